From an optimization exercise on the open Yosys and OpenROAD flow, aimed at small area; shortcuts taken in it are not production practice.
At most, simulation tests tie the RTL to the original design; equivalence was not proved.
Order is by start time. A run may have started before the one above it ended, and the first run may already hold edits.
The series may have gaps, and a smaller design here may also do less where the tests do not look.
The RTL of runs 1 to 6 was laid out without a check of its function.
Power is estimated from default activity; no workload was simulated.

<file path="flow/config.mk">
export PLATFORM = sky130hd
export DESIGN_NAME = clock_top_57
export DESIGN_NICKNAME = clock_top_57
export VERILOG_FILES = /design/flow/design.v
export SDC_FILE = /design/flow/constraint.sdc
export NUM_CORES = 4
export LEC_CHECK = 0
export CAP_MARGIN = 20
export CORE_MARGIN = 2
export CORE_UTILIZATION = 40
export SLEW_MARGIN = 20
</file>
<file path="flow/constraint.sdc">
create_clock -name core_clock -period 20.0 [get_ports {clk_50m_57}]
set_input_delay 4.0000 -clock core_clock [delete_from_list [all_inputs] [get_ports {clk_50m_57}]]
set_output_delay 4.0000 -clock core_clock [all_outputs]
set_load 0.01 [all_outputs]
</file>
<file path="flow/design.v">
module deshake1_57(
    input  clk_50m_57 ,
    input  key_in_57  ,
    output key_out_57
); 
reg     key_in_57_1;
reg     key_in_57_2;
reg     key_in_57_3;
reg     key_in_57_4;
reg     key_in_57_5;
reg     key_in_57_6;
reg     key_in_57_7;
reg     key_in_57_8;
always@(posedge clk_50m_57)begin
        begin
            key_in_57_1 <= key_in_57;
            key_in_57_2 <= key_in_57_1;
            key_in_57_3 <= key_in_57_2;
            key_in_57_4 <= key_in_57_3;
            key_in_57_5 <= key_in_57_4;
            key_in_57_6 <= key_in_57_5;
            key_in_57_7 <= key_in_57_6;
            key_in_57_8 <= key_in_57_7;
        end
end
assign key_out_57 = key_in_57_1 &
                    key_in_57_2 &
                    key_in_57_3 &
                    key_in_57_4 &
                    key_in_57_5 &
                    key_in_57_6 &
                    key_in_57_7 &
                    key_in_57_8 ;
endmodule
module fre_div_57 (
    input               clk_50m_57  ,
    input               rst_57      ,
    output   reg        clk_1fs_57  ,
    output   reg        clk_1_57    ,
    output   reg        clk_05_57   ,  
    output   reg        clk_500_57  ,
    output   reg        clk_1k_57   ,
    output   reg        clk_5k_57   ,
    output   reg        clk_523_57  ,
    output   reg        clk_587_57  ,
    output   reg        clk_659_57  ,
    output   reg        clk_698_57  ,
    output   reg        clk_784_57  ,
    output   reg        clk_880_57  ,
    output   reg        clk_988_57  ,
    output   reg        clk_1047_57 
);
parameter freqfs1  =  5;
parameter freq1    =  2500;
parameter freq05   =  1250;
parameter freq500  =  50;
parameter freq1k   =  25;
parameter freq5k   =  5;
parameter freq523  =  47;
parameter freq587  =  42;
parameter freq659  =  37;
parameter freq698  =  35;
parameter freq784  =  31;
parameter freq880  =  28;
parameter freq988  =  25;
parameter freq1047 =  23;
reg [31:0] cnt_fs1_57   ;
reg [31:0] cnt_1_57     ;
reg [31:0] cnt_05_57    ;
reg [31:0] cnt_500_57   ;
reg [31:0] cnt_1k_57    ;
reg [31:0] cnt_5k_57    ;
reg [31:0] cnt_523_57   ;
reg [31:0] cnt_587_57   ;
reg [31:0] cnt_659_57   ;
reg [31:0] cnt_698_57   ;
reg [31:0] cnt_784_57   ;
reg [31:0] cnt_880_57   ;
reg [31:0] cnt_988_57   ;
reg [31:0] cnt_1047_57  ;
always @(posedge clk_50m_57) begin
    if(rst_57) begin
        cnt_fs1_57 <= 0;clk_1fs_57 <= 0;
        cnt_1_57 <= 0; clk_1_57 <= 0;
        cnt_05_57 <= 0; clk_05_57 <= 0;
        cnt_500_57 <= 0; clk_500_57 <= 0;
        cnt_1k_57 <= 0; clk_1k_57 <= 0;
        cnt_5k_57 <= 0; clk_5k_57 <= 0;
    end else begin
        if(cnt_fs1_57 == freqfs1-1)begin
            cnt_fs1_57 <= 0; clk_1fs_57 <= ~clk_1fs_57;
        end else cnt_fs1_57 <= cnt_fs1_57+1;
        if(cnt_1_57 == freq1-1)begin
            cnt_1_57 <= 0; clk_1_57 <= ~clk_1_57;
        end else cnt_1_57 <= cnt_1_57+1;
        if(cnt_05_57 == freq05-1)begin
            cnt_05_57 <= 0; clk_05_57 <= ~clk_05_57;
        end else cnt_05_57 <= cnt_05_57+1;
        if (cnt_500_57 == freq500 - 1) begin 
            cnt_500_57 <= 0; clk_500_57 <= ~clk_500_57; 
        end else cnt_500_57 <= cnt_500_57 + 1;
        if (cnt_1k_57 == freq1k - 1) begin 
            cnt_1k_57 <= 0; clk_1k_57 <= ~clk_1k_57; 
        end else cnt_1k_57 <= cnt_1k_57 + 1;
        if (cnt_5k_57 == freq5k - 1) begin 
            cnt_5k_57 <= 0; clk_5k_57 <= ~clk_5k_57; 
        end else cnt_5k_57 <= cnt_5k_57 + 1;
    end
end
always @(posedge clk_50m_57) begin
    if (rst_57) begin
        cnt_523_57  <= 0; clk_523_57  <= 0;
        cnt_587_57  <= 0; clk_587_57  <= 0;
        cnt_659_57  <= 0; clk_659_57  <= 0;
        cnt_698_57  <= 0; clk_698_57  <= 0;
        cnt_784_57  <= 0; clk_784_57  <= 0;
        cnt_880_57  <= 0; clk_880_57  <= 0;
        cnt_988_57  <= 0; clk_988_57  <= 0;
        cnt_1047_57 <= 0; clk_1047_57 <= 0;
    end else begin
        if (cnt_523_57 == freq523 - 1) begin 
            cnt_523_57 <= 0; clk_523_57 <= ~clk_523_57; 
        end else cnt_523_57 <= cnt_523_57 + 1;
        if (cnt_587_57 == freq587 - 1) begin 
            cnt_587_57 <= 0; clk_587_57 <= ~clk_587_57; 
        end else cnt_587_57 <= cnt_587_57 + 1;
        if (cnt_659_57 == freq659 - 1) begin 
            cnt_659_57 <= 0; clk_659_57 <= ~clk_659_57; 
        end else cnt_659_57 <= cnt_659_57 + 1;
        if (cnt_698_57 == freq698 - 1) begin 
            cnt_698_57 <= 0; clk_698_57 <= ~clk_698_57; 
        end else cnt_698_57 <= cnt_698_57 + 1;
        if (cnt_784_57 == freq784 - 1) begin 
            cnt_784_57 <= 0; clk_784_57 <= ~clk_784_57; 
        end else cnt_784_57 <= cnt_784_57 + 1;
        if (cnt_880_57 == freq880 - 1) begin 
            cnt_880_57 <= 0; clk_880_57 <= ~clk_880_57; 
        end else cnt_880_57 <= cnt_880_57 + 1;
        if (cnt_988_57 == freq988 - 1) begin 
            cnt_988_57 <= 0; clk_988_57 <= ~clk_988_57; 
        end else cnt_988_57 <= cnt_988_57 + 1;
        if (cnt_1047_57 == freq1047 - 1) begin 
            cnt_1047_57 <= 0; clk_1047_57 <= ~clk_1047_57; 
        end else cnt_1047_57 <= cnt_1047_57 + 1;
    end
end
endmodule
module display_57 (
    input               clk_57       ,
    input               tick_57      ,  
    input               clk_05_57    ,
    input               rst_57       ,
    input               time_model_57,
    input               shine_e_57   ,  
    input  wire [2:0]   select_57    ,  
    input  wire [6:0]   sec_57       ,
    input  wire [6:0]   min_57       ,
    input  wire [6:0]   hour_57      ,
    input               week_e_57    ,
    input  wire [3:0]   week_day_57  ,
    output wire [6:0]    seg_57      ,
    output wire [7:0]    dig_o_57    
);
reg   shine_57;
parameter freq05   =  1000/2/2;
reg [31:0] cnt_05_57    ;
always @(posedge clk_57) begin
    if(rst_57) begin
        cnt_05_57 <= 0; shine_57 <= 0;
    end else if(tick_57) begin
        if(cnt_05_57 == freq05-1)begin
            cnt_05_57 <= 0; shine_57 <= ~shine_57;
        end else cnt_05_57 <= cnt_05_57+1;
    end
end
reg  [7:0]    dig_scan_57;
wire [7:0]    dig_shine_57;
wire [7:0]    dig_0_57 = 8'b11111110;
always @(posedge clk_57) begin
    if(rst_57)begin
        dig_scan_57 <= 8'b11111110;
    end else if(tick_57) begin
        dig_scan_57 <= {dig_scan_57[6:0], dig_scan_57[7]};
    end
end
wire [7:0] select_two_57;
assign select_two_57 = select_57==3'b001 ? 8'b00000011 : 
                       select_57==3'b010 ? 8'b00011000 :
                       select_57==3'b100 ? 8'b11000000 :
                       8'b00000000 ;
integer  i;
assign dig_shine_57[0] = select_two_57[0] == 1'b1 ? ((~shine_57) | dig_scan_57[0]) : dig_scan_57[0];
assign dig_shine_57[1] = select_two_57[1] == 1'b1 ? ((~shine_57) | dig_scan_57[1]) : dig_scan_57[1];
assign dig_shine_57[2] = select_two_57[2] == 1'b1 ? ((~shine_57) | dig_scan_57[2]) : dig_scan_57[2];
assign dig_shine_57[3] = select_two_57[3] == 1'b1 ? ((~shine_57) | dig_scan_57[3]) : dig_scan_57[3];
assign dig_shine_57[4] = select_two_57[4] == 1'b1 ? ((~shine_57) | dig_scan_57[4]) : dig_scan_57[4];
assign dig_shine_57[5] = select_two_57[5] == 1'b1 ? ((~shine_57) | dig_scan_57[5]) : dig_scan_57[5];
assign dig_shine_57[6] = select_two_57[6] == 1'b1 ? ((~shine_57) | dig_scan_57[6]) : dig_scan_57[6];
assign dig_shine_57[7] = select_two_57[7] == 1'b1 ? ((~shine_57) | dig_scan_57[7]) : dig_scan_57[7];
assign dig_o_57 =   week_e_57  ? dig_0_57     :
                    shine_e_57 ? dig_shine_57 : 
                    dig_scan_57;
wire [3:0] current_num_57;
assign current_num_57 = week_e_57 ? week_day_57:
    time_model_57 ? (
    dig_scan_57 == 8'b11111110 ? sec_57 % 10 : 
    dig_scan_57 == 8'b11111101 ? sec_57 / 10 : 
    dig_scan_57 == 8'b11111011 ? 10 : 
    dig_scan_57 == 8'b11110111 ? min_57 % 10 : 
    dig_scan_57 == 8'b11101111 ? min_57 / 10 : 
    dig_scan_57 == 8'b11011111 ? 10 : 
    dig_scan_57 == 8'b10111111 ? hour_57 % 10 : 
    dig_scan_57 == 8'b01111111 ? hour_57 / 10 : 
    4'b1111                            ) : 
    4'b1111                              ;  
assign seg_57 = (current_num_57 == 4'b0000) ? 7'b0111111 :  
                (current_num_57 == 4'b0001) ? 7'b0000110 :  
                (current_num_57 == 4'b0010) ? 7'b1011011 :  
                (current_num_57 == 4'b0011) ? 7'b1001111 :  
                (current_num_57 == 4'b0100) ? 7'b1100110 :  
                (current_num_57 == 4'b0101) ? 7'b1101101 :  
                (current_num_57 == 4'b0110) ? 7'b1111101 :  
                (current_num_57 == 4'b0111) ? 7'b0000111 :  
                (current_num_57 == 4'b1000) ? 7'b1111111 :  
                (current_num_57 == 4'b1001) ? 7'b1101111 :  
                (current_num_57 == 4'b1010) ? 7'b1000000 :  
                7'b0000000;  
endmodule
module register_57(
    input wire clk_57,                 
    input wire rst_57,               
    input wire read_e_57,              
    input wire [2:0] read_addr_57,       
    input wire write_e_57,             
    input wire [2:0] write_addr_57,      
    input wire [6:0] write_sec_57,       
    input wire [6:0] write_min_57,       
    input wire [6:0] write_hour_57,      
    output reg [6:0] read_sec_57,        
    output reg [6:0] read_min_57,        
    output reg [6:0] read_hour_57       
);
reg [6:0] second [6:0];
reg [6:0] minute [6:0];
reg [6:0] hour   [6:0];
integer i;
always @(posedge clk_57) begin
    if (rst_57) begin
        for (i = 0; i < 7; i = i + 1) begin
            second[i] <= 0;
            minute[i] <= 0;
            hour[i] <= 0;
        end
    end else if (write_e_57) begin
        second[write_addr_57] <= write_sec_57;
        minute[write_addr_57] <= write_min_57;
        hour[write_addr_57] <= write_hour_57;
    end
end
always @(posedge clk_57) begin
    if (rst_57) begin
        read_sec_57 <= 0;
        read_min_57 <= 0;
        read_hour_57 <= 0;
    end else if (read_e_57) begin
        read_sec_57 <= second[read_addr_57];
        read_min_57 <= minute[read_addr_57];
        read_hour_57 <= hour[read_addr_57];
    end
end
endmodule
module time_clock_correct_57 (
    input               clk_50m_57   ,
    input               clk_1_57     ,
    input               rst_57       ,
    input               clock_e_57   ,  
    input               correct_e_57 ,
    input               key_select_rise_57,  
    input               key_select_57,  
    input               key_add_57   ,  
    input               key_sub_57   ,  
    output  wire[2:0]  select_57    ,
    output  reg [6:0]   sec_57       ,
    output  reg [6:0]   min_57       ,
    output  reg [6:0]   hour_57      
);
reg [2:0]    select_reg_57;
assign select_57 = select_reg_57;
reg clk_1_57_prev;
always @(posedge clk_50m_57) begin
    if(rst_57) begin
        clk_1_57_prev <= 1'b0;
    end else begin
        clk_1_57_prev <= clk_1_57;
    end
end
reg key_add_57_prev;
always @(posedge clk_50m_57) begin
    if(rst_57) begin
        key_add_57_prev <= 1'b0;
    end else begin
        key_add_57_prev <= key_add_57;
    end
end
reg key_sub_57_prev;
always @(posedge clk_50m_57) begin
    if(rst_57) begin
        key_sub_57_prev <= 1'b0;
    end else begin
        key_sub_57_prev <= key_sub_57;
    end
end
always @(posedge clk_50m_57) begin
    if(rst_57) begin
        sec_57  <= 0;
        min_57  <= 0;
        hour_57 <= 0;
    end
    else if(clock_e_57) begin
        if(clk_1_57 && !clk_1_57_prev) begin
            if(sec_57==59) begin
                sec_57<=0;
                if(min_57==59) begin
                    min_57<=0;
                    if(hour_57==23) begin
                        hour_57<=0;
                    end else begin
                        hour_57<=hour_57+1;
                    end
                end else begin
                    min_57<=min_57+1;
                end
            end 
            else begin
                sec_57<=sec_57+1;
            end
        end
    end 
    else if(correct_e_57) begin
        if(key_add_57 && !key_add_57_prev) begin
            case (select_57)
                3'b001: begin
                    if(sec_57==59) begin
                        sec_57<=0;
                    end 
                    else begin
                        sec_57<=sec_57+1;
                    end
                end
                3'b010: begin
                    if(min_57==59) begin
                        min_57<=0;
                    end 
                    else begin
                        min_57<=min_57+1;
                    end
                end
                3'b100: begin
                    if(hour_57==23) begin
                        hour_57<=0;
                    end 
                    else begin
                        hour_57<=hour_57+1;
                    end
                end                
                default: ;
            endcase
        end
        else if(key_sub_57 && !key_sub_57_prev) begin
            case (select_57)
                3'b001: begin
                    if(sec_57==0) begin
                        sec_57<=59;
                    end 
                    else begin
                        sec_57<=sec_57-1;
                    end
                end
                3'b010: begin
                    if(min_57==0) begin
                        min_57<=59;
                    end 
                    else begin
                        min_57<=min_57-1;
                    end
                end
                3'b100: begin
                    if(hour_57==0) begin
                        hour_57<=23;
                    end 
                    else begin
                        hour_57<=hour_57-1;
                    end
                end                
                default: ;
            endcase
        end
    end
end
always @(posedge clk_50m_57) begin
    if(rst_57)
        select_reg_57  <= 3'b001;
    else if(key_select_rise_57 && correct_e_57)
        select_reg_57  <= {select_reg_57[1:0], select_reg_57[2]};
end
endmodule
module time_stopwatch_run (
    input               clk_50m_57                ,
    input               tick_fs_57                ,  
    input               rst_57                    ,
    input               stopwatch_run_e_57            ,
    input               key_run_stop_57           ,  
    input               key_record_57             ,  
    input               key_rst_57                ,  
    output   reg         write_e_57               ,
    output   reg  [2:0]  write_addr_57            ,
    output   reg  [6:0]  record_stopwatch_sec_57  ,
    output   reg  [6:0]  record_stopwatch_min_57  ,
    output   reg  [6:0]  record_stopwatch_hour_57 ,
    output  reg [6:0]    fsec_57                  ,
    output  reg [6:0]    sec_57                   ,
    output  reg [6:0]    min_57     
);
reg     run_57;
reg key_record_57_prev;
always @(posedge clk_50m_57) begin
    if(rst_57) begin
        key_record_57_prev <= 1'b0;
    end else begin
        key_record_57_prev <= key_record_57;
    end
end
reg key_run_stop_57_prev;
always @(posedge clk_50m_57) begin
    if(rst_57) begin
        key_run_stop_57_prev <= 1'b0;
    end else begin
        key_run_stop_57_prev <= key_run_stop_57;
    end
end
wire key_record_rise_57   = key_record_57 && !key_record_57_prev;
wire key_run_stop_rise_57 = key_run_stop_57 && !key_run_stop_57_prev;
always @(posedge clk_50m_57) begin
    if(rst_57) begin
        fsec_57 <= 0;
        sec_57  <= 0;
        min_57  <= 0;
    end
    else if(tick_fs_57) begin
        if(key_rst_57) begin
            fsec_57 <= 0;
            sec_57  <= 0;
            min_57  <= 0;
        end
        else if(run_57 & stopwatch_run_e_57) begin
            if(fsec_57==99) begin
                fsec_57<=0;
                if(sec_57==59) begin
                    sec_57<=0;
                    if(min_57==59) begin
                        min_57<=0;
                    end else begin
                        min_57<=min_57+1;
                    end
                end else begin
                    sec_57<=sec_57+1;
                end
            end 
            else begin
                fsec_57<=fsec_57+1;
            end
        end
    end
end
always @(posedge clk_50m_57) begin
    if(rst_57)
        run_57 <= 1'b0;
    else if(key_run_stop_rise_57 && stopwatch_run_e_57)begin
        run_57  <= ~run_57;
    end
end
always @(posedge clk_50m_57) begin
    if(rst_57)begin
        record_stopwatch_sec_57 <= 0;
        record_stopwatch_min_57 <= 0;
        record_stopwatch_hour_57<= 0;
    end
    else if(key_record_rise_57 && stopwatch_run_e_57)begin
        record_stopwatch_sec_57 <= fsec_57;
        record_stopwatch_min_57 <= sec_57 ;
        record_stopwatch_hour_57<= min_57 ;
    end
end
always @(posedge clk_50m_57) begin
    if(rst_57)begin
        write_addr_57 <= 0;
        write_e_57 <= 0;
    end
    else if(stopwatch_run_e_57)begin
        if(key_record_rise_57)begin
            write_e_57 <= 1;
            if(write_addr_57==4) begin
                write_addr_57 <= 0;
            end
            else begin
                write_addr_57 <= write_addr_57+1;
            end
        end
        else write_e_57 <= 0;
    end
    else write_e_57 <= 0;
end
endmodule
module time_stopwatch_record_57 (
    input               clk_50m_57                ,
    input               rst_57                    ,
    input               stopwatch_read_e_57       ,
    input               key_next_57               ,  
    output   reg        read_e_57               ,
    output   reg  [2:0] read_addr_57            ,
    input     [6:0]     record_stopwatch_sec_57  ,
    input     [6:0]     record_stopwatch_min_57  ,
    input     [6:0]     record_stopwatch_hour_57 ,
    output  reg [6:0]   sec_57                   ,
    output  reg [6:0]   min_57                   ,
    output  reg [6:0]   hour_57    
);
reg key_next_57_prev;
always @(posedge clk_50m_57) begin
    if(rst_57) begin
        key_next_57_prev <= 1'b0;
    end else begin
        key_next_57_prev <= key_next_57;
    end
end
always @(posedge clk_50m_57) begin
    if(rst_57)begin
        read_addr_57 <= 0;
        read_e_57 <= 0;
    end
    else if(stopwatch_read_e_57)begin
        if(key_next_57 && !key_next_57_prev)begin
            read_e_57 <= 1;
            if(read_addr_57==4) begin
                read_addr_57 <= 0;
            end
            else begin
                read_addr_57 <= read_addr_57+1;
            end
        end
        else read_e_57 <= 0;
    end
    else read_e_57 <= 0;
end
always @(posedge clk_50m_57) begin
    if(rst_57)begin
        sec_57  <= 0;
        min_57  <= 0;
        hour_57 <= 0;
    end
    else begin
        if(stopwatch_read_e_57) begin
            sec_57  <= record_stopwatch_sec_57  ;
            min_57  <= record_stopwatch_min_57  ; 
            hour_57 <= record_stopwatch_hour_57 ;
        end
    end
end
endmodule
module time_alarm_set_57 (
    input               clk_50m_57   ,
    input               clk_1_57     ,
    input               rst_57       ,
    input               alarm_e_57   ,
    input               key_select_rise_57,  
    input               key_select_57,  
    input               key_add_57   ,  
    input               key_sub_57   ,  
    input               key_confirm_57,  
    output  wire[2:0]   select_57    ,
    output  reg [6:0]   sec_57       ,
    output  reg [6:0]   min_57       ,
    output  reg [6:0]   hour_57      ,
    output  reg         write_clock_e_57
);
reg [2:0]    select_reg_57;
assign select_57 = select_reg_57;
reg key_confirm_57_prev;
always @(posedge clk_50m_57) begin
    if(rst_57) begin
        key_confirm_57_prev <= 1'b0;
    end else begin
        key_confirm_57_prev <= key_confirm_57;
    end
end
reg key_add_57_prev;
always @(posedge clk_50m_57) begin
    if(rst_57) begin
        key_add_57_prev <= 1'b0;
    end else begin
        key_add_57_prev <= key_add_57;
    end
end
reg key_sub_57_prev;
always @(posedge clk_50m_57) begin
    if(rst_57) begin
        key_sub_57_prev <= 1'b0;
    end else begin
        key_sub_57_prev <= key_sub_57;
    end
end
always @(posedge clk_50m_57) begin
    if(rst_57) begin
        sec_57  <= 0;
        min_57  <= 0;
        hour_57 <= 0;
    end
    else if(alarm_e_57) begin
        if(key_add_57 && !key_add_57_prev) begin
            case (select_57)
                3'b001: begin
                    if(sec_57==59) begin
                        sec_57<=0;
                    end 
                    else begin
                        sec_57<=sec_57+1;
                    end
                end
                3'b010: begin
                    if(min_57==59) begin
                        min_57<=0;
                    end 
                    else begin
                        min_57<=min_57+1;
                    end
                end
                3'b100: begin
                    if(hour_57==23) begin
                        hour_57<=0;
                    end 
                    else begin
                        hour_57<=hour_57+1;
                    end
                end                
                default: ;
            endcase
        end
        else if(key_sub_57 && !key_sub_57_prev) begin
            case (select_57)
                3'b001: begin
                    if(sec_57==0) begin
                        sec_57<=59;
                    end 
                    else begin
                        sec_57<=sec_57-1;
                    end
                end
                3'b010: begin
                    if(min_57==0) begin
                        min_57<=59;
                    end 
                    else begin
                        min_57<=min_57-1;
                    end
                end
                3'b100: begin
                    if(hour_57==0) begin
                        hour_57<=23;
                    end 
                    else begin
                        hour_57<=hour_57-1;
                    end
                end                
                default: ;
            endcase
        end
    end
end
always @(posedge clk_50m_57) begin
    if(rst_57)
        select_reg_57  <= 3'b001;
    else if(key_select_rise_57 && alarm_e_57)
        select_reg_57  <= {select_reg_57[1:0], select_reg_57[2]};
end
always @(posedge clk_50m_57) begin
    if(rst_57) write_clock_e_57 <= 0;
    else if(alarm_e_57) begin
        if(key_add_57 && !key_add_57_prev) begin
            write_clock_e_57 <= 1;
        end
        else write_clock_e_57 <= 0;
    end
end
endmodule
module week_ctrl_57 (
    input               clk_50m_57   ,
    input               tick_57     ,  
    input               rst_57      ,
    input               week_e_57   ,
    input               key_add_57  ,
    input               key_sub_57  ,
    output   [2:0]      week_day_o_57
);
reg [2:0]   week_day_57;
assign week_day_o_57 = week_day_57;
reg key_add_57_prev;
always @(posedge clk_50m_57) begin
    if(rst_57) begin
        key_add_57_prev <= 1'b0;
    end else if(tick_57) begin
        key_add_57_prev <= key_add_57;
    end
end
reg key_sub_57_prev;
always @(posedge clk_50m_57) begin
    if(rst_57) begin
        key_sub_57_prev <= 1'b0;
    end else if(tick_57) begin
        key_sub_57_prev <= key_sub_57;
    end
end
always @(posedge clk_50m_57) begin
    if(rst_57) begin
        week_day_57  <= 0;
    end
    else if(tick_57 && week_e_57) begin
        if(key_add_57 && !key_add_57_prev) begin
            week_day_57 <= week_day_57+1;
            if (week_day_57 == 7) begin
                week_day_57 <= 1;
            end
        end
        else if(key_sub_57 && !key_sub_57_prev) begin
            week_day_57 <= week_day_57-1;
            if (week_day_57 == 1) begin
                week_day_57 <= 7;
            end
        end
    end
end
endmodule
module bell_sound_57(
    input 	  clk_50m_57    ,
    input     tick_05_57    ,  
    input     rst_57        ,
    input     bell_e_57     ,    
    input     sound_e_57    ,  
    input     sound_model_57,  
    input     organ_e_57    ,
    input     key0_out_57   ,
    input     key1_out_57   ,
    input     key2_out_57   ,
    input     key3_out_57   ,
    input     key4_out_57   ,
    input     key5_out_57   ,    
    input     key6_out_57   ,
    input     key7_out_57   ,
    input     do_57         ,
    input     re_57         ,
    input     mi_57         ,
    input     fa_57         ,
    input     so_57         ,
    input     la_57         ,
    input     ti_57         ,
    input     doh_57        ,
    output  wire  bell_w_57    
);
reg [6:0] cnt_57     ;
reg [5:0] num_57      ;
reg [6:0] cnt1_57     ;
reg [5:0] num1_57      ;
reg bell_57;
always @(posedge clk_50m_57) begin
    if(rst_57) begin
        cnt_57 <= 0;    
        num_57 <= 0;
    end
    else if(tick_05_57) begin
        if(cnt_57 == 63) begin
            cnt_57 <=0;
        end else begin
            cnt_57 <= cnt_57+1;
        end
    end
end
always @(posedge clk_50m_57) begin
    if(rst_57) begin
        bell_57 <= 0;    
    end
    else begin
        case (cnt_57)
            7'd0, 7'd1, 7'd2, 7'd16, 7'd17, 7'd18:bell_57<=doh_57 ;
            7'd3, 7'd19, 7'd48, 7'd49, 7'd50, 7'd51:bell_57<=la_57;
            7'd4, 7'd5, 7'd6, 7'd20, 7'd21, 7'd22, 7'd52, 7'd53, 7'd54, 7'd56, 7'd57, 7'd58, 7'd59, 7'd60, 7'd61:bell_57<=so_57;
            7'd7, 7'd23, 7'd12, 7'd13, 7'd14, 7'd15, 7'd27, 7'd35, 7'd44, 7'd45, 7'd46, 7'd55:bell_57<=fa_57;
            7'd8, 7'd9, 7'd10, 7'd24, 7'd25, 7'd26, 7'd32, 7'd33, 7'd34, 7'd40, 7'd41, 7'd42:bell_57<=re_57;
            7'd11, 7'd43:bell_57<=mi_57;
            7'd28, 7'd29, 7'd30, 7'd31, 7'd36, 7'd37, 7'd38, 7'd39:bell_57<=do_57;
            7'd47:bell_57<=ti_57;
            7'd62, 7'd63:bell_57<=0;
            default: bell_57<=0;
        endcase
    end
end
reg bell1_57;
always @(posedge clk_50m_57) begin
    if(rst_57) begin
        cnt1_57 <= 0;    
        num1_57 <= 0;
    end
    else if(tick_05_57 && sound_e_57) begin
        if(cnt1_57 == 63) begin
            cnt1_57 <=0;
            num1_57 <= num1_57 +1;
        end else if(num1_57>=4)begin
            cnt1_57 <= 64;
        end else begin
            cnt1_57 <= cnt1_57+1;
        end
    end
end
always @(posedge clk_50m_57) begin
    if(rst_57) begin
        bell1_57 <= 0;    
    end
    else if(sound_e_57) begin
        case (cnt1_57)
            7'd0, 7'd2:bell1_57<=re_57 ;
            7'd4, 7'd6:bell1_57<=la_57;
            default: bell1_57<=0;
        endcase
    end
end
reg bell3_57;
always @(posedge clk_50m_57) begin
    if(rst_57) begin
        bell3_57 <= 0;    
    end
    else begin
        if(key7_out_57)      bell3_57 <= do_57 ;
        else if(key6_out_57) bell3_57 <= re_57 ;
        else if(key5_out_57) bell3_57 <= mi_57 ;
        else if(key4_out_57) bell3_57 <= fa_57 ;
        else if(key3_out_57) bell3_57 <= so_57 ;
        else if(key2_out_57) bell3_57 <= la_57 ;
        else if(key1_out_57) bell3_57 <= ti_57 ;   
        else if(key0_out_57) bell3_57 <= doh_57;        
    end
end
assign bell_w_57 = organ_e_57 ? bell3_57 :
                bell_e_57 ? bell_57 : 0;
endmodule
module bell_led_ctrl_57(
    input 	  clk_50m_57    ,
    input     clk_05_57     ,
    input     rst_57        ,
    input [6:0]    now_sec_57    ,
    input [6:0]    now_min_57    ,
    input [6:0]    now_hour_57    ,
    input [6:0]    clock_sec_57    ,
    input [6:0]    clock_min_57    ,
    input [6:0]    clock_hour_57   ,
    output       sound_e_57      ,
    output reg   sound_model_57 
);
reg sound0_57;
reg sound1_57;
always @(posedge clk_50m_57) begin
    if(rst_57) begin
        sound0_57 <= 0;
        sound1_57 <= 0;
        sound_model_57 <= 0;
    end
    else if(now_sec_57 == clock_sec_57 && now_min_57 == clock_min_57 && now_hour_57 == clock_hour_57 ) begin
        sound0_57 <= 1;
        sound_model_57 <= 0;
    end
    else if(now_sec_57 == 0 && now_min_57 == 0) begin
        sound1_57 <= 1;
        sound_model_57 <= 1;
    end
end
assign sound_e_57 = sound0_57 | sound1_57;
endmodule
module led_light_57(
    input 	  clk_50m_57    ,
    input     clk_1_57     ,
    input     rst_57        ,
    input     game_e_57     ,
    input     sound_e_57    ,  
    input     sound_model_57,  
    output  wire [7:0]  led_w_57 
);
reg clk_1_57_prev;
always @(posedge clk_50m_57) begin
    if(rst_57) begin
        clk_1_57_prev <= 1'b0;
    end else begin
        clk_1_57_prev <= clk_1_57;
    end
end
reg [7:0] led2_57;
always @(posedge clk_50m_57) begin
    if(rst_57) begin
        led2_57 <= 8'b00000001;
    end
    else if(game_e_57) begin
        if(clk_1_57 && !clk_1_57_prev) begin
            led2_57 <= {led2_57[6:0], led2_57[7]};
        end
    end
end
reg [6:0] cnt_57     ;
reg [5:0] num_57      ;
reg [6:0] cnt1_57     ;
reg [5:0] num1_57      ;
reg [7:0] led_57;
wire tick_1_57 = clk_1_57 && !clk_1_57_prev;
always @(posedge clk_50m_57) begin
    if(rst_57) begin
        cnt_57 <= 0;    
        num_57 <= 0;
    end
    else if(tick_1_57 && sound_e_57) begin
        if(cnt_57 == 63) begin
            cnt_57 <=0;
            num_57 <= num_57 +1;
        end else if(num_57>=4)begin
            cnt_57 <= 64;
        end else begin
            cnt_57 <= cnt_57+1;
        end
    end
end
always @(posedge clk_50m_57) begin
    if(rst_57) begin
        led_57 <= 8'b00000001;    
    end
    else if(!tick_1_57) begin
    end
    else if(cnt_57!=64) begin
        led_57 <= {led_57[6:0], led_57[7]};
    end else begin
        led_57 <= 8'b00000000;
    end
end
reg [7:0] led1_57;
always @(posedge clk_50m_57) begin
    if(rst_57) begin
        cnt1_57 <= 0;    
        num1_57 <= 0;
    end
    else if(tick_1_57 && sound_e_57) begin
        if(cnt1_57 == 7) begin
            cnt1_57 <=0;
            num1_57 <= num1_57 +1;
        end else if(num1_57>=4)begin
            cnt1_57 <= 64;
        end else begin
            cnt1_57 <= cnt1_57+1;
        end
    end
end
always @(posedge clk_50m_57) begin
    if(rst_57) begin
        led1_57 <= 8'b00000000;    
    end
    else if(tick_1_57 && sound_e_57) begin
        case (cnt1_57)
            7'd0, 7'd2:led1_57<=8'b01010101 ;
            7'd4, 7'd6:led1_57<=8'b10101010;
            default: led1_57<=8'b00000000;
        endcase
    end
end
assign led_w_57 = game_e_57 ? led2_57 :
                    sound_e_57 ? 
                   (sound_model_57 ? led1_57 : led_57) : 8'b00000000;
endmodule
module clock_top_57 (
    input           clk_50m_57,
    input   [7:0]   sw_57 ,
    input   [7:0]   key_57 ,
    output  [6:0]    seg_57,
    output  [7:0]    dig_57,
    output  [7:0]    led_57,
    output           bell_57
);
wire   rst_57         ;
wire   clock_e_57     ;
wire   correct_e_57   ;
wire   stopwatch_e_57 ;
wire   alarm_e_57     ;
wire   week_e_57      ;
wire   game_e_57      ;
wire   organ_e_57     ;
wire   bell_e_57      ;
assign  clock_e_57     = sw_57[0];
assign  correct_e_57   = sw_57[1];
assign  stopwatch_e_57 = sw_57[2];
assign  alarm_e_57     = sw_57[3];
assign  week_e_57      = sw_57[4];
assign  game_e_57      = sw_57[5];
assign  organ_e_57     = sw_57[6];
assign  bell_e_57      = sw_57[7];
wire    key0_in_57 ;
wire    key1_in_57 ;
wire    key2_in_57 ;
wire    key3_in_57 ;
wire    key4_in_57 ;
wire    key5_in_57 ;
wire    key6_in_57 ;
wire    key7_in_57 ;
assign  key0_in_57 = key_57[0];
assign  key1_in_57 = key_57[1]; 
assign  key2_in_57 = key_57[2]; 
assign  key3_in_57 = key_57[3]; 
assign  key4_in_57 = key_57[4]; 
assign  key5_in_57 = key_57[5]; 
assign  key6_in_57 = key_57[6]; 
assign  key7_in_57 = key_57[7]; 
wire    key0_out_57 ;
wire    key1_out_57 ;
wire    key2_out_57 ;
wire    key3_out_57 ;
wire    key4_out_57 ;
wire    key5_out_57 ;
wire    key6_out_57 ;
wire    key7_out_57 ;
deshake1_57 u_deshake0(
    .clk_50m_57     (clk_50m_57     ),
    .key_in_57      (key0_in_57     ),
    .key_out_57     (key0_out_57    )
); 
deshake1_57 u_deshake1(
    .clk_50m_57     (clk_50m_57     ),
    .key_in_57      (key1_in_57     ),
    .key_out_57     (key1_out_57    )
); 
deshake1_57 u_deshake2(
    .clk_50m_57     (clk_50m_57     ),
    .key_in_57      (key2_in_57     ),
    .key_out_57     (key2_out_57    )
); 
deshake1_57 u_deshake3(
    .clk_50m_57     (clk_50m_57     ),
    .key_in_57      (key3_in_57     ),
    .key_out_57     (key3_out_57    )
); 
deshake1_57 u_deshake4(
    .clk_50m_57     (clk_50m_57     ),
    .key_in_57      (key4_in_57     ),
    .key_out_57     (key4_out_57    )
); 
deshake1_57 u_deshake5(
    .clk_50m_57     (clk_50m_57     ),
    .key_in_57      (key5_in_57     ),
    .key_out_57     (key5_out_57    )
); 
deshake1_57 u_deshake6(
    .clk_50m_57     (clk_50m_57     ),
    .key_in_57      (key6_in_57     ),
    .key_out_57     (key6_out_57    )
); 
deshake1_57 u_deshake7(
    .clk_50m_57     (clk_50m_57     ),
    .key_in_57      (key7_in_57     ),
    .key_out_57     (key7_out_57    )
); 
assign rst_57 = key7_out_57;
wire  clk_1fs_57 ;
wire  clk_1_57   ;
wire  clk_05_57  ;
wire  clk_500_57 ;
wire  clk_1k_57  ;
wire  clk_5k_57  ;
wire  do_57   ;
wire  re_57   ;
wire  mi_57   ;
wire  fa_57   ;
wire  so_57   ;
wire  la_57   ;
wire  ti_57   ;
wire  doh_57  ;
fre_div_57 u_fre_div_57(
    .clk_50m_57  (clk_50m_57 ),
    .rst_57      (rst_57     ),
    .clk_1fs_57  (clk_1fs_57 ),
    .clk_1_57    (clk_1_57   ),
    .clk_05_57   (clk_05_57  ),
    .clk_500_57  (clk_500_57 ),
    .clk_1k_57   (clk_1k_57  ),
    .clk_5k_57   (clk_5k_57  ),
    .clk_523_57  (do_57      ),
    .clk_587_57  (re_57      ),
    .clk_659_57  (mi_57      ),
    .clk_698_57  (fa_57      ),
    .clk_784_57  (so_57      ),
    .clk_880_57  (la_57      ),
    .clk_988_57  (ti_57      ),
    .clk_1047_57 (doh_57     )
);
reg clk_1fs_57_prev;
reg clk_1_57_prev;
reg clk_1k_57_prev;
reg clk_5k_57_prev;
reg key2_out_57_prev;
reg key6_out_57_prev;
always @(posedge clk_50m_57) begin
    if(rst_57) begin
        clk_1fs_57_prev  <= 1'b0;
        clk_1_57_prev    <= 1'b0;
        clk_1k_57_prev   <= 1'b0;
        clk_5k_57_prev   <= 1'b0;
        key2_out_57_prev <= 1'b0;
        key6_out_57_prev <= 1'b0;
    end else begin
        clk_1fs_57_prev  <= clk_1fs_57;
        clk_1_57_prev    <= clk_1_57;
        clk_1k_57_prev   <= clk_1k_57;
        clk_5k_57_prev   <= clk_5k_57;
        key2_out_57_prev <= key2_out_57;
        key6_out_57_prev <= key6_out_57;
    end
end
wire tick_1fs_57  = clk_1fs_57  && !clk_1fs_57_prev;
wire tick_1_57    = clk_1_57    && !clk_1_57_prev;
wire tick_1k_57   = clk_1k_57   && !clk_1k_57_prev;
wire tick_5k_57   = clk_5k_57   && !clk_5k_57_prev;
wire key2_rise_57 = key2_out_57 && !key2_out_57_prev;
wire key6_rise_57 = key6_out_57 && !key6_out_57_prev;
wire  is_time_model_57;
wire  is_week_model_57; 
wire  shine_e_57;
wire  [2:0] select_dig_57;
wire  stopwatch_run_model_57;
wire  stopwatch_record_model_57;
wire  alarm_set_model_57;
wire  [2:0] clock_select_dig_57;
wire  [2:0] alarm_select_dig_57;
wire  [6:0] display_sec_57 ;
wire  [6:0] display_min_57 ;
wire  [6:0] display_hour_57;
wire  [2:0] display_weekday_57;
assign is_time_model_57 = clock_e_57 | correct_e_57 | stopwatch_e_57 | alarm_e_57;
assign is_week_model_57 =     ~correct_e_57  
                            & ~stopwatch_e_57
                            & ~alarm_e_57    
                            & week_e_57     
                            & ~game_e_57     
                            & ~organ_e_57    ;
assign shine_e_57 = correct_e_57 | alarm_set_model_57;
assign stopwatch_run_model_57 = stopwatch_e_57 & ~alarm_e_57;
assign stopwatch_record_model_57 = stopwatch_e_57 & alarm_e_57;
assign alarm_set_model_57 = alarm_e_57 & ~stopwatch_e_57;
assign select_dig_57 =  alarm_set_model_57 ?  alarm_select_dig_57 : 
                        correct_e_57       ?  clock_select_dig_57 :
                        3'b000;
wire [6:0] sec_clock_57   ;
wire [6:0] min_clock_57   ;
wire [6:0] hour_clock_57  ;
wire [6:0] sec_stopwatch_run_57    ;
wire [6:0] min_stopwatch_run_57    ;
wire [6:0] hour_stopwatch_run_57   ;
wire [6:0] sec_stopwatch_record_57 ;
wire [6:0] min_stopwatch_record_57 ;
wire [6:0] hour_stopwatch_record_57;
wire [6:0] alarm_sec_clock_57 ;
wire [6:0] alarm_min_clock_57 ;
wire [6:0] alarm_hour_clock_57;
assign display_sec_57 = stopwatch_run_model_57 ? sec_stopwatch_run_57 :
                        stopwatch_record_model_57 ? sec_stopwatch_record_57 :
                        alarm_set_model_57 ? alarm_sec_clock_57 :
                        sec_clock_57 ;
assign display_min_57 = stopwatch_run_model_57 ? min_stopwatch_run_57 :
                        stopwatch_record_model_57 ? min_stopwatch_record_57 :
                        alarm_set_model_57 ? alarm_min_clock_57 :
                        min_clock_57 ;
assign display_hour_57= stopwatch_run_model_57 ? hour_stopwatch_run_57 :
                        stopwatch_record_model_57 ? hour_stopwatch_record_57 :
                        alarm_set_model_57 ? alarm_hour_clock_57 :
                        hour_clock_57 ;
wire write_clock_e_57;
reg [6:0]  sotred_sec_clock_57 ;
reg [6:0]  sotred_min_clock_57 ;
reg [6:0]  sotred_hour_clock_57;
always @(posedge clk_50m_57) begin
    if(rst_57)begin
        sotred_sec_clock_57  <= 0;
        sotred_min_clock_57  <= 0;
        sotred_hour_clock_57 <= 0;
    end
    else if(tick_5k_57 && write_clock_e_57)begin
        sotred_sec_clock_57  <= alarm_sec_clock_57  ;
        sotred_min_clock_57  <= alarm_min_clock_57  ;
        sotred_hour_clock_57 <= alarm_hour_clock_57 ;
    end
end
display_57 u_display_57(
    .clk_57       (clk_50m_57),
    .tick_57      (tick_1k_57),
    .clk_05_57    (clk_05_57),
    .rst_57       (rst_57),
    .time_model_57(is_time_model_57),
    .shine_e_57   (shine_e_57      ),
    .select_57    (select_dig_57),
    .sec_57       (display_sec_57),
    .min_57       (display_min_57),
    .hour_57      (display_hour_57),
    .week_e_57    (is_week_model_57),
    .week_day_57  (display_weekday_57),
    .seg_57       (seg_57),
    .dig_o_57     (dig_57)
);
wire         read_e_57    ;
wire [2:0]   read_addr_57 ;
wire         write_e_57   ;
wire [2:0]   write_addr_57;
wire [6:0]   write_sec_57 ;
wire [6:0]   write_min_57 ;
wire [6:0]   write_hour_57;
wire [6:0]   read_sec_57  ;
wire [6:0]   read_min_57  ;
wire [6:0]   read_hour_57 ;
register_57 u_register_57(
    .clk_57             (clk_50m_57   ),                 
    .rst_57             (rst_57       ),               
    .read_e_57          (read_e_57    ),     
    .read_addr_57       (read_addr_57 ),  
    .write_e_57         (write_e_57   ),    
    .write_addr_57      (write_addr_57), 
    .write_sec_57       (write_sec_57 ),  
    .write_min_57       (write_min_57 ),  
    .write_hour_57      (write_hour_57), 
    .read_sec_57        (read_sec_57  ),   
    .read_min_57        (read_min_57  ),   
    .read_hour_57       (read_hour_57 )
);
reg [1:0] freq_choice_57;
always @(posedge clk_50m_57) begin
    if(rst_57)begin
        freq_choice_57 <= 2'd0;
    end else if(!key6_rise_57)begin
    end else if(freq_choice_57 == 2'd3)begin
        freq_choice_57 <= 2'd0;
    end else begin
        freq_choice_57 <= freq_choice_57+ 1;
    end
end
wire clk_clock_57;
assign clk_clock_57 = freq_choice_57 == 2'd0 ? clk_1_57   :
                      freq_choice_57 == 2'd1 ? clk_500_57 :
                      freq_choice_57 == 2'd2 ? clk_5k_57  :
                      0;
time_clock_correct_57 u_time_clock_correct_57(
    .clk_50m_57     (clk_50m_57),
    .clk_1_57       (clk_clock_57),
    .rst_57         (rst_57),
    .clock_e_57     (clock_e_57),
    .correct_e_57   (correct_e_57),
    .key_select_rise_57 (key2_rise_57),
    .key_select_57  (key2_out_57),
    .key_add_57     (key0_out_57), 
    .key_sub_57     (key1_out_57),
    .select_57      (clock_select_dig_57),
    .sec_57         (sec_clock_57 ),
    .min_57         (min_clock_57 ),
    .hour_57        (hour_clock_57)
);
time_stopwatch_run U_time_stopwatch_run(
   .clk_50m_57                (clk_50m_57),
   .tick_fs_57                (tick_1fs_57),
   .rst_57                    (rst_57),
   .stopwatch_run_e_57        (stopwatch_run_model_57),
   .key_run_stop_57           (key0_out_57),  
   .key_record_57             (key1_out_57),  
   .key_rst_57                (key2_out_57),  
   . write_e_57               (write_e_57),
   . write_addr_57            (write_addr_57),
   . record_stopwatch_sec_57  (write_sec_57 ),
   . record_stopwatch_min_57  (write_min_57 ),
   . record_stopwatch_hour_57 (write_hour_57),
   .fsec_57                   (sec_stopwatch_run_57 ),
   .sec_57                    (min_stopwatch_run_57 ),
   .min_57                    (hour_stopwatch_run_57)
);
time_stopwatch_record_57 u_time_stopwatch_record_57(
    .clk_50m_57               (clk_50m_57),
    .rst_57                   (rst_57),
    .stopwatch_read_e_57      (stopwatch_record_model_57),
    .key_next_57              (key0_out_57),
    .read_e_57                (read_e_57    ),
    .read_addr_57             (read_addr_57 ),
    .record_stopwatch_sec_57  (read_sec_57 ),
    .record_stopwatch_min_57  (read_min_57 ),
    .record_stopwatch_hour_57 (read_hour_57),
    .sec_57                   (sec_stopwatch_record_57 ),
    .min_57                   (min_stopwatch_record_57 ),
    .hour_57                  (hour_stopwatch_record_57)
);
time_alarm_set_57 u_time_alarm_set_57(
    .clk_50m_57       (clk_50m_57),
    .clk_1_57         (clk_1_57),
    .rst_57           (rst_57),
    .alarm_e_57       (alarm_set_model_57),
    .key_select_rise_57 (key2_rise_57),
    .key_select_57    (key2_out_57),  
    .key_add_57       (key0_out_57),  
    .key_sub_57       (key1_out_57),  
    .key_confirm_57   (key3_out_57),  
    .select_57        (alarm_select_dig_57),
    .sec_57           (alarm_sec_clock_57 ),
    .min_57           (alarm_min_clock_57 ),
    .hour_57          (alarm_hour_clock_57),
    .write_clock_e_57 (write_clock_e_57   )
);
week_ctrl_57 u_week_ctrl_57 (
    .clk_50m_57 (clk_50m_57),
    .tick_57    (tick_1k_57),
    .rst_57     (rst_57),
    .week_e_57  (is_week_model_57),
    .key_add_57 (key0_out_57),
    .key_sub_57 (key1_out_57),
    .week_day_o_57(display_weekday_57)
);
wire sound_e_57;
wire sound_model_57;
bell_sound_57 u_bell_sound_57(
    .clk_50m_57    (clk_50m_57),
    .tick_05_57    (tick_1_57),
    .rst_57        (rst_57),
    .bell_e_57     (bell_e_57),    
    .sound_e_57    (sound_e_57),  
    .sound_model_57(sound_model_57),  
    .organ_e_57    (organ_e_57 ),  
    .key0_out_57   (key0_out_57),  
    .key1_out_57   (key1_out_57),  
    .key2_out_57   (key2_out_57),  
    .key3_out_57   (key3_out_57),  
    .key4_out_57   (key4_out_57),  
    .key5_out_57   (key5_out_57),  
    .key6_out_57   (key6_out_57),  
    .key7_out_57   (key7_out_57),  
    .do_57         (do_57 ),
    .re_57         (re_57 ),
    .mi_57         (mi_57 ),
    .fa_57         (fa_57 ),
    .so_57         (so_57 ),
    .la_57         (la_57 ),
    .ti_57         (ti_57 ),
    .doh_57        (doh_57),
    .bell_w_57     (bell_57)
);
bell_led_ctrl_57 u_bell_led_ctrl_57(
    .clk_50m_57    (clk_50m_57),
    .clk_05_57     (clk_1_57),
    .rst_57        (rst_57),
    .now_sec_57    (sec_clock_57 ),
    .now_min_57    (min_clock_57 ),
    .now_hour_57   (hour_clock_57),
    .clock_sec_57    (sotred_sec_clock_57),
    .clock_min_57    (sotred_min_clock_57),
    .clock_hour_57   (sotred_hour_clock_57),
    .sound_e_57      (sound_e_57),
    .sound_model_57  (sound_model_57)
);
led_light_57 u_led_light_57(
    .clk_50m_57     (clk_50m_57),
    .clk_1_57       (clk_1_57),
    .rst_57         (rst_57),
    .game_e_57      (game_e_57),
    .sound_e_57     (sound_e_57),
    .sound_model_57 (sound_model_57),
    .led_w_57       (led_57)
);
endmodule
</file>
<file path="flow/run.sh">
#!/bin/bash
# synth_recipe.tcl (not shown) runs the flow's synth.tcl, then flattens the netlist and writes it again
# the make line also repeats each setting of config.mk as NAME=value (left out here)
make -C /OpenROAD-flow-scripts/flow DESIGN_CONFIG=/design/flow/config.mk WORK_HOME=/design/flow/orfs CLKGATE_MAP_FILE= SYNTH_SCRIPT=/design/flow/synth_recipe.tcl finish
</file>
==> results of run 1 <==
-- worst max-delay path, cell delays in order --
cell,delay (ns)
buf_2,0.08
buf_4,0.46
mux4_2,0.72
inv_1,0.17
ha_1,0.16
inv_1,0.04
ha_1,0.33
nand2b_1,0.19
o21ai_1,0.46
nand2_1,0.11
o22ai_1,0.24
inv_1,0.13
ha_1,0.27
a211o_1,0.27
o211ai_1,0.10
a32o_2,0.19
nand4b_2,0.22
o22a_1,0.32
a211oi_2,0.28
mux2_2,0.38
a211oi_2,0.71
nand2_1,0.23
and2_4,0.24
a211oi_1,0.17
clkdlybuf4s50_1,0.57
-- layout make-up --
cell class | instances | area share
Clock buffer | 146 | 0.0597
Multi-Input combinational cell | 3708 | 0.454
Inverter | 157 | 0.0119
Clock inverter | 41 | 0.0134
Timing Repair Buffer | 86 | 0.0151
Sequential cell | 937 | 0.409
Tap cell | 1476 | 0.0373
-- power groups by stage --
stage                     Clock, uW  Sequential [uW]  Combinational, uW
after global routing           2120             2340                812
final                          2000             2310                707
after global placement            0             2340                696
after CTS                      2050             2310                713
after floorplan                   0             2250                597
after detailed placement          0             2350                709
-- routing by layer --
metal / routed length, um / vias up / global-route usage
li1: - / 17500 / -
met1: 48900 / 16400 / 0.248
met2: 47900 / 665 / 0.301
met3: 4320 / 165 / 0.0261
met4: 2580 / 2 / 0.0530
met5: 20 / - / 0
-- synthesized netlist by cell type (all sizes together), types with 84 or more instances --
master,n,area share
a21oi,275,0.031
and3,86,0.012
clkbuf,201,0.017
dfxtp,790,0.36
edfxtp,147,0.10
ha,87,0.025
inv,157,0.013
nand2,563,0.048
nand3,250,0.028
nand4,137,0.019
nor2,851,0.073
nor3,101,0.012
nor4,94,0.013
o21ai,172,0.020
or3,84,0.012
xnor2,160,0.032
xor2,304,0.061
-- through the flow --
step / cells / hold WS [ns] / setup WS (ns) / util
2_1_floorplan: 5027 / 0.330 / 6.82 / -
3_3_place_gp: 6364 / 0.333 / 4.94 / 0.420
3_5_place_dp: 6364 / 0.337 / 4.89 / 0.420
4_1_cts: 6551 / 0.348 / 4.89 / 0.453
5_1_grt: 6551 / 0.353 / 4.36 / 0.453
6_report: 6551 / 0.347 / 4.90 / 0.453
-- worst min-delay path by stage --
stage | startpoint | end | slack, ns | cells after the start
after global routing | u_deshake5.key_in_57_2 | u_deshake5.key_in_57_3 | 0.35 | 0
final | u_deshake0.key_in_57_6 | u_deshake0.key_in_57_7 | 0.35 | 0
after global placement | u_deshake5.key_in_57_3 | u_deshake5.key_in_57_4 | 0.33 | 0
after CTS | u_deshake3.key_in_57_7 | u_deshake3.key_in_57_8 | 0.35 | 0
after detailed placement | u_deshake6.key_in_57_4 | u_deshake6.key_in_57_5 | 0.34 | 0
after floorplan | u_deshake0.key_in_57_2 | u_deshake0.key_in_57_3 | 0.33 | 0
-- logic make-up after synthesis --
| group | after synthesis |
|---|---|
| buf+inv | 382 |
| xor+xnor | 464 |
| simple gates | 2384 |
| fa+ha+maj | 87 |
| compound gates | 668 |
| mux | 105 |
| flops | 937 |
==> reports/metrics.cfg, run 1 <==
[cells_and_area]
area_growth_pct=12.2
largestRegisters=u_register_57.hour (56), u_register_57.minute (56), u_register_57.second (56)
multi_input_comb_area_um2=22400
fin_nets=5095
regArea_um2=20200
drive_gt1_frac=0.0739
antenna_cells=0
layout_commonest_cell=nor2_1
fin_area_um2=49500
filler_cell_count=10600
mostFrequentLayoutCells=nor2_1 (846), dfxtp_1 (788), nand2_1 (563), xor2_1 (303), a21oi_1 (273)

[global_routing]
grt_pass1_wl_um=170000
grt_pass1_vias=32700
overflow=0
antenna_found_initial=3
grt_usage=0.182
grt_max_degree=114

[yosys]
synth_warnings=14
synthSimpleGateAreaFrac=0.254
syn-mean-instance-area_um2=8.77
synth_compound_area_frac=0.0942
synthMuxAreaShare=0.0418
async_reset_ff_frac=0
synth_edf_count=147
netlist_instances=5027
synth_seq_cells=937
ys.flop_type=dfxtp_1
synth_cell_type_count=106
yosysSeqAreaShare=0.459
synth_xor_area_frac=0.0923
synth_nets=5131
syn-cell-area_um2=44100
synth_top_family_by_area=simple AND/OR/NAND/NOR gates
synth_fa_ha_area_frac=0.0247

[floorplan]
initial_core_util=0.404
die-width_um=336
rows=121
die_area_um2=113000
die-height_um=336
coreArea_um2=109000
ios=41

[cts]
post_cts_buffers=0
postCtsHoldBufs=0
post_cts_resized=0
cts.sinks=937
cts_tree=built
cts_buffers=101
clockRootBuffer=clkbuf_16
clk_pin_slew_ns=0.06
clk_path_buf_depth=3
h-tree-depth=3
clk_latency_ns=0.70

[power]
p_leak_uw=0.0185
swShare=0.279
power_density_nw_per_um2=101
vdd_ir_drop_max_mv=0.0615
clockPowerShare=0.398
pwr-share-comb=0.141
p_int_uw=3610
switchingPower_uw=1400
power.share.sequential=0.461
report.power.total_uw=5010

[setup_path]
endpoint=seg_57[3]
timing.rr.end=u_register_57.minute[2][3]
crit_path_max_fanout=35
cp.required_ns=16.00
reg2reg_depth=8
arrival_ns=11.10
r2r_start=u_deshake7.key_in_57_1
worstSetupPathType=in -> out
cp-end-kind=primary output
start_kind=input port
ff2ff_setup_slack_ns=16.50
critPathLaunch=sw_57[2]

[routing]
first_pass_iters=6
vias=34700
wl_per_cell_um=15.8
totalWireLength_um=104000
drc=0
viasPerCell=5.30
drt_iter0_markers=2116
detail-route-antenna-nets=0

[place]
portBuffers=40
gp_routability_congestion=0.896
dpl_cell_area_um2=45900
dp_hpwl_um=69200

[timing]
hold_viol_final=0
finalSetupTns_ns=0
tightest_slew_ns=1.06
maxSlewHeadroom=0.286
fin_crit_sh=0.755
fin_crit_ns=15.10
skew_ns=0.0537
final_max_slew_viol_count=0
grt_setup_unrepaired=no
setup_viol=0
max_freq_mhz=66.2

[worst_hold_path]
min_path_type=reg -> reg

[run]
drv_cap=0

[outcome]
status=finished clean

==> inputs of run 2 (changes only) <==
==> flow/design.v (replaced) <==
module deshake1_57 #(
    parameter EDGE = 1
) (
    input  clk_50m_57 ,
    input  rst_57     ,
    input  key_in_57  ,
    output key_out_57 ,
    output key_rise_57
);
reg [3:0] cnt_57;
always @(posedge clk_50m_57) begin
    if (!key_in_57)
        cnt_57 <= 4'd0;
    else if (!cnt_57[3])
        cnt_57 <= cnt_57 + 4'd1;
    else
        cnt_57 <= {3'b100, (EDGE != 0) & ~rst_57};
end
assign key_out_57  = cnt_57[3];
assign key_rise_57 = cnt_57[3] & ~cnt_57[0];
endmodule
module clock_top_57 (
    input           clk_50m_57,
    input   [7:0]   sw_57 ,
    input   [7:0]   key_57 ,
    output  [6:0]   seg_57,
    output  [7:0]   dig_57,
    output  [7:0]   led_57,
    output          bell_57
);
wire clk = clk_50m_57;
wire rst;
wire [7:0] kout;
wire [7:0] krise;
deshake1_57 #(.EDGE(1)) u_deshake0 (.clk_50m_57(clk), .rst_57(rst), .key_in_57(key_57[0]), .key_out_57(kout[0]), .key_rise_57(krise[0]));
deshake1_57 #(.EDGE(1)) u_deshake1 (.clk_50m_57(clk), .rst_57(rst), .key_in_57(key_57[1]), .key_out_57(kout[1]), .key_rise_57(krise[1]));
deshake1_57 #(.EDGE(1)) u_deshake2 (.clk_50m_57(clk), .rst_57(rst), .key_in_57(key_57[2]), .key_out_57(kout[2]), .key_rise_57(krise[2]));
deshake1_57 #(.EDGE(0)) u_deshake3 (.clk_50m_57(clk), .rst_57(rst), .key_in_57(key_57[3]), .key_out_57(kout[3]), .key_rise_57(krise[3]));
deshake1_57 #(.EDGE(0)) u_deshake4 (.clk_50m_57(clk), .rst_57(rst), .key_in_57(key_57[4]), .key_out_57(kout[4]), .key_rise_57(krise[4]));
deshake1_57 #(.EDGE(0)) u_deshake5 (.clk_50m_57(clk), .rst_57(rst), .key_in_57(key_57[5]), .key_out_57(kout[5]), .key_rise_57(krise[5]));
deshake1_57 #(.EDGE(1)) u_deshake6 (.clk_50m_57(clk), .rst_57(rst), .key_in_57(key_57[6]), .key_out_57(kout[6]), .key_rise_57(krise[6]));
deshake1_57 #(.EDGE(0)) u_deshake7 (.clk_50m_57(clk), .rst_57(rst), .key_in_57(key_57[7]), .key_out_57(kout[7]), .key_rise_57(krise[7]));
assign rst = kout[7];
reg  [1:0] t4;       
reg  [2:0] t5;       
reg  [2:0] t25;      
reg        c500;     
reg  [4:0] t50;      
reg        c1;       
reg  [2:0] t2500;    
reg  [1:0] t3;       
reg  [2:0] t7;       
reg  [5:0] n47;      
reg  [5:0] n37;      
reg  [4:0] n31;      
reg  [4:0] n23;      
reg        n42;      
reg        n35;      
reg        n28;      
wire p        = t4[0];
wire t5_end   = t5 == 3'd4;
wire t25_end  = t5_end & (t25 == 3'd4);           
wire t50_end  = t25_end & p;                      
wire t2500_end= t50_end & (t50 == 5'd24) & c500;  
wire t7_end   = t7 == 3'd6;
wire t25_zero = (t5 == 3'd0) & (t25 == 3'd0);
wire clk5k    = t5[0] ^ p;                        
wire tick5k   = (t5 == 3'd0) & p;                 
wire clk1k    = t5[0] ^ t25[0] ^ p;               
wire tick1k   = t25_zero & p;                     
wire tick1    = t25_zero & ~p & ~c500 & (t50 == 5'd0) & c1;   
always @(posedge clk) begin
    if (rst) begin
        t4 <= 0; t5 <= 0; t25 <= 0; c500 <= 0; t50 <= 0; c1 <= 0; t2500 <= 0;
        t3 <= 0; t7 <= 0; n47 <= 0; n37 <= 0; n31 <= 0; n23 <= 0;
        n42 <= 0; n35 <= 0; n28 <= 0;
    end else begin
        t4 <= t4 + 2'd1;
        t5 <= t5_end ? 3'd0 : t5 + 3'd1;
        if (t5_end) t25 <= (t25 == 3'd4) ? 3'd0 : t25 + 3'd1;
        if (t50_end) begin
            c500 <= ~c500;
            t50  <= (t50 == 5'd24) ? 5'd0 : t50 + 5'd1;
        end
        if (t2500_end) begin
            c1    <= ~c1;
            t2500 <= (t2500 == 3'd4) ? 3'd0 : t2500 + 3'd1;
        end
        t3  <= (t3 == 2'd2) ? 2'd0 : t3 + 2'd1;
        t7  <= t7_end ? 3'd0 : t7 + 3'd1;
        n47 <= (n47 == 6'd46) ? 6'd0 : n47 + 6'd1;
        n37 <= (n37 == 6'd36) ? 6'd0 : n37 + 6'd1;
        n31 <= (n31 == 5'd30) ? 5'd0 : n31 + 5'd1;
        n23 <= (n23 == 5'd22) ? 5'd0 : n23 + 5'd1;
        if (t7_end & p & (t3 == 2'd2)) n42 <= ~n42;
        if (t7_end & t5_end)           n35 <= ~n35;
        if (t7_end & (t4 == 2'd3))     n28 <= ~n28;
    end
end
wire note_do  = n47[0] ^ p;
wire note_re  = n42;
wire note_mi  = n37[0] ^ p;
wire note_fa  = n35;
wire note_so  = n31[0] ^ p;
wire note_la  = n28;
wire note_ti  = clk1k;
wire note_doh = n23[0] ^ p;
reg [2:0] scan;
reg       shine;
always @(posedge clk) begin
    if (rst) begin
        scan  <= 0;
        shine <= 0;
    end else if (tick1k) begin
        scan <= scan + 3'd1;
        if ((t50 == 5'd24) & c500 & (t2500 == 3'd4)) shine <= ~shine;   
    end
end
reg [5:0] mel;
reg [2:0] num;
always @(posedge clk) begin
    if (rst) begin
        mel <= 0;
        num <= 0;
    end else if (tick1) begin
        mel <= mel + 6'd1;
        if ((mel == 6'd63) & (num != 3'd5)) num <= num + 3'd1;
    end
end
wire clock_e   = sw_57[0];
wire correct_e = sw_57[1];
wire run_m     = sw_57[2] & ~sw_57[3];
wire rec_m     = sw_57[2] &  sw_57[3];
wire alarm_m   = sw_57[3] & ~sw_57[2];
wire game_e    = sw_57[5];
wire organ_e   = sw_57[6];
wire bell_e    = sw_57[7];
wire time_m    = sw_57[0] | sw_57[1] | sw_57[2] | sw_57[3];
wire week_m    = ~sw_57[1] & ~sw_57[2] & ~sw_57[3] & sw_57[4] & ~sw_57[5] & ~sw_57[6];
function [5:0] inc60(input [5:0] v);
    inc60 = (v == 6'd59) ? 6'd0 : v + 6'd1;
endfunction
function [5:0] dec60(input [5:0] v);
    dec60 = (v == 6'd0) ? 6'd59 : v - 6'd1;
endfunction
function [4:0] inc24(input [4:0] v);
    inc24 = (v == 5'd23) ? 5'd0 : v + 5'd1;
endfunction
function [4:0] dec24(input [4:0] v);
    dec24 = (v == 5'd0) ? 5'd23 : v - 5'd1;
endfunction
reg [1:0] fc;        
reg       cprev;
reg [5:0] sec, min;
reg [4:0] hour;
reg [1:0] csel;      
wire cclk  = (fc == 2'd0) ? c1 : (fc == 2'd1) ? c500 : (fc == 2'd2) ? clk5k : 1'b0;
wire ctick = cclk & ~cprev;
always @(posedge clk) begin
    if (rst) begin
        fc    <= 0;
        cprev <= 0;
        csel  <= 0;
    end else begin
        if (krise[6]) fc <= fc + 2'd1;
        cprev <= cclk;
        if (krise[2] & correct_e) csel <= (csel == 2'd2) ? 2'd0 : csel + 2'd1;
    end
end
always @(posedge clk) begin
    if (rst) begin
        sec <= 0; min <= 0; hour <= 0;
    end else if (clock_e) begin
        if (ctick) begin
            sec <= inc60(sec);
            if (sec == 6'd59) begin
                min <= inc60(min);
                if (min == 6'd59) hour <= inc24(hour);
            end
        end
    end else if (correct_e) begin
        if (krise[0]) begin
            case (csel)
                2'd0: sec  <= inc60(sec);
                2'd1: min  <= inc60(min);
                2'd2: hour <= inc24(hour);
                default: ;
            endcase
        end else if (krise[1]) begin
            case (csel)
                2'd0: sec  <= dec60(sec);
                2'd1: min  <= dec60(min);
                2'd2: hour <= dec24(hour);
                default: ;
            endcase
        end
    end
end
reg [5:0] asec, amin;
reg [4:0] ahour;
reg [1:0] asel;
reg       wce;
reg [5:0] ssec, smin;    
reg [4:0] shour;
always @(posedge clk) begin
    if (rst) begin
        asec <= 0; amin <= 0; ahour <= 0; asel <= 0; wce <= 0;
    end else begin
        if (alarm_m) begin
            if (krise[0]) begin
                case (asel)
                    2'd0: asec  <= inc60(asec);
                    2'd1: amin  <= inc60(amin);
                    2'd2: ahour <= inc24(ahour);
                    default: ;
                endcase
            end else if (krise[1]) begin
                case (asel)
                    2'd0: asec  <= dec60(asec);
                    2'd1: amin  <= dec60(amin);
                    2'd2: ahour <= dec24(ahour);
                    default: ;
                endcase
            end
            wce <= krise[0];
            if (krise[2]) asel <= (asel == 2'd2) ? 2'd0 : asel + 2'd1;
        end
    end
end
always @(posedge clk) begin
    if (rst) begin
        ssec <= 0; smin <= 0; shour <= 0;
    end else if (tick5k & wce) begin
        ssec <= asec; smin <= amin; shour <= ahour;
    end
end
reg       wpa, wps;
reg [2:0] wd;
always @(posedge clk) begin
    if (rst) begin
        wpa <= 0; wps <= 0; wd <= 0;
    end else if (tick1k) begin
        wpa <= kout[0];
        wps <= kout[1];
        if (week_m) begin
            if (kout[0] & ~wpa)      wd <= (wd == 3'd7) ? 3'd1 : wd + 3'd1;
            else if (kout[1] & ~wps) wd <= (wd == 3'd1) ? 3'd7 : wd - 3'd1;
        end
    end
end
reg        run;
reg  [6:0] fs;
reg  [5:0] ss, ms;
reg  [2:0] wa;       
reg  [2:0] ra;
reg        re;
reg [18:0] m0, m1, m2, m3, m4;
reg [18:0] rd, rec;
wire wr = run_m & krise[1];
always @(posedge clk) begin
    if (rst) begin
        run <= 0;
        fs <= 0; ss <= 0; ms <= 0;
    end else begin
        if (krise[0] & run_m) run <= ~run;
        if (tick5k) begin
            if (kout[2]) begin
                fs <= 0; ss <= 0; ms <= 0;
            end else if (run & run_m) begin
                fs <= (fs == 7'd99) ? 7'd0 : fs + 7'd1;
                if (fs == 7'd99) begin
                    ss <= inc60(ss);
                    if (ss == 6'd59) ms <= inc60(ms);
                end
            end
        end
    end
end
always @(posedge clk) begin
    if (rst) begin
        wa <= 3'd1;
        ra <= 0;
        re <= 0;
    end else begin
        if (wr) wa <= wa[2] ? 3'd0 : wa + 3'd1;
        if (rec_m & krise[0]) ra <= ra[2] ? 3'd0 : ra + 3'd1;
        re <= rec_m & krise[0];
    end
end
wire [18:0] lap = {ms, ss, fs};
always @(posedge clk) begin
    if (rst) begin
        m0 <= 0; m1 <= 0; m2 <= 0; m3 <= 0; m4 <= 0;
    end else if (wr) begin
        if (wa == 3'd0) m0 <= lap;
        if (wa == 3'd1) m1 <= lap;
        if (wa == 3'd2) m2 <= lap;
        if (wa == 3'd3) m3 <= lap;
        if (wa[2])      m4 <= lap;
    end
end
wire [18:0] mrd = ra[2] ? m4 : ra[1] ? (ra[0] ? m3 : m2) : (ra[0] ? m1 : m0);
always @(posedge clk) begin
    if (rst) begin
        rd  <= 0;
        rec <= 0;
    end else begin
        if (re) rd <= mrd;
        if (rec_m) rec <= rd;
    end
end
wire [6:0] v_sec  = run_m ? fs : rec_m ? rec[6:0]   : alarm_m ? {1'b0, asec}  : {1'b0, sec};
wire [5:0] v_min  = run_m ? ss : rec_m ? rec[12:7]  : alarm_m ? amin  : min;
wire [5:0] v_hour = run_m ? ms : rec_m ? rec[18:13] : alarm_m ? {1'b0, ahour} : {1'b0, hour};
wire pos_sec  = (scan == 3'd0) | (scan == 3'd1);
wire pos_min  = (scan == 3'd3) | (scan == 3'd4);
wire pos_dash = (scan == 3'd2) | (scan == 3'd5);
wire pos_tens = (scan == 3'd1) | (scan == 3'd4) | (scan == 3'd7);
wire [6:0] v = pos_sec ? v_sec : pos_min ? {1'b0, v_min} : {1'b0, v_hour};
reg [7:0] bcd;
integer bi;
always @(*) begin
    bcd = 8'd0;
    for (bi = 0; bi < 100; bi = bi + 1)
        if (v == bi) bcd = ((bi / 10) << 4) | (bi % 10);
end
wire [3:0] num_d = week_m ? {1'b0, wd} :
                   time_m ? (pos_dash ? 4'd10 : pos_tens ? bcd[7:4] : bcd[3:0]) :
                   4'd15;
assign seg_57 = (num_d == 4'd0) ? 7'b0111111 :
                (num_d == 4'd1) ? 7'b0000110 :
                (num_d == 4'd2) ? 7'b1011011 :
                (num_d == 4'd3) ? 7'b1001111 :
                (num_d == 4'd4) ? 7'b1100110 :
                (num_d == 4'd5) ? 7'b1101101 :
                (num_d == 4'd6) ? 7'b1111101 :
                (num_d == 4'd7) ? 7'b0000111 :
                (num_d == 4'd8) ? 7'b1111111 :
                (num_d == 4'd9) ? 7'b1101111 :
                (num_d == 4'd10) ? 7'b1000000 :
                7'b0000000;
wire       shine_e = correct_e | alarm_m;
wire [1:0] bsel    = alarm_m ? asel : csel;
wire       blink   = shine_e & ~shine & ~pos_dash &
                     (bsel == (pos_sec ? 2'd0 : pos_min ? 2'd1 : 2'd2));
wire [7:0] scan_oh = 8'd1 << scan;
assign dig_57 = week_m ? 8'b11111110 : ~(scan_oh & {8{~blink}});
reg se;        
reg model;     
always @(posedge clk) begin
    if (rst) begin
        se    <= 0;
        model <= 0;
    end else begin
        se <= 1'b1;
        if ((sec == ssec) & (min == smin) & (hour == shour)) model <= 1'b0;
        else if ((sec == 6'd0) & (min == 6'd0))              model <= 1'b1;
    end
end
reg [2:0] pos2;
always @(posedge clk) begin
    if (rst) pos2 <= 0;
    else if (tick1 & game_e) pos2 <= pos2 + 3'd1;
end
wire       cleared = (num == 3'd5) | ((num == 3'd4) & (mel[5:1] != 5'd0));
wire       led1_on = (num == 3'd0) & mel[0] & (mel <= 6'd33);
wire [7:0] led1    = led1_on ? (mel[2] ? 8'b10101010 : 8'b01010101) : 8'd0;
wire [7:0] led0    = cleared ? 8'd0 : (8'd1 << mel[2:0]);
assign led_57 = game_e ? (8'd1 << pos2) : se ? (model ? led1 : led0) : 8'd0;
reg bm, b3;
reg note_m;
always @(*) begin
    case (mel)
        6'd0, 6'd1, 6'd2, 6'd16, 6'd17, 6'd18: note_m = note_doh;
        6'd3, 6'd19, 6'd48, 6'd49, 6'd50, 6'd51: note_m = note_la;
        6'd4, 6'd5, 6'd6, 6'd20, 6'd21, 6'd22, 6'd52, 6'd53, 6'd54, 6'd56, 6'd57, 6'd58, 6'd59, 6'd60, 6'd61: note_m = note_so;
        6'd7, 6'd23, 6'd12, 6'd13, 6'd14, 6'd15, 6'd27, 6'd35, 6'd44, 6'd45, 6'd46, 6'd55: note_m = note_fa;
        6'd8, 6'd9, 6'd10, 6'd24, 6'd25, 6'd26, 6'd32, 6'd33, 6'd34, 6'd40, 6'd41, 6'd42: note_m = note_re;
        6'd11, 6'd43: note_m = note_mi;
        6'd28, 6'd29, 6'd30, 6'd31, 6'd36, 6'd37, 6'd38, 6'd39: note_m = note_do;
        6'd47: note_m = note_ti;
        default: note_m = 1'b0;
    endcase
end
always @(posedge clk) begin
    if (rst) begin
        bm <= 0;
        b3 <= 0;
    end else begin
        bm <= note_m;
        if      (kout[6]) b3 <= note_re;
        else if (kout[5]) b3 <= note_mi;
        else if (kout[4]) b3 <= note_fa;
        else if (kout[3]) b3 <= note_so;
        else if (kout[2]) b3 <= note_la;
        else if (kout[1]) b3 <= note_ti;
        else if (kout[0]) b3 <= note_doh;
    end
end
assign bell_57 = organ_e ? b3 : bell_e ? bm : 1'b0;
endmodule
==> run 2 against run 1 <==
Net effect: still clean; clock power is 63% lower; non-clock buffer count is 28 lower; utilization decreased by 0.080 points; die area down 60%; power down 53%; count of clock-buffer cells in the layout is 95 lower; sequential share of layout area is 6.9 points lower; cell area down 61%; critical path type unchanged; highest routed layer is now met4.
==> reports/metrics.cfg, run 2 <==
[outcome]
status=finished clean

[worst_hold_path]
min_path_type=reg -> reg

[power]
switchingPower_uw=832
p_int_uw=1540
vdd_ir_drop_max_mv=0.0550
report.power.total_uw=2370
p_leak_uw=0.00702
clockPowerShare=0.309
pwr-share-comb=0.314
power_density_nw_per_um2=124
power.share.sequential=0.376
swShare=0.351

[cts]
cts_tree=built
clk_pin_slew_ns=0.06
cts.sinks=324
clk_path_buf_depth=3
cts_buffers=37
clockRootBuffer=clkbuf_16
post_cts_resized=0
postCtsHoldBufs=0
post_cts_buffers=0
h-tree-depth=2
clk_latency_ns=0.56

[routing]
first_pass_iters=8
vias=14600
drt_iter0_markers=1111
drc=0
wl_per_cell_um=17.4
viasPerCell=5.57
detail-route-antenna-nets=0
totalWireLength_um=45500

[floorplan]
initial_core_util=0.407
die-width_um=211
die_area_um2=44700
coreArea_um2=42200
die-height_um=211
ios=41
rows=75

[timing]
finalSetupTns_ns=0
fin_crit_ns=12.68
grt_setup_unrepaired=no
hold_viol_final=0
skew_ns=0.0161
maxSlewHeadroom=0.277
final_max_slew_viol_count=0
fin_crit_sh=0.634
tightest_slew_ns=1.08
setup_viol=0
max_freq_mhz=78.9

[cells_and_area]
regArea_um2=6490
fin_nets=2147
antenna_cells=0
mostFrequentLayoutCells=nand2_1 (384), dfxtp_1 (323), a21oi_1 (228), nor2_1 (196), ha_1 (78)
fin_area_um2=19100
filler_cell_count=4140
multi_input_comb_area_um2=9870
area_growth_pct=11.1
layout_commonest_cell=nand2_1
drive_gt1_frac=0.0707

[setup_path]
arrival_ns=8.68
worstSetupPathType=in -> out
start_kind=input port
crit_chain=clkdlybuf4s50_1, buf_4, mux4_2, a32o_1, a21oi_2, a41oi_1, a211oi_1, o32ai_1, a221oi_4, inv_2, a2111oi_0, a21oi_1, clkdlybuf4s50_1
cp_common_cell=clkdlybuf4s50_1
crit_path_max_fanout=27
max_stage_delay_ns=0.59
cp-end-kind=primary output
crit_buf_inv=4
cp.required_ns=16.00
crit_slowest_cell=mux4_2
crit_family=compound AO/OA/AOI/OAI gates

[yosys]
synth.most_common_cell=nand2_1
synth_edf_count=0
netlist_instances=2109
synth_nets=2204
ys.flop_type=dfxtp_1
synth_seq_cells=324
yosys-top-cells-count=nand2_1 (384), dfxtp_1 (324), a21oi_1 (228)
yosysSeqAreaShare=0.377
synth_top_area_share=0.377
synth_warnings=3
synth_cell_type_count=93
syn-mean-instance-area_um2=8.16
yosys-top-cells-area=dfxtp_1 (38%), nand2_1 (8.4%), a21oi_1 (6.6%), ha_1 (5.7%), mux4_2 (4.6%)
async_reset_ff_frac=0
synth_top_cell_by_area=dfxtp_1
syn-cell-area_um2=17200

[place]
portBuffers=40
dpl_cell_area_um2=17800
dp_hpwl_um=30900
gp_routability_congestion=0.857

[global_routing]
antenna_found_initial=0
grt_pass1_wl_um=73200
grt_pass1_vias=13800
grt_usage=0.203
overflow=0
grt_max_degree=98

[run]
drv_cap=0

run 2: cell count changes in the layout (fill, tap and decap cells not counted), sizes merged, moves of 147 or more:
cell,change
nor2,-655
dfxtp,-466
xor2,-268
nand3,-194
nand2,-178
edfxtp,-147
run 2: final cells by class:
class | instances | area share
clock inverters | 15 | 0.0135
repair buffers | 58 | 0.0280
well taps | 539 | 0.0353
inverters | 58 | 0.0114
clock buffers | 51 | 0.0554
flip-flops and latches | 324 | 0.340
multi-input cells | 1573 | 0.517
run 2: power by group through the flow:
stage / logic, uW / clock network [uW] / registers [uW]
floorplan: 580 / 0 / 824
global placement: 726 / 0 / 900
detailed placement: 740 / 0 / 904
CTS: 745 / 751 / 891
global route: 830 / 775 / 909
finish: 746 / 734 / 894
run 2: final timing paths:
check	startpoint	to	slack (ns)	cells after the start
min reg2reg	t3[0]	t3[0]	0.43	1
max reg2reg	t4[0]	min[5]	17.01	9
max	sw_57[2]	seg_57[1]	7.32	13
min	t3[0]	t3[0]	0.43	1
run 2: through the flow:
step	instances	hold WS (ns)	utilization	worst slack, ns
after floorplan	2109	0.401	-	9.22
after global placement	2552	0.409	0.421	7.43
after detailed placement	2552	0.417	0.421	7.41
after CTS	2618	0.425	0.453	7.41
after global routing	2618	0.457	0.453	7.02
final	2618	0.425	0.453	7.32
run 2: layer usage:
| metal | global-route usage | part of all wire | vias up |
|---|---|---|---|
| met2 | 0.339 | 0.46 | 330 |
| met4 | 0.0585 | 0.024 | 0 |
| met3 | 0.0313 | 0.044 | 79 |
| met1 | 0.271 | 0.47 | 6952 |
| met5 | 0 | 0 | - |
| li1 | - | - | 7215 |
run 2: cells by family after synthesis:
kind of cell             count (synthesis)  synth area share
AND/OR/NAND/NOR                        845             0.224
multiplexers                            87            0.0766
adder cells (fa/ha/maj)                 79            0.0573
XOR/XNOR                                90            0.0458
flip-flops                             324             0.377
AO/OA/AOI/OAI                          472             0.170
buffers and inverters                  212            0.0492
==> inputs of run 3 (changes only) <==
--- a/flow/config.mk
+++ b/flow/config.mk
@@ -8,4 +8,6 @@
 export CAP_MARGIN = 20
 export CORE_MARGIN = 2
 export CORE_UTILIZATION = 40
+export CTS_BUF_LIST = sky130_fd_sc_hd__clkbuf_16
+export CTS_CLUSTER_SIZE = 20
 export SLEW_MARGIN = 20
==> run 3 against run 2 <==
Net effect: register-to-register slack is essentially flat; synthesized cell count unchanged; power down 1.4%; maximum frequency fell by 0.28%; sequential power hardly changed; count of clock-buffer cells in the layout decreased by 14; flip-flop and latch count unchanged; setup slack worse by 0.036 ns.
==> reports/metrics.cfg, run 3 <==
[outcome]
status=finished clean

[setup_path]
crit_family=compound AO/OA/AOI/OAI gates
worstSetupPathType=in -> out
max_stage_delay_ns=0.59
arrival_ns=8.71
cp.required_ns=16.00
reg2reg_depth=9
crit_slowest_cell=mux4_2
crit_buf_inv=4
ff2ff_setup_slack_ns=17.02
r2r_start=t4[0]
crit_path_max_fanout=27
start_kind=input port
crit_chain=clkdlybuf4s50_1, buf_4, mux4_2, a32o_1, a21oi_2, a41oi_1, a211oi_1, o32ai_1, a221oi_4, inv_2, a2111oi_0, a21oi_1, clkdlybuf4s50_1
cp_common_cell=clkdlybuf4s50_1
timing.rr.end=min[5]
cp-end-kind=primary output

[yosys]
synth_fa_ha_area_frac=0.0573
async_reset_ff_frac=0
synth.most_common_cell=nand2_1
synth_nets=2204
synth_warnings=3
synth_xor_area_frac=0.0458
syn-mean-instance-area_um2=8.16
netlist_instances=2109
synth_compound_area_frac=0.170
synth_top_cell_by_area=dfxtp_1
synth_cell_type_count=93
ys.flop_type=dfxtp_1
synth_edf_count=0
yosys-top-cells-count=nand2_1 (384), dfxtp_1 (324), a21oi_1 (228)
synthMuxAreaShare=0.0766
synth_seq_cells=324
synth_top_area_share=0.377
synth_top_family_by_area=simple AND/OR/NAND/NOR gates
yosysSeqAreaShare=0.377
syn-cell-area_um2=17200
yosys-top-cells-area=dfxtp_1 (38%), nand2_1 (8.4%), a21oi_1 (6.6%), ha_1 (5.7%), mux4_2 (4.6%)
synthSimpleGateAreaFrac=0.224

[routing]
drt_iter0_markers=1113
detail-route-antenna-nets=0
drc=0
first_pass_iters=7
vias=14600
wl_per_cell_um=17.4
viasPerCell=5.58
totalWireLength_um=45500

[cts]
clk_pin_slew_ns=0.06
cts.sinks=324
cts_buffers=37
h-tree-depth=2
clockRootBuffer=clkbuf_16
post_cts_buffers=0
postCtsHoldBufs=0
post_cts_resized=0
clk_path_buf_depth=3
cts_tree=built
clk_latency_ns=0.56

[cells_and_area]
fin_nets=2147
antenna_cells=0
fin_area_um2=19000
multi_input_comb_area_um2=9870
area_growth_pct=10.6
layout_commonest_cell=nand2_1
filler_cell_count=4146
drive_gt1_frac=0.0669
instances_no_fill=2618
regArea_um2=6490
mostFrequentLayoutCells=nand2_1 (384), dfxtp_1 (323), a21oi_1 (228), nor2_1 (196), ha_1 (78)

[timing]
layout_setup_ws_ns=7.29
skew_ns=0.0150
max_freq_mhz=78.7
hold_viol_final=0
grt_setup_unrepaired=no
setup_viol=0
tightest_slew_ns=1.12
final_max_slew_viol_count=0
maxSlewHeadroom=0.254
fin_crit_ns=12.71
fin_crit_sh=0.636
finalSetupTns_ns=0

[place]
dpl_cell_area_um2=17800
portBuffers=40
dp_hpwl_um=30900
place_inst=2552
gp_routability_congestion=0.857
place_ws_ns=7.41

[power]
swShare=0.356
p_leak_uw=0.00700
power.share.sequential=0.382
pwr-share-comb=0.319
p_int_uw=1510
power_density_nw_per_um2=123
clockPowerShare=0.299
switchingPower_uw=832
vdd_ir_drop_max_mv=0.0552

[floorplan]
rows=75
die_area_um2=44700
initial_core_util=0.407
coreArea_um2=42200
ios=41
die-width_um=211
die-height_um=211

[global_routing]
grt_pass1_wl_um=73100
grt_use_met1=0.271
grt_use_met3=0.0313
grtUsageMet2=0.339
grt_pass1_vias=13800
grt_usage=0.203
grt_max_degree=98
antenna_found_initial=0
overflow=0
grt.busiest_layer=met2

[run]
drv_cap=0

[worst_hold_path]
hold_start=t3[0]
holdPathEnd=t3[0]
whs_path_depth=1
min_path_type=reg -> reg

==> run 3: cell types whose count changed in the layout (fill, tap and decap cells not counted) <==
cell      before  now
clkbuf_1       6    0
clkinv_1       0    8
inv_1         57   63
clkbuf_8       8    0
==> run 3: how the worst max path moves through the flow <==
stage | startpoint | endpoint | slack (ns) | cells past startpoint
6_report | sw_57[2] | seg_57[1] | 7.29 | 13
5_1_grt | sw_57[2] | seg_57[1] | 7.02 | 12
4_1_cts | sw_57[2] | seg_57[0] | 7.41 | 13
3_5_place_dp | sw_57[2] | seg_57[1] | 7.41 | 13
3_3_place_gp | sw_57[2] | seg_57[0] | 7.43 | 13
2_1_floorplan | sw_57[3] | seg_57[1] | 9.22 | 11
==> run 3: area by class of cell <==
class | instances | area share
timing repair buffer | 58 | 0.0281
clock buffer | 37 | 0.0487
tap | 539 | 0.0354
sequential | 324 | 0.341
clock inverter | 29 | 0.0163
inverter | 58 | 0.0114
multi-input combinational | 1573 | 0.519
==> run 3: logic make-up (layout without fill, tap and decap cells) <==
| family | Yosys count | after routing |
|---|---|---|
| AO/OA/AOI/OAI | 472 | 472 |
| XOR/XNOR | 90 | 90 |
| adder cells (fa/ha/maj) | 79 | 79 |
| buffers and inverters | 212 | 182 |
| flip-flops | 324 | 324 |
| multiplexers | 87 | 87 |
| AND/OR/NAND/NOR | 845 | 845 |
==> run 3: metrics by stage <==
step,util,hold slack (ns),power [uW]
2_1_floorplan,-,0.401,1400
3_3_place_gp,0.421,0.409,1630
3_5_place_dp,0.421,0.417,1640
4_1_cts,0.451,0.425,2350
5_1_grt,0.451,0.457,2480
6_report,0.451,0.425,2340
==> run 3: worst reg2reg max path: stages (launching register included) <==
cell and delay (ns):
dfxtp_1 0.85, xor2_1 0.30, nand3b_1 0.11, a21oi_1 0.15
a21oi_1 0.08, nor3b_1 0.24, o22ai_1 0.17, a221o_1 0.48
or3_1 0.40, a21oi_1 0.14
==> run 3: power groups by stage <==
stage	Combinational, uW	Sequential (uW)	Clock, uW
after detailed placement	740	904	0
after floorplan	580	824	0
after global placement	726	900	0
final	747	894	699
after global routing	830	909	740
after CTS	745	891	715
==> run 3: layer usage <==
layer / wire length, um / share of wire
met1: 21400 / 0.47
met4: 1050 / 0.023
met3: 1990 / 0.044
met5: 0 / 0
met2: 21100 / 0.46
==> inputs of run 4 (changes only) <==
--- a/flow/config.mk
+++ b/flow/config.mk
@@ -8,6 +8,6 @@
 export CAP_MARGIN = 20
 export CORE_MARGIN = 2
 export CORE_UTILIZATION = 40
-export CTS_BUF_LIST = sky130_fd_sc_hd__clkbuf_16
-export CTS_CLUSTER_SIZE = 20
+export CTS_BUF_LIST = sky130_fd_sc_hd__clkbuf_8
+export CTS_CLUSTER_SIZE = 10
 export SLEW_MARGIN = 20
==> run 4 against run 3 <==
Net effect: still clean; critical path depth unchanged; worst hold slack worse by 0.0021 ns; sequential share of layout area up 0.24 points; first-iteration DRC count up 7.9%; critical endpoint unchanged.
==> reports/metrics.cfg, run 4 <==
[global_routing]
grt_usage=0.202
grt_max_degree=98
grt_pass1_vias=13900
grt_pass1_wl_um=73300
overflow=0
antenna_found_initial=0

[cells_and_area]
fin_area_um2=18900
antenna_cells=0
instances_no_fill=2651
layout_commonest_cell=nand2_1
area_growth_pct=9.86
final_core_util=0.447
fin_nets=2164
mostFrequentLayoutCells=nand2_1 (384), dfxtp_1 (323), a21oi_1 (228), nor2_1 (196), ha_1 (78)
drive_gt1_frac=0.0800
filler_cell_count=4170

[yosys]
async_reset_ff_frac=0
yosys-top-cells-area=dfxtp_1 (38%), nand2_1 (8.4%), a21oi_1 (6.6%), ha_1 (5.7%), mux4_2 (4.6%)
syn-cell-area_um2=17200
yosys-top-cells-count=nand2_1 (384), dfxtp_1 (324), a21oi_1 (228)
synth_seq_cells=324
ys.flop_type=dfxtp_1
synth_top_cell_by_area=dfxtp_1
syn-mean-instance-area_um2=8.16
synth_edf_count=0
synth_warnings=3
yosysSeqAreaShare=0.377
synth_nets=2204
synth.most_common_cell=nand2_1
synth_cell_type_count=93
netlist_instances=2109
synth_top_area_share=0.377

[cts]
cts_tree=built
clk_path_buf_depth=3
post_cts_buffers=0
cts.sinks=324
post_cts_resized=0
clockRootBuffer=clkbuf_8
clk_latency_ns=0.64
clk_pin_slew_ns=0.06
postCtsHoldBufs=0
h-tree-depth=2
cts_buffers=54

[place]
portBuffers=40
dpl_cell_area_um2=17800
gp_routability_congestion=0.857
place_inst=2552
dp_hpwl_um=30900

[worst_hold_path]
min_path_type=reg -> reg
holdPathEnd=t3[0]
whs_path_depth=1
hold_start=t3[0]

[floorplan]
initial_core_util=0.407
die-width_um=211
rows=75
die_area_um2=44700
ios=41
coreArea_um2=42200
die-height_um=211

[setup_path]
start_kind=input port
timing.rr.end=min[5]
cp.required_ns=16.00
crit_path_max_fanout=27
arrival_ns=8.68
worstSetupPathType=in -> out
r2r_start=t4[0]
cp-end-kind=primary output
reg2reg_depth=9
ff2ff_setup_slack_ns=17.03

[timing]
setup_viol=0
fin_crit_ns=12.68
grt_setup_unrepaired=no
final_max_slew_viol_count=0
tightest_slew_ns=1.08
fin_crit_sh=0.634
maxSlewHeadroom=0.276
max_freq_mhz=78.8
skew_ns=0.0239
hold_viol_final=0
finalSetupTns_ns=0
hold_slack_ns=0.423

[routing]
viasPerCell=5.54
first_pass_iters=5
totalWireLength_um=45500
vias=14700
drc=0
detail-route-antenna-nets=0
drt_iter0_markers=1201
wl_per_cell_um=17.1

[power]
p_leak_uw=0.00702
vdd_ir_drop_max_mv=0.0533
power_density_nw_per_um2=118

[outcome]
status=finished clean

[run]
drv_cap=0

[run 4: where the power goes]
part / leakage (uW) / internal [uW] / switching, uW / total [uW]
Combinational: 0.00373 / 346 / 400 / 746
Sequential: 0.00265 / 745 / 148 / 893
Clock: 0.000646 / 317 / 278 / 595
Total: 0.00702 / 1410 / 825 / 2230
[run 4: metal layers]
layer  up-vias  wire [um]  track usage
met1      7008      21400        0.270
met3        66       2020       0.0288
met5         -          0            0
met2       344      21200        0.339
met4         0        857       0.0597
li1       7268          -            -
[run 4: per-stage QoR]
step	setup slack, ns	power (uW)
after detailed placement	7.41	1640
after global routing	7.02	2380
after CTS	7.41	2250
final	7.32	2230
after floorplan	9.22	1400
after global placement	7.43	1630
[run 4: critical path: stages]
cell             delay (ns)
clkdlybuf4s50_1        0.45
buf_4                  0.36
mux4_2                 0.59
a32o_1                 0.31
a21oi_2                0.53
a41oi_1                0.26
a211oi_1               0.31
o32ai_1                0.17
a221oi_4               0.42
inv_2                  0.13
a2111oi_0              0.52
a21oi_1                0.09
clkdlybuf4s50_1        0.51
[run 4: cell type report]
class	instances	area, um^2	area share
inverter	58	218	0.0115
multi-input combinational	1573	9870	0.523
clock inverter	32	180	0.00954
sequential	324	6490	0.343
clock buffer	67	922	0.0488
timing repair buffer	58	536	0.0283
tap	539	674	0.0357
[run 4: how the worst max path moves through the flow]
stage	from	to	cells past startpoint
after detailed placement	sw_57[2]	seg_57[1]	13
after global placement	sw_57[2]	seg_57[0]	13
after global routing	sw_57[2]	seg_57[1]	12
after floorplan	sw_57[3]	seg_57[1]	11
after CTS	sw_57[2]	seg_57[0]	13
final	sw_57[2]	seg_57[1]	13
[run 4: cells by family after synthesis]
| group | Yosys count | share of synthesized area |
|---|---|---|
| DFF | 324 | 0.377 |
| muxes | 87 | 0.0766 |
| xor gates and xnor gates | 90 | 0.0458 |
| AOI/OAI and AO/OA | 472 | 0.170 |
| buffers and inverters | 212 | 0.0492 |
| and+or+nand+nor | 845 | 0.224 |
| adders and majority gates | 79 | 0.0573 |
==> inputs of run 5 (changes only) <==
--- a/flow/config.mk
+++ b/flow/config.mk
@@ -8,6 +8,7 @@
 export CAP_MARGIN = 20
 export CORE_MARGIN = 2
 export CORE_UTILIZATION = 40
-export CTS_BUF_LIST = sky130_fd_sc_hd__clkbuf_8
-export CTS_CLUSTER_SIZE = 10
+export CTS_BUF_LIST = sky130_fd_sc_hd__clkbuf_16
+export CTS_CLUSTER_DIAMETER = 150
+export CTS_CLUSTER_SIZE = 25
 export SLEW_MARGIN = 20
==> run 5 against run 4 <==
Net effect: clock skew decreased by 0.0047 ns; clock power decreased by 36%; sequential share of layout area increased by 1.2 points; setup slack got worse by 0.019 ns; flip-flop and latch count unchanged; critical endpoint unchanged; largest cell class unchanged.
==> reports/metrics.cfg, run 5 <==
[cells_and_area]
drive_gt1_frac=0.0526
instances_no_fill=2572
area_growth_pct=6.16
filler_cell_count=4201
mostFrequentLayoutCells=nand2_1 (384), dfxtp_1 (323), a21oi_1 (228), nor2_1 (196), ha_1 (78)
layout_commonest_cell=nand2_1
fin_area_um2=18300
antenna_cells=0
fin_nets=2127

[floorplan]
die_area_um2=44700
coreArea_um2=42200
initial_core_util=0.407
rows=75
die-width_um=211
die-height_um=211
ios=41

[yosys]
async_reset_ff_frac=0
synth_top_area_share=0.377
syn-cell-area_um2=17200
yosysSeqAreaShare=0.377
synth_edf_count=0
synth.most_common_cell=nand2_1
synth_seq_cells=324
synth_cell_type_count=93
synth_warnings=3
syn-mean-instance-area_um2=8.16
ys.flop_type=dfxtp_1
synth_top_cell_by_area=dfxtp_1
yosys-top-cells-count=nand2_1 (384), dfxtp_1 (324), a21oi_1 (228)
yosys-top-cells-area=dfxtp_1 (38%), nand2_1 (8.4%), a21oi_1 (6.6%), ha_1 (5.7%), mux4_2 (4.6%)
synth_nets=2204
netlist_instances=2109

[timing]
hold_viol_final=0
final_max_slew_viol_count=0
tightest_slew_ns=1.10
fin_crit_ns=12.70
skew_ns=0.0192
hold_slack_ns=0.430
max_freq_mhz=78.7
finalSetupTns_ns=0
fin_crit_sh=0.635
grt_setup_unrepaired=no
maxSlewHeadroom=0.264
setup_viol=0

[routing]
detail-route-antenna-nets=0
wl_per_cell_um=17.4
vias=14400
viasPerCell=5.59
totalWireLength_um=44800
drt_iter0_markers=1118
drc=0
first_pass_iters=7

[setup_path]
reg2reg_depth=9
crit_path_max_fanout=27
timing.rr.end=min[5]
worstSetupPathType=in -> out
r2r_start=t4[0]
cp.required_ns=16.00
arrival_ns=8.70
cp-end-kind=primary output
start_kind=input port
ff2ff_setup_slack_ns=17.02
critPathLaunch=sw_57[2]

[cts]
clk_path_buf_depth=3
cts_buffers=17
post_cts_resized=0
h-tree-depth=1
clk_pin_slew_ns=0.10
cts_tree=built
cts.sinks=324
post_cts_buffers=0
clk_latency_ns=0.54
postCtsHoldBufs=0
clockRootBuffer=clkbuf_16

[place]
portBuffers=40
dp_hpwl_um=30900
dpl_cell_area_um2=17800
gp_routability_congestion=0.857
place_inst=2552

[outcome]
status=finished clean

[power]
power_density_nw_per_um2=110
p_leak_uw=0.00661
vdd_ir_drop_max_mv=0.0533

[global_routing]
grt_pass1_wl_um=72200
grt_pass1_vias=13600
overflow=0
antenna_found_initial=0
grt_usage=0.198
grt_max_degree=98

[worst_hold_path]
holdPathEnd=t3[0]
hold_start=t3[0]
whs_path_depth=1
min_path_type=reg -> reg

[run]
drv_cap=0

[run 5: changes by cell type in the layout (fill, tap and decap cells not counted), sizes merged]
cell	change
clkbuf	-50
inv	-18
clkinv	-10
bufinv	-1
[run 5: final cells by class]
class / instances / area [um^2] / share of cell area
well taps: 539 / 674 / 0.0369
flip-flops and latches: 324 / 6490 / 0.355
clock buffers: 17 / 425 / 0.0233
inverters: 58 / 218 / 0.0119
clock inverters: 3 / 41.3 / 0.00226
multi-input cells: 1573 / 9870 / 0.541
repair buffers: 58 / 536 / 0.0293
[run 5: worst max-delay path: stages]
cell	delay, ns
clkdlybuf4s50_1	0.45
buf_4	0.36
mux4_2	0.59
a32o_1	0.31
a21oi_2	0.55
a41oi_1	0.27
a211oi_1	0.31
o32ai_1	0.17
a221oi_4	0.42
inv_2	0.13
a2111oi_0	0.52
a21oi_1	0.09
clkdlybuf4s50_1	0.51
[run 5: routing by layer]
layer	up-vias	wire [um]	global-route usage	part of all wire
li1	7150	-	-	-
met1	6921	21200	0.270	0.47
met2	265	21100	0.338	0.47
met3	51	1690	0.0208	0.038
met4	0	791	0.0444	0.018
met5	-	0	0	0
[run 5: worst max path at each step]
stage / slack (ns) / to / depth (start not counted)
floorplan: 9.22 / seg_57[1] / 11
global placement: 7.43 / seg_57[0] / 13
detailed placement: 7.41 / seg_57[1] / 13
CTS: 7.41 / seg_57[0] / 13
global route: 7.02 / seg_57[1] / 12
finish: 7.30 / seg_57[1] / 13
[run 5: report_power, final]
group          switching (uW)  leakage (uW)  internal (uW)
Clock                     220      0.000228            158
Combinational             400       0.00373            346
Sequential                148       0.00265            744
[run 5: kinds of logic (layout without fill, tap and decap cells)]
family	Yosys count	in the layout	synth area share
simple gates	845	845	0.224
compound gates	472	472	0.170
flops	324	324	0.377
buf+inv	212	136	0.0492
xor+xnor	90	90	0.0458
mux	87	87	0.0766
fa+ha+maj	79	79	0.0573
[run 5: through the flow]
step            util  setup WS, ns  power [uW]
6_report       0.432          7.30        2020
5_1_grt        0.432          7.02        2150
4_1_cts        0.432          7.41        2030
3_5_place_dp   0.421          7.41        1640
3_3_place_gp   0.421          7.43        1630
2_1_floorplan      -          9.22        1400
==> inputs of run 6 (changes only) <==
--- a/flow/config.mk
+++ b/flow/config.mk
@@ -8,7 +8,7 @@
 export CAP_MARGIN = 20
 export CORE_MARGIN = 2
 export CORE_UTILIZATION = 40
-export CTS_BUF_LIST = sky130_fd_sc_hd__clkbuf_16
+export CTS_BUF_LIST = sky130_fd_sc_hd__clkbuf_8
 export CTS_CLUSTER_DIAMETER = 150
-export CTS_CLUSTER_SIZE = 25
+export CTS_CLUSTER_SIZE = 16
 export SLEW_MARGIN = 20
==> run 6 against run 5 <==
Net effect: combinational power is essentially flat; global-route usage is 0.059 points higher; cell area decreased by 0.59%; sequential share of layout area rose by 0.21 points; setup slack improved by 0.032 ns; first-iteration DRC count up 12%; register-to-register slack got worse by 0.04 ns; die area did not move; count of clock-buffer cells in the layout grew 7; power down 2.7%; maximum frequency rose by 0.25%; clock power decreased by 14%; critical path type unchanged.
==> reports/metrics.cfg, run 6 <==
[routing]
viasPerCell=5.59
wl_per_cell_um=17.4
detail-route-antenna-nets=0
first_pass_iters=9
drc=0
vias=14400
drt_iter0_markers=1252
totalWireLength_um=44800

[timing]
tightest_slew_ns=1.10
final_max_slew_viol_count=0
fin_crit_sh=0.634
grt_setup_unrepaired=no
fin_crit_ns=12.67
hold_viol_final=0
maxSlewHeadroom=0.264
finalSetupTns_ns=0
skew_ns=0.0436
setup_viol=0
max_freq_mhz=78.9

[cells_and_area]
instances_no_fill=2579
final_core_util=0.430
fin_nets=2134
antenna_cells=0
filler_cell_count=4226
layout_commonest_cell=nand2_1
mostFrequentLayoutCells=nand2_1 (384), dfxtp_1 (323), a21oi_1 (228), nor2_1 (196), ha_1 (78)
drive_gt1_frac=0.0554
area_growth_pct=5.54

[floorplan]
rows=75
die_area_um2=44700
die-width_um=211
die-height_um=211
coreArea_um2=42200
initial_core_util=0.407
ios=41

[yosys]
yosysSeqAreaShare=0.377
synth_seq_cells=324
ys.flop_type=dfxtp_1
netlist_instances=2109
synth_cell_type_count=93
synth.most_common_cell=nand2_1
synth_edf_count=0
async_reset_ff_frac=0
synth_warnings=3
yosys-top-cells-area=dfxtp_1 (38%), nand2_1 (8.4%), a21oi_1 (6.6%), ha_1 (5.7%), mux4_2 (4.6%)
syn-mean-instance-area_um2=8.16
synth_top_cell_by_area=dfxtp_1
yosys-top-cells-count=nand2_1 (384), dfxtp_1 (324), a21oi_1 (228)
synth_nets=2204
synth_top_area_share=0.377
syn-cell-area_um2=17200

[cts]
cts.sinks=324
post_cts_resized=0
clk_pin_slew_ns=0.10
cts_buffers=24
post_cts_buffers=0
h-tree-depth=1
cts_tree=built
clk_path_buf_depth=3
clk_latency_ns=0.63
postCtsHoldBufs=0
clockRootBuffer=clkbuf_8

[worst_hold_path]
min_path_type=reg -> reg

[global_routing]
grt_usage=0.199
grt_pass1_vias=13600
overflow=0
antenna_found_initial=0
grt_max_degree=98
grt_pass1_wl_um=72400

[place]
portBuffers=40
place_inst=2552
gp_routability_congestion=0.857
dp_hpwl_um=30900

[power]
p_leak_uw=0.00657
vdd_ir_drop_max_mv=0.0533
power_density_nw_per_um2=108
report.power.total_uw=1960

[run]
drv_cap=0

[setup_path]
arrival_ns=8.67
crit_path_max_fanout=27
start_kind=input port
cp.required_ns=16.00
worstSetupPathType=in -> out
cp-end-kind=primary output

[outcome]
status=finished clean

[run 6: cells by family after synthesis]
logic type	share of synthesized area
buffers and inverters	0.0492
flip-flops	0.377
AND/OR/NAND/NOR	0.224
adder cells (fa/ha/maj)	0.0573
XOR/XNOR	0.0458
multiplexers	0.0766
AO/OA/AOI/OAI	0.170
[run 6: metal layers]
metal,GRT usage,wire (um)
met4,0.0505,1020
met2,0.337,20800
met1,0.271,21100
met5,0,0
met3,0.0215,1800
[run 6: report_power, final]
part / internal (uW) / total, uW / switching (uW)
clock network: 111 / 326 / 215
registers: 744 / 891 / 147
logic: 346 / 746 / 399
total: 1200 / 1960 / 761
[run 6: final timing paths]
| check | start | end | slack, ns | cells past startpoint |
|---|---|---|---|---|
| worst min-delay path | t3[0] | t3[0] | 0.43 | 1 |
| worst max register to register | t4[0] | min[5] | 16.98 | 9 |
| worst max-delay path | sw_57[2] | seg_57[1] | 7.33 | 13 |
| worst min register to register | t3[0] | t3[0] | 0.43 | 1 |
[run 6: through the flow]
stage	hold slack, ns	cell area, um^2	worst slack (ns)
final	0.427	18200	7.33
after global routing	0.464	18200	7.02
after CTS	0.431	18200	7.41
after detailed placement	0.417	17800	7.41
after global placement	0.409	17800	7.43
after floorplan	0.401	17200	9.22
[run 6: cell type report]
| type | instances | area [um^2] | area share |
|---|---|---|---|
| timing repair buffer | 58 | 536 | 0.0295 |
| tap | 539 | 674 | 0.0372 |
| inverter | 58 | 218 | 0.0120 |
| clock buffer | 24 | 330 | 0.0182 |
| sequential | 324 | 6490 | 0.358 |
| clock inverter | 3 | 28.8 | 0.00159 |
| multi-input combinational | 1573 | 9870 | 0.544 |
[run 6: critical path, cell delays in order]
cell and delay [ns]:
clkdlybuf4s50_1 0.45, buf_4 0.36, mux4_2 0.59, a32o_1 0.31, a21oi_2 0.52, a41oi_1 0.26
a211oi_1 0.31, o32ai_1 0.17, a221oi_4 0.42, inv_2 0.13, a2111oi_0 0.51, a21oi_1 0.09
clkdlybuf4s50_1 0.51
==> inputs of run 7 (changes only) <==
--- a/flow/design.v
+++ b/flow/design.v
@@ -137,17 +137,13 @@
 wire bell_e    = sw_57[7];
 wire time_m    = sw_57[0] | sw_57[1] | sw_57[2] | sw_57[3];
 wire week_m    = ~sw_57[1] & ~sw_57[2] & ~sw_57[3] & sw_57[4] & ~sw_57[5] & ~sw_57[6];
-function [5:0] inc60(input [5:0] v);
-    inc60 = (v == 6'd59) ? 6'd0 : v + 6'd1;
-endfunction
-function [5:0] dec60(input [5:0] v);
-    dec60 = (v == 6'd0) ? 6'd59 : v - 6'd1;
-endfunction
-function [4:0] inc24(input [4:0] v);
-    inc24 = (v == 5'd23) ? 5'd0 : v + 5'd1;
-endfunction
-function [4:0] dec24(input [4:0] v);
-    dec24 = (v == 5'd0) ? 5'd23 : v - 5'd1;
+function [5:0] step(input [5:0] v, input dn, input h);
+    reg [5:0] lim;
+    begin
+        lim = h ? 6'd23 : 6'd59;
+        if (dn) step = (v == 6'd0) ? lim : v - 6'd1;
+        else    step = (v == lim) ? 6'd0 : v + 6'd1;
+    end
 endfunction
 reg [1:0] fc;        
 reg       cprev;
@@ -167,33 +163,22 @@
         if (krise[2] & correct_e) csel <= (csel == 2'd2) ? 2'd0 : csel + 2'd1;
     end
 end
+wire       cdn  = ~clock_e & ~krise[0];
+wire [5:0] s_n  = step(sec, cdn, 1'b0);
+wire [5:0] m_n  = step(min, cdn, 1'b0);
+wire [5:0] h_n  = step({1'b0, hour}, cdn, 1'b1);
+wire       ckey = correct_e & ~clock_e & (krise[0] | krise[1]);
+wire       crun = clock_e & ctick;
+wire       s_en = crun | (ckey & (csel == 2'd0));
+wire       m_en = (crun & (sec == 6'd59)) | (ckey & (csel == 2'd1));
+wire       h_en = (crun & (sec == 6'd59) & (min == 6'd59)) | (ckey & (csel == 2'd2));
 always @(posedge clk) begin
     if (rst) begin
         sec <= 0; min <= 0; hour <= 0;
-    end else if (clock_e) begin
-        if (ctick) begin
-            sec <= inc60(sec);
-            if (sec == 6'd59) begin
-                min <= inc60(min);
-                if (min == 6'd59) hour <= inc24(hour);
-            end
-        end
-    end else if (correct_e) begin
-        if (krise[0]) begin
-            case (csel)
-                2'd0: sec  <= inc60(sec);
-                2'd1: min  <= inc60(min);
-                2'd2: hour <= inc24(hour);
-                default: ;
-            endcase
-        end else if (krise[1]) begin
-            case (csel)
-                2'd0: sec  <= dec60(sec);
-                2'd1: min  <= dec60(min);
-                2'd2: hour <= dec24(hour);
-                default: ;
-            endcase
-        end
+    end else begin
+        if (s_en) sec  <= s_n;
+        if (m_en) min  <= m_n;
+        if (h_en) hour <= h_n[4:0];
     end
 end
 reg [5:0] asec, amin;
@@ -202,26 +187,17 @@
 reg       wce;
 reg [5:0] ssec, smin;    
 reg [4:0] shour;
+wire       akey = alarm_m & (krise[0] | krise[1]);
+wire [5:0] a_in = (asel == 2'd0) ? asec : (asel == 2'd1) ? amin : {1'b0, ahour};
+wire [5:0] a_n  = step(a_in, ~krise[0], asel[1]);
 always @(posedge clk) begin
     if (rst) begin
         asec <= 0; amin <= 0; ahour <= 0; asel <= 0; wce <= 0;
     end else begin
+        if (akey & (asel == 2'd0)) asec  <= a_n;
+        if (akey & (asel == 2'd1)) amin  <= a_n;
+        if (akey & (asel == 2'd2)) ahour <= a_n[4:0];
         if (alarm_m) begin
-            if (krise[0]) begin
-                case (asel)
-                    2'd0: asec  <= inc60(asec);
-                    2'd1: amin  <= inc60(amin);
-                    2'd2: ahour <= inc24(ahour);
-                    default: ;
-                endcase
-            end else if (krise[1]) begin
-                case (asel)
-                    2'd0: asec  <= dec60(asec);
-                    2'd1: amin  <= dec60(amin);
-                    2'd2: ahour <= dec24(ahour);
-                    default: ;
-                endcase
-            end
             wce <= krise[0];
             if (krise[2]) asel <= (asel == 2'd2) ? 2'd0 : asel + 2'd1;
         end
@@ -269,8 +245,8 @@
             end else if (run & run_m) begin
                 fs <= (fs == 7'd99) ? 7'd0 : fs + 7'd1;
                 if (fs == 7'd99) begin
-                    ss <= inc60(ss);
-                    if (ss == 6'd59) ms <= inc60(ms);
+                    ss <= step(ss, 1'b0, 1'b0);
+                    if (ss == 6'd59) ms <= step(ms, 1'b0, 1'b0);
                 end
             end
         end
@@ -287,17 +263,14 @@
         re <= rec_m & krise[0];
     end
 end
-wire [18:0] lap = {ms, ss, fs};
+wire [18:0] lap  = {ms, ss, fs};
+wire [18:0] lapd = lap & {19{~rst}};    
 always @(posedge clk) begin
-    if (rst) begin
-        m0 <= 0; m1 <= 0; m2 <= 0; m3 <= 0; m4 <= 0;
-    end else if (wr) begin
-        if (wa == 3'd0) m0 <= lap;
-        if (wa == 3'd1) m1 <= lap;
-        if (wa == 3'd2) m2 <= lap;
-        if (wa == 3'd3) m3 <= lap;
-        if (wa[2])      m4 <= lap;
-    end
+    if (rst | (wr & (wa == 3'd0))) m0 <= lapd;
+    if (rst | (wr & (wa == 3'd1))) m1 <= lapd;
+    if (rst | (wr & (wa == 3'd2))) m2 <= lapd;
+    if (rst | (wr & (wa == 3'd3))) m3 <= lapd;
+    if (rst | (wr & wa[2]))        m4 <= lapd;
 end
 wire [18:0] mrd = ra[2] ? m4 : ra[1] ? (ra[0] ? m3 : m2) : (ra[0] ? m1 : m0);
 always @(posedge clk) begin
==> run 7 against run 6 <==
Net effect: largest power group unchanged; highest routed layer unchanged; utilization is 0.44 points higher; final cell count decreased by 12%; sequential share of layout area increased by 6.1 points; worst hold slack worse by 0.0056 ns; first-iteration DRC count down 22%; still clean; critical endpoint unchanged; power is 6.9% higher; global-route usage down 1.5 points; critical path type unchanged; critical path depth is the same; maximum frequency increased by 1.1%.
==> reports/metrics.cfg, run 7 <==
[cells_and_area]
antenna_cells=0
mostFrequentLayoutCells=dfxtp_1 (228), nor2_1 (213), nand2_1 (186), a21oi_1 (113), edfxtp_1 (95)
fin_area_um2=17800
drive_gt1_frac=0.0646
area_growth_pct=6.80
layout_commonest_cell=dfxtp_1
fin_nets=1817

[setup_path]
crit_path_max_fanout=28
cp-end-kind=primary output
reg2reg_depth=11
arrival_ns=8.53
worstSetupPathType=in -> out
r2r_start=t5[0]
cp.required_ns=16.00
timing.rr.end=ms[5]
start_kind=input port
critPathLaunch=sw_57[2]
ff2ff_setup_slack_ns=16.99
endpoint=seg_57[1]

[yosys]
synth_nets=1836
ys.flop_type=dfxtp_1
synth.most_common_cell=dfxtp_1
syn-cell-area_um2=16600
synth_cell_type_count=82
netlist_instances=1743
synth_edf_count=95
synth_seq_cells=324
yosys-top-cells-count=dfxtp_1 (229), nor2_1 (213), nand2_1 (188)
yosys-top-cells-area=dfxtp_1 (28%), edfxtp_1 (17%), ha_1 (5.7%), mux4_2 (4.9%), nor2_1 (4.8%)
synth_top_area_share=0.276
async_reset_ff_frac=0
yosysSeqAreaShare=0.447
synth_warnings=3
synth_top_cell_by_area=dfxtp_1
syn-mean-instance-area_um2=9.55

[timing]
max_freq_mhz=79.8
finalSetupTns_ns=0
fin_crit_sh=0.626
fin_crit_ns=12.53
tightest_slew_ns=1.13
maxSlewHeadroom=0.249
skew_ns=0.0460
hold_viol_final=0
setup_viol=0
final_max_slew_viol_count=0
grt_setup_unrepaired=no

[global_routing]
grt_usage=0.184
overflow=0
grt_pass1_vias=11900
antenna_found_initial=0
grt_max_degree=87
grt_pass1_wl_um=64900

[cts]
post_cts_resized=0
cts_tree=built
clk_path_buf_depth=3
clk_latency_ns=0.61
clk_pin_slew_ns=0.09
cts_buffers=24
postCtsHoldBufs=0
clockRootBuffer=clkbuf_8
h-tree-depth=1
cts.sinks=324
post_cts_buffers=0

[routing]
drc=0
wl_per_cell_um=17.9
viasPerCell=5.56
first_pass_iters=7
totalWireLength_um=40500
detail-route-antenna-nets=0
vias=12600
drt_iter0_markers=981

[power]
vdd_ir_drop_max_mv=0.104
switchingPower_uw=815
p_leak_uw=0.00667
swShare=0.388
clockPowerShare=0.159
pwr-share-comb=0.410
report.power.total_uw=2100
power_density_nw_per_um2=118
power.share.sequential=0.431
p_int_uw=1280

[floorplan]
ios=41
coreArea_um2=40900
rows=74
die_area_um2=43200
die-height_um=208
die-width_um=208
initial_core_util=0.407

[place]
portBuffers=40
gp_routability_congestion=0.882
dp_hpwl_um=28500
dpl_cell_area_um2=17400

[outcome]
status=finished clean

[worst_hold_path]
hold_start=t3[0]
min_path_type=reg -> reg

[run]
drv_cap=0

run 7: changes by cell type after synthesis, moves of 14 or more:
cell      change
mux2i_1      +16
edfxtp_1     +95
nand3_1      -15
nor2_1       +17
a21oi_1     -115
nand2_1     -196
o21ai_0      -18
dfxtp_1      -95
clkbuf_1     -49
nor2b_1      +14
a211oi_1     +15
run 7: worst min-delay path by stage:
stage          slack, ns  depth (start not counted)     to
2_1_floorplan       0.40                          1  t3[0]
3_3_place_gp        0.40                          1  t3[0]
3_5_place_dp        0.41                          1  t3[0]
4_1_cts             0.43                          1  t3[0]
5_1_grt             0.44                          1  t3[0]
6_report            0.42                          1  t3[0]
run 7: power by group through the flow:
stage	Clock [uW]	Combinational [uW]	Sequential (uW)
finish	333	861	904
global placement	0	839	915
floorplan	0	658	848
CTS	345	861	904
global route	370	959	919
detailed placement	0	856	919
run 7: logic make-up after synthesis:
family,share of synthesized area
and+or+nand+nor,0.182
adders and majority gates,0.0578
DFF,0.447
AOI/OAI and AO/OA,0.133
buffers and inverters,0.0398
muxes,0.0928
xor gates and xnor gates,0.0474
run 7: critical path: stages:
cell,delay (ns)
clkdlybuf4s50_1,0.46
buf_4,0.34
clkinv_1,0.32
or4_1,0.64
nor2b_1,0.66
nor2_1,0.12
a311o_1,0.36
a31oi_1,0.18
o211a_1,0.23
a2bb2oi_4,0.28
o21ai_2,0.14
o22ai_1,0.20
clkdlybuf4s50_1,0.56
run 7: area by class of cell:
cell class	instances	area (um^2)
Fill cell	4065	23200
Multi-Input combinational cell	1263	8540
Sequential cell	324	7440
Tap cell	532	666
Timing Repair Buffer	56	519
Clock buffer	25	344
Inverter	55	206
Clock inverter	11	48.8
run 7: metal layers:
metal  GRT usage  vias up  routed length (um)
met5           0        -                   0
met4      0.0455        0                 938
met3      0.0229       58                1840
met2       0.311      293               19300
met1       0.251     6095               18400
li1            -     6152                   -
run 7: metrics by stage:
stage          hold WS (ns)  std cells   util  setup WS [ns]
6_report              0.422       2266  0.434           7.47
5_1_grt               0.438       2266  0.434           7.18
4_1_cts               0.426       2265  0.434           7.51
3_5_place_dp          0.411       2229  0.424           7.51
3_3_place_gp          0.405       2229  0.424           7.60
2_1_floorplan         0.397       1743      -           9.31
==> inputs of run 8 (changes only) <==
--- a/flow/design.v
+++ b/flow/design.v
@@ -228,7 +228,7 @@
 reg  [6:0] fs;
 reg  [5:0] ss, ms;
 reg  [2:0] wa;       
-reg  [2:0] ra;
+reg  [4:0] ra;       
 reg        re;
 reg [18:0] m0, m1, m2, m3, m4;
 reg [18:0] rd, rec;
@@ -255,11 +255,11 @@
 always @(posedge clk) begin
     if (rst) begin
         wa <= 3'd1;
-        ra <= 0;
+        ra <= 5'b00001;
         re <= 0;
     end else begin
         if (wr) wa <= wa[2] ? 3'd0 : wa + 3'd1;
-        if (rec_m & krise[0]) ra <= ra[2] ? 3'd0 : ra + 3'd1;
+        if (rec_m & krise[0]) ra <= {ra[3:0], ra[4]};
         re <= rec_m & krise[0];
     end
 end
@@ -272,31 +272,36 @@
     if (rst | (wr & (wa == 3'd3))) m3 <= lapd;
     if (rst | (wr & wa[2]))        m4 <= lapd;
 end
-wire [18:0] mrd = ra[2] ? m4 : ra[1] ? (ra[0] ? m3 : m2) : (ra[0] ? m1 : m0);
+wire        rd_keep = ~rst & ~re;
+wire [4:0]  rd_sel  = ra & {5{~rst & re}};
+wire [18:0] rd_n = ({19{rd_sel[0]}} & m0) | ({19{rd_sel[1]}} & m1) | ({19{rd_sel[2]}} & m2) |
+                   ({19{rd_sel[3]}} & m3) | ({19{rd_sel[4]}} & m4) | ({19{rd_keep}} & rd);
 always @(posedge clk) begin
-    if (rst) begin
-        rd  <= 0;
-        rec <= 0;
-    end else begin
-        if (re) rd <= mrd;
-        if (rec_m) rec <= rd;
-    end
+    rd <= rd_n;
+    if (rst) rec <= 0;
+    else if (rec_m) rec <= rd;
 end
-wire [6:0] v_sec  = run_m ? fs : rec_m ? rec[6:0]   : alarm_m ? {1'b0, asec}  : {1'b0, sec};
-wire [5:0] v_min  = run_m ? ss : rec_m ? rec[12:7]  : alarm_m ? amin  : min;
-wire [5:0] v_hour = run_m ? ms : rec_m ? rec[18:13] : alarm_m ? {1'b0, ahour} : {1'b0, hour};
+wire clock_m  = ~sw_57[2] & ~sw_57[3];
 wire pos_sec  = (scan == 3'd0) | (scan == 3'd1);
 wire pos_min  = (scan == 3'd3) | (scan == 3'd4);
+wire pos_hour = (scan == 3'd6) | (scan == 3'd7);
 wire pos_dash = (scan == 3'd2) | (scan == 3'd5);
 wire pos_tens = (scan == 3'd1) | (scan == 3'd4) | (scan == 3'd7);
-wire [6:0] v = pos_sec ? v_sec : pos_min ? {1'b0, v_min} : {1'b0, v_hour};
-reg [7:0] bcd;
-integer bi;
-always @(*) begin
-    bcd = 8'd0;
-    for (bi = 0; bi < 100; bi = bi + 1)
-        if (v == bi) bcd = ((bi / 10) << 4) | (bi % 10);
-end
+wire [6:0] v = ({7{run_m   & pos_sec }} & fs)               | ({7{run_m   & pos_min }} & {1'b0, ss})
+             | ({7{run_m   & pos_hour}} & {1'b0, ms})        | ({7{rec_m   & pos_sec }} & rec[6:0])
+             | ({7{rec_m   & pos_min }} & {1'b0, rec[12:7]}) | ({7{rec_m   & pos_hour}} & {1'b0, rec[18:13]})
+             | ({7{alarm_m & pos_sec }} & {1'b0, asec})      | ({7{alarm_m & pos_min }} & {1'b0, amin})
+             | ({7{alarm_m & pos_hour}} & {2'b0, ahour})     | ({7{clock_m & pos_sec }} & {1'b0, sec})
+             | ({7{clock_m & pos_min }} & {1'b0, min})       | ({7{clock_m & pos_hour}} & {2'b0, hour});
+function [3:0] add3(input [3:0] x);
+    add3 = (x >= 4'd5) ? x + 4'd3 : x;
+endfunction
+wire [3:0] dd1 = add3({1'b0, v[6:4]});
+wire [3:0] dd2 = add3({dd1[2:0], v[3]});
+wire [3:0] dd3 = add3({dd2[2:0], v[2]});
+wire [3:0] dd4 = add3({dd3[2:0], v[1]});
+wire [3:0] dd5 = add3({1'b0, dd1[3], dd2[3], dd3[3]});
+wire [7:0] bcd = {dd5[2:0], dd4[3], dd4[2:0], v[0]};
 wire [3:0] num_d = week_m ? {1'b0, wd} :
                    time_m ? (pos_dash ? 4'd10 : pos_tens ? bcd[7:4] : bcd[3:0]) :
                    4'd15;
==> flow/flow/run.sh (new file) <==
#!/bin/bash
# Own layout flow: the standard ORFS flow (standard.sh) with three changes:
#  - synthesis maps all logic (no separate adder-cell mapping) with an area-oriented
#    ABC script (flow/abc_area.script).
#    Flip-flops are mapped before ABC runs, so the registers, their names and cell
#    types are exactly those of the standard synthesis;
#  - port buffers are the smallest buffer (buf_1) instead of clkdlybuf4s50_1;
#  - clock tree synthesis options (flow/cts_args.txt).
# Each tool's full output goes to the ORFS step logs under orfs/logs/ and the whole
# make output to flow_make.log in the folder the flow runs in.
set -euo pipefail
F="$(cd "$(dirname "${BASH_SOURCE[0]}")" && pwd)"
W="$(pwd)"
{
    printf 'proc abc {args} {\n'
    printf '  set i [lsearch -exact $args -script]\n'
    printf '  if {$i >= 0} { lset args [expr {$i + 1}] {%s} }\n' "$F/abc_area.script"
    printf '  puts "own flow: abc with %s"\n' "$F/abc_area.script"
    printf '  yosys abc {*}$args\n'
    printf '}\n'
    cat "$W/synth_recipe.tcl"
} > "$W/own_synth.tcl"
CTS="$(tr '\n' ' ' < "$F/cts_args.txt")"
bash "$W/standard.sh" \
    SYNTH_SCRIPT="$W/own_synth.tcl" \
    ADDER_MAP_FILE= \
    BUFFER_PORTS_ARGS="-buffer_cell sky130_fd_sc_hd__buf_1" \
    CTS_ARGS="$CTS" \
    finish > "$W/flow_make.log" 2>&1
==> flow/flow/abc_area.script (new file) <==
strash
dch -f
map -a
mfs2 -a
strash
dch -f
map -a
mfs2 -a
strash
dch -f
map -a
mfs2 -a
strash
dch -f
map -a
mfs2 -a
strash
dch -f
map -a
topo
==> flow/flow/cts_args.txt (new file) <==
-sink_clustering_enable -repair_clock_nets -buf_list sky130_fd_sc_hd__clkbuf_8 -sink_clustering_size 12 -sink_clustering_max_diameter 100
==> flow/standard.sh (new file) <==
#!/bin/bash
# synth_recipe.tcl (not shown) runs the flow's synth.tcl, then flattens the netlist and writes it again
# the make line also repeats each setting of config.mk as NAME=value (left out here)
make -C /OpenROAD-flow-scripts/flow DESIGN_CONFIG=/design/flow/config.mk WORK_HOME=/design/flow/orfs CLKGATE_MAP_FILE= SYNTH_SCRIPT=/design/flow/synth_recipe.tcl "${@:-finish}"
--- a/flow/config.mk
+++ b/flow/config.mk
@@ -8,7 +8,4 @@
 export CAP_MARGIN = 20
 export CORE_MARGIN = 2
 export CORE_UTILIZATION = 40
-export CTS_BUF_LIST = sky130_fd_sc_hd__clkbuf_8
-export CTS_CLUSTER_DIAMETER = 150
-export CTS_CLUSTER_SIZE = 16
 export SLEW_MARGIN = 20
removed: flow/run.sh
==> run 8 against run 7 <==
Net effect: sequential share of layout area grew 6.8 points; still clean; cell area shrank 13%; routed wire length shrank 6.1%; count of clock-buffer cells in the layout grew 6; clock power grew 14%.
==> reports/metrics.cfg, run 8 <==
[outcome]
status=finished clean

[global_routing]
grt_pass1_wl_um=60400
antenna_found_initial=2
grt.busiest_layer=met2
grt_max_degree=73
overflow=0
grt_usage=0.209
grtUsageMet2=0.351
grt_use_met1=0.278
grt_use_met3=0.0356
grt_pass1_vias=11400

[timing]
skew_ns=0.0347
hold_viol_final=0
final_max_slew_viol_count=0
finalSetupTns_ns=0
setup_viol=0
fin_crit_sh=0.673
fin_crit_ns=13.45
max_freq_mhz=74.3
grt_setup_unrepaired=no
maxSlewHeadroom=0.275
tightest_slew_ns=1.09

[yosys]
netlist_instances=1709
synth_seq_cells=326
synth_nets=1726
synth_warnings=3
yosys-top-cells-area=dfxtp_1 (33%), edfxtp_1 (20%), nor2_1 (8.6%), clkinv_1 (6.3%), nand2_1 (5.8%)
ys.flop_type=dfxtp_1
synth_edf_count=95
yosys-top-cells-count=nor2_1 (322), clkinv_1 (237), dfxtp_1 (231)
syn-mean-instance-area_um2=8.21
yosysSeqAreaShare=0.533
syn-cell-area_um2=14000
synth_top_area_share=0.330
synth.most_common_cell=nor2_1
async_reset_ff_frac=0
synth_top_cell_by_area=dfxtp_1
synth_cell_type_count=37

[setup_path]
timing.rr.end=rd[11]
ff2ff_setup_slack_ns=16.41
start_kind=input port
cp_common_cell=nand2_1
endpoint=seg_57[3]
worstSetupPathType=in -> out
crit_slowest_cell=nor2_1
critPathLaunch=sw_57[2]
crit_path_max_fanout=25
cp.required_ns=16.00
r2r_start=u_deshake7.cnt_57[3]
reg2reg_depth=8
cp-end-kind=primary output
max_stage_delay_ns=0.64
arrival_ns=9.45

[routing]
first_pass_iters=5
totalWireLength_um=38000
wl_per_cell_um=16.8
drc=0
vias=12100
detail-route-antenna-nets=0
viasPerCell=5.36
drt_iter0_markers=986

[cts]
post_cts_buffers=0
postCtsHoldBufs=0
clk_latency_ns=0.62
cts_buffers=31
clockRootBuffer=clkbuf_8
clk_pin_slew_ns=0.08
post_cts_resized=0
cts_tree=built
clk_path_buf_depth=3
h-tree-depth=1
cts.sinks=326

[floorplan]
die_area_um2=36600
rows=68
ios=41
coreArea_um2=34500
die-width_um=191
die-height_um=191
initial_core_util=0.406

[power]
p_leak_uw=0.00548
vdd_ir_drop_max_mv=0.0721
power_density_nw_per_um2=119

[place]
dp_hpwl_um=26800
gp_routability_congestion=0.925
portBuffers=40

[run]
drv_cap=0

[worst_hold_path]
min_path_type=reg -> reg

[cells_and_area]
area_growth_pct=9.63
layout_commonest_cell=nor2_1
final_core_util=0.445
fin_nets=1810
mostFrequentLayoutCells=nor2_1 (320), clkinv_1 (236), dfxtp_1 (230), nand2_1 (217), o21ai_0 (158)
drive_gt1_frac=0.0327
filler_cell_count=3482

## run 8: changes by cell type after synthesis, sizes merged, moves of 50 or more
cell	delta
a22oi	+50
clkbuf	-77
clkinv	+236
ha	-76
inv	-54
mux2i	-65
nor2	+109
o21ai	+97
## run 8: cells by family after synthesis
group,count (synthesis),synth area share
AO/OA/AOI/OAI,452,0.194
AND/OR/NAND/NOR,672,0.196
buffers and inverters,237,0.0634
XOR/XNOR,22,0.0137
flip-flops,326,0.533
## run 8: worst min path at each step
stage / start / to / slack [ns] / cells after the start
floorplan: t3[0] / t3[0] / 0.41 / 1
global placement: t3[0] / t3[0] / 0.41 / 1
detailed placement: t3[0] / t3[0] / 0.42 / 1
CTS: t3[0] / t3[0] / 0.44 / 1
global route: t3[0] / t3[0] / 0.46 / 1
finish: t3[0] / t3[0] / 0.43 / 1
## run 8: final cells by class
type | instances | area (um^2) | area share
flip-flops and latches | 326 | 7480 | 0.486
multi-input cells | 1146 | 5680 | 0.369
inverters | 237 | 891 | 0.0579
well taps | 455 | 569 | 0.0370
clock buffers | 31 | 427 | 0.0278
repair buffers | 51 | 236 | 0.0154
clock inverters | 15 | 95.1 | 0.00618
diodes | 1 | 2.50 | 0.000163
## run 8: worst max-delay path, delay by kind of cell
family                    cells  cell delay (ns)
and+or+nand+nor              18             2.35
buffers and inverters        11             1.75
AOI/OAI and AO/OA             7             1.15
xor gates and xnor gates      1             0.17
## run 8: per-stage QoR
step | worst slack, ns | hold WS, ns | instance area, um^2 | cells | power, uW
global route | 5.91 | 0.456 | 15400 | 2261 | 1970
detailed placement | 6.68 | 0.424 | 14800 | 2214 | 1460
finish | 6.55 | 0.435 | 15400 | 2262 | 1840
global placement | 6.99 | 0.413 | 14800 | 2214 | 1440
floorplan | 7.60 | 0.406 | 14000 | 1709 | 1290
CTS | 6.68 | 0.435 | 15400 | 2260 | 1840
## run 8: per-layer routing
layer	up-vias	wire [um]
met5	-	13
met4	2	881
met3	71	1960
met2	285	17800
met1	5674	17400
li1	6093	-
## run 8: report_power, final
| part | total [uW] | switching [uW] | internal (uW) |
|---|---|---|---|
| logic | 574 | 373 | 201 |
| registers | 884 | 97.8 | 786 |
| clock network | 379 | 223 | 156 |
==> inputs of run 9 (changes only) <==
--- a/flow/design.v
+++ b/flow/design.v
@@ -106,16 +106,12 @@
 wire note_ti  = clk1k;
 wire note_doh = n23[0] ^ p;
 reg [2:0] scan;
-reg       shine;
 always @(posedge clk) begin
-    if (rst) begin
-        scan  <= 0;
-        shine <= 0;
-    end else if (tick1k) begin
-        scan <= scan + 3'd1;
-        if ((t50 == 5'd24) & c500 & (t2500 == 3'd4)) shine <= ~shine;   
-    end
+    if (rst)         scan <= 0;
+    else if (tick1k) scan <= scan + 3'd1;
 end
+wire late  = (t50 == 5'd24) & c500 & clk1k & ~t25_zero;
+wire shine = t2500[0] ^ c1 ^ (late & (t2500 == 3'd4));
 reg [5:0] mel;
 reg [2:0] num;
 always @(posedge clk) begin
@@ -342,9 +338,11 @@
 end
 wire       cleared = (num == 3'd5) | ((num == 3'd4) & (mel[5:1] != 5'd0));
 wire       led1_on = (num == 3'd0) & mel[0] & (mel <= 6'd33);
-wire [7:0] led1    = led1_on ? (mel[2] ? 8'b10101010 : 8'b01010101) : 8'd0;
-wire [7:0] led0    = cleared ? 8'd0 : (8'd1 << mel[2:0]);
-assign led_57 = game_e ? (8'd1 << pos2) : se ? (model ? led1 : led0) : 8'd0;
+wire       led_oh  = game_e | (se & ~model & ~cleared);
+wire       led_pat = ~game_e & se & model & led1_on;
+wire [2:0] led_idx = game_e ? pos2 : mel[2:0];
+assign led_57 = ({8{led_oh}} & (8'd1 << led_idx)) |
+                ({8{led_pat}} & (mel[2] ? 8'b10101010 : 8'b01010101));
 reg bm, b3;
 reg note_m;
 always @(*) begin
==> run 9 against run 8 <==
Net effect: still clean on timing, DRC and antenna; non-clock buffer count unchanged; via count decreased by 1.1%; critical path depth decreased by 1; synthesized area decreased by 0.21%; critical path type unchanged.
==> reports/metrics.cfg, run 9 <==
[outcome]
status=finished clean

[place]
gp_routability_congestion=0.921
dp_hpwl_um=26600
place_inst=2209
portBuffers=40
place_ws_ns=6.27
dpl_cell_area_um2=14800

[yosys]
synth_cell_type_count=38
synth.most_common_cell=nor2_1
yosys-top-cells-area=dfxtp_1 (33%), edfxtp_1 (20%), nor2_1 (7.6%), clkinv_1 (6.8%), nand2_1 (6.3%)
synth_top_cell_by_area=dfxtp_1
synth_warnings=3
synth_edf_count=95
synth_nets=1722
syn-mean-instance-area_um2=8.21
ys.flop_type=dfxtp_1
synth_seq_cells=325
synth_top_area_share=0.329
yosys-top-cells-count=nor2_1 (283), clkinv_1 (252), nand2_1 (236)
yosysSeqAreaShare=0.533
async_reset_ff_frac=0
syn-cell-area_um2=14000
netlist_instances=1705

[routing]
vias=12000
drc=0
viasPerCell=5.31
first_pass_iters=5
drt_iter0_markers=916
totalWireLength_um=37700
wl_per_cell_um=16.7
detail-route-antenna-nets=0

[floorplan]
die-height_um=191
rows=68
die_area_um2=36500
initial_core_util=0.406
ios=41
die-width_um=191
coreArea_um2=34500

[setup_path]
crit_path_max_fanout=25
crit_buf_inv=9
arrival_ns=9.84
ff2ff_setup_slack_ns=16.52
crit_family=simple AND/OR/NAND/NOR gates
cp.required_ns=16.00
timing.rr.end=ms[3]
worstSetupPathType=in -> out
path_depth=36
crit_slowest_cell=nor2_1
reg2reg_depth=16
max_stage_delay_ns=0.63
cp-end-kind=primary output
start_kind=input port
cp_common_cell=nor2_1
r2r_start=t4[0]

[worst_hold_path]
holdPathEnd=t3[0]
hold_start=t3[0]
min_path_type=reg -> reg
whs_path_depth=1

[power]
power_density_nw_per_um2=119
pwr-share-comb=0.312
switchingPower_uw=695
p_int_uw=1130
p_leak_uw=0.00549
clockPowerShare=0.203
vdd_ir_drop_max_mv=0.194
swShare=0.380
power.share.sequential=0.485

[timing]
finalSetupTns_ns=0
layout_setup_ws_ns=6.16
setup_viol=0
hold_slack_ns=0.433
skew_ns=0.0191
max_freq_mhz=72.2
final_max_slew_viol_count=0
hold_viol_final=0
fin_crit_sh=0.692
tightest_slew_ns=1.08
fin_crit_ns=13.84
maxSlewHeadroom=0.279
grt_setup_unrepaired=no

[cts]
h-tree-depth=1
clk_pin_slew_ns=0.08
cts_buffers=31
clk_path_buf_depth=3
cts_tree=built
post_cts_resized=0
clockRootBuffer=clkbuf_8
postCtsHoldBufs=0
cts.sinks=325
clk_latency_ns=0.62
post_cts_buffers=0

[cells_and_area]
mostFrequentLayoutCells=nor2_1 (281), clkinv_1 (251), nand2_1 (236), dfxtp_1 (229), o21ai_0 (146)
drive_gt1_frac=0.0350
layout_commonest_cell=nor2_1
area_growth_pct=9.65
instances_no_fill=2257
fin_area_um2=15300
fin_nets=1806
antenna_cells=0

[global_routing]
overflow=0
antenna_found_initial=0
grt_pass1_wl_um=60000
grt_usage=0.208
grt_pass1_vias=10900
grt_max_degree=127

[run]
drv_cap=0

run 9: through the flow:
step / utilization / total power, uW
after CTS: 0.445 / 1840
after global placement: 0.430 / 1450
final: 0.445 / 1830
after global routing: 0.445 / 1960
after floorplan: - / 1290
after detailed placement: 0.430 / 1460
run 9: area by class of cell:
cell class	instances	area, um^2
clock buffer	32	440
inverter	252	947
tap	455	569
sequential	325	7460
clock inverter	14	67.6
multi-input combinational	1128	5610
timing repair buffer	51	254
fill	3365	19100
run 9: worst max-delay path by stage:
stage,endpoint,slack (ns),startpoint
floorplan,seg_57[3],7.17,sw_57[2]
global placement,seg_57[6],6.57,sw_57[2]
detailed placement,seg_57[5],6.27,sw_57[2]
CTS,seg_57[5],6.25,sw_57[2]
global route,seg_57[5],5.29,sw_57[3]
finish,seg_57[5],6.16,sw_57[2]
run 9: power by group through the flow:
| stage | Sequential (uW) | Combinational [uW] | Clock (uW) |
|---|---|---|---|
| final | 887 | 570 | 372 |
| after global routing | 901 | 647 | 408 |
| after CTS | 885 | 568 | 384 |
| after detailed placement | 899 | 565 | 0 |
| after global placement | 897 | 554 | 0 |
| after floorplan | 866 | 421 | 0 |
run 9: cells by family after synthesis:
kind of cell,synth area share
flops,0.533
buf+inv,0.0676
simple gates,0.192
xor+xnor,0.0150
compound gates,0.192
run 9: metal layers:
metal	vias to the layer above	wire (um)	share of wire	global-route usage
met4	0	803	0.021	0.0541
li1	6052	-	-	-
met1	5579	19000	0.50	0.315
met3	62	1870	0.049	0.0240
met5	-	0	0	0
met2	300	16000	0.42	0.313
==> inputs of run 10 (changes only) <==
==> flow/flow/cts_args.txt (replaced) <==
-sink_clustering_enable -repair_clock_nets -buf_list sky130_fd_sc_hd__clkbuf_8 -sink_clustering_size 12 -sink_clustering_max_diameter 100 -dont_use_dummy_load
==> run 10 against run 9 <==
Net effect: still clean on timing, DRC and antenna; clock power is 5.6% lower; largest power group unchanged; highest routed layer unchanged; maximum frequency fell by 0.44%; flip-flop and latch count unchanged; sequential share of layout area up 0.26 points.
==> reports/metrics.cfg, run 10 <==
[cts]
cts.sinks=325
post_cts_resized=0
clk_latency_ns=0.63
h-tree-depth=1
cts_tree=built
cts_buffers=31
clk_pin_slew_ns=0.08
clk_path_buf_depth=3
postCtsHoldBufs=0
post_cts_buffers=0
clockRootBuffer=clkbuf_8

[yosys]
synth_top_cell_by_area=dfxtp_1
synth.most_common_cell=nor2_1
async_reset_ff_frac=0
synth_warnings=3
synth_seq_cells=325
netlist_instances=1705
yosys-top-cells-count=nor2_1 (283), clkinv_1 (252), nand2_1 (236)
yosys-top-cells-area=dfxtp_1 (33%), edfxtp_1 (20%), nor2_1 (7.6%), clkinv_1 (6.8%), nand2_1 (6.3%)
ys.flop_type=dfxtp_1
syn-cell-area_um2=14000
synth_edf_count=95
yosysSeqAreaShare=0.533
synth_top_area_share=0.329
syn-mean-instance-area_um2=8.21
synth_nets=1722
synth_cell_type_count=38

[power]
p_leak_uw=0.00541
power_density_nw_per_um2=118
vdd_ir_drop_max_mv=0.194
report.power.total_uw=1810

[outcome]
status=finished clean

[global_routing]
grt_usage=0.208
grt_pass1_wl_um=59900
antenna_found_initial=0
grt_pass1_vias=10900
grt_max_degree=127
overflow=0

[routing]
wl_per_cell_um=16.8
vias=12000
viasPerCell=5.35
first_pass_iters=5
drc=0
drt_iter0_markers=920
dr_wl_met2_um=16000
dr_wl_met3_um=2270
top_layer_used=met4
detail-route-antenna-nets=0
totalWireLength_um=37600
met1_length_um=18400

[worst_hold_path]
min_path_type=reg -> reg
holdPathEnd=t3[0]
hold_start=t3[0]
whs_path_depth=1

[setup_path]
crit_slowest_cell=nor2_1
arrival_ns=9.90
max_stage_delay_ns=0.66
worstSetupPathType=in -> out
reg2reg_depth=16
ff2ff_setup_slack_ns=16.61
cp.required_ns=16.00
crit_path_max_fanout=25
start_kind=input port
cp-end-kind=primary output
cp_common_cell=nor2_1
timing.rr.end=ms[3]
r2r_start=t4[0]

[timing]
hold_viol_final=0
tightest_slew_ns=1.09
grt_setup_unrepaired=no
maxSlewHeadroom=0.276
fin_crit_sh=0.695
skew_ns=0.0540
setup_viol=0
fin_crit_ns=13.90
finalSetupTns_ns=0
final_max_slew_viol_count=0
max_freq_mhz=71.9

[floorplan]
initial_core_util=0.406
coreArea_um2=34500
rows=68
ios=41
die-width_um=191
die_area_um2=36500
die-height_um=191

[cells_and_area]
fin_nets=1806
antenna_cells=0
mostFrequentLayoutCells=nor2_1 (281), clkinv_1 (251), nand2_1 (236), dfxtp_1 (229), o21ai_0 (146)
multi_input_comb_area_um2=5610
drive_gt1_frac=0.0336
layout_commonest_cell=nor2_1
filler_cell_count=3367
regArea_um2=7460
area_growth_pct=9.07

[place]
portBuffers=40
dp_hpwl_um=26600
gp_routability_congestion=0.921

[run]
drv_cap=0

-- run 10: cell types whose count changed in the layout (fill, tap and decap cells not counted), sizes merged --
cell / delta
inv: -14
clkbuf: -1
-- run 10: worst max path at each step --
stage / from / endpoint / slack (ns) / depth (start not counted)
global route: sw_57[3] / seg_57[5] / 5.29 / 37
finish: sw_57[2] / seg_57[5] / 6.10 / 36
global placement: sw_57[2] / seg_57[6] / 6.57 / 33
CTS: sw_57[2] / seg_57[5] / 6.25 / 36
floorplan: sw_57[2] / seg_57[3] / 7.17 / 35
detailed placement: sw_57[2] / seg_57[5] / 6.27 / 36
-- run 10: metal layers --
metal / vias to the layer above / GRT usage
li1: 6030 / -
met1: 5537 / 0.314
met2: 362 / 0.312
met3: 62 / 0.0244
met4: 0 / 0.0562
met5: - / 0
-- run 10: power by group --
part           internal, uW  leakage [uW]  total (uW)  switching (uW)
sequential              786       0.00282         887             102
combinational           201       0.00237         569             368
clock                   137      0.000223         351             214
total                  1120       0.00541        1810             683
-- run 10: area by class of cell --
type / count / area share
Timing Repair Buffer: 51 / 0.0166
Inverter: 252 / 0.0620
Sequential cell: 325 / 0.489
Multi-Input combinational cell: 1128 / 0.368
Clock buffer: 31 / 0.0279
Tap cell: 455 / 0.0373
-- run 10: kinds of logic (layout without fill, tap and decap cells) --
logic type      Yosys count  in the layout  share of synthesized area
simple gates            655            655                      0.192
buf+inv                 252            334                     0.0676
flops                   325            325                      0.533
xor+xnor                 24             24                     0.0150
compound gates          449            449                      0.192
-- run 10: stage by stage --
stage / cell area (um^2) / util / instances / setup slack [ns] / hold WS, ns
floorplan: 14000 / - / 1705 / 7.17 / 0.406
global placement: 14800 / 0.430 / 2208 / 6.57 / 0.413
detailed placement: 14800 / 0.430 / 2209 / 6.27 / 0.427
CTS: 15200 / 0.442 / 2240 / 6.25 / 0.437
global route: 15300 / 0.443 / 2242 / 5.29 / 0.459
finish: 15300 / 0.443 / 2242 / 6.10 / 0.433
-- run 10: worst max-delay path: cells and delay by family --
kind / cells / cell delay [ns]
and+or+nand+nor: 17 / 2.55
buffers and inverters: 9 / 1.66
AOI/OAI and AO/OA: 9 / 1.49
xor gates and xnor gates: 1 / 0.20
==> inputs of run 11 (changes only) <==
==> flow/flow/cts_args.txt (replaced) <==
-sink_clustering_enable -repair_clock_nets -buf_list sky130_fd_sc_hd__clkbuf_8 -sink_clustering_size 14 -sink_clustering_max_diameter 120 -dont_use_dummy_load
--- a/flow/config.mk
+++ b/flow/config.mk
@@ -5,7 +5,7 @@
 export SDC_FILE = /design/flow/constraint.sdc
 export NUM_CORES = 4
 export LEC_CHECK = 0
-export CAP_MARGIN = 20
+export CAP_MARGIN = 10
 export CORE_MARGIN = 2
 export CORE_UTILIZATION = 40
-export SLEW_MARGIN = 20
+export SLEW_MARGIN = 10
==> run 11 against run 10 <==
Net effect: via count decreased by 0.85%; non-clock buffer count shrank 3; combinational power about the same; clock skew grew 0.0055 ns; sequential power about the same; critical path depth did not move; critical endpoint unchanged.
==> reports/metrics.cfg, run 11 <==
[run]
drv_cap=0

[floorplan]
ios=41
die-height_um=191
initial_core_util=0.406
die-width_um=191
rows=68
coreArea_um2=34500
die_area_um2=36500

[timing]
fin_crit_ns=13.90
final_max_slew_viol_count=0
setup_viol=0
fin_crit_sh=0.695
hold_viol_final=0
grt_setup_unrepaired=no
maxSlewHeadroom=0.246
finalSetupTns_ns=0
tightest_slew_ns=1.12
skew_ns=0.0595
max_freq_mhz=71.9

[global_routing]
grt_pass1_wl_um=59400
overflow=0
antenna_found_initial=0
grt_max_degree=127
grt_pass1_vias=10800
grt_usage=0.205

[routing]
first_pass_iters=6
viasPerCell=5.32
totalWireLength_um=37200
vias=11900
drt_iter0_markers=1077
detail-route-antenna-nets=0
drc=0
wl_per_cell_um=16.6

[cts]
clk_pin_slew_ns=0.09
postCtsHoldBufs=0
cts_tree=built
clockRootBuffer=clkbuf_8
cts.sinks=325
clk_path_buf_depth=3
post_cts_buffers=0
clk_latency_ns=0.61
cts_buffers=27
post_cts_resized=0
h-tree-depth=1

[cells_and_area]
fin_nets=1799
antenna_cells=0
layout_commonest_cell=nor2_1
filler_cell_count=3376
mostFrequentLayoutCells=nor2_1 (281), clkinv_1 (251), nand2_1 (236), dfxtp_1 (229), o21ai_0 (146)
drive_gt1_frac=0.0298
area_growth_pct=8.46
instances_no_fill=2235

[worst_hold_path]
whs_path_depth=1
holdPathEnd=t3[0]
min_path_type=reg -> reg
hold_start=t3[0]

[yosys]
ys.flop_type=dfxtp_1
synth_seq_cells=325
synth_top_cell_by_area=dfxtp_1
netlist_instances=1705
syn-mean-instance-area_um2=8.21
synth.most_common_cell=nor2_1
yosys-top-cells-area=dfxtp_1 (33%), edfxtp_1 (20%), nor2_1 (7.6%), clkinv_1 (6.8%), nand2_1 (6.3%)
synth_warnings=3
synth_top_area_share=0.329
synth_nets=1722
syn-cell-area_um2=14000
yosys-top-cells-count=nor2_1 (283), clkinv_1 (252), nand2_1 (236)
synth_cell_type_count=38
async_reset_ff_frac=0
synth_edf_count=95
yosysSeqAreaShare=0.533

[setup_path]
crit_slowest_cell=nor2_1
reg2reg_depth=9
worstSetupPathType=in -> out
ff2ff_setup_slack_ns=16.61
cp-end-kind=primary output
start_kind=input port
cp_common_cell=nor2_1
max_stage_delay_ns=0.65
timing.rr.end=sec[0]
arrival_ns=9.90
critPathLaunch=sw_57[2]
crit_path_max_fanout=25
r2r_start=u_deshake0.cnt_57[3]
cp.required_ns=16.00

[place]
gp_routability_congestion=0.921
dp_hpwl_um=26300
place_inst=2208
portBuffers=40

[outcome]
status=finished clean

[power]
p_leak_uw=0.00536
power_density_nw_per_um2=117
vdd_ir_drop_max_mv=0.185

[run 11: kinds of logic (layout without fill, tap and decap cells)]
group,after synthesis,in the layout,share of synthesized area
simple gates,655,655,0.192
compound gates,449,449,0.192
flops,325,325,0.533
buf+inv,252,327,0.0676
xor+xnor,24,24,0.0150
[run 11: worst max-delay path: cells and delay by family]
kind,cells,cell delay (ns)
compound gates,9,1.52
xor+xnor,1,0.20
buf+inv,9,1.65
simple gates,17,2.53
[run 11: where the power goes]
group / internal [uW] / switching, uW
sequential: 786 / 100
clock: 120 / 207
combinational: 201 / 367
total: 1110 / 674
[run 11: area by class of cell]
class	instances	area, um^2	area share
Multi-Input combinational cell	1128	5610	0.370
Sequential cell	325	7460	0.491
Tap cell	455	569	0.0375
Inverter	252	947	0.0624
Timing Repair Buffer	48	223	0.0147
Clock buffer	27	372	0.0245
[run 11: stage by stage]
step | total power [uW] | util | instance area (um^2) | setup slack, ns | hold WS [ns]
finish | 1780 | 0.441 | 15200 | 6.10 | 0.431
global route | 1910 | 0.441 | 15200 | 5.33 | 0.457
CTS | 1790 | 0.440 | 15200 | 6.23 | 0.435
detailed placement | 1460 | 0.430 | 14800 | 6.27 | 0.421
global placement | 1450 | 0.430 | 14800 | 6.57 | 0.413
floorplan | 1290 | - | 14000 | 7.17 | 0.406
[run 11: how the worst max path moves through the flow]
stage / end / slack [ns] / cells after the start
after floorplan: seg_57[3] / 7.17 / 35
after global placement: seg_57[6] / 6.57 / 33
after detailed placement: seg_57[5] / 6.27 / 36
after CTS: seg_57[5] / 6.23 / 36
after global routing: seg_57[5] / 5.33 / 38
final: seg_57[5] / 6.10 / 36
[run 11: per-layer routing]
layer,global-route usage,vias to the layer above,share of wire
met5,0,-,0
met2,0.310,311,0.42
met3,0.0299,53,0.062
met4,0.0420,0,0.018
li1,-,6019,-
met1,0.309,5506,0.50
==> inputs of run 12 (changes only) <==
--- a/flow/flow/abc_area.script
+++ b/flow/flow/abc_area.script
@@ -1,4 +1,7 @@
 strash
+&get -n
+&deepsyn -T 60
+&put
 dch -f
 map -a
 mfs2 -a
--- a/flow/config.mk
+++ b/flow/config.mk
@@ -5,7 +5,7 @@
 export SDC_FILE = /design/flow/constraint.sdc
 export NUM_CORES = 4
 export LEC_CHECK = 0
-export CAP_MARGIN = 10
+export CAP_MARGIN = 20
 export CORE_MARGIN = 2
 export CORE_UTILIZATION = 40
-export SLEW_MARGIN = 10
+export SLEW_MARGIN = 20
==> run 12 against run 11 <==
Net effect: clock power hardly changed; via count is 3.8% lower; register-to-register slack worse by 0.05 ns; routed wire length is 3.2% lower; die area is 2.9% lower; sequential share of layout area is 1.3 points higher; synthesized area is 3.0% lower; power is 27% lower; combinational power is 58% lower; critical path type unchanged; non-clock buffer count is 1 higher; still clean; cell area is 2.6% lower.
==> reports/metrics.cfg, run 12 <==
[setup_path]
start_kind=input port
max_stage_delay_ns=0.70
timing.rr.end=ms[4]
crit_family=compound AO/OA/AOI/OAI gates
crit_path_max_fanout=18
crit_buf_inv=5
crit_chain=buf_1, clkinv_1, nor2_1, clkinv_1, o22ai_1, o21ai_0, nand4_1, a21oi_1, o21ai_0, nand2_1, xnor2_1, o21ai_0, a31oi_1, or2_2, a22oi_1, clkinv_1, nand2_1, nand2_1, a31oi_1, o21a_1, buf_1
cp-end-kind=primary output
crit_slowest_cell=clkinv_1
arrival_ns=8.81
ff2ff_setup_slack_ns=16.56
worstSetupPathType=in -> out
reg2reg_depth=14
r2r_start=t4[0]
cp.required_ns=16.00
critPathLaunch=sw_57[2]

[yosys]
synth_edf_count=95
syn-mean-instance-area_um2=8.39
syn-cell-area_um2=13600
synth_top_cell_by_area=dfxtp_1
ys.flop_type=dfxtp_1
synth_warnings=3
yosys-top-cells-area=dfxtp_1 (34%), edfxtp_1 (21%), clkinv_1 (7.3%), nor2_1 (6.7%), o21ai_0 (6.0%)
yosysSeqAreaShare=0.549
synth_cell_type_count=35
synth_seq_cells=325
yosys-top-cells-count=clkinv_1 (265), nor2_1 (242), dfxtp_1 (230)
synth_top_area_share=0.339
synth.most_common_cell=clkinv_1
synth_nets=1635
netlist_instances=1618
async_reset_ff_frac=0

[cells_and_area]
layout_commonest_cell=clkinv_1
final_core_util=0.442
antenna_cells=0
mostFrequentLayoutCells=clkinv_1 (264), nor2_1 (242), dfxtp_1 (229), nand2_1 (194), o21ai_0 (161)
area_growth_pct=8.80
multi_input_comb_area_um2=5170
regArea_um2=7460
filler_cell_count=3304
drive_gt1_frac=0.0401
fin_nets=1713

[timing]
tightest_slew_ns=1.10
layout_setup_ws_ns=7.19
finalSetupTns_ns=0
maxSlewHeadroom=0.264
fin_crit_sh=0.640
skew_ns=0.0445
fin_crit_ns=12.81
max_freq_mhz=78.1
hold_slack_ns=0.426
hold_viol_final=0
final_max_slew_viol_count=0
grt_setup_unrepaired=no
setup_viol=0

[global_routing]
antenna_found_initial=0
grt_max_degree=51
grt_pass1_vias=11000
grt_pass1_wl_um=58500
grt_usage=0.204
overflow=0

[place]
dp_hpwl_um=25700
place_ws_ns=7.34
gp_routability_congestion=0.890
portBuffers=40

[power]
switchingPower_uw=392
swShare=0.303
pwr-share-comb=0.182
power.share.sequential=0.567
clockPowerShare=0.251
vdd_ir_drop_max_mv=0.0589
p_int_uw=903
power_density_nw_per_um2=87.6
report.power.total_uw=1300
p_leak_uw=0.00499

[cts]
clockRootBuffer=clkbuf_8
post_cts_buffers=0
cts_buffers=27
cts.sinks=325
post_cts_resized=0
cts_tree=built
postCtsHoldBufs=0
clk_path_buf_depth=3
h-tree-depth=1
clk_pin_slew_ns=0.04
clk_latency_ns=0.56

[routing]
viasPerCell=5.34
first_pass_iters=7
drt_iter0_markers=711
wl_per_cell_um=16.8
detail-route-antenna-nets=0
drc=0
vias=11400
totalWireLength_um=36000

[run]
drv_cap=0

[floorplan]
rows=67
die_area_um2=35400
die-height_um=188
initial_core_util=0.406
ios=41
coreArea_um2=33400
die-width_um=188

[worst_hold_path]
whs_path_depth=1
holdPathEnd=u_deshake7.cnt_57[0]
min_path_type=reg -> reg
hold_start=u_deshake7.cnt_57[0]

[outcome]
status=finished clean

[run 12: metrics by stage]
step	std cells	instance area [um^2]
6_report	2142	14800
3_5_place_dp	2115	14400
3_3_place_gp	2115	14400
5_1_grt	2142	14800
4_1_cts	2142	14800
2_1_floorplan	1618	13600
[run 12: logic make-up after synthesis]
logic type,after synthesis,synth area share
AO/OA/AOI/OAI,446,0.197
XOR/XNOR,13,0.00838
buffers and inverters,265,0.0732
flip-flops,325,0.549
AND/OR/NAND/NOR,569,0.172
[run 12: final cells by class]
| class | instances | area share |
|---|---|---|
| multi-input cells | 1028 | 0.350 |
| well taps | 448 | 0.0379 |
| clock buffers | 27 | 0.0251 |
| flip-flops and latches | 325 | 0.505 |
| inverters | 265 | 0.0673 |
| repair buffers | 49 | 0.0147 |
[run 12: how the worst max path moves through the flow]
stage	endpoint	slack [ns]	cells past startpoint
final	seg_57[3]	7.19	21
after global routing	seg_57[3]	6.76	21
after CTS	seg_57[3]	7.32	21
after detailed placement	seg_57[3]	7.34	21
after global placement	seg_57[3]	7.44	21
after floorplan	seg_57[3]	8.38	19
[run 12: power by group through the flow]
stage                     logic (uW)  clock network, uW  registers (uW)
after floorplan                  164                  0             744
final                            236                325             735
after global routing             265                358             739
after global placement           230                  0             749
after CTS                        235                336             735
after detailed placement         234                  0             750
[run 12: metal layers]
metal	GRT usage	up-vias	routed length, um
met2	0.350	259	17200
li1	-	5745	-
met5	0	-	0
met3	0.0285	44	1790
met1	0.277	5390	16400
met4	0.0400	0	621
==> inputs of run 13 (changes only) <==
==> flow/flow/abc_area.script (replaced) <==
strash
dch -f
map -a
mfs2 -a
strash
dch -f
map -a
mfs2 -a
strash
dch -f
map -a
mfs2 -a
strash
dch -f
map -a
mfs2 -a
strash
dch -f
map -a
topo
--- a/flow/config.mk
+++ b/flow/config.mk
@@ -7,5 +7,5 @@
 export LEC_CHECK = 0
 export CAP_MARGIN = 20
 export CORE_MARGIN = 2
-export CORE_UTILIZATION = 40
+export CORE_UTILIZATION = 65
 export SLEW_MARGIN = 20
==> run 13 against run 12 <==
Net effect: count of clock-buffer cells in the layout is the same; utilization grew 27 points; critical path depth grew 17; synthesized area grew 3.0%; global-route usage grew 12 points; critical endpoint unchanged; still clean; setup slack lost 1.1 ns; cell area grew 1.1%; first-iteration DRC count grew 45%; critical path type unchanged; routed wire length grew 0.14%; synthesized cell count grew 5.4%.
==> reports/metrics.cfg, run 13 <==
[outcome]
status=finished clean

[cells_and_area]
drive_gt1_frac=0.0298
mostFrequentLayoutCells=nor2_1 (281), clkinv_1 (251), nand2_1 (236), dfxtp_1 (229), o21ai_0 (146)
antenna_cells=0
filler_cell_count=1723
regArea_um2=7460
area_growth_pct=6.75
multi_input_comb_area_um2=5620
layout_commonest_cell=nor2_1
fin_nets=1798

[cts]
cts_tree=built
clockRootBuffer=clkbuf_8
postCtsHoldBufs=0
post_cts_buffers=0
cts.sinks=325
cts_buffers=27
post_cts_resized=0
clk_path_buf_depth=3
clk_latency_ns=0.59
clk_pin_slew_ns=0.08
h-tree-depth=1

[yosys]
synth_warnings=3
ys.flop_type=dfxtp_1
synth_cell_type_count=38
netlist_instances=1705
yosys-top-cells-count=nor2_1 (283), clkinv_1 (252), nand2_1 (236)
yosys-top-cells-area=dfxtp_1 (33%), edfxtp_1 (20%), nor2_1 (7.6%), clkinv_1 (6.8%), nand2_1 (6.3%)
synth_top_cell_by_area=dfxtp_1
synth_top_area_share=0.329
synth_seq_cells=325
async_reset_ff_frac=0
synth_nets=1722
yosysSeqAreaShare=0.533
synth_edf_count=95
syn-cell-area_um2=14000
synth.most_common_cell=nor2_1
syn-mean-instance-area_um2=8.21

[routing]
vias=12300
detail-route-antenna-nets=0
wl_per_cell_um=17.5
drc=0
viasPerCell=5.98
first_pass_iters=9
totalWireLength_um=36000
drt_iter0_markers=1032

[floorplan]
initial_core_util=0.664
die_area_um2=22700
rows=53
ios=41
die-width_um=151
die-height_um=151
coreArea_um2=21100

[setup_path]
cp_common_cell=nor2_1
cp-end-kind=primary output
crit_path_max_fanout=25
start_kind=input port
cp.required_ns=16.00
arrival_ns=9.94
max_stage_delay_ns=0.56
crit_slowest_cell=nor2_1
worstSetupPathType=in -> out

[global_routing]
grt_pass1_vias=11400
overflow=0
grt_pass1_wl_um=57400
grt_usage=0.322
grt_max_degree=91
antenna_found_initial=2

[run]
drv_cap=0

[timing]
hold_slack_ns=0.435
skew_ns=0.0521
hold_viol_final=0
max_freq_mhz=71.8
tightest_slew_ns=1.09
fin_crit_sh=0.697
finalSetupTns_ns=0
grt_setup_unrepaired=no
maxSlewHeadroom=0.275
setup_viol=0
final_max_slew_viol_count=0
fin_crit_ns=13.94

[place]
gp_routability_congestion=0.930
portBuffers=40
dp_hpwl_um=25500

[power]
p_leak_uw=0.00536
vdd_ir_drop_max_mv=0.0862
power_density_nw_per_um2=119

[worst_hold_path]
min_path_type=reg -> reg

-- run 13: cell types whose count changed after synthesis, sizes merged, moves of 7 or more --
cell	previous run	this run
clkinv	265	252
o21a	8	1
a22oi	50	59
o22ai	66	20
a21oi	91	136
a211oi	4	12
nand3	52	26
nor3	55	72
o21ai	163	147
nor2	242	283
a31o	20	0
o2111ai	0	22
nand2	194	236
-- run 13: worst paths after layout --
check,start,slack [ns],depth (start not counted),endpoint
worst max-delay path,sw_57[2],6.06,38,seg_57[3]
worst min-delay path,t3[0],0.43,1,t3[0]
worst max register to register,asel[0],16.63,18,ahour[2]
worst min register to register,t3[0],0.43,1,t3[0]
-- run 13: kinds of logic after synthesis --
group	after synthesis	synth area share
simple gates	655	0.192
xor+xnor	24	0.0150
compound gates	449	0.192
buf+inv	252	0.0676
flops	325	0.533
-- run 13: worst max-delay path: cells and delay by family --
kind	cells	cell delay, ns
AOI/OAI and AO/OA	11	1.59
and+or+nand+nor	16	2.51
buffers and inverters	10	1.63
xor gates and xnor gates	1	0.20
-- run 13: final cells by class --
type                    instances  area share
repair buffers                 47      0.0136
flip-flops and latches        325       0.499
inverters                     252      0.0634
multi-input cells            1128       0.376
well taps                     275      0.0230
clock buffers                  27      0.0249
-- run 13: layer usage --
metal | vias up | GRT usage | wire length (um)
li1 | 6035 | - | -
met1 | 5747 | 0.432 | 15600
met2 | 413 | 0.542 | 17000
met3 | 79 | 0.0503 | 2320
met4 | 4 | 0.0972 | 1050
met5 | - | 0 | 25
-- run 13: per-stage QoR --
stage	std cells	total power (uW)	util	worst slack [ns]	area, um^2
5_1_grt	2054	1880	0.708	5.45	14900
3_5_place_dp	2027	1450	0.691	6.34	14600
6_report	2054	1770	0.708	6.06	14900
4_1_cts	2054	1760	0.708	6.33	14900
3_3_place_gp	2027	1430	0.691	6.67	14600
2_1_floorplan	1705	1290	-	7.17	14000
-- run 13: power by group --
group	leakage [uW]	internal (uW)	total, uW	switching, uW
clock network	0.000194	120	320	200
registers	0.00282	786	885	99.0
logic	0.00235	201	567	366
total	0.00536	1110	1770	665
==> inputs of run 14 (changes only) <==
--- a/flow/design.v
+++ b/flow/design.v
@@ -58,11 +58,12 @@
 reg        n35;      
 reg        n28;      
 wire p        = t4[0];
-wire t5_end   = t5 == 3'd4;
-wire t25_end  = t5_end & (t25 == 3'd4);           
+wire t5_end   = t5[2];                           
+wire t25_end  = t5_end & t25[2];           
 wire t50_end  = t25_end & p;                      
-wire t2500_end= t50_end & (t50 == 5'd24) & c500;  
-wire t7_end   = t7 == 3'd6;
+wire t50_24   = t50[4] & t50[3];                 
+wire t2500_end= t50_end & t50_24 & c500;  
+wire t7_end   = t7[2] & t7[1];                   
 wire t25_zero = (t5 == 3'd0) & (t25 == 3'd0);
 wire clk5k    = t5[0] ^ p;                        
 wire tick5k   = (t5 == 3'd0) & p;                 
@@ -77,22 +78,22 @@
     end else begin
         t4 <= t4 + 2'd1;
         t5 <= t5_end ? 3'd0 : t5 + 3'd1;
-        if (t5_end) t25 <= (t25 == 3'd4) ? 3'd0 : t25 + 3'd1;
+        if (t5_end) t25 <= t25[2] ? 3'd0 : t25 + 3'd1;
         if (t50_end) begin
             c500 <= ~c500;
-            t50  <= (t50 == 5'd24) ? 5'd0 : t50 + 5'd1;
+            t50  <= t50_24 ? 5'd0 : t50 + 5'd1;
         end
         if (t2500_end) begin
             c1    <= ~c1;
-            t2500 <= (t2500 == 3'd4) ? 3'd0 : t2500 + 3'd1;
+            t2500 <= t2500[2] ? 3'd0 : t2500 + 3'd1;
         end
-        t3  <= (t3 == 2'd2) ? 2'd0 : t3 + 2'd1;
+        t3  <= t3[1] ? 2'd0 : t3 + 2'd1;
         t7  <= t7_end ? 3'd0 : t7 + 3'd1;
-        n47 <= (n47 == 6'd46) ? 6'd0 : n47 + 6'd1;
-        n37 <= (n37 == 6'd36) ? 6'd0 : n37 + 6'd1;
-        n31 <= (n31 == 5'd30) ? 5'd0 : n31 + 5'd1;
-        n23 <= (n23 == 5'd22) ? 5'd0 : n23 + 5'd1;
-        if (t7_end & p & (t3 == 2'd2)) n42 <= ~n42;
+        n47 <= (n47[5] & n47[3] & n47[2] & n47[1]) ? 6'd0 : n47 + 6'd1;    
+        n37 <= (n37[5] & n37[2]) ? 6'd0 : n37 + 6'd1;                      
+        n31 <= (n31[4] & n31[3] & n31[2] & n31[1]) ? 5'd0 : n31 + 5'd1;    
+        n23 <= (n23[4] & n23[2] & n23[1]) ? 5'd0 : n23 + 5'd1;             
+        if (t7_end & p & t3[1])        n42 <= ~n42;
         if (t7_end & t5_end)           n35 <= ~n35;
         if (t7_end & (t4 == 2'd3))     n28 <= ~n28;
     end
@@ -110,8 +111,8 @@
     if (rst)         scan <= 0;
     else if (tick1k) scan <= scan + 3'd1;
 end
-wire late  = (t50 == 5'd24) & c500 & clk1k & ~t25_zero;
-wire shine = t2500[0] ^ c1 ^ (late & (t2500 == 3'd4));
+wire late  = t50_24 & c500 & clk1k & ~t25_zero;
+wire shine = t2500[0] ^ c1 ^ (late & t2500[2]);
 reg [5:0] mel;
 reg [2:0] num;
 always @(posedge clk) begin
@@ -120,7 +121,7 @@
         num <= 0;
     end else if (tick1) begin
         mel <= mel + 6'd1;
-        if ((mel == 6'd63) & (num != 3'd5)) num <= num + 3'd1;
+        if ((mel == 6'd63) & ~(num[2] & num[0])) num <= num + 3'd1;    
     end
 end
 wire clock_e   = sw_57[0];
@@ -138,7 +139,7 @@
     begin
         lim = h ? 6'd23 : 6'd59;
         if (dn) step = (v == 6'd0) ? lim : v - 6'd1;
-        else    step = (v == lim) ? 6'd0 : v + 6'd1;
+        else    step = (h ? (v[4] & v[2] & v[1] & v[0]) : (v[5] & v[4] & v[3] & v[1] & v[0])) ? 6'd0 : v + 6'd1;   
     end
 endfunction
 reg [1:0] fc;        
@@ -156,7 +157,7 @@
     end else begin
         if (krise[6]) fc <= fc + 2'd1;
         cprev <= cclk;
-        if (krise[2] & correct_e) csel <= (csel == 2'd2) ? 2'd0 : csel + 2'd1;
+        if (krise[2] & correct_e) csel <= {csel[0], ~csel[1] & ~csel[0]};
     end
 end
 wire       cdn  = ~clock_e & ~krise[0];
@@ -165,9 +166,11 @@
 wire [5:0] h_n  = step({1'b0, hour}, cdn, 1'b1);
 wire       ckey = correct_e & ~clock_e & (krise[0] | krise[1]);
 wire       crun = clock_e & ctick;
-wire       s_en = crun | (ckey & (csel == 2'd0));
-wire       m_en = (crun & (sec == 6'd59)) | (ckey & (csel == 2'd1));
-wire       h_en = (crun & (sec == 6'd59) & (min == 6'd59)) | (ckey & (csel == 2'd2));
+wire       sec59 = sec[5] & sec[4] & sec[3] & sec[1] & sec[0];
+wire       min59 = min[5] & min[4] & min[3] & min[1] & min[0];
+wire       s_en = crun | (ckey & ~csel[1] & ~csel[0]);
+wire       m_en = (crun & sec59) | (ckey & csel[0]);
+wire       h_en = (crun & sec59 & min59) | (ckey & csel[1]);
 always @(posedge clk) begin
     if (rst) begin
         sec <= 0; min <= 0; hour <= 0;
@@ -184,18 +187,18 @@
 reg [5:0] ssec, smin;    
 reg [4:0] shour;
 wire       akey = alarm_m & (krise[0] | krise[1]);
-wire [5:0] a_in = (asel == 2'd0) ? asec : (asel == 2'd1) ? amin : {1'b0, ahour};
+wire [5:0] a_in = asel[1] ? {1'b0, ahour} : asel[0] ? amin : asec;
 wire [5:0] a_n  = step(a_in, ~krise[0], asel[1]);
 always @(posedge clk) begin
     if (rst) begin
         asec <= 0; amin <= 0; ahour <= 0; asel <= 0; wce <= 0;
     end else begin
-        if (akey & (asel == 2'd0)) asec  <= a_n;
-        if (akey & (asel == 2'd1)) amin  <= a_n;
-        if (akey & (asel == 2'd2)) ahour <= a_n[4:0];
+        if (akey & ~asel[1] & ~asel[0]) asec  <= a_n;
+        if (akey & asel[0]) amin  <= a_n;
+        if (akey & asel[1]) ahour <= a_n[4:0];
         if (alarm_m) begin
             wce <= krise[0];
-            if (krise[2]) asel <= (asel == 2'd2) ? 2'd0 : asel + 2'd1;
+            if (krise[2]) asel <= {asel[0], ~asel[1] & ~asel[0]};
         end
     end
 end
@@ -229,6 +232,7 @@
 reg [18:0] m0, m1, m2, m3, m4;
 reg [18:0] rd, rec;
 wire wr = run_m & krise[1];
+wire fs99 = fs[6] & fs[5] & fs[1] & fs[0];    
 always @(posedge clk) begin
     if (rst) begin
         run <= 0;
@@ -239,10 +243,10 @@
             if (kout[2]) begin
                 fs <= 0; ss <= 0; ms <= 0;
             end else if (run & run_m) begin
-                fs <= (fs == 7'd99) ? 7'd0 : fs + 7'd1;
-                if (fs == 7'd99) begin
+                fs <= fs99 ? 7'd0 : fs + 7'd1;
+                if (fs99) begin
                     ss <= step(ss, 1'b0, 1'b0);
-                    if (ss == 6'd59) ms <= step(ms, 1'b0, 1'b0);
+                    if (ss[5] & ss[4] & ss[3] & ss[1] & ss[0]) ms <= step(ms, 1'b0, 1'b0);
                 end
             end
         end
@@ -262,10 +266,10 @@
 wire [18:0] lap  = {ms, ss, fs};
 wire [18:0] lapd = lap & {19{~rst}};    
 always @(posedge clk) begin
-    if (rst | (wr & (wa == 3'd0))) m0 <= lapd;
-    if (rst | (wr & (wa == 3'd1))) m1 <= lapd;
-    if (rst | (wr & (wa == 3'd2))) m2 <= lapd;
-    if (rst | (wr & (wa == 3'd3))) m3 <= lapd;
+    if (rst | (wr & ~wa[2] & ~wa[1] & ~wa[0])) m0 <= lapd;
+    if (rst | (wr & ~wa[1] & wa[0])) m1 <= lapd;
+    if (rst | (wr & wa[1] & ~wa[0])) m2 <= lapd;
+    if (rst | (wr & wa[1] & wa[0])) m3 <= lapd;
     if (rst | (wr & wa[2]))        m4 <= lapd;
 end
 wire        rd_keep = ~rst & ~re;
@@ -316,7 +320,7 @@
 wire       shine_e = correct_e | alarm_m;
 wire [1:0] bsel    = alarm_m ? asel : csel;
 wire       blink   = shine_e & ~shine & ~pos_dash &
-                     (bsel == (pos_sec ? 2'd0 : pos_min ? 2'd1 : 2'd2));
+                     (pos_sec ? ~bsel[1] & ~bsel[0] : pos_min ? bsel[0] : bsel[1]);
 wire [7:0] scan_oh = 8'd1 << scan;
 assign dig_57 = week_m ? 8'b11111110 : ~(scan_oh & {8{~blink}});
 reg se;        
@@ -336,7 +340,7 @@
     if (rst) pos2 <= 0;
     else if (tick1 & game_e) pos2 <= pos2 + 3'd1;
 end
-wire       cleared = (num == 3'd5) | ((num == 3'd4) & (mel[5:1] != 5'd0));
+wire       cleared = (num[2] & num[0]) | (num[2] & (mel[5:1] != 5'd0));    
 wire       led1_on = (num == 3'd0) & mel[0] & (mel <= 6'd33);
 wire       led_oh  = game_e | (se & ~model & ~cleared);
 wire       led_pat = ~game_e & se & model & led1_on;
--- a/flow/flow/run.sh
+++ b/flow/flow/run.sh
@@ -1,11 +1,14 @@
 #!/bin/bash
 # Own layout flow: the standard ORFS flow (standard.sh) with three changes:
 #  - synthesis maps all logic (no separate adder-cell mapping) with an area-oriented
-#    ABC script (flow/abc_area.script).
+#    ABC script (flow/abc_area.script: &deepsyn AIG optimisation, then repeated
+#    area mapping with map -a and mfs2 resubstitution).
 #    Flip-flops are mapped before ABC runs, so the registers, their names and cell
 #    types are exactly those of the standard synthesis;
 #  - port buffers are the smallest buffer (buf_1) instead of clkdlybuf4s50_1;
-#  - clock tree synthesis options (flow/cts_args.txt).
+#    every input and output port still gets its own buffer;
+#  - clock tree synthesis options (flow/cts_args.txt): clkbuf_8 buffers, clusters of
+#    at most 14 sinks, no dummy loads.
 # Each tool's full output goes to the ORFS step logs under orfs/logs/ and the whole
 # make output to flow_make.log in the folder the flow runs in.
 set -euo pipefail
--- a/flow/flow/abc_area.script
+++ b/flow/flow/abc_area.script
@@ -1,4 +1,7 @@
 strash
+&get -n
+&deepsyn -T 60
+&put
 dch -f
 map -a
 mfs2 -a
--- a/flow/config.mk
+++ b/flow/config.mk
@@ -7,5 +7,5 @@
 export LEC_CHECK = 0
 export CAP_MARGIN = 20
 export CORE_MARGIN = 2
-export CORE_UTILIZATION = 65
+export CORE_UTILIZATION = 40
 export SLEW_MARGIN = 20
==> run 14 against run 13 <==
Net effect: global-route usage is 12 points lower; sequential share of layout area is 0.88 points higher; routed wire length decreased by 1.1%; combinational power decreased by 47%; cell area shrank 1.7%; worst hold slack got worse by 0.017 ns; clock power hardly changed; register-to-register slack got worse by 0.19 ns; die area up 56%; utilization shrank 27 points; largest cell class unchanged; largest power group unchanged.
==> reports/metrics.cfg, run 14 <==
[power]
vdd_ir_drop_max_mv=0.134
power_density_nw_per_um2=93.0
p_leak_uw=0.00488

[floorplan]
die-height_um=188
rows=67
die-width_um=188
coreArea_um2=33400
ios=41
initial_core_util=0.405
die_area_um2=35400

[yosys]
yosysSeqAreaShare=0.550
synth_top_area_share=0.340
synth_xor_area_frac=0.00776
synthMuxAreaShare=0
synth_top_family_by_area=compound AO/OA/AOI/OAI gates
synth_cell_type_count=36
synth_top_cell_by_area=dfxtp_1
synth_edf_count=95
async_reset_ff_frac=0
yosys-top-cells-count=clkinv_1 (259), dfxtp_1 (230), nor2_1 (217)
ys.flop_type=dfxtp_1
synth_seq_cells=325
syn-mean-instance-area_um2=8.56
synth_fa_ha_area_frac=0
netlist_instances=1582
syn-cell-area_um2=13500
synthSimpleGateAreaFrac=0.163
synth_compound_area_frac=0.207
synth.most_common_cell=clkinv_1
synth_warnings=3
synth_nets=1599
yosys-top-cells-area=dfxtp_1 (34%), edfxtp_1 (21%), clkinv_1 (7.2%), nor2_1 (6.0%), o21ai_0 (5.2%)

[routing]
viasPerCell=5.36
detail-route-antenna-nets=0
vias=11300
drc=0
totalWireLength_um=35600
drt_iter0_markers=858
first_pass_iters=5
wl_per_cell_um=16.9

[cells_and_area]
multi_input_comb_area_um2=5130
layout_commonest_cell=clkinv_1
drive_gt1_frac=0.0393
mostFrequentLayoutCells=clkinv_1 (258), dfxtp_1 (229), nor2_1 (217), nand2_1 (160), o21ai_0 (141)
fin_nets=1673
filler_cell_count=3333
area_growth_pct=8.38
regArea_um2=7460
antenna_cells=0

[place]
place_ws_ns=6.99
gp_routability_congestion=0.916
portBuffers=40
dp_hpwl_um=25400

[setup_path]
crit_family=compound AO/OA/AOI/OAI gates
start_kind=input port
max_stage_delay_ns=0.62
worstSetupPathType=in -> out
arrival_ns=9.20
cp.required_ns=16.00
crit_slowest_cell=clkinv_1
crit_path_max_fanout=15
cp_common_cell=nor2_1
cp-end-kind=primary output
crit_buf_inv=6

[timing]
max_freq_mhz=75.7
tightest_slew_ns=1.02
grt_setup_unrepaired=no
fin_crit_ns=13.20
skew_ns=0.0542
final_max_slew_viol_count=0
hold_viol_final=0
setup_viol=0
fin_crit_sh=0.660
maxSlewHeadroom=0.316
finalSetupTns_ns=0
layout_setup_ws_ns=6.80

[global_routing]
grt_max_degree=60
grtUsageMet2=0.332
grt_use_met1=0.271
overflow=0
grt_use_met3=0.0288
grt_pass1_wl_um=56600
antenna_found_initial=0
grt_pass1_vias=10400
grt.busiest_layer=met2
grt_usage=0.200

[worst_hold_path]
min_path_type=reg -> reg

[cts]
cts_buffers=27
clk_pin_slew_ns=0.09
post_cts_resized=0
post_cts_buffers=0
h-tree-depth=1
clk_latency_ns=0.60
clockRootBuffer=clkbuf_8
cts.sinks=325
postCtsHoldBufs=0
clk_path_buf_depth=3
cts_tree=built

[outcome]
status=finished clean

[run]
drv_cap=0

## run 14: changes by cell type in the layout (fill, tap and decap cells not counted), sizes merged, moves of 19 or more
cell     delta
o22ai      +40
o2111ai    -19
nand3      +23
a21oi      -20
nor2       -66
a31o       +19
nand2      -75
## run 14: cell type report
cell class                      instances  share of cell area
Clock buffer                           27              0.0253
Tap cell                              448              0.0382
Inverter                              259              0.0662
Timing Repair Buffer                   45              0.0128
Multi-Input combinational cell        998               0.350
Sequential cell                       325               0.508
## run 14: routing by layer
metal  share of wire  wire length, um  up-vias
met3           0.054             1910       66
met2            0.46            16300      307
met1            0.46            16300     5211
met5               0                0        -
li1                -                -     5680
met4           0.030             1060        0
## run 14: logic make-up after synthesis
group | after synthesis
compound gates | 461
xor+xnor | 12
buf+inv | 259
flops | 325
simple gates | 525
## run 14: metrics by stage
step	std cells	instance area (um^2)	hold WS, ns	total power [uW]	utilization
3_3_place_gp	2075	14300	0.395	1050	0.428
4_1_cts	2102	14700	0.422	1380	0.439
6_report	2102	14700	0.418	1370	0.439
2_1_floorplan	1582	13500	0.389	965	-
5_1_grt	2102	14700	0.437	1450	0.439
3_5_place_dp	2075	14300	0.409	1060	0.428
## run 14: worst paths after layout
| check | from | to | slack [ns] | depth (start not counted) |
|---|---|---|---|---|
| hold reg to reg | u_deshake4.cnt_57[0] | u_deshake4.cnt_57[0] | 0.42 | 1 |
| hold / removal | u_deshake4.cnt_57[0] | u_deshake4.cnt_57[0] | 0.42 | 1 |
| setup / recovery | sw_57[3] | seg_57[5] | 6.80 | 26 |
| setup reg to reg | t4[0] | ms[3] | 16.44 | 13 |
## run 14: power breakdown
part	leakage, uW	internal (uW)	total, uW	switching [uW]
Combinational	0.00188	97.0	302	205
Clock	0.000194	120	320	200
Sequential	0.00280	715	743	28.6
Total	0.00488	932	1370	434
## run 14: worst reg2reg max path: cells and delay by family, from the launching register on
kind	cells	cell delay [ns]
and+or+nand+nor	9	1.65
DFF	1	0.63
buffers and inverters	3	0.62
AOI/OAI and AO/OA	1	0.58
==> inputs of run 15 (changes only) <==
--- a/flow/config.mk
+++ b/flow/config.mk
@@ -7,5 +7,5 @@
 export LEC_CHECK = 0
 export CAP_MARGIN = 20
 export CORE_MARGIN = 2
-export CORE_UTILIZATION = 40
+export CORE_UTILIZATION = 60
 export SLEW_MARGIN = 20
==> run 15 against run 14 <==
Net effect: cell area is 1.5% lower; register-to-register slack better by 0.06 ns; still clean on timing, DRC and antenna; combinational power shrank 1%; global-route usage increased by 8.3 points; clock power barely moved; first-iteration DRC count up 20%; die area shrank 33%; via count is 1.8% higher; critical path depth decreased by 2; flip-flop and latch count stayed put; power decreased by 0.34%; routed wire length decreased by 4.9%.
==> reports/metrics.cfg, run 15 <==
[yosys]
netlist_instances=1582
synth_top_family_by_area=compound AO/OA/AOI/OAI gates
synth_cell_type_count=36
yosys-top-cells-count=clkinv_1 (259), dfxtp_1 (230), nor2_1 (217)
synth_warnings=3
synthMuxAreaShare=0
synth_edf_count=95
synth_top_area_share=0.340
syn-cell-area_um2=13500
ys.flop_type=dfxtp_1
synth_top_cell_by_area=dfxtp_1
synth_compound_area_frac=0.207
synth_fa_ha_area_frac=0
yosys-top-cells-area=dfxtp_1 (34%), edfxtp_1 (21%), clkinv_1 (7.2%), nor2_1 (6.0%), o21ai_0 (5.2%)
synthSimpleGateAreaFrac=0.163
async_reset_ff_frac=0
synth.most_common_cell=clkinv_1
synth_seq_cells=325
synth_xor_area_frac=0.00776
synth_nets=1599
syn-mean-instance-area_um2=8.56
yosysSeqAreaShare=0.550

[setup_path]
arrival_ns=9.15
r2r_start=t4[0]
crit_slowest_cell=clkinv_1
crit_chain=buf_1, clkinv_1, nor2_1, clkinv_1, o221ai_1, o311ai_0, nor2_1, clkinv_1, nand2_1, o21ai_0, nor2_1, a31oi_1, a31oi_1, nand2_1, a31oi_1, a311oi_1, a21oi_1, nor2_1, nor2_1, clkinv_1, nor3b_1, a21oi_1, o21ai_0, buf_1
worstSetupPathType=in -> out
crit_path_max_fanout=23
max_stage_delay_ns=0.74
cp.required_ns=16.00
cp_common_cell=nor2_1
cp-end-kind=primary output
critPathLaunch=sw_57[2]
start_kind=input port

[power]
power_density_nw_per_um2=94.1
p_leak_uw=0.00487
vdd_ir_drop_max_mv=0.0981

[timing]
hold_viol_final=0
maxSlewHeadroom=0.329
grt_setup_unrepaired=no
tightest_slew_ns=1.00
final_max_slew_viol_count=0
skew_ns=0.0446
fin_crit_ns=13.15
setup_viol=0
max_freq_mhz=76.0
layout_setup_ws_ns=6.85
fin_crit_sh=0.657
finalSetupTns_ns=0

[global_routing]
grt_usage=0.283
grt_max_degree=47
overflow=0
antenna_found_initial=2
grt_pass1_wl_um=54100
grt_pass1_vias=10500

[place]
place_ws_ns=6.98
gp_routability_congestion=0.952
place_inst=1907
portBuffers=40
dp_hpwl_um=24500

[cells_and_area]
area_growth_pct=6.75
layout_commonest_cell=clkinv_1
antenna_cells=0
fin_nets=1673
instances_no_fill=1934
mostFrequentLayoutCells=clkinv_1 (258), dfxtp_1 (229), nor2_1 (217), nand2_1 (161), o21ai_0 (141)
drive_gt1_frac=0.0387

[floorplan]
coreArea_um2=22000
rows=54
die_area_um2=23800
die-width_um=154
initial_core_util=0.615
die-height_um=154
ios=41

[routing]
totalWireLength_um=33900
wl_per_cell_um=17.5
dr_wl_met2_um=15400
viasPerCell=5.93
drt_iter0_markers=1030
dr_wl_met3_um=2460
first_pass_iters=6
drc=0
top_layer_used=met5
met1_length_um=15000
detail-route-antenna-nets=0
vias=11500

[cts]
post_cts_resized=0
post_cts_buffers=0
cts.sinks=325
clk_pin_slew_ns=0.08
clk_latency_ns=0.57
h-tree-depth=1
postCtsHoldBufs=0
cts_buffers=27
clockRootBuffer=clkbuf_8
cts_tree=built
clk_path_buf_depth=3

[outcome]
status=finished clean

[run]
drv_cap=0

[worst_hold_path]
min_path_type=reg -> reg
hold_start=u_deshake4.cnt_57[0]

## run 15: layer usage
layer / GRT usage / vias to the layer above
met5: 0 / -
met2: 0.465 / 407
met1: 0.390 / 5291
met3: 0.0437 / 71
met4: 0.0882 / 4
li1: - / 5692
## run 15: where the power goes
part | switching, uW | internal [uW] | total, uW | leakage, uW
registers | 30.5 | 715 | 745 | 0.00280
logic | 201 | 97.1 | 298 | 0.00188
clock network | 198 | 120 | 318 | 0.000194
## run 15: kinds of logic after synthesis
group	count (synthesis)
compound gates	461
xor+xnor	12
buf+inv	259
flops	325
simple gates	525
## run 15: per-stage QoR
| step | instance area [um^2] | hold WS [ns] | util | total power, uW |
|---|---|---|---|---|
| 2_1_floorplan | 13500 | 0.389 | - | 965 |
| 3_3_place_gp | 14100 | 0.396 | 0.640 | 1050 |
| 3_5_place_dp | 14100 | 0.411 | 0.640 | 1050 |
| 4_1_cts | 14500 | 0.424 | 0.657 | 1370 |
| 5_1_grt | 14500 | 0.437 | 0.657 | 1440 |
| 6_report | 14500 | 0.419 | 0.657 | 1360 |
## run 15: final timing paths
check / slack, ns / cells after the start / end
worst min register to register: 0.42 / 1 / u_deshake4.cnt_57[0]
worst min-delay path: 0.42 / 1 / u_deshake4.cnt_57[0]
worst max register to register: 16.50 / 13 / ms[3]
worst max-delay path: 6.85 / 24 / seg_57[5]
## run 15: worst max-delay path, delay by kind of cell
kind / cells / cell delay [ns]
buf+inv: 6 / 1.41
simple gates: 8 / 1.77
compound gates: 10 / 1.95
## run 15: cell type report
class                   count  area, um^2
clock buffers              27         372
flip-flops and latches    325        7460
multi-input cells         998        5120
well taps                 280         350
repair buffers             45         188
fillers                  1895        7560
inverters                 259         972
==> inputs of run 16 (changes only) <==
==> flow/flow/cts_args.txt (replaced) <==
-sink_clustering_enable -repair_clock_nets -buf_list sky130_fd_sc_hd__clkbuf_8 -sink_clustering_size 16 -sink_clustering_max_diameter 100 -dont_use_dummy_load
--- a/flow/config.mk
+++ b/flow/config.mk
@@ -7,5 +7,5 @@
 export LEC_CHECK = 0
 export CAP_MARGIN = 20
 export CORE_MARGIN = 2
-export CORE_UTILIZATION = 60
+export CORE_UTILIZATION = 40
 export SLEW_MARGIN = 20
==> run 16 against run 15 <==
Net effect: worst hold slack improved by 0.0010 ns; critical path depth increased by 2; die area increased by 49%; via count decreased by 1.1%; clock power decreased by 3%; non-clock buffer count unchanged; global-route usage decreased by 8.3 points; combinational power increased by 1%; flip-flop and latch count unchanged; final cell count increased by 8.5%; critical path type unchanged; largest cell class unchanged.
==> reports/metrics.cfg, run 16 <==
[cells_and_area]
layout_commonest_cell=clkinv_1
drive_gt1_frac=0.0376
fin_nets=1670
fin_area_um2=14600
mostFrequentLayoutCells=clkinv_1 (258), dfxtp_1 (229), nor2_1 (217), nand2_1 (160), o21ai_0 (141)
antenna_cells=0
instances_no_fill=2099
area_growth_pct=8.07
final_core_util=0.438
filler_cell_count=3337

[timing]
hold_slack_ns=0.421
skew_ns=0.0343
setup_viol=0
finalSetupTns_ns=0
fin_crit_ns=13.21
tightest_slew_ns=1.04
maxSlewHeadroom=0.305
hold_viol_final=0
fin_crit_sh=0.660
grt_setup_unrepaired=no
final_max_slew_viol_count=0
max_freq_mhz=75.7

[floorplan]
die-width_um=188
rows=67
die_area_um2=35400
ios=41
initial_core_util=0.405
die-height_um=188
coreArea_um2=33400

[power]
clockPowerShare=0.227
power.share.sequential=0.550
vdd_ir_drop_max_mv=0.133
switchingPower_uw=434
p_leak_uw=0.00485
p_int_uw=920
power_density_nw_per_um2=92.4
swShare=0.321
pwr-share-comb=0.223

[yosys]
ys.flop_type=dfxtp_1
synth.most_common_cell=clkinv_1
synth_cell_type_count=36
syn-cell-area_um2=13500
synth_top_area_share=0.340
async_reset_ff_frac=0
yosysSeqAreaShare=0.550
synth_nets=1599
synth_top_cell_by_area=dfxtp_1
synth_edf_count=95
synth_seq_cells=325
syn-mean-instance-area_um2=8.56
synth_warnings=3
yosys-top-cells-count=clkinv_1 (259), dfxtp_1 (230), nor2_1 (217)
netlist_instances=1582
yosys-top-cells-area=dfxtp_1 (34%), edfxtp_1 (21%), clkinv_1 (7.2%), nor2_1 (6.0%), o21ai_0 (5.2%)

[setup_path]
start_kind=input port
crit_path_max_fanout=15
cp-end-kind=primary output
cp.required_ns=16.00
arrival_ns=9.21
worstSetupPathType=in -> out

[global_routing]
grt_usage=0.200
antenna_found_initial=0
grt_max_degree=60
overflow=0
grt_pass1_wl_um=56600
grt_pass1_vias=10400

[cts]
h-tree-depth=1
clk_latency_ns=0.59
clk_pin_slew_ns=0.09
cts_tree=built
clk_path_buf_depth=3
post_cts_resized=0
cts.sinks=325
postCtsHoldBufs=0
post_cts_buffers=0
cts_buffers=24
clockRootBuffer=clkbuf_8

[place]
place_inst=2075
dp_hpwl_um=25400
gp_routability_congestion=0.916
portBuffers=40
dpl_cell_area_um2=14300

[routing]
vias=11300
drt_iter0_markers=852
first_pass_iters=5
detail-route-antenna-nets=0
viasPerCell=5.40
drc=0
wl_per_cell_um=17.1
totalWireLength_um=35800

[worst_hold_path]
min_path_type=reg -> reg

[run]
drv_cap=0

[outcome]
status=finished clean

-- run 16: cell counts after synthesis --
No cell type changed its count.
-- run 16: final timing paths --
| check | slack (ns) | end | start | cells after the start |
|---|---|---|---|---|
| min | 0.42 | u_deshake4.cnt_57[0] | u_deshake4.cnt_57[0] | 1 |
| max | 6.79 | seg_57[5] | sw_57[3] | 26 |
| max reg2reg | 16.41 | ms[3] | t4[0] | 13 |
| min reg2reg | 0.42 | u_deshake4.cnt_57[0] | u_deshake4.cnt_57[0] | 1 |
-- run 16: kinds of logic (layout without fill, tap and decap cells) --
logic type,after synthesis,in the layout,synth area share
AOI/OAI and AO/OA,461,461,0.207
buffers and inverters,259,328,0.0718
xor gates and xnor gates,12,12,0.00776
and+or+nand+nor,525,525,0.163
DFF,325,325,0.550
-- run 16: layout make-up --
| type | count | area (um^2) | area share |
|---|---|---|---|
| clock buffer | 24 | 330 | 0.0226 |
| sequential | 325 | 7460 | 0.509 |
| multi-input combinational | 998 | 5130 | 0.351 |
| tap | 448 | 561 | 0.0383 |
| timing repair buffer | 45 | 188 | 0.0128 |
| inverter | 259 | 972 | 0.0664 |
-- run 16: per-layer routing --
layer  share of wire  track usage  vias to the layer above  routed length (um)
met5               0            0                        -                   0
met4           0.027       0.0569                        0                 952
met3           0.058       0.0324                       60                2070
met2            0.46        0.329                      328               16400
met1            0.46        0.273                     5275               16400
li1                -            -                     5671                   -
-- run 16: power by group through the flow --
stage / clock network (uW) / registers, uW / logic, uW
after floorplan: 0 / 751 / 214
after global routing: 343 / 749 / 342
after detailed placement: 0 / 758 / 299
final: 307 / 744 / 302
after global placement: 0 / 758 / 293
after CTS: 319 / 743 / 300
-- run 16: worst max-delay path, stage by stage --
cell      delay (ns)
buf_1           0.12
clkinv_1        0.09
nor2_1          0.57
clkinv_1        0.63
o22ai_1         0.34
a21oi_1         0.07
nand2_1         0.09
o311ai_0        0.29
nor2_1          0.24
clkinv_1        0.16
nand2_1         0.11
o21ai_0         0.14
nor2_1          0.17
a31oi_1         0.07
a31oi_1         0.25
nand2_1         0.12
a31oi_1         0.18
a311oi_1        0.14
a21oi_1         0.34
nor2_1          0.09
nor2_1          0.18
clkinv_1        0.11
nor3b_1         0.26
a21oi_1         0.10
o21ai_0         0.13
buf_1           0.18
-- run 16: stage by stage --
stage / total power (uW) / setup WS, ns
4_1_cts: 1360 / 6.97
3_5_place_dp: 1060 / 6.99
6_report: 1350 / 6.79
5_1_grt: 1430 / 6.24
2_1_floorplan: 965 / 8.34
3_3_place_gp: 1050 / 7.20
==> inputs of run 17 (changes only) <==
--- a/flow/flow/run.sh
+++ b/flow/flow/run.sh
@@ -8,7 +8,7 @@
 #  - port buffers are the smallest buffer (buf_1) instead of clkdlybuf4s50_1;
 #    every input and output port still gets its own buffer;
 #  - clock tree synthesis options (flow/cts_args.txt): clkbuf_8 buffers, clusters of
-#    at most 14 sinks, no dummy loads.
+#    at most 16 sinks within 100 um, no dummy loads.
 # Each tool's full output goes to the ORFS step logs under orfs/logs/ and the whole
 # make output to flow_make.log in the folder the flow runs in.
 set -euo pipefail
==> run 17 against run 16 <==
Net effect: critical path depth is the same; flip-flop and latch count is the same; register-to-register slack is essentially flat; count of clock-buffer cells in the layout is the same; die area is the same; clock skew is the same; utilization is the same; combinational power is essentially flat; still clean on timing, DRC and antenna; first-iteration DRC count is the same; global-route usage is the same; sequential share of layout area is the same; maximum frequency is the same.
==> reports/metrics.cfg, run 17 <==
[outcome]
status=finished clean

[power]
power_density_nw_per_um2=92.4
swShare=0.321
report.power.total_uw=1350
clockPowerShare=0.227
p_leak_uw=0.00485
pwr-share-comb=0.223
p_int_uw=920
vdd_ir_drop_max_mv=0.133
switchingPower_uw=434
power.share.sequential=0.550

[cts]
clk_latency_ns=0.59
cts_tree=built
clk_path_buf_depth=3
post_cts_buffers=0
h-tree-depth=1
cts.sinks=325
post_cts_resized=0
cts_buffers=24
clockRootBuffer=clkbuf_8
postCtsHoldBufs=0
clk_pin_slew_ns=0.09

[global_routing]
grt_max_degree=60
grt_pass1_vias=10400
overflow=0
grt_pass1_wl_um=56600
antenna_found_initial=0
grt_usage=0.200

[setup_path]
crit_family=compound AO/OA/AOI/OAI gates
r2r_start=t4[0]
crit_slowest_cell=clkinv_1
arrival_ns=9.21
cp_common_cell=nor2_1
start_kind=input port
cp.required_ns=16.00
crit_buf_inv=6
critPathLaunch=sw_57[3]
worstSetupPathType=in -> out
cp-end-kind=primary output
max_stage_delay_ns=0.63
ff2ff_setup_slack_ns=16.41
crit_path_max_fanout=15

[yosys]
synth_cell_type_count=36
syn-cell-area_um2=13500
synth.most_common_cell=clkinv_1
yosysSeqAreaShare=0.550
syn-mean-instance-area_um2=8.56
ys.flop_type=dfxtp_1
synth_top_cell_by_area=dfxtp_1
netlist_instances=1582
synth_top_area_share=0.340
yosys-top-cells-count=clkinv_1 (259), dfxtp_1 (230), nor2_1 (217)
async_reset_ff_frac=0
yosys-top-cells-area=dfxtp_1 (34%), edfxtp_1 (21%), clkinv_1 (7.2%), nor2_1 (6.0%), o21ai_0 (5.2%)
synth_seq_cells=325
synth_edf_count=95
synth_warnings=3
synth_nets=1599

[timing]
setup_viol=0
fin_crit_ns=13.21
maxSlewHeadroom=0.305
max_freq_mhz=75.7
layout_setup_ws_ns=6.79
tightest_slew_ns=1.04
grt_setup_unrepaired=no
final_max_slew_viol_count=0
hold_slack_ns=0.421
skew_ns=0.0343
finalSetupTns_ns=0
fin_crit_sh=0.660
hold_viol_final=0

[floorplan]
die-width_um=188
die-height_um=188
rows=67
die_area_um2=35400
coreArea_um2=33400
ios=41
initial_core_util=0.405

[cells_and_area]
antenna_cells=0
drive_gt1_frac=0.0376
filler_cell_count=3337
mostFrequentLayoutCells=clkinv_1 (258), dfxtp_1 (229), nor2_1 (217), nand2_1 (160), o21ai_0 (141)
fin_nets=1670
area_growth_pct=8.07
layout_commonest_cell=clkinv_1

[routing]
totalWireLength_um=35800
detail-route-antenna-nets=0
drc=0
viasPerCell=5.40
first_pass_iters=5
wl_per_cell_um=17.1
drt_iter0_markers=852
vias=11300

[run]
drv_cap=0

[place]
place_ws_ns=6.99
portBuffers=40
gp_routability_congestion=0.916
dp_hpwl_um=25400

[worst_hold_path]
hold_start=u_deshake4.cnt_57[0]
min_path_type=reg -> reg

-- run 17: cell counts in the layout (fill, tap and decap cells not counted) --
Identical to the previous run, type by type.
-- run 17: worst paths after layout --
| check | endpoint | cells after the start |
|---|---|---|
| setup / recovery | seg_57[5] | 26 |
| hold / removal | u_deshake4.cnt_57[0] | 1 |
| setup reg to reg | ms[3] | 13 |
| hold reg to reg | u_deshake4.cnt_57[0] | 1 |
-- run 17: per-layer routing --
metal | up-vias | global-route usage | wire length [um]
met1 | 5275 | 0.273 | 16400
li1 | 5671 | - | -
met5 | - | 0 | 0
met2 | 328 | 0.329 | 16400
met4 | 0 | 0.0569 | 952
met3 | 60 | 0.0324 | 2070
-- run 17: cells by family after synthesis --
family,Yosys count,share of synthesized area
AND/OR/NAND/NOR,525,0.163
AO/OA/AOI/OAI,461,0.207
flip-flops,325,0.550
buffers and inverters,259,0.0718
XOR/XNOR,12,0.00776
-- run 17: final cells by class --
class                           count  area [um^2]  share of cell area
Tap cell                          448          561              0.0383
Sequential cell                   325         7460               0.509
Inverter                          259          972              0.0664
Clock buffer                       24          330              0.0226
Timing Repair Buffer               45          188              0.0128
Multi-Input combinational cell    998         5130               0.351
-- run 17: power by group through the flow --
stage / clock network [uW] / logic (uW) / registers [uW]
3_3_place_gp: 0 / 293 / 758
6_report: 307 / 302 / 744
4_1_cts: 319 / 300 / 743
2_1_floorplan: 0 / 214 / 751
3_5_place_dp: 0 / 299 / 758
5_1_grt: 343 / 342 / 749
-- run 17: stage by stage --
| stage | util | std cells | area, um^2 |
|---|---|---|---|
| detailed placement | 0.428 | 2075 | 14300 |
| finish | 0.438 | 2099 | 14600 |
| CTS | 0.438 | 2099 | 14600 |
| global route | 0.438 | 2099 | 14600 |
| floorplan | - | 1582 | 13500 |
| global placement | 0.428 | 2075 | 14300 |
==> inputs of run 18 (changes only) <==
--- a/flow/flow/run.sh
+++ b/flow/flow/run.sh
@@ -1,7 +1,7 @@
 #!/bin/bash
 # Own layout flow: the standard ORFS flow (standard.sh) with three changes:
 #  - synthesis maps all logic (no separate adder-cell mapping) with an area-oriented
-#    ABC script (flow/abc_area.script: &deepsyn AIG optimisation, then repeated
+#    ABC script (flow/abc_area.script: three rounds of &deepsyn AIG optimisation, then repeated
 #    area mapping with map -a and mfs2 resubstitution).
 #    Flip-flops are mapped before ABC runs, so the registers, their names and cell
 #    types are exactly those of the standard synthesis;
--- a/flow/flow/abc_area.script
+++ b/flow/flow/abc_area.script
@@ -1,6 +1,6 @@
 strash
 &get -n
-&deepsyn -T 60
+&deepsyn -I 3 -T 150
 &put
 dch -f
 map -a
==> run 18 against run 17 <==
Net effect: flip-flop and latch count did not move; critical endpoint is now seg_57[3]; cell area shrank 0.73%; highest routed layer unchanged; largest cell class unchanged; utilization rose by 0.67 points; clock skew up 0.015 ns; via count is 0.97% lower; critical path type unchanged; global-route usage shrank 0.36 points; synthesized cell count fell by 1.3%; power decreased by 5.1%; register-to-register slack got worse by 0.26 ns; largest power group unchanged; worst hold slack hardly changed; routed wire length down 1.9%.
==> reports/metrics.cfg, run 18 <==
[power]
power.share.sequential=0.565
clockPowerShare=0.241
swShare=0.306
p_leak_uw=0.00500
switchingPower_uw=393
p_int_uw=891
pwr-share-comb=0.194
power_density_nw_per_um2=88.4
vdd_ir_drop_max_mv=0.139

[routing]
vias=11200
drt_iter0_markers=1134
wl_per_cell_um=16.9
drc=0
viasPerCell=5.39
first_pass_iters=5
totalWireLength_um=35100
detail-route-antenna-nets=0

[yosys]
yosysSeqAreaShare=0.557
syn-cell-area_um2=13400
ys.flop_type=dfxtp_1
synth_top_area_share=0.344
synth_edf_count=95
synth_top_cell_by_area=dfxtp_1
netlist_instances=1561
synth.most_common_cell=clkinv_1
synth_cell_type_count=36
synth_seq_cells=325
synth_warnings=3
syn-mean-instance-area_um2=8.57
yosys-top-cells-count=clkinv_1 (255), dfxtp_1 (230), nor2_1 (218)
synth_nets=1578
async_reset_ff_frac=0
yosys-top-cells-area=dfxtp_1 (34%), edfxtp_1 (21%), clkinv_1 (7.2%), nor2_1 (6.1%), nand2_1 (5.2%)

[timing]
hold_slack_ns=0.420
max_freq_mhz=73.9
tightest_slew_ns=1.30
final_max_slew_viol_count=0
fin_crit_sh=0.677
grt_setup_unrepaired=no
finalSetupTns_ns=0
maxSlewHeadroom=0.123
fin_crit_ns=13.53
hold_viol_final=0
setup_viol=0
skew_ns=0.0495

[global_routing]
grt_pass1_vias=10300
antenna_found_initial=1
grt_max_degree=76
grt_usage=0.197
grt_pass1_wl_um=55700
overflow=0

[cells_and_area]
fin_area_um2=14500
area_growth_pct=8.66
drive_gt1_frac=0.0287
instances_no_fill=2081
layout_commonest_cell=clkinv_1
mostFrequentLayoutCells=clkinv_1 (254), dfxtp_1 (229), nor2_1 (218), nand2_1 (185), o21ai_0 (114)
fin_nets=1657

[setup_path]
cp.required_ns=16.00
crit_slowest_cell=clkinv_1
cp-end-kind=primary output
arrival_ns=9.53
crit_path_max_fanout=26
start_kind=input port
reg2reg_depth=16
max_stage_delay_ns=0.82
crit_chain=buf_1, clkinv_1, nor2_1, clkinv_1, o221ai_1, o311ai_0, nor2_1, a21oi_1, a211o_2, xnor2_1, nand4_1, or2_2, nand2_1, o2111ai_1, o21ai_0, clkinv_1, nand2_1, nand2_1, o21ai_0, nand2_1, xnor2_1, clkinv_1, buf_1
worstSetupPathType=in -> out

[place]
portBuffers=40
gp_routability_congestion=0.879
place_inst=2056
dpl_cell_area_um2=14200
dp_hpwl_um=25000

[floorplan]
die-width_um=187
initial_core_util=0.409
rows=66
die-height_um=187
coreArea_um2=32700
die_area_um2=34900
ios=41

[cts]
clk_path_buf_depth=3
cts_tree=built
h-tree-depth=1
cts_buffers=24
cts.sinks=325
post_cts_buffers=0
postCtsHoldBufs=0
clockRootBuffer=clkbuf_8
post_cts_resized=0
clk_latency_ns=0.59
clk_pin_slew_ns=0.10

[run]
drv_cap=0

[worst_hold_path]
whs_path_depth=1
min_path_type=reg -> reg

[outcome]
status=finished clean

## run 18: final timing paths
| kind | start | to | slack (ns) |
|---|---|---|---|
| setup / recovery | sw_57[2] | seg_57[3] | 6.47 |
| hold / removal | t3[0] | t3[0] | 0.42 |
| setup reg to reg | t4[0] | sec[5] | 16.15 |
| hold reg to reg | t3[0] | t3[0] | 0.42 |
## run 18: kinds of logic after synthesis
| kind of cell | after synthesis | share of synthesized area |
|---|---|---|
| DFF | 325 | 0.557 |
| AOI/OAI and AO/OA | 415 | 0.190 |
| xor gates and xnor gates | 14 | 0.00917 |
| buffers and inverters | 255 | 0.0716 |
| and+or+nand+nor | 552 | 0.172 |
## run 18: area by class of cell
cell class	count	area, um^2
diodes	1	2.50
repair buffers	53	248
fillers	3297	18200
inverters	255	957
well taps	442	553
multi-input cells	981	4990
flip-flops and latches	325	7460
clock buffers	24	330
## run 18: power by group through the flow
stage | Combinational [uW] | Clock [uW] | Sequential (uW)
global route | 277 | 344 | 729
CTS | 248 | 320 | 726
global placement | 244 | 0 | 740
finish | 249 | 309 | 726
floorplan | 173 | 0 | 736
detailed placement | 246 | 0 | 740
## run 18: critical path: cells and delay by family
kind,cells,cell delay (ns)
XOR/XNOR,2,0.51
AO/OA/AOI/OAI,7,1.81
AND/OR/NAND/NOR,8,1.71
buffers and inverters,6,1.45
## run 18: through the flow
step                      power (uW)   util  setup WS [ns]
after global placement           984  0.434           6.87
after detailed placement         986  0.434           6.71
after global routing            1350  0.444           6.01
after floorplan                  909      -           7.88
final                           1280  0.444           6.47
after CTS                       1290  0.444           6.69
## run 18: metal layers
| layer | part of all wire | up-vias | track usage |
|---|---|---|---|
| li1 | - | 5597 | - |
| met1 | 0.48 | 5278 | 0.286 |
| met2 | 0.45 | 298 | 0.313 |
| met5 | 0 | - | 0 |
| met3 | 0.054 | 51 | 0.0235 |
| met4 | 0.019 | 0 | 0.0467 |
==> inputs of run 19 (changes only) <==
==> flow/flow/cts_args.txt (replaced) <==
-sink_clustering_enable -repair_clock_nets -buf_list sky130_fd_sc_hd__clkbuf_8 -sink_clustering_size 18 -sink_clustering_max_diameter 90 -dont_use_dummy_load
==> run 19 against run 18 <==
Net effect: count of clock-buffer cells in the layout fell by 2; largest power group unchanged; first-iteration DRC count decreased by 6.0%; sequential share of layout area rose by 0.11 points; die area stayed put; maximum frequency up 0.68%; utilization down 0.092 points; setup slack better by 0.091 ns; clock power down 4%; largest cell class unchanged; cell area fell by 0.21%; critical path depth is the same.
==> reports/metrics.cfg, run 19 <==
[timing]
fin_crit_sh=0.672
final_max_slew_viol_count=0
max_freq_mhz=74.4
finalSetupTns_ns=0
hold_viol_final=0
hold_slack_ns=0.421
skew_ns=0.0651
fin_crit_ns=13.44
tightest_slew_ns=1.21
grt_setup_unrepaired=no
setup_viol=0
maxSlewHeadroom=0.185

[routing]
wl_per_cell_um=16.8
viasPerCell=5.38
drc=0
first_pass_iters=6
drt_iter0_markers=1066
totalWireLength_um=34900
vias=11200
detail-route-antenna-nets=0

[yosys]
synthSimpleGateAreaFrac=0.172
synth_compound_area_frac=0.190
synthMuxAreaShare=0
synth.most_common_cell=clkinv_1
synth_seq_cells=325
netlist_instances=1561
synth_fa_ha_area_frac=0
synth_top_family_by_area=compound AO/OA/AOI/OAI gates
yosysSeqAreaShare=0.557
ys.flop_type=dfxtp_1
synth_xor_area_frac=0.00917
synth_top_area_share=0.344
syn-mean-instance-area_um2=8.57
synth_nets=1578
yosys-top-cells-count=clkinv_1 (255), dfxtp_1 (230), nor2_1 (218)
synth_warnings=3
synth_edf_count=95
yosys-top-cells-area=dfxtp_1 (34%), edfxtp_1 (21%), clkinv_1 (7.2%), nor2_1 (6.1%), nand2_1 (5.2%)
synth_cell_type_count=36
synth_top_cell_by_area=dfxtp_1
async_reset_ff_frac=0
syn-cell-area_um2=13400

[setup_path]
cp.required_ns=16.00
reg2reg_depth=16
worstSetupPathType=in -> out
ff2ff_setup_slack_ns=16.09
cp-end-kind=primary output
critPathLaunch=sw_57[2]
endpoint=seg_57[3]
start_kind=input port
crit_path_max_fanout=26
timing.rr.end=sec[5]
arrival_ns=9.44
r2r_start=t4[0]

[cells_and_area]
drive_gt1_frac=0.0275
layout_commonest_cell=clkinv_1
area_growth_pct=8.44
fin_area_um2=14500
antenna_cells=0
mostFrequentLayoutCells=clkinv_1 (254), dfxtp_1 (229), nor2_1 (218), nand2_1 (185), o21ai_0 (114)
filler_cell_count=3294
fin_nets=1655

[power]
p_int_uw=883
switchingPower_uw=388
swShare=0.305
power.share.sequential=0.571
report.power.total_uw=1270
p_leak_uw=0.00498
clockPowerShare=0.233
vdd_ir_drop_max_mv=0.144
pwr-share-comb=0.196
power_density_nw_per_um2=87.6

[cts]
post_cts_resized=0
clk_path_buf_depth=3
cts_tree=built
clockRootBuffer=clkbuf_8
h-tree-depth=1
post_cts_buffers=0
postCtsHoldBufs=0
clk_pin_slew_ns=0.11
cts.sinks=325
clk_latency_ns=0.59
cts_buffers=22

[floorplan]
initial_core_util=0.409
die-width_um=187
die-height_um=187
ios=41
coreArea_um2=32700
die_area_um2=34900
rows=66

[global_routing]
grt_usage=0.195
grt_pass1_wl_um=55400
overflow=0
grt_max_degree=76
antenna_found_initial=0
grt_pass1_vias=10300

[place]
portBuffers=40
dpl_cell_area_um2=14200
dp_hpwl_um=25000
gp_routability_congestion=0.879

[run]
drv_cap=0

[outcome]
status=finished clean

[worst_hold_path]
min_path_type=reg -> reg

[run 19: how the worst min path moves through the flow]
stage / from / slack, ns / endpoint / cells past startpoint
after floorplan: t3[0] / 0.39 / t3[0] / 1
after global placement: t3[0] / 0.40 / t3[0] / 1
after detailed placement: t3[0] / 0.41 / t3[0] / 1
after CTS: t3[0] / 0.42 / t3[0] / 1
after global routing: t3[0] / 0.43 / t3[0] / 1
final: m0[2] / 0.42 / rd[2] / 2
[run 19: per-layer routing]
| metal | share of wire | global-route usage | vias to the layer above |
|---|---|---|---|
| met5 | 0 | 0 | - |
| met4 | 0.019 | 0.0424 | 0 |
| met3 | 0.060 | 0.0244 | 44 |
| met2 | 0.45 | 0.311 | 302 |
| met1 | 0.48 | 0.285 | 5259 |
| li1 | - | - | 5583 |
[run 19: power by group through the flow]
stage | Clock, uW | Sequential, uW | Combinational (uW)
final | 296 | 726 | 249
after global routing | 330 | 729 | 277
after CTS | 307 | 726 | 248
after detailed placement | 0 | 740 | 246
after global placement | 0 | 740 | 244
after floorplan | 0 | 736 | 173
[run 19: layout make-up]
cell class                 instances  area, um^2  share of cell area
sequential                       325        7460               0.514
multi-input combinational        981        4990               0.344
inverter                         255         957              0.0660
tap                              442         553              0.0381
clock buffer                      22         303              0.0209
timing repair buffer              53         248              0.0171
[run 19: per-stage QoR]
step           utilization  cells  setup slack [ns]
2_1_floorplan            -   1561              7.88
3_3_place_gp         0.434   2056              6.87
3_5_place_dp         0.434   2056              6.71
4_1_cts              0.443   2078              6.69
5_1_grt              0.444   2078              6.01
6_report             0.444   2078              6.56
[run 19: kinds of logic after synthesis]
group,count (synthesis)
buffers and inverters,255
XOR/XNOR,14
AO/OA/AOI/OAI,415
flip-flops,325
AND/OR/NAND/NOR,552
[run 19: worst max-delay path, cell delays in order]
cell,delay (ns)
buf_1,0.13
clkinv_1,0.10
nor2_1,0.52
clkinv_1,0.81
o221ai_1,0.44
o311ai_0,0.44
nor2_1,0.28
a21oi_1,0.12
a211o_2,0.38
xnor2_1,0.25
nand4_1,0.16
or2_2,0.35
nand2_1,0.13
o2111ai_1,0.13
o21ai_0,0.19
clkinv_1,0.18
nand2_1,0.11
nand2_1,0.05
o21ai_0,0.11
nand2_1,0.09
xnor2_1,0.25
clkinv_1,0.10
buf_1,0.13

-- static timing again, ports no longer ideal --
In the flow no input, the clock included, has a driving cell. The finished layouts below were timed again as built, in two steps.
Step 1 sets driving cells, clkbuf_16 on the clock port and buf_2 on the other inputs (assumed; they add their load-dependent delay and slew).
Step 2 also shifts input and output timing later by t, the mid clock arrival at the registers, as if the neighbouring blocks saw the same clock.
Slacks: ideal ports / drivers / drivers and shift; pairs: ideal ports / drivers.
run	t, ns	setup slack, ns	hold WS [ns]	clock arrival spread, ns	slew at the worst register clock pin (ns)
run 1	0.747	4.900 / 4.877 / 4.877	0.347 / 0.347 / 0.347	0.055 / 0.056	0.07 / 0.07
run 2	0.607	7.324 / 7.299 / 7.299	0.425 / 0.425 / 0.425	0.020 / 0.021	0.06 / 0.06
run 3	0.605	7.288 / 7.264 / 7.264	0.425 / 0.425 / 0.425	0.020 / 0.019	0.06 / 0.06
run 4	0.682	7.316 / 7.291 / 7.291	0.423 / 0.423 / 0.423	0.029 / 0.029	0.07 / 0.07
run 5	0.581	7.297 / 7.272 / 7.272	0.430 / 0.430 / 0.430	0.020 / 0.021	0.11 / 0.11
run 6	0.662	7.328 / 7.304 / 7.304	0.427 / 0.427 / 0.427	0.043 / 0.044	0.11 / 0.11
run 7	0.645	7.470 / 7.444 / 7.444	0.422 / 0.422 / 0.422	0.046 / 0.046	0.12 / 0.12
run 8	0.651	6.549 / 6.470 / 6.470	0.435 / 0.435 / 0.435	0.035 / 0.036	0.09 / 0.09
run 9	0.658	6.157 / 6.108 / 6.108	0.433 / 0.433 / 0.433	0.024 / 0.024	0.09 / 0.09
run 10	0.651	6.096 / 6.047 / 6.047	0.433 / 0.433 / 0.433	0.054 / 0.054	0.09 / 0.09
run 11	0.623	6.096 / 6.045 / 6.045	0.431 / 0.431 / 0.431	0.063 / 0.063	0.10 / 0.10
run 12	0.596	7.194 / 7.135 / 7.135	0.426 / 0.426 / 0.426	0.072 / 0.072	0.11 / 0.11
run 13	0.609	6.063 / 5.986 / 5.986	0.435 / 0.435 / 0.435	0.052 / 0.053	0.11 / 0.11
run 14	0.602	6.797 / 6.741 / 6.741	0.418 / 0.418 / 0.418	0.087 / 0.088	0.10 / 0.10
run 15	0.600	6.850 / 6.774 / 6.774	0.419 / 0.419 / 0.419	0.058 / 0.058	0.10 / 0.10
run 16	0.615	6.795 / 6.740 / 6.740	0.421 / 0.421 / 0.421	0.035 / 0.035	0.11 / 0.11
run 17	0.615	6.795 / 6.740 / 6.740	0.421 / 0.421 / 0.421	0.035 / 0.035	0.11 / 0.11
run 18	0.613	6.467 / 6.380 / 6.380	0.420 / 0.420 / 0.420	0.051 / 0.051	0.11 / 0.11
run 19	0.605	6.558 / 6.473 / 6.473	0.421 / 0.421 / 0.421	0.066 / 0.066	0.13 / 0.13
After both steps every run listed still meets setup and hold. For run 18, which loses most, drivers alone change the setup slack by -0.087 ns; drivers and shift together by -0.087 ns.
